This is an optimization exercise on Yosys and OpenROAD, whose aim is small area and a short achievable clock period, not a production implementation. Where RTL was checked, it was by simulation tests only, not by an equivalence proof against the original. The runs stand in the order in which they began. Some may have run side by side, so a run need not build on the results above it, and the first need not be the original design. Not every run is shown, and edits may drop behaviour that the tests do not exercise. For runs 7, 8 and 10 to 12, only the layout was checked, not whether the RTL still works. Power and IR drop assume default switching activity.

`flow/design.v`:
```
`timescale 1ns / 1ps
module fp16_adder(
input [15:0] numi1,
input [15:0] numi2,
input clk,
output reg [15:0] ans,
output reg [1:0] iszero,
output reg [1:0] isinf,
output reg isnan
    );
    reg sign1o,sign2o;
    reg [4:0] exp1o;
    reg [4:0] exp2o;
    reg [4:0] expdiffo;
    reg szo;
    reg [4:0] lambdao;
    reg flago;
    reg [10:0] mro;
    reg [4:0] rexpo;
    reg [4:0] ra;
    reg [10:0] num1;
    reg [10:0] num2;
    reg sign1,sign2;
    reg [15:0] num3;
    reg [11:0] tempreg;
    reg [4:0] exp1;
    reg [4:0] exp2;
    reg [4:0] expdiff;
    reg sz;
    reg [4:0] lambda;
    reg flag;
    reg f1,f2;
    reg [4:0] rb,rc,rd;
    always@(posedge clk)
    begin
        if(numi1 == 16'h7c00 || numi2 == 16'h7c00)
        begin
            isinf = 2'b01;
            isnan = 0;
            iszero = 2'b00;
            ans = 16'b0000000000000000;
        end
        else if(numi1 == 16'hfc00 || numi2 == 16'hfc00)
        begin
            isinf = 2'b10;
            isnan = 0;
            iszero = 2'b00;
            ans = 16'b0000000000000000;
        end
        else if((numi1[14:10] == 5'b11111 && numi1[9:0] != 10'b0000000000) || ((numi2[14:10] == 5'b11111 && numi2[9:0] != 10'b0000000000)))
        begin
            isnan = 1;
            isinf = 2'b00;
            iszero = 2'b00;
            ans = 16'b0000000000000000;
        end
        else begin
            isnan = 0;
            isinf = 0;
            ans = 0;
        end
        if(isnan == 0 && isinf == 2'b00)
        begin
            num1 = 0;
            num2 = 0;
            num3 = 0;
            exp1 = 0;
            exp2 = 0;
            sign1 = 0;
            sign2 = 0;
            tempreg = 0;
            sz = 0;
            f1 = 0;
            f2 = 0;
            flag = 0;
            lambda = 0;
            expdiff = 0;
            num1[9:0] = numi1[9:0];
            num2[9:0] = numi2[9:0];
            num1[10] = 1;
            num2[10] = 1;
            iszero = 2'b00;
            sign1 = numi1[15];
            sign2 = numi2[15];
            if(numi1[14:10] >= numi2[14:10])
            begin
                exp1 = numi1[14:10] - 5'b01111;
                exp2 = numi2[14:10] - 5'b01111;
            end
            else 
            begin
                exp1 = numi2[14:10] - 5'b01111;
                exp2 = numi1[14:10] - 5'b01111;
            end
            expdiff = exp1 - exp2;
            num2[10:0] = num2[10:0] >> expdiff;
            mro = num2[10:0];
            sz = sign1 ^ sign2;
            if(sz)
            begin
                if(num2 < num1)
                begin
                    tempreg[11:0] = num1[10:0] - num2[10:0];
                    num3[9:0] = tempreg[9:0];
                    num3[15] = sign1;
                end
                else if(num2 > num1) begin
                    tempreg[11:0] = num1[10:0] - num2[10:0];
                    num3[9:0] = tempreg[9:0];
                    num3[9:0] = -num3[9:0];
                    num3[15] = sign2;
                end
                else begin
                    num3[15] = 1'b0;
                    tempreg[11:0] = 0;
                    num3[9:0] = 0;
                end
                f1 = 1;
            end
            else begin
                if(sign1 == 0 && sign2 == 0) 
                begin
                    tempreg[11:0] = num1[10:0] + num2[10:0];
                    num3[9:0] = tempreg[9:0];
                    num3[15] = 0;
                end
                else begin
                    tempreg[11:0] = num1[10:0] + num2[10:0];
                    num3[9:0] = tempreg[9:0];
                    num3[15] = 1;
                end
                f2 = 1;
            end
            num3[14:10] = exp1;
            rexpo = num3[14:10];
            if(tempreg[11])
            begin
                num3[9:0] = num3[9:0] >> 1;
                num3[14:10] = num3[14:10] + 5'b00001 + 5'b01111;
                ra = 5'b00000;
            end
            else if(tempreg[10] == 0 && tempreg[11:0] != 12'b000000000000)
            begin
                flag = 0;
                lambda = 1;
                if((num3[9] ^ 1 == 1) && flag == 0)
                begin
                    lambda = lambda + 1;
                end
                else begin
                    flag = 1;
                end
                if(((num3[8] ^ 1 == 1) && flag == 0))
                begin
                    lambda = lambda + 1;
                end
                else begin
                    flag = 1;
                end
                if((num3[7] ^ 1 == 1) && flag == 0)
                    lambda = lambda + 1;
                else flag = 1;
                if((num3[6] ^ 1 == 1) && flag == 0)
                    lambda = lambda + 1;
                else flag = 1;
                if((num3[5] ^ 1 == 1) && flag == 0)
                    lambda = lambda + 1;
                else flag = 1;
                if((num3[4] ^ 1 == 1) && flag == 0)
                    lambda = lambda + 1;
                else flag = 1;
                if((num3[3] ^ 1 == 1) && flag == 0)
                    lambda = lambda + 1;
                else flag = 1;
                if((num3[2] ^ 1 == 1) && flag == 0)
                    lambda = lambda + 1;
                else flag = 1;
                if((num3[1] ^ 1 == 1) && flag == 0)     
                    lambda = lambda + 1;
                else flag = 1;
                if((num3[0] ^ 1 == 1) && flag == 0)
                    lambda = lambda + 1;
                else flag = 1;
                if(num3[14:10] - lambda < 5'b10010)
                begin
                    num3[9:0] = num3[9:0] << (num3[14:11] + 14);
                    num3[14:10] = -14;
                    rexpo = 1;
                end
                else begin
                    num3[9:0] = num3[9:0] << lambda;
                    rexpo = num3[14:10];
                    rexpo = rexpo - lambda;
                    num3[14:10] = rexpo + 5'b01111;
                end
            end
            else begin
                num3[14:10] = 0;
            end
        if(num3[14:0] == 15'b000000000000000)
        begin
            if(num3[15] == 1)
            begin
                iszero = 2'b10;
                ans = 16'b0000000000000000;
            end
            else if(num3[15] == 1'b0) begin
                iszero = 2'b11;
                ans = 16'b0000000000000000;
            end
            else
            begin
                iszero = 2'b01;
                ans = 16'b0000000000000000;
            end
        end
       else begin 
        ans = num3;
       end
        sign1o = sign1;
        sign2o = sign2;
        exp1o = exp1;
        exp2o = exp2;
        expdiffo = expdiff;
        szo = sz;
        lambdao = lambda;
        flago = flag;
        end 
    end
endmodule
`timescale 1ns / 1ps
module fp16_simple_multiplier(
input [15:0] numi1,
input [15:0] numi2,
input clk,
output reg [15:0] ans
    );
    reg [10:0] num1;
    reg [10:0] num2;
    reg [4:0] exp1;
    reg [4:0] exp2;
    reg [4:0] expsum;
    reg [15:0] tempreg;
    reg [21:0] multi;
    reg [11:0] mrounded;
    reg s1,s2,sz;
    reg [9:0] round;
    always@(posedge clk)
    begin
        num1[9:0] = numi1[9:0];
        num1[10] = 1'b1;
        num2[9:0] = numi2[9:0];
        num2[10] = 1'b1;
        exp1 = numi1[14:10];
        exp2 = numi2[14:10];
        s1 = numi1[15];
        s2 = numi2[15];
        sz = s1 ^ s2;
        expsum = exp1 + exp2 - 5'b01111;
        multi = num1 * num2;
        mrounded = multi[21:10];
        round = multi[9:0];
        if(round <= 10'd512)
        begin
            if(sz)
                mrounded = mrounded + 12'd1;
        end
        else begin
            if(!sz)
                mrounded = mrounded + 12'd1;
        end
        if(mrounded[11])
        begin
            mrounded = mrounded >> 1;
            expsum = expsum + 5'b00001;
        end
        tempreg[9:0] = mrounded[9:0];
        tempreg[14:10] = expsum[4:0];
        tempreg[15] = sz;
        ans <= tempreg;
    end
endmodule
`timescale 1ns / 1ps
module fp16_arith(
input clk,
input [15:0] numi1,
input [15:0] numi2,
output [15:0] sum,
output [1:0] iszero,
output [1:0] isinf,
output isnan,
output [15:0] prod
    );
    fp16_adder u_add(
        .numi1(numi1),
        .numi2(numi2),
        .clk(clk),
        .ans(sum),
        .iszero(iszero),
        .isinf(isinf),
        .isnan(isnan)
    );
    fp16_simple_multiplier u_mul(
        .numi1(numi1),
        .numi2(numi2),
        .clk(clk),
        .ans(prod)
    );
endmodule
```
`flow/run.sh`:
```
#!/bin/bash
# synth_recipe.tcl (not shown) runs the flow's synth.tcl, then flattens the netlist and writes it again
# the make line also repeats each setting of config.mk as NAME=value (left out here)
make -C /OpenROAD-flow-scripts/flow DESIGN_CONFIG=/design/flow/config.mk WORK_HOME=/design/flow/orfs CLKGATE_MAP_FILE= SYNTH_SCRIPT=/design/flow/synth_recipe.tcl finish
```
`flow/config.mk`:
```
export PLATFORM = sky130hd
export DESIGN_NAME = fp16_arith
export DESIGN_NICKNAME = fp16_arith
export VERILOG_FILES = /design/flow/design.v
export SDC_FILE = /design/flow/constraint.sdc
export NUM_CORES = 4
export LEC_CHECK = 0
export CAP_MARGIN = 20
export CORE_MARGIN = 2
export CORE_UTILIZATION = 40
export SLEW_MARGIN = 20
```
`flow/constraint.sdc`:
```
create_clock -name core_clock -period 17.0 [get_ports {clk}]
set_input_delay 3.4000 -clock core_clock [delete_from_list [all_inputs] [get_ports {clk}]]
set_output_delay 3.4000 -clock core_clock [all_outputs]
set_load 0.01 [all_outputs]
```
==> results of run 1 <==
## layer usage
metal  track usage, %  up-vias  part of all wire (%)
li1                 -     4464                     -
met2             35.7      231                    46
met1             30.6     4428                    48
met4             4.79        0                   1.6
met5                0        -                     0
met3             2.30       34                   4.7
## cells in the final DEF (no fill, tap or decap), types with 13 or more instances in the layout
cell	Yosys	layout
nor2_1	69	67
dfxtp_1	35	35
o21ai_0	41	38
and2_1	68	68
nor3_1	29	28
a21o_1	20	20
o211ai_1	14	14
nor2b_1	14	14
a21oi_1	68	63
nand2_1	97	95
buf_4	1	69
nor4_1	15	13
fa_1	85	84
xnor2_1	42	40
mux2i_1	27	24
clkdlybuf4s50_1	0	68
ha_1	115	109
xor2_1	18	17
and3_1	14	13
nand3_1	35	35
inv_1	133	133
## synth_stat cells, types with 5 or more instances
cell	count	area (µm²)
inv_1	133	499
ha_1	115	1440
nand2_1	97	364
fa_1	85	1700
nor2_1	69	259
a21oi_1	68	340
and2_1	68	425
xnor2_1	42	368
o21ai_0	41	205
clkbuf_1	40	150
dfxtp_1	35	701
nand3_1	35	175
nor3_1	29	145
mux2i_1	27	270
a21o_1	20	150
xor2_1	18	158
nor4_1	15	93.8
and3_1	14	87.6
nor2b_1	14	87.6
o211ai_1	14	105
o21a_1	13	97.6
or3_1	13	81.3
nand2b_1	12	75.1
o31ai_1	12	90.1
nand4_1	10	62.6
o21ai_1	10	50.1
o22ai_1	10	62.6
a211oi_1	8	60.1
a21boi_0	8	60.1
mux2_2	7	78.8
buf_2	6	30.0
o2111ai_1	6	52.6
or2_2	6	37.5
a31oi_1	5	31.3
mux4_2	5	113
o21bai_1	5	37.5
## logic make-up (layout without fill, tap and decap cells)
group                      after synthesis  in the layout  share of synthesized area (%)
and+or+nand+nor                        419            419                           22.8
AOI/OAI and AO/OA                      279            279                           19.7
adders and majority gates              200            200                           32.1
buffers and inverters                  184            279                           7.34
xor gates and xnor gates                60             60                           5.38
muxes                                   40             40                           4.84
DFF                                     37             37                           7.78
other                                    1              2                         0.0384
## power breakdown
part	total [µW]	internal (µW)	switching, µW
Combinational	2310	996	1310
Clock	129	84.8	43.9
Sequential	146	136	9.32
Total	2580	1220	1360
## through the flow
step,std cells,hold slack (ns)
2_1_floorplan,1221,3.51
3_3_place_gp,1621,4.08
3_5_place_dp,1621,4.06
4_1_cts,1629,3.75
5_1_grt,1640,3.77
6_report,1640,3.77
## flip-flops by register name (all words and copies together), names as in the netlist
register / count
u_add.ans: 16
u_mul.ans: 16
u_add.isinf: 2
u_add.iszero: 2
u_add.isnan: 1
## layout make-up
class	count	area share (%)
multi-input combinational	1000	73.7
timing repair buffer	138	10.4
sequential	37	6.50
inverter	133	4.27
tap	324	3.47
clock buffer	5	1.07
clock inverter	3	0.588
## path summary, 6_finish.rpt
check,end,slack [ns],depth (start not counted)
worst max-delay path,u_add.ans[15],0.78,66
worst min-delay path,u_add.isinf[0],3.77,2
## timing repair
item	in CTS	in global routing
setup endpoints to repair	2	13
gates resized for setup	1	59
pin swaps	0	13
setup buffers	0	11
==> flow_summary.ini, run 1 <==
[timing]
worst_pin_slew_ns = 1.02
period_share_pct = 95.4
fmaxAchievable_mhz = 61.6
tns_ns = 0
final-hold-violation-count = 0
relSlewSlack_pct = 30.3
min_period_ns = 16.22
setup_ws_ns = 0.776
setup_viol = 0
finalMaxSlewViolations = 0

[status]
outcome = finished clean

[synthesis]
synth_edf_count = 2
yosys_most_used_dff = dfxtp_1
syn_area_mm2 = 0.00977
async_flop_share_pct = 0
synth-seq-cells = 37
yosysSeqAreaShare_pct = 7.78
syn_inst = 1220
synth_area_per_cell_um2 = 8.01
ys_warn_count = 2
synth.distinct_cells = 95

[die]
core_area_mm2 = 0.0242
ios = 70
die_area_mm2 = 0.0257
start_util_pct = 40.4
die_x_um = 160
dieHeight_um = 160
num_rows = 57

[critical_path]
crit_path_start_kind = input pin
crit_top_cell = ha_1
cp_top_family = compound AO/OA/AOI/OAI gates
critPathArrivalTime_ns = 16.40
cp.required_ns = 17.17
crit_path_max_incr_delay_ns = 0.48
cp_num_buf_inv = 10
cp-startpoint = numi2[12]
cp-end-kind = flip-flop
crit_slowest_cell = clkdlybuf4s50_1
worstSetupPathType = in2reg
cp_max_fo = 12

[routing]
wl_per_cell_um = 16.8
route.detailed.drc = 0
dr.pass1.iters = 5
drt_iter0_drc = 509
drt_wl_total_um = 27600
ant_nets = 0
via_per_inst = 5.58
num_vias = 9157

[cts]
clk_pin_slew_ns = 0.06
hold_buffers = 0
clockBufferDepth = 2
root_buffer = clkbuf_16
cts_made_buffers = 5
cts_tree = done
htreeDepth = 2
cts_sinks = 37

[global_route]
grt_max_degree = 27
antenna_found_initial = 1
grt_first_pass_wirelength_um = 45600
grt-ovfl-total = 0
grt_pass1_vias = 9164
grt_usage_pct = 21.6

[layout]
synthToLayoutAreaGrowth_pct = 19.7
seq_area_um2 = 761
fillCellCount = 2387
finish.utilization_pct = 48.4
n_antenna_cell = 0
multi_input_area_mm2 = 0.00863
drive_gt1_share_pct = 12.4
final_area_mm2 = 0.0117
nNetsFinal = 1548

[min_path]
min-delay-start = numi2[15]
hp-class = in2reg

[place]
io_buffer_count = 69
placed_cell_area_mm2 = 0.0111
hpwl_um = 22400
globalplace.congestion = 0.907
dp_slack_ns = -0.331

[pwr]
vdd_drop_max_v = 0.000179
powerDensity_mw_per_mm2 = 221
total_power_uw = 2580
leakage_uw = 0.00527

[run]
maxCapViolations = 0
==> run 2: changes to the inputs <==
==> flow/design.v (replaced) <==
`timescale 1ns / 1ps
module fp16_adder(
input [15:0] numi1,
input [15:0] numi2,
input clk,
output [15:0] ans,
output [1:0] iszero,
output reg [1:0] isinf,
output reg isnan
    );
    wire [4:0]  e1 = numi1[14:10];
    wire [4:0]  e2 = numi2[14:10];
    wire        s1 = numi1[15];
    wire        s2 = numi2[15];
    wire [10:0] m1 = {1'b1, numi1[9:0]};
    wire [10:0] m2 = {1'b1, numi2[9:0]};
    wire inf_p = (numi1 == 16'h7c00) | (numi2 == 16'h7c00);
    wire inf_n = (numi1 == 16'hfc00) | (numi2 == 16'hfc00);
    wire special = (&e1) | (&e2);
    wire [5:0]  d12  = {1'b0, e1} - {1'b0, e2};
    wire [4:0]  d21  = e2 - e1;
    wire        ge   = ~d12[5];
    wire [4:0]  d    = ge ? d12[4:0] : d21;
    wire [4:0]  emax = ge ? e1 : e2;
    wire [10:0] m2s  = m2 >> d;
    wire        sz = s1 ^ s2;
    wire [11:0] t  = {1'b0, m1} + ({1'b0, m2s} ^ {12{sz}}) + {11'd0, sz};
    wire        neg = sz & (e1 == e2) & (numi2[9:0] > numi1[9:0]);
    wire [9:0]  nt  = numi2[9:0] - numi1[9:0];
    reg [4:0] emax_r;
    reg       c_r, h_r, rs_r;
    reg [9:0] v_r;
    always @(posedge clk) begin
        isinf  <= inf_p ? 2'b01 : inf_n ? 2'b10 : 2'b00;
        isnan  <= special & ~inf_p & ~inf_n;
        emax_r <= emax;
        c_r    <= t[11];
        h_r    <= t[10];
        rs_r   <= neg ? s2 : s1;
        v_r    <= neg ? {nt[9:1], 1'b0} : t[9:0];
    end
    reg [3:0] lz;
    integer i;
    always @* begin
        lz = 4'd10;
        for (i = 0; i < 10; i = i + 1)
            if (v_r[i]) lz = 4'd9 - i[3:0];
    end
    wire [4:0] xe = emax_r + ~{1'b0, lz};
    wire       uf = (xe == 5'd0) | (xe >= 5'd15);
    wire [9:0] vn = v_r << lz;
    reg [4:0] re;
    reg [9:0] rf;
    always @* begin
        if (c_r) begin
            re = emax_r + 5'd1;
            rf = {1'b0, v_r[9:1]};
        end else if (!h_r) begin
            re = uf ? 5'd18 : xe;
            rf = uf ? 10'd0 : {vn[8:0], 1'b0};
        end else begin
            re = 5'd0;
            rf = v_r;
        end
    end
    wire zero = ~c_r & (v_r == 10'd0);
    wire zsgn = rs_r & h_r;
    wire spec = isinf[1] | isinf[0] | isnan;
    assign iszero = (spec | ~zero) ? 2'b00 : {1'b1, ~zsgn};
    assign ans    = (spec | zero) ? 16'd0 : {rs_r, re, rf};
endmodule
`timescale 1ns / 1ps
module fp16_simple_multiplier(
input [15:0] numi1,
input [15:0] numi2,
input clk,
output [15:0] ans
    );
    wire [9:0]  x = numi1[9:0];
    wire [9:0]  y = numi2[9:0];
    wire [21:0] ra, rb;
    wire pp0_0 = x[0] & y[0];
    wire pp0_1 = x[0] & y[1];
    wire pp0_2 = x[0] & y[2];
    wire pp0_3 = x[0] & y[3];
    wire pp0_4 = x[0] & y[4];
    wire pp0_5 = x[0] & y[5];
    wire pp0_6 = x[0] & y[6];
    wire pp0_7 = x[0] & y[7];
    wire pp0_8 = x[0] & y[8];
    wire pp0_9 = x[0] & y[9];
    wire pp1_0 = x[1] & y[0];
    wire pp1_1 = x[1] & y[1];
    wire pp1_2 = x[1] & y[2];
    wire pp1_3 = x[1] & y[3];
    wire pp1_4 = x[1] & y[4];
    wire pp1_5 = x[1] & y[5];
    wire pp1_6 = x[1] & y[6];
    wire pp1_7 = x[1] & y[7];
    wire pp1_8 = x[1] & y[8];
    wire pp1_9 = x[1] & y[9];
    wire pp2_0 = x[2] & y[0];
    wire pp2_1 = x[2] & y[1];
    wire pp2_2 = x[2] & y[2];
    wire pp2_3 = x[2] & y[3];
    wire pp2_4 = x[2] & y[4];
    wire pp2_5 = x[2] & y[5];
    wire pp2_6 = x[2] & y[6];
    wire pp2_7 = x[2] & y[7];
    wire pp2_8 = x[2] & y[8];
    wire pp2_9 = x[2] & y[9];
    wire pp3_0 = x[3] & y[0];
    wire pp3_1 = x[3] & y[1];
    wire pp3_2 = x[3] & y[2];
    wire pp3_3 = x[3] & y[3];
    wire pp3_4 = x[3] & y[4];
    wire pp3_5 = x[3] & y[5];
    wire pp3_6 = x[3] & y[6];
    wire pp3_7 = x[3] & y[7];
    wire pp3_8 = x[3] & y[8];
    wire pp3_9 = x[3] & y[9];
    wire pp4_0 = x[4] & y[0];
    wire pp4_1 = x[4] & y[1];
    wire pp4_2 = x[4] & y[2];
    wire pp4_3 = x[4] & y[3];
    wire pp4_4 = x[4] & y[4];
    wire pp4_5 = x[4] & y[5];
    wire pp4_6 = x[4] & y[6];
    wire pp4_7 = x[4] & y[7];
    wire pp4_8 = x[4] & y[8];
    wire pp4_9 = x[4] & y[9];
    wire pp5_0 = x[5] & y[0];
    wire pp5_1 = x[5] & y[1];
    wire pp5_2 = x[5] & y[2];
    wire pp5_3 = x[5] & y[3];
    wire pp5_4 = x[5] & y[4];
    wire pp5_5 = x[5] & y[5];
    wire pp5_6 = x[5] & y[6];
    wire pp5_7 = x[5] & y[7];
    wire pp5_8 = x[5] & y[8];
    wire pp5_9 = x[5] & y[9];
    wire pp6_0 = x[6] & y[0];
    wire pp6_1 = x[6] & y[1];
    wire pp6_2 = x[6] & y[2];
    wire pp6_3 = x[6] & y[3];
    wire pp6_4 = x[6] & y[4];
    wire pp6_5 = x[6] & y[5];
    wire pp6_6 = x[6] & y[6];
    wire pp6_7 = x[6] & y[7];
    wire pp6_8 = x[6] & y[8];
    wire pp6_9 = x[6] & y[9];
    wire pp7_0 = x[7] & y[0];
    wire pp7_1 = x[7] & y[1];
    wire pp7_2 = x[7] & y[2];
    wire pp7_3 = x[7] & y[3];
    wire pp7_4 = x[7] & y[4];
    wire pp7_5 = x[7] & y[5];
    wire pp7_6 = x[7] & y[6];
    wire pp7_7 = x[7] & y[7];
    wire pp7_8 = x[7] & y[8];
    wire pp7_9 = x[7] & y[9];
    wire pp8_0 = x[8] & y[0];
    wire pp8_1 = x[8] & y[1];
    wire pp8_2 = x[8] & y[2];
    wire pp8_3 = x[8] & y[3];
    wire pp8_4 = x[8] & y[4];
    wire pp8_5 = x[8] & y[5];
    wire pp8_6 = x[8] & y[6];
    wire pp8_7 = x[8] & y[7];
    wire pp8_8 = x[8] & y[8];
    wire pp8_9 = x[8] & y[9];
    wire pp9_0 = x[9] & y[0];
    wire pp9_1 = x[9] & y[1];
    wire pp9_2 = x[9] & y[2];
    wire pp9_3 = x[9] & y[3];
    wire pp9_4 = x[9] & y[4];
    wire pp9_5 = x[9] & y[5];
    wire pp9_6 = x[9] & y[6];
    wire pp9_7 = x[9] & y[7];
    wire pp9_8 = x[9] & y[8];
    wire pp9_9 = x[9] & y[9];
    wire hs0, hc0;
    fp16_ha u_hs0 (.a(pp0_9), .b(pp1_8), .s(hs0), .co(hc0));
    wire fs1, fc1;
    fp16_fa u_fs1 (.a(pp1_9), .b(pp2_8), .c(pp3_7), .s(fs1), .co(fc1));
    wire hs2, hc2;
    fp16_ha u_hs2 (.a(pp4_6), .b(pp5_5), .s(hs2), .co(hc2));
    wire fs3, fc3;
    fp16_fa u_fs3 (.a(pp2_9), .b(pp3_8), .c(pp4_7), .s(fs3), .co(fc3));
    wire hs4, hc4;
    fp16_ha u_hs4 (.a(pp5_6), .b(pp6_5), .s(hs4), .co(hc4));
    wire fs5, fc5;
    fp16_fa u_fs5 (.a(pp3_9), .b(pp4_8), .c(pp5_7), .s(fs5), .co(fc5));
    wire hs6, hc6;
    fp16_ha u_hs6 (.a(pp0_6), .b(pp1_5), .s(hs6), .co(hc6));
    wire fs7, fc7;
    fp16_fa u_fs7 (.a(pp0_7), .b(pp1_6), .c(pp2_5), .s(fs7), .co(fc7));
    wire hs8, hc8;
    fp16_ha u_hs8 (.a(pp3_4), .b(pp4_3), .s(hs8), .co(hc8));
    wire fs9, fc9;
    fp16_fa u_fs9 (.a(pp0_8), .b(pp1_7), .c(pp2_6), .s(fs9), .co(fc9));
    wire fs10, fc10;
    fp16_fa u_fs10 (.a(pp3_5), .b(pp4_4), .c(pp5_3), .s(fs10), .co(fc10));
    wire hs11, hc11;
    fp16_ha u_hs11 (.a(pp6_2), .b(pp7_1), .s(hs11), .co(hc11));
    wire fs12, fc12;
    fp16_fa u_fs12 (.a(hs0), .b(pp2_7), .c(pp3_6), .s(fs12), .co(fc12));
    wire fs13, fc13;
    fp16_fa u_fs13 (.a(pp4_5), .b(pp5_4), .c(pp6_3), .s(fs13), .co(fc13));
    wire fs14, fc14;
    fp16_fa u_fs14 (.a(pp7_2), .b(pp8_1), .c(pp9_0), .s(fs14), .co(fc14));
    wire fs15, fc15;
    fp16_fa u_fs15 (.a(hc0), .b(fs1), .c(hs2), .s(fs15), .co(fc15));
    wire fs16, fc16;
    fp16_fa u_fs16 (.a(pp6_4), .b(pp7_3), .c(pp8_2), .s(fs16), .co(fc16));
    wire fs17, fc17;
    fp16_fa u_fs17 (.a(pp9_1), .b(x[0]), .c(y[0]), .s(fs17), .co(fc17));
    wire fs18, fc18;
    fp16_fa u_fs18 (.a(fc1), .b(hc2), .c(fs3), .s(fs18), .co(fc18));
    wire fs19, fc19;
    fp16_fa u_fs19 (.a(hs4), .b(pp7_4), .c(pp8_3), .s(fs19), .co(fc19));
    wire fs20, fc20;
    fp16_fa u_fs20 (.a(pp9_2), .b(x[1]), .c(y[1]), .s(fs20), .co(fc20));
    wire fs21, fc21;
    fp16_fa u_fs21 (.a(fc3), .b(hc4), .c(fs5), .s(fs21), .co(fc21));
    wire fs22, fc22;
    fp16_fa u_fs22 (.a(pp6_6), .b(pp7_5), .c(pp8_4), .s(fs22), .co(fc22));
    wire fs23, fc23;
    fp16_fa u_fs23 (.a(pp9_3), .b(x[2]), .c(y[2]), .s(fs23), .co(fc23));
    wire fs24, fc24;
    fp16_fa u_fs24 (.a(fc5), .b(pp4_9), .c(pp5_8), .s(fs24), .co(fc24));
    wire fs25, fc25;
    fp16_fa u_fs25 (.a(pp6_7), .b(pp7_6), .c(pp8_5), .s(fs25), .co(fc25));
    wire fs26, fc26;
    fp16_fa u_fs26 (.a(pp9_4), .b(x[3]), .c(y[3]), .s(fs26), .co(fc26));
    wire fs27, fc27;
    fp16_fa u_fs27 (.a(pp5_9), .b(pp6_8), .c(pp7_7), .s(fs27), .co(fc27));
    wire fs28, fc28;
    fp16_fa u_fs28 (.a(pp8_6), .b(pp9_5), .c(x[4]), .s(fs28), .co(fc28));
    wire fs29, fc29;
    fp16_fa u_fs29 (.a(pp6_9), .b(pp7_8), .c(pp8_7), .s(fs29), .co(fc29));
    wire hs30, hc30;
    fp16_ha u_hs30 (.a(pp0_4), .b(pp1_3), .s(hs30), .co(hc30));
    wire fs31, fc31;
    fp16_fa u_fs31 (.a(pp0_5), .b(pp1_4), .c(pp2_3), .s(fs31), .co(fc31));
    wire hs32, hc32;
    fp16_ha u_hs32 (.a(pp3_2), .b(pp4_1), .s(hs32), .co(hc32));
    wire fs33, fc33;
    fp16_fa u_fs33 (.a(hs6), .b(pp2_4), .c(pp3_3), .s(fs33), .co(fc33));
    wire fs34, fc34;
    fp16_fa u_fs34 (.a(pp4_2), .b(pp5_1), .c(pp6_0), .s(fs34), .co(fc34));
    wire fs35, fc35;
    fp16_fa u_fs35 (.a(hc6), .b(fs7), .c(hs8), .s(fs35), .co(fc35));
    wire fs36, fc36;
    fp16_fa u_fs36 (.a(pp5_2), .b(pp6_1), .c(pp7_0), .s(fs36), .co(fc36));
    wire fs37, fc37;
    fp16_fa u_fs37 (.a(fc7), .b(hc8), .c(fs9), .s(fs37), .co(fc37));
    wire fs38, fc38;
    fp16_fa u_fs38 (.a(fs10), .b(hs11), .c(pp8_0), .s(fs38), .co(fc38));
    wire fs39, fc39;
    fp16_fa u_fs39 (.a(fc9), .b(fc10), .c(hc11), .s(fs39), .co(fc39));
    wire fs40, fc40;
    fp16_fa u_fs40 (.a(fs12), .b(fs13), .c(fs14), .s(fs40), .co(fc40));
    wire fs41, fc41;
    fp16_fa u_fs41 (.a(fc12), .b(fc13), .c(fc14), .s(fs41), .co(fc41));
    wire fs42, fc42;
    fp16_fa u_fs42 (.a(fs15), .b(fs16), .c(fs17), .s(fs42), .co(fc42));
    wire fs43, fc43;
    fp16_fa u_fs43 (.a(fc15), .b(fc16), .c(fc17), .s(fs43), .co(fc43));
    wire fs44, fc44;
    fp16_fa u_fs44 (.a(fs18), .b(fs19), .c(fs20), .s(fs44), .co(fc44));
    wire fs45, fc45;
    fp16_fa u_fs45 (.a(fc18), .b(fc19), .c(fc20), .s(fs45), .co(fc45));
    wire fs46, fc46;
    fp16_fa u_fs46 (.a(fs21), .b(fs22), .c(fs23), .s(fs46), .co(fc46));
    wire fs47, fc47;
    fp16_fa u_fs47 (.a(fc21), .b(fc22), .c(fc23), .s(fs47), .co(fc47));
    wire fs48, fc48;
    fp16_fa u_fs48 (.a(fs24), .b(fs25), .c(fs26), .s(fs48), .co(fc48));
    wire fs49, fc49;
    fp16_fa u_fs49 (.a(fc24), .b(fc25), .c(fc26), .s(fs49), .co(fc49));
    wire fs50, fc50;
    fp16_fa u_fs50 (.a(fs27), .b(fs28), .c(y[4]), .s(fs50), .co(fc50));
    wire fs51, fc51;
    fp16_fa u_fs51 (.a(fc27), .b(fc28), .c(fs29), .s(fs51), .co(fc51));
    wire fs52, fc52;
    fp16_fa u_fs52 (.a(pp9_6), .b(x[5]), .c(y[5]), .s(fs52), .co(fc52));
    wire fs53, fc53;
    fp16_fa u_fs53 (.a(fc29), .b(pp7_9), .c(pp8_8), .s(fs53), .co(fc53));
    wire fs54, fc54;
    fp16_fa u_fs54 (.a(pp9_7), .b(x[6]), .c(y[6]), .s(fs54), .co(fc54));
    wire fs55, fc55;
    fp16_fa u_fs55 (.a(pp8_9), .b(pp9_8), .c(x[7]), .s(fs55), .co(fc55));
    wire hs56, hc56;
    fp16_ha u_hs56 (.a(pp0_3), .b(pp1_2), .s(hs56), .co(hc56));
    wire fs57, fc57;
    fp16_fa u_fs57 (.a(hs30), .b(pp2_2), .c(pp3_1), .s(fs57), .co(fc57));
    wire fs58, fc58;
    fp16_fa u_fs58 (.a(hc30), .b(fs31), .c(hs32), .s(fs58), .co(fc58));
    wire fs59, fc59;
    fp16_fa u_fs59 (.a(fc31), .b(hc32), .c(fs33), .s(fs59), .co(fc59));
    wire fs60, fc60;
    fp16_fa u_fs60 (.a(fc33), .b(fc34), .c(fs35), .s(fs60), .co(fc60));
    wire fs61, fc61;
    fp16_fa u_fs61 (.a(fc35), .b(fc36), .c(fs37), .s(fs61), .co(fc61));
    wire fs62, fc62;
    fp16_fa u_fs62 (.a(fc37), .b(fc38), .c(fs39), .s(fs62), .co(fc62));
    wire fs63, fc63;
    fp16_fa u_fs63 (.a(fc39), .b(fc40), .c(fs41), .s(fs63), .co(fc63));
    wire fs64, fc64;
    fp16_fa u_fs64 (.a(fc41), .b(fc42), .c(fs43), .s(fs64), .co(fc64));
    wire fs65, fc65;
    fp16_fa u_fs65 (.a(fc43), .b(fc44), .c(fs45), .s(fs65), .co(fc65));
    wire fs66, fc66;
    fp16_fa u_fs66 (.a(fc45), .b(fc46), .c(fs47), .s(fs66), .co(fc66));
    wire fs67, fc67;
    fp16_fa u_fs67 (.a(fc47), .b(fc48), .c(fs49), .s(fs67), .co(fc67));
    wire fs68, fc68;
    fp16_fa u_fs68 (.a(fc49), .b(fc50), .c(fs51), .s(fs68), .co(fc68));
    wire fs69, fc69;
    fp16_fa u_fs69 (.a(fc51), .b(fc52), .c(fs53), .s(fs69), .co(fc69));
    wire fs70, fc70;
    fp16_fa u_fs70 (.a(fc53), .b(fc54), .c(fs55), .s(fs70), .co(fc70));
    wire fs71, fc71;
    fp16_fa u_fs71 (.a(fc55), .b(pp9_9), .c(x[8]), .s(fs71), .co(fc71));
    wire hs72, hc72;
    fp16_ha u_hs72 (.a(pp0_2), .b(pp1_1), .s(hs72), .co(hc72));
    wire fs73, fc73;
    fp16_fa u_fs73 (.a(hs56), .b(pp2_1), .c(pp3_0), .s(fs73), .co(fc73));
    wire fs74, fc74;
    fp16_fa u_fs74 (.a(hc56), .b(fs57), .c(pp4_0), .s(fs74), .co(fc74));
    wire fs75, fc75;
    fp16_fa u_fs75 (.a(fc57), .b(fs58), .c(pp5_0), .s(fs75), .co(fc75));
    wire fs76, fc76;
    fp16_fa u_fs76 (.a(fc58), .b(fs59), .c(fs34), .s(fs76), .co(fc76));
    wire fs77, fc77;
    fp16_fa u_fs77 (.a(fc59), .b(fs60), .c(fs36), .s(fs77), .co(fc77));
    wire fs78, fc78;
    fp16_fa u_fs78 (.a(fc60), .b(fs61), .c(fs38), .s(fs78), .co(fc78));
    wire fs79, fc79;
    fp16_fa u_fs79 (.a(fc61), .b(fs62), .c(fs40), .s(fs79), .co(fc79));
    wire fs80, fc80;
    fp16_fa u_fs80 (.a(fc62), .b(fs63), .c(fs42), .s(fs80), .co(fc80));
    wire fs81, fc81;
    fp16_fa u_fs81 (.a(fc63), .b(fs64), .c(fs44), .s(fs81), .co(fc81));
    wire fs82, fc82;
    fp16_fa u_fs82 (.a(fc64), .b(fs65), .c(fs46), .s(fs82), .co(fc82));
    wire fs83, fc83;
    fp16_fa u_fs83 (.a(fc65), .b(fs66), .c(fs48), .s(fs83), .co(fc83));
    wire fs84, fc84;
    fp16_fa u_fs84 (.a(fc66), .b(fs67), .c(fs50), .s(fs84), .co(fc84));
    wire fs85, fc85;
    fp16_fa u_fs85 (.a(fc67), .b(fs68), .c(fs52), .s(fs85), .co(fc85));
    wire fs86, fc86;
    fp16_fa u_fs86 (.a(fc68), .b(fs69), .c(fs54), .s(fs86), .co(fc86));
    wire fs87, fc87;
    fp16_fa u_fs87 (.a(fc69), .b(fs70), .c(y[7]), .s(fs87), .co(fc87));
    wire fs88, fc88;
    fp16_fa u_fs88 (.a(fc70), .b(fs71), .c(y[8]), .s(fs88), .co(fc88));
    wire fs89, fc89;
    fp16_fa u_fs89 (.a(fc71), .b(x[9]), .c(y[9]), .s(fs89), .co(fc89));
    assign ra = {1'b0, fc89, fc88, fc87, fc86, fc85, fc84, fc83, fc82, fc81, fc80, fc79, fc78, fc77, fc76, fc75, fc74, fc73, hc72, hs72, pp0_1, pp0_0};
    assign rb = {1'b0, 1'b1, fs89, fs88, fs87, fs86, fs85, fs84, fs83, fs82, fs81, fs80, fs79, fs78, fs77, fs76, fs75, fs74, fs73, pp2_0, pp1_0, 1'b0};
    wire [21:0] p   = ra + rb;
    wire        sz  = numi1[15] ^ numi2[15];
    reg  [11:0] hi_r;
    reg         inc_r, sz_r;
    reg  [4:0]  eb_r;
    always @(posedge clk) begin
        hi_r  <= p[21:10];
        inc_r <= sz ^ (p[9] & (p[8:0] != 9'd0));
        sz_r  <= sz;
        eb_r  <= numi1[14:10] + numi2[14:10] + 5'd17;
    end
    wire [11:0] r   = hi_r + {11'd0, inc_r};
    wire [4:0]  eb1 = eb_r + 5'd1;
    assign ans = r[11] ? {sz_r, eb1, r[10:1]} : {sz_r, eb_r, r[9:0]};
endmodule
module fp16_fa(input a, input b, input c, output s, output co);
    assign s  = a ^ b ^ c;
    assign co = (a & b) | (c & (a ^ b));
endmodule
module fp16_ha(input a, input b, output s, output co);
    assign s  = a ^ b;
    assign co = a & b;
endmodule
`timescale 1ns / 1ps
module fp16_arith(
input clk,
input [15:0] numi1,
input [15:0] numi2,
output [15:0] sum,
output [1:0] iszero,
output [1:0] isinf,
output isnan,
output [15:0] prod
    );
    fp16_adder u_add(
        .numi1(numi1),
        .numi2(numi2),
        .clk(clk),
        .ans(sum),
        .iszero(iszero),
        .isinf(isinf),
        .isnan(isnan)
    );
    fp16_simple_multiplier u_mul(
        .numi1(numi1),
        .numi2(numi2),
        .clk(clk),
        .ans(prod)
    );
endmodule
==> flow_summary.ini, run 2 <==
[routing]
ant_nets = 0
drt_iter0_drc = 480
via_per_inst = 5.29
wl_per_cell_um = 16.0
route.detailed.drc = 0
dr.pass1.iters = 5
drt_wl_total_um = 21800
num_vias = 7213

[critical_path]
critPathArrivalTime_ns = 8.76
crit_path_max_incr_delay_ns = 0.72
cp.depth = 20
cp_max_fo = 10
cp-end-kind = flip-flop
crit_top_cell = inv_1
crit_chain = clkdlybuf4s50_1 > inv_1 > nor2_1 > ha_1 > inv_1 > fa_1 > fa_1 > inv_1 > fa_1 > inv_1 > fa_1 > inv_1 > ha_1 > nand3_1 > o211ai_1 > nand3_1 > and3_1 > o41ai_1 > a21oi_1 > xor2_1
cp.required_ns = 17.17
worstSetupPathType = in2reg
crit_slowest_cell = clkdlybuf4s50_1
cp_num_buf_inv = 6
cp_top_family = adder cells
crit_path_start_kind = input pin

[synthesis]
async_flop_share_pct = 0
synth_top_area_share_pct = 21.2
synth_xor_xnor_area_share_pct = 6.09
yosysSeqAreaShare_pct = 9.77
synth.most_common_cell = inv_1
synth_top_family_by_area = adder cells
synth_area_per_cell_um2 = 7.80
syn_inst = 1051
ys_top_cells_by_count = inv_1 (175), nand2_1 (122), nor2_1 (92), fa_1 (87), ha_1 (82)
yosys-top-cells-area = fa_1 (21%), ha_1 (13%), dfxtp_1 (9.8%)
yosysTopAreaCell = fa_1
synth-seq-cells = 40
synth.mux.area_fraction_pct = 4.44
syn_area_mm2 = 0.00820
synth_edf_count = 0
synth_compound_area_share_pct = 16.5
synth-simple-area-share_pct = 19.3
yosys_most_used_dff = dfxtp_1
synthAdderAreaFrac_pct = 33.8
synth.distinct_cells = 74
ys_warn_count = 2

[layout]
top_register = u_mul.hi_r
reg_top3 = u_mul.hi_r: 12 flops, u_add.v_r: 10 flops
multi_input_area_mm2 = 0.00658
nNetsFinal = 1294
final_common_cell = inv_1
fillCellCount = 2038
final_cell_mix = inv_1 (175), nand2_1 (122), nor2_1 (92), fa_1 (87), ha_1 (82)
n_antenna_cell = 0
drive_gt1_share_pct = 3.57
seq_area_um2 = 801
synthToLayoutAreaGrowth_pct = 13.2
largest_reg_flops = 12

[cts]
cts_resized = 0
hold_buffers = 0
post_cts_buffers = 0
cts_tree = done
htreeDepth = 2
cts_sinks = 40
clk_pin_slew_ns = 0.06
cts_made_buffers = 5
clockBufferDepth = 2
root_buffer = clkbuf_16

[pwr]
powerDensity_mw_per_mm2 = 141
vdd_drop_max_v = 0.0000760
power_frac_comb_pct = 76.7
leakage_uw = 0.00437
switchingPower_uw = 632
p_clk_share_pct = 8.3
intPower_uw = 672
switching_share_pct = 48.5
seqPwrFrac_pct = 15.0

[global_route]
grt-ovfl-total = 0
grt_pass1_vias = 6706
grt_max_degree = 27
antenna_found_initial = 0
grt_first_pass_wirelength_um = 35500
grt_usage_pct = 20.1

[place]
dp_slack_ns = 8.12
globalplace.congestion = 0.879
hpwl_um = 17800
io_buffer_count = 69

[timing]
min_period_ns = 8.59
final-hold-violation-count = 0
fmaxAchievable_mhz = 116
relSlewSlack_pct = 32.6
setup_viol = 0
worst_pin_slew_ns = 1.00
setup_ws_ns = 8.41
rsz0062_at_grt = false
finalMaxSlewViolations = 0
tns_ns = 0
period_share_pct = 50.6

[die]
core_area_mm2 = 0.0202
dieHeight_um = 147
die_x_um = 147
start_util_pct = 40.7
die_area_mm2 = 0.0217
ios = 70
num_rows = 52

[status]
outcome = finished clean

[run]
maxCapViolations = 0

[min_path]
hp-class = in2reg
hold_depth = 3
[run 2: changes by cell type in the layout (fill, tap and decap cells not counted), sizes merged, moves of 15 or more]
cell,previous run,this run
nand2,99,122
a21oi,70,55
o21ai,55,36
inv,134,177
ha,115,82
and2,69,20
nor2,70,93
buf,69,4
[run 2: cell families (layout without fill, tap and decap cells)]
logic type	after synthesis	in the layout
AND/OR/NAND/NOR	342	342
adder cells (fa/ha/maj)	169	169
buffers and inverters	216	258
multiplexers	31	31
XOR/XNOR	57	57
AO/OA/AOI/OAI	196	196
flip-flops	40	40
[run 2: final cells by class]
class | count | area share (%)
Clock buffer | 6 | 1.50
Sequential cell | 40 | 8.63
Clock inverter | 2 | 0.418
Timing Repair Buffer | 73 | 7.77
Multi-Input combinational cell | 795 | 70.9
Inverter | 177 | 7.16
Tap cell | 270 | 3.64
[run 2: path summary, 6_finish.rpt]
check	from	to
max	numi1[1]	u_mul.hi_r[10]
min	numi2[15]	u_add.rs_r
[run 2: metrics by stage]
stage          hold slack, ns  instances  cell area [µm²]  util (%)  total power (µW)
2_1_floorplan            3.50       1051             8200         -               899
3_3_place_gp             4.05       1355             9100      45.1              1190
3_5_place_dp             4.07       1355             9100      45.1              1190
4_1_cts                  3.77       1363             9280      46.0              1310
5_1_grt                  3.80       1363             9280      46.0              1430
6_report                 3.77       1363             9280      46.0              1300
[run 2: layer usage]
metal	wire length (µm)	vias up	GRT usage [%]	part of all wire (%)
met1	11000	3428	31.8	50
met5	0	-	0	0
met4	162	0	3.32	0.74
met2	9500	217	30.5	44
met3	1180	11	1.30	5.4
li1	-	3557	-	-
[run 2: tightest hold or removal path: cells and delay by family]
kind	cells	cell delay (ns)
buf+inv	1	0.46
simple gates	2	0.13
[run 2: power groups by stage]
stage	logic [µW]	registers [µW]	clock network, µW
after floorplan	736	163	0
final	1000	196	108
after CTS	1000	194	110
after detailed placement	998	197	0
after global placement	990	196	0
after global routing	1120	204	113
==> run 3: changes to the inputs <==
--- a/flow/config.mk
+++ b/flow/config.mk
@@ -10,2 +10,3 @@
 export CORE_UTILIZATION = 40
 export SLEW_MARGIN = 20
+export SYNTH_HIERARCHICAL = 1
==> flow_summary.ini, run 3 <==
[status]
outcome = finished clean

[cts]
cts_tree = done
root_buffer = clkbuf_16
cts_sinks = 40
htreeDepth = 2
cts_made_buffers = 5
clockBufferDepth = 2
cts_resized = 0
hold_buffers = 0
clk_pin_slew_ns = 0.06
post_cts_buffers = 0

[pwr]
powerDensity_mw_per_mm2 = 144
vdd_drop_max_v = 0.0000859
leakage_uw = 0.00389

[timing]
final-hold-violation-count = 0
setup_viol = 0
finalMaxSlewViolations = 0
setup_ws_ns = 7.90
fmaxAchievable_mhz = 110
period_share_pct = 53.5
tns_ns = 0
worst_pin_slew_ns = 0.993
relSlewSlack_pct = 33.3
rsz0062_at_grt = false
min_period_ns = 9.10

[synthesis]
synth.most_common_cell = and2_1
syn_area_mm2 = 0.00795
synth.distinct_cells = 81
synth_edf_count = 0
synth_top_area_share_pct = 21.9
async_flop_share_pct = 0
yosys-top-cells-area = fa_1 (22%), ha_1 (11%), dfxtp_1 (10%)
synth_area_per_cell_um2 = 8.54
syn_inst = 930
ys_warn_count = 8
yosys_most_used_dff = dfxtp_1
ys_top_cells_by_count = and2_1 (104), fa_1 (87), nand2_1 (73), ha_1 (72), nor2_1 (61)
yosysTopAreaCell = fa_1
synth-seq-cells = 40
yosysSeqAreaShare_pct = 10.1

[place]
globalplace.congestion = 0.860
hpwl_um = 15500
placed_cell_area_mm2 = 0.00885
io_buffer_count = 69
dp.cells = 1236
dp_slack_ns = 7.72

[layout]
final_area_mm2 = 0.00899
fillCellCount = 1974
n_antenna_cell = 0
final_common_cell = and2_1
stdcell_count = 1243
final_cell_mix = and2_1 (104), fa_1 (87), nand2_1 (73), ha_1 (72), clkdlybuf4s50_1 (69)
drive_gt1_share_pct = 3.99
reg_top3 = u_mul.hi_r: 12 flops, u_add.v_r: 10 flops
nNetsFinal = 1170
top_register = u_mul.hi_r
largest_reg_flops = 12
synthToLayoutAreaGrowth_pct = 13.1

[routing]
drt_wl_total_um = 19800
via_per_inst = 5.49
route.detailed.drc = 0
dr.pass1.iters = 5
wl_per_cell_um = 15.9
ant_nets = 0
num_vias = 6818
drt_iter0_drc = 288

[global_route]
grt_pass1_vias = 6630
grt_max_degree = 30
grt-ovfl-total = 0
grt_usage_pct = 18.9
grt_first_pass_wirelength_um = 33100
antenna_found_initial = 0

[critical_path]
cp.required_ns = 17.24
cp_num_buf_inv = 2
worstSetupPathType = in2reg
crit_path_start_kind = input pin
cp-end-kind = flip-flop
cp_top_family = compound AO/OA/AOI/OAI gates
crit_top_cell = a21o_1
crit_slowest_cell = mux2i_1
cp_max_fo = 13
critPathArrivalTime_ns = 9.34
crit_path_max_incr_delay_ns = 0.64
crit_chain = clkdlybuf4s50_1 > inv_1 > ha_1 > a21o_1 > a31oi_1 > and2_1 > mux2i_1 > mux2i_1 > or3b_2 > a21oi_1 > xnor2_1 > ha_1 > a21o_1 > a21o_1 > a2111oi_0 > nor3_1 > a21oi_1 > nor2b_1 > nor2_1 > nand4_1 > a311oi_1 > or3_1

[die]
die_x_um = 145
dieHeight_um = 145
core_area_mm2 = 0.0195
num_rows = 51
start_util_pct = 40.8
die_area_mm2 = 0.0210
ios = 70

[run]
maxCapViolations = 0

[min_path]
hp-class = in2reg
[run 3: changes by cell type after synthesis, sizes merged, moves of 11 or more]
cell   change
inv      -127
nor2      -31
and2      +85
nand2     -49
xor2      +11
[run 3: final cells by class]
class	count	area, µm²	area share [%]
multi-input cells	808	6810	75.8
clock buffers	5	125	1.39
inverters	50	188	2.09
repair buffers	73	721	8.02
flip-flops and latches	40	801	8.91
well taps	265	332	3.69
clock inverters	2	12.5	0.139
[run 3: path summary, 6_finish.rpt]
path	from	to	slack [ns]	cells after the start
max	numi2[14]	u_add.c_r	7.90	22
min	numi2[13]	u_add.emax_r[3]	3.82	3
[run 3: modules after synthesis, one instance, submodules excluded, a selection]
| module | times used | flip-flops and latches |
|---|---|---|
| fp16_fa | 80 | 0 |
| fp16_adder | 1 | 21 |
| fp16_simple_multiplier | 1 | 19 |
| fp16_ha | 10 | 0 |
[run 3: logic make-up after synthesis]
group	share of synthesized area, %
XOR/XNOR	7.57
AO/OA/AOI/OAI	16.0
adder cells (fa/ha/maj)	33.3
AND/OR/NAND/NOR	24.1
buffers and inverters	4.31
multiplexers	4.61
flip-flops	10.1
[run 3: per-stage QoR]
stage	utilization, %	hold slack (ns)	total power, µW
after floorplan	-	3.51	933
after global placement	45.5	4.11	1210
after detailed placement	45.5	4.12	1210
after CTS	46.2	3.81	1310
after global routing	46.2	3.84	1440
final	46.2	3.82	1300
[run 3: layer usage]
metal / GRT usage, % / vias up / routed length, µm
met2: 32.0 / 146 / 9420
met5: 0 / - / 0
li1: - / 3352 / -
met1: 25.8 / 3306 / 9340
met4: 3.56 / 0 / 192
met3: 2.77 / 14 / 831
[run 3: tightest hold or removal path, delay by kind of cell]
family	cells	cell delay (ns)
buffers and inverters	1	0.50
AO/OA/AOI/OAI	1	0.07
AND/OR/NAND/NOR	1	0.09
[run 3: power breakdown]
group | leakage [µW] | total (µW) | switching, µW | internal, µW
clock | 0.0000657 | 91.5 | 38.2 | 53.2
combinational | 0.00349 | 1000 | 525 | 480
sequential | 0.000336 | 201 | 64.3 | 137
==> run 4: changes to the inputs <==
==> flow/flow/run.sh (new file) <==
#!/bin/bash
# Own layout flow: the standard ORFS flow, with plain buf_1 cells as the
# port buffers (buffer_ports would otherwise pick clkdlybuf4s50_1, a slow
# delay cell). Every input and output port still gets its own buffer.
set -euo pipefail
export BUFFER_PORTS_ARGS="-buffer_cell sky130_fd_sc_hd__buf_1"
if [[ -f flow/env.sh ]]; then source flow/env.sh; fi
bash standard.sh > standard.log 2>&1
==> flow/standard.sh (new file) <==
#!/bin/bash
# synth_recipe.tcl (not shown) runs the flow's synth.tcl, then flattens the netlist and writes it again
# the make line also repeats each setting of config.mk as NAME=value (left out here)
make -C /OpenROAD-flow-scripts/flow DESIGN_CONFIG=/design/flow/config.mk WORK_HOME=/design/flow/orfs CLKGATE_MAP_FILE= SYNTH_SCRIPT=/design/flow/synth_recipe.tcl "${@:-finish}"
--- a/flow/config.mk
+++ b/flow/config.mk
@@ -10,3 +10,2 @@
 export CORE_UTILIZATION = 40
 export SLEW_MARGIN = 20
-export SYNTH_HIERARCHICAL = 1
removed: flow/run.sh
==> flow_summary.ini, run 4 <==
[global_route]
grt_first_pass_wirelength_um = 35000
grt_usage_pct = 19.8
grt-ovfl-total = 0
grt_pass1_vias = 6797
grt_max_degree = 27
antenna_found_initial = 0

[pwr]
total_power_uw = 1210
intPower_uw = 584
vdd_drop_max_v = 0.0000826
power_frac_comb_pct = 76.6
switchingPower_uw = 628
p_clk_share_pct = 7.2
seqPwrFrac_pct = 16.1
leakage_uw = 0.00419
powerDensity_mw_per_mm2 = 137
switching_share_pct = 51.8

[critical_path]
crit_path_start_kind = input pin
critPathArrivalTime_ns = 8.39
worstSetupPathType = in2reg
crit_end = u_mul.hi_r[10]
cp_max_fo = 10
cp-startpoint = numi1[1]
cp-end-kind = flip-flop
cp.required_ns = 17.16

[run]
maxCapViolations = 0

[cts]
cts_tree = done
cts_sinks = 40
clk_pin_slew_ns = 0.05
hold_buffers = 0
htreeDepth = 2
cts_made_buffers = 5
root_buffer = clkbuf_16
cts_resized = 0
post_cts_buffers = 0
clockBufferDepth = 2

[place]
io_buffer_count = 69
globalplace.congestion = 0.884
placed_cell_area_mm2 = 0.00871
hpwl_um = 17500

[synthesis]
synth_area_per_cell_um2 = 7.80
synth.most_common_cell = inv_1
yosys-top-cells-area = fa_1 (21%), ha_1 (13%), dfxtp_1 (9.8%)
yosys_most_used_dff = dfxtp_1
ys_top_cells_by_count = inv_1 (175), nand2_1 (122), nor2_1 (92), fa_1 (87), ha_1 (82)
syn_inst = 1051
syn_area_mm2 = 0.00820
ys_warn_count = 2
synth_edf_count = 0
yosysTopAreaCell = fa_1
yosysSeqAreaShare_pct = 9.77
synth_top_area_share_pct = 21.2
async_flop_share_pct = 0
synth-seq-cells = 40
synth.distinct_cells = 74

[die]
start_util_pct = 40.7
core_area_mm2 = 0.0202
die_area_mm2 = 0.0217
dieHeight_um = 147
die_x_um = 147
ios = 70
num_rows = 52

[layout]
nNetsFinal = 1300
synthToLayoutAreaGrowth_pct = 7.95
final_cell_mix = inv_1 (175), nand2_1 (122), nor2_1 (92), fa_1 (87), ha_1 (82)
largest_reg_flops = 12
reg_top3 = u_mul.hi_r: 12 flops, u_add.v_r: 10 flops
final_common_cell = inv_1
top_register = u_mul.hi_r
final_area_mm2 = 0.00885
n_antenna_cell = 0
drive_gt1_share_pct = 4.01

[min_path]
hp-class = in2reg

[timing]
fmaxAchievable_mhz = 122
finalMaxSlewViolations = 0
setup_viol = 0
period_share_pct = 48.4
rsz0062_at_grt = false
tns_ns = 0
relSlewSlack_pct = 30.3
final-hold-violation-count = 0
min_period_ns = 8.23
worst_pin_slew_ns = 1.04

[status]
outcome = finished clean

[routing]
drt_wl_total_um = 21300
route.detailed.drc = 0
via_per_inst = 5.19
num_vias = 7102
dr.pass1.iters = 5
wl_per_cell_um = 15.6
ant_nets = 0
drt_iter0_drc = 357
## run 4: how the worst min path moves through the flow
| stage | from | endpoint | slack (ns) | cells after the start |
|---|---|---|---|---|
| after floorplan | numi2[15] | u_add.rs_r | 3.50 | 2 |
| after global placement | numi2[15] | u_add.rs_r | 3.71 | 3 |
| after detailed placement | numi2[15] | u_add.rs_r | 3.72 | 3 |
| after CTS | numi2[15] | u_add.rs_r | 3.42 | 3 |
| after global routing | numi1[15] | u_add.rs_r | 3.47 | 3 |
| final | numi2[15] | u_add.rs_r | 3.43 | 3 |
## run 4: through the flow
step / hold WS, ns / cells / setup slack, ns / util [%]
4_1_cts: 3.42 / 1368 / 8.81 / 43.9
2_1_floorplan: 3.50 / 1051 / 9.23 / -
5_1_grt: 3.47 / 1368 / 8.45 / 43.9
3_5_place_dp: 3.72 / 1361 / 8.48 / 43.2
3_3_place_gp: 3.71 / 1361 / 8.60 / 43.2
6_report: 3.43 / 1368 / 8.77 / 43.9
## run 4: area by class of cell
type / instances / area, µm²
fill: 2107 / 11300
multi-input combinational: 795 / 6580
sequential: 40 / 801
inverter: 177 / 664
tap: 270 / 338
timing repair buffer: 79 / 334
clock buffer: 5 / 125
clock inverter: 2 / 12.5
## run 4: power groups by stage
stage	Combinational, µW	Sequential [µW]	Clock, µW
floorplan	736	163	0
global placement	918	196	0
detailed placement	927	196	0
CTS	930	194	90.6
global route	1050	203	92.9
finish	929	196	87.9
## run 4: worst max-delay path: stages
cell	delay [ns]
buf_1	0.47
inv_1	0.32
nor2_1	0.16
ha_1	0.13
inv_1	0.05
fa_1	0.46
fa_1	0.54
inv_1	0.05
fa_1	0.47
inv_1	0.05
fa_1	0.49
inv_1	0.04
ha_1	0.38
nand3_1	0.14
o211ai_1	0.30
nand3_1	0.14
and3_1	0.18
o41ai_1	0.33
a21oi_1	0.13
xor2_1	0.15
## run 4: cell families (layout without fill, tap and decap cells)
logic type | after synthesis | after routing | synth area share, %
compound gates | 196 | 196 | 16.5
xor+xnor | 57 | 57 | 6.09
buf+inv | 216 | 263 | 10.1
fa+ha+maj | 169 | 169 | 33.8
mux | 31 | 31 | 4.44
simple gates | 342 | 342 | 19.3
flops | 40 | 40 | 9.77
## run 4: layer usage
layer | part of all wire, % | vias to the layer above | GRT usage (%)
met1 | 51 | 3343 | 31.3
li1 | - | 3573 | -
met2 | 44 | 179 | 30.3
met5 | 0 | - | 0
met4 | 0.62 | 0 | 2.88
met3 | 4.6 | 7 | 1.18
==> run 5: changes to the inputs <==
==> flow/flow/env.sh (new file) <==
export SETUP_SLACK_MARGIN=10
--- a/flow/config.mk
+++ b/flow/config.mk
@@ -8,4 +8,4 @@
 export CAP_MARGIN = 20
 export CORE_MARGIN = 2
-export CORE_UTILIZATION = 40
+export CORE_UTILIZATION = 70
 export SLEW_MARGIN = 20
==> flow_summary.ini, run 5 <==
[status]
outcome = finished clean

[routing]
wl_per_cell_um = 19.3
m1WireLength_um = 9890
drt_iter0_drc = 1003
met3WireLength_um = 2120
ant_nets = 0
drt_wl_total_um = 25100
via_per_inst = 6.29
highest_layer = met4
num_vias = 8210
dr.pass1.iters = 6
met2WireLength_um = 12200
route.detailed.drc = 0

[global_route]
grt-ovfl-total = 0
grt_first_pass_wirelength_um = 36100
grt_usage_pct = 34.9
antenna_found_initial = 1
grt_pass1_vias = 7541
grt_max_degree = 27

[place]
dp.cells = 1228
globalplace.congestion = 0.936
io_buffer_count = 69
placed_cell_area_mm2 = 0.00866
hpwl_um = 16300

[synthesis]
yosysSeqAreaShare_pct = 9.77
yosys-top-cells-area = fa_1 (21%), ha_1 (13%), dfxtp_1 (9.8%)
yosys_most_used_dff = dfxtp_1
syn_area_mm2 = 0.00820
synth_area_per_cell_um2 = 7.80
async_flop_share_pct = 0
yosysTopAreaCell = fa_1
synth-seq-cells = 40
synth.most_common_cell = inv_1
syn_inst = 1051
ys_top_cells_by_count = inv_1 (175), nand2_1 (122), nor2_1 (92), fa_1 (87), ha_1 (82)
synth_top_area_share_pct = 21.2
synth.distinct_cells = 74
ys_warn_count = 2
synth_edf_count = 0

[layout]
synthToLayoutAreaGrowth_pct = 22.4
top_register = u_mul.hi_r
final_common_cell = inv_1
final_cell_mix = inv_1 (157), nand2_1 (120), nor2_1 (83), fa_1 (78), buf_4 (74)
stdcell_count = 1305
nNetsFinal = 1362
largest_reg_flops = 12
reg_top3 = u_mul.hi_r: 12 flops, u_add.v_r: 10 flops
drive_gt1_share_pct = 22.0
final_area_mm2 = 0.0100

[pwr]
total_power_uw = 1620
leakage_uw = 0.00471
vdd_drop_max_v = 0.000213
powerDensity_mw_per_mm2 = 161

[critical_path]
crit_slowest_cell = fa_1
crit_path_start_kind = input pin
cp_num_buf_inv = 6
cp_top_family = adder cells
crit_path_max_incr_delay_ns = 0.52
cp-end-kind = flip-flop
crit_top_cell = fa_1
cp.required_ns = 17.17
critPathArrivalTime_ns = 7.60
worstSetupPathType = in2reg
cp_max_fo = 6
crit_chain = buf_12 > buf_6 > and2_4 > fa_1 > inv_1 > fa_2 > fa_1 > inv_1 > fa_1 > inv_1 > fa_1 > inv_2 > ha_4 > and3_4 > nand3_4 > and3_4 > o41ai_2 > a21oi_1 > xor2_1

[run]
maxCapViolations = 0

[cts]
htreeDepth = 2
cts_made_buffers = 5
cts_tree = done
cts_sinks = 40
root_buffer = clkbuf_16
clockBufferDepth = 2
clk_pin_slew_ns = 0.06

[min_path]
hp-class = in2reg
min-delay-start = numi2[15]
whs_endpoint = u_add.rs_r
hold_depth = 3

[timing]
fmaxAchievable_mhz = 135
worst_pin_slew_ns = 0.956
tns_ns = 0
rsz0062_at_grt = true
finalMaxSlewViolations = 0
period_share_pct = 43.7
worst_hold_slack_ns = 3.39
min_period_ns = 7.43
relSlewSlack_pct = 35.8
final-hold-violation-count = 0
setup_viol = 0

[die]
num_rows = 39
ios = 70
core_area_mm2 = 0.0114
die_x_um = 112
start_util_pct = 71.8
dieHeight_um = 112
die_area_mm2 = 0.0126
-- run 5: where the power goes --
group | leakage (µW) | internal [µW] | switching [µW]
clock | 0.0000691 | 58.3 | 37.2
combinational | 0.00431 | 608 | 713
sequential | 0.000337 | 139 | 64.3
-- run 5: tightest hold or removal path: stages --
cell and delay (ns):
buf_1 0.12, nand2_1 0.07, nand2_1 0.04
-- run 5: how the worst max path moves through the flow --
stage                        start             end  slack (ns)  cells past startpoint
after floorplan           numi2[7]  u_mul.hi_r[10]        9.49                     19
after global placement    numi2[7]  u_mul.hi_r[10]        8.77                     18
after detailed placement  numi2[7]  u_mul.hi_r[10]        8.66                     18
after CTS                 numi1[2]  u_mul.hi_r[10]        9.54                     19
after global routing      numi2[9]  u_mul.hi_r[10]        9.43                     19
final                     numi2[9]  u_mul.hi_r[10]        9.57                     19
-- run 5: cell families after synthesis --
kind of cell	after synthesis	synth area share (%)
adders and majority gates	169	33.8
muxes	31	4.44
AOI/OAI and AO/OA	196	16.5
DFF	40	9.77
and+or+nand+nor	342	19.3
buffers and inverters	216	10.1
xor gates and xnor gates	57	6.09
-- run 5: cell type report --
| class | count | area (µm²) |
|---|---|---|
| Fill cell | 613 | 1380 |
| Clock inverter | 2 | 15.0 |
| Antenna cell | 1 | 2.50 |
| Multi-Input combinational cell | 795 | 7180 |
| Sequential cell | 40 | 811 |
| Inverter | 177 | 697 |
| Timing Repair Buffer | 141 | 1010 |
| Clock buffer | 6 | 139 |
| Tap cell | 143 | 179 |
-- run 5: repair_timing --
action / in CTS / in global routing
cloned: 0 / 1
setup buffers: 36 / 31
pin swaps: 42 / 65
hold buffers: 0 / 0
endpoints found under the setup margin: 33 / 35
resized for setup: 107 / 97
-- run 5: per-layer routing --
layer | up-vias | global-route usage (%)
met3 | 112 | 3.35
met4 | 0 | 9.43
met1 | 3899 | 47.8
li1 | 3706 | -
met5 | - | 0
met2 | 493 | 59.8
-- run 5: metrics by stage --
stage,setup WS [ns],util (%)
after floorplan,9.49,-
after global placement,8.77,75.8
after detailed placement,8.66,75.8
after CTS,9.54,82.6
after global routing,9.43,87.9
final,9.57,87.9
==> run 6: changes to the inputs <==
==> flow/flow/env.sh (replaced) <==
export SETUP_SLACK_MARGIN=10.5
--- a/flow/config.mk
+++ b/flow/config.mk
@@ -8,4 +8,4 @@
 export CAP_MARGIN = 20
 export CORE_MARGIN = 2
-export CORE_UTILIZATION = 70
+export CORE_UTILIZATION = 60
 export SLEW_MARGIN = 20
==> flow_summary.ini, run 6 <==
[timing]
final-hold-violation-count = 0
rsz0062_at_grt = true
fmaxAchievable_mhz = 135
worst_pin_slew_ns = 1.06
finalMaxSlewViolations = 0
min_period_ns = 7.41
period_share_pct = 43.6
tns_ns = 0
setup_viol = 0
setup_ws_ns = 9.59
relSlewSlack_pct = 29.1

[place]
placed_cell_area_mm2 = 0.00882
hpwl_um = 16700
io_buffer_count = 69
globalplace.congestion = 0.923
dp_slack_ns = 8.60

[routing]
dr.pass1.iters = 5
ant_nets = 0
drt_wl_total_um = 24100
num_vias = 7894
wl_per_cell_um = 17.8
drt_iter0_drc = 699
route.detailed.drc = 0
via_per_inst = 5.83

[layout]
multi_input_area_mm2 = 0.00745
drive_gt1_share_pct = 27.6
final_cell_mix = inv_1 (152), nand2_1 (113), nor2_1 (81), buf_4 (80), fa_1 (78)
seq_area_um2 = 813
nNetsFinal = 1379
final_area_mm2 = 0.0105
fillCellCount = 927
largest_reg_flops = 12
top_register = u_mul.hi_r
final_common_cell = inv_1
synthToLayoutAreaGrowth_pct = 28.6
n_antenna_cell = 0
reg_top3 = u_mul.hi_r: 12 flops, u_add.v_r: 10 flops

[global_route]
grt_first_pass_wirelength_um = 38600
grt_max_degree = 27
grt-ovfl-total = 0
antenna_found_initial = 0
grt_pass1_vias = 7759
grt_usage_pct = 33.1

[die]
die_x_um = 121
dieHeight_um = 121
core_area_mm2 = 0.0133
ios = 70
die_area_mm2 = 0.0146
num_rows = 42
start_util_pct = 61.7

[pwr]
p_clk_share_pct = 6.5
vdd_drop_max_v = 0.000128
power_frac_comb_pct = 81.3
leakage_uw = 0.00491
seqPwrFrac_pct = 12.2
switching_share_pct = 47.7
powerDensity_mw_per_mm2 = 159
total_power_uw = 1680
intPower_uw = 876
switchingPower_uw = 800

[synthesis]
synth.distinct_cells = 74
synth_edf_count = 0
yosysTopAreaCell = fa_1
synth_area_per_cell_um2 = 7.80
synth_top_area_share_pct = 21.2
syn_area_mm2 = 0.00820
syn_inst = 1051
synth.most_common_cell = inv_1
ys_warn_count = 2
yosys-top-cells-area = fa_1 (21%), ha_1 (13%), dfxtp_1 (9.8%)
synth-seq-cells = 40
async_flop_share_pct = 0
yosys_most_used_dff = dfxtp_1
ys_top_cells_by_count = inv_1 (175), nand2_1 (122), nor2_1 (92), fa_1 (87), ha_1 (82)
yosysSeqAreaShare_pct = 9.77

[critical_path]
worstSetupPathType = in2reg
cp_max_fo = 7
cp-end-kind = flip-flop
cp.required_ns = 17.17
critPathArrivalTime_ns = 7.58
crit_path_start_kind = input pin

[status]
outcome = finished clean

[min_path]
hp-class = in2reg
hold_depth = 3
whs_endpoint = u_add.rs_r
min-delay-start = numi1[15]

[run]
maxCapViolations = 0

[cts]
cts_sinks = 40
cts_made_buffers = 5
clk_pin_slew_ns = 0.06
hold_buffers = 0
cts_tree = done
htreeDepth = 2
root_buffer = clkbuf_16
clockBufferDepth = 2
-- run 6: cell counts after synthesis --
No cell type changed its count.
-- run 6: logic make-up (layout without fill, tap and decap cells) --
logic type / count (synthesis) / count (layout) / synth area share (%)
simple gates: 342 / 342 / 19.3
compound gates: 196 / 196 / 16.5
buf+inv: 216 / 343 / 10.1
mux: 31 / 31 / 4.44
xor+xnor: 57 / 57 / 6.09
fa+ha+maj: 169 / 169 / 33.8
flops: 40 / 40 / 9.77
-- run 6: layout make-up --
class,count,share of cell area [%]
Multi-Input combinational cell,795,70.7
Timing Repair Buffer,158,11.3
Sequential cell,40,7.71
Inverter,177,6.55
Tap cell,176,2.09
Clock buffer,6,1.32
Clock inverter,2,0.368
-- run 6: worst max-delay path by stage --
stage | startpoint | end | slack, ns | depth (start not counted)
4_1_cts | numi1[0] | u_mul.hi_r[10] | 9.62 | 20
3_5_place_dp | numi2[7] | u_mul.hi_r[10] | 8.60 | 18
5_1_grt | numi1[2] | u_mul.hi_r[9] | 9.46 | 19
6_report | numi1[0] | u_mul.hi_r[10] | 9.59 | 20
2_1_floorplan | numi2[7] | u_mul.hi_r[10] | 9.49 | 19
3_3_place_gp | numi2[7] | u_mul.hi_r[10] | 8.66 | 18
-- run 6: what timing repair did --
item	CTS	global route
setup buffers	70	13
setup endpoints to repair	39	41
gates resized for setup	198	64
pin swaps	82	62
-- run 6: routing by layer --
metal	wire (µm)	up-vias	global-route usage [%]	share of wire [%]
li1	-	3726	-	-
met2	11600	308	54.6	48
met5	0	-	0	0
met1	10300	3812	46.3	43
met3	1600	48	3.38	6.6
met4	589	0	9.67	2.4
-- run 6: power by group through the flow --
stage	combinational (µW)	sequential (µW)	clock (µW)
2_1_floorplan	823	164	0
3_3_place_gp	993	196	0
3_5_place_dp	1000	196	0
4_1_cts	1230	199	112
5_1_grt	1490	211	116
6_report	1360	204	109
-- run 6: worst max-delay path: stages --
cell,delay (ns)
buf_1,0.08
buf_6,0.13
and2_4,0.14
ha_4,0.25
inv_2,0.03
fa_2,0.33
fa_1,0.51
inv_1,0.05
fa_1,0.50
inv_2,0.04
fa_1,0.51
inv_2,0.04
ha_4,0.28
nand3_2,0.07
o211ai_1,0.29
nand3_2,0.13
and3_4,0.17
o41ai_2,0.33
a21oi_1,0.11
xor2_1,0.16
-- run 6: per-stage QoR --
stage	hold slack (ns)	util, %	std cells
after floorplan	3.50	-	1051
after global placement	3.69	66.3	1263
after detailed placement	3.69	66.3	1263
after CTS	3.39	77.0	1341
after global routing	3.40	79.3	1354
final	3.39	79.3	1354
==> run 7: changes to the inputs <==
--- a/flow/design.v
+++ b/flow/design.v
@@ -26,8 +26,6 @@
     wire        sz = s1 ^ s2;
     wire [11:0] t  = {1'b0, m1} + ({1'b0, m2s} ^ {12{sz}}) + {11'd0, sz};
-    wire        neg = sz & (e1 == e2) & (numi2[9:0] > numi1[9:0]);
-    wire [9:0]  nt  = numi2[9:0] - numi1[9:0];
     reg [4:0] emax_r;
-    reg       c_r, h_r, rs_r;
+    reg       c_r, h_r, s1_r, sz_r;
     reg [9:0] v_r;
     always @(posedge clk) begin
@@ -37,7 +35,11 @@
         c_r    <= t[11];
         h_r    <= t[10];
-        rs_r   <= neg ? s2 : s1;
-        v_r    <= neg ? {nt[9:1], 1'b0} : t[9:0];
+        s1_r   <= s1;
+        sz_r   <= sz;
+        v_r    <= t[9:0];
     end
+    wire       neg = c_r & sz_r;
+    wire       rs  = s1_r ^ neg;
+    wire [9:0] nv  = 10'd0 - v_r;
     reg [3:0] lz;
     integer i;
@@ -55,5 +57,5 @@
         if (c_r) begin
             re = emax_r + 5'd1;
-            rf = {1'b0, v_r[9:1]};
+            rf = neg ? {1'b0, nv[9:1]} : {1'b0, v_r[9:1]};
         end else if (!h_r) begin
             re = uf ? 5'd18 : xe;
@@ -65,8 +67,8 @@
     end
     wire zero = ~c_r & (v_r == 10'd0);
-    wire zsgn = rs_r & h_r;
+    wire zsgn = s1_r & h_r;
     wire spec = isinf[1] | isinf[0] | isnan;
     assign iszero = (spec | ~zero) ? 2'b00 : {1'b1, ~zsgn};
-    assign ans    = (spec | zero) ? 16'd0 : {rs_r, re, rf};
+    assign ans    = (spec | zero) ? 16'd0 : {rs, re, rf};
 endmodule
 `timescale 1ns / 1ps
@@ -362,5 +364,8 @@
     assign ra = {1'b0, fc89, fc88, fc87, fc86, fc85, fc84, fc83, fc82, fc81, fc80, fc79, fc78, fc77, fc76, fc75, fc74, fc73, hc72, hs72, pp0_1, pp0_0};
     assign rb = {1'b0, 1'b1, fs89, fs88, fs87, fs86, fs85, fs84, fs83, fs82, fs81, fs80, fs79, fs78, fs77, fs76, fs75, fs74, fs73, pp2_0, pp1_0, 1'b0};
-    wire [21:0] p   = ra + rb;
+    wire [10:0] ls  = {1'b0, ra[9:0]} + {1'b0, rb[9:0]};
+    wire [8:0]  zb  = (ra[8:0] ^ rb[8:0]) ^ {ra[7:0] | rb[7:0], 1'b0};
+    wire        gt  = ls[9] & (zb != 9'd0);
+    wire [11:0] hi  = ra[21:10] + rb[21:10] + {11'd0, ls[10]};
     wire        sz  = numi1[15] ^ numi2[15];
     reg  [11:0] hi_r;
@@ -368,6 +373,6 @@
     reg  [4:0]  eb_r;
     always @(posedge clk) begin
-        hi_r  <= p[21:10];
-        inc_r <= sz ^ (p[9] & (p[8:0] != 9'd0));
+        hi_r  <= hi;
+        inc_r <= sz ^ gt;
         sz_r  <= sz;
         eb_r  <= numi1[14:10] + numi2[14:10] + 5'd17;
==> flow/flow/env.sh (replaced) <==
export SETUP_SLACK_MARGIN=9
--- a/flow/config.mk
+++ b/flow/config.mk
@@ -10,2 +10,3 @@
 export CORE_UTILIZATION = 60
 export SLEW_MARGIN = 20
+export SYNTH_HIERARCHICAL = 1
==> flow_summary.ini, run 7 <==
[synthesis]
syn_area_mm2 = 0.00737
synth_area_per_cell_um2 = 8.98
synth_top_family_by_area = adder cells
synth_top_area_share_pct = 23.6
ys_warn_count = 8
async_flop_share_pct = 0
syn_inst = 820
synth_xor_xnor_area_share_pct = 8.09
synth.most_common_cell = and2_1
synth-seq-cells = 41
synth.mux.area_fraction_pct = 5.71
synth-simple-area-share_pct = 20.2
yosys-top-cells-area = fa_1 (24%), ha_1 (12%), dfxtp_1 (11%)
yosysSeqAreaShare_pct = 11.1
yosysTopAreaCell = fa_1
synthAdderAreaFrac_pct = 35.7
synth_compound_area_share_pct = 15.3
synth.distinct_cells = 68
yosys_most_used_dff = dfxtp_1
synth_edf_count = 0
ys_top_cells_by_count = and2_1 (99), fa_1 (87), ha_1 (71), nor2_1 (54), inv_1 (51)

[cts]
cts_sinks = 41
htreeDepth = 2
root_buffer = clkbuf_16
cts_made_buffers = 5
clockBufferDepth = 2
hold_buffers = 0
clk_pin_slew_ns = 0.06
cts_tree = done

[routing]
drt_wl_total_um = 19200
num_vias = 6488
wl_per_cell_um = 18.2
ant_nets = 0
dr.pass1.iters = 5
route.detailed.drc = 0
via_per_inst = 6.14
drt_iter0_drc = 553

[global_route]
grt-ovfl-total = 0
grt_usage_pct = 29.7
grt_pass1_vias = 6418
grt_max_degree = 30
grt_first_pass_wirelength_um = 31300
antenna_found_initial = 0

[die]
ios = 70
num_rows = 40
die_area_mm2 = 0.0132
die_x_um = 115
dieHeight_um = 115
core_area_mm2 = 0.0120
start_util_pct = 61.3

[critical_path]
cp.required_ns = 17.21
critPathArrivalTime_ns = 8.55
crit_path_start_kind = input pin
cp_max_fo = 2
worstSetupPathType = in2reg
cp-end-kind = flip-flop

[layout]
reg_top3 = u_mul.hi_r: 12 flops, u_add.v_r: 10 flops
largest_reg_flops = 12
seq_area_um2 = 823
final_area_mm2 = 0.00848
drive_gt1_share_pct = 13.2
synthToLayoutAreaGrowth_pct = 15.1
nNetsFinal = 1100
top_register = u_mul.hi_r
multi_input_area_mm2 = 0.00646
fillCellCount = 962
final_common_cell = and2_1
n_antenna_cell = 0
final_cell_mix = and2_1 (93), fa_1 (85), ha_1 (68), buf_1 (55), nor2_1 (53)

[timing]
worst_hold_slack_ns = 3.32
rsz0062_at_grt = true
min_period_ns = 8.34
finalMaxSlewViolations = 0
fmaxAchievable_mhz = 120
worst_pin_slew_ns = 0.969
relSlewSlack_pct = 35.3
tns_ns = 0
setup_ws_ns = 8.66
period_share_pct = 49.1
setup_viol = 0
final-hold-violation-count = 0

[place]
placed_cell_area_mm2 = 0.00777
hpwl_um = 14500
io_buffer_count = 69
dp_slack_ns = 7.74
globalplace.congestion = 0.915

[pwr]
intPower_uw = 701
switching_share_pct = 49.2
p_clk_share_pct = 6.5
power_frac_comb_pct = 78.3
leakage_uw = 0.00374
vdd_drop_max_v = 0.0000869
total_power_uw = 1380
switchingPower_uw = 680
seqPwrFrac_pct = 15.2
powerDensity_mw_per_mm2 = 163

[min_path]
hp-class = in2reg

[status]
outcome = finished clean

[run]
maxCapViolations = 0
run 7: changes by cell type in the layout (fill, tap and decap cells not counted), sizes merged, moves of 11 or more:
cell,change
buf,-48
xor2,+21
and2,+79
nand2,-73
nor2,-39
ha,-11
inv,-124
a21oi,-18
run 7: metal layers:
layer | global-route usage (%) | vias up | share of wire [%]
li1 | - | 3027 | -
met1 | 41.5 | 3168 | 45
met2 | 49.3 | 260 | 47
met3 | 3.32 | 33 | 6.0
met4 | 8.35 | 0 | 2.2
met5 | 0 | - | 0
run 7: through the flow:
step	instances	utilization (%)
after CTS	1040	68.2
after detailed placement	1013	64.7
after floorplan	820	-
final	1057	70.6
after global placement	1013	64.7
after global routing	1057	70.6
run 7: power groups by stage:
| stage | logic (µW) | registers [µW] | clock network (µW) |
|---|---|---|---|
| finish | 1080 | 210 | 90.1 |
| global route | 1180 | 216 | 96.4 |
| CTS | 956 | 205 | 91.6 |
| detailed placement | 895 | 206 | 0 |
| global placement | 869 | 204 | 0 |
| floorplan | 717 | 165 | 0 |
run 7: modules after synthesis (local to each module, per instance), a selection:
module                  cells inside  flip-flops and latches  cell area (µm²)  times used
fp16_ha                            1                       0             12.5          10
fp16_adder                       401                      22             3090           1
fp16_fa                            1                       0             20.0          80
fp16_simple_multiplier           329                      19             2550           1
run 7: cells by family (layout without fill, tap and decap cells):
family	after synthesis	in the layout
AOI/OAI and AO/OA	163	163
xor gates and xnor gates	68	68
adders and majority gates	158	158
buffers and inverters	76	166
DFF	41	41
muxes	36	36
and+or+nand+nor	278	278
run 7: what timing repair did:
action | CTS | global route
endpoints found under the setup margin | 21 | 22
gates resized for setup | 43 | 35
pin swaps | 10 | 18
buffers inserted | 19 | 17
run 7: cell type report:
cell class,count,area share [%]
clock inverter,2,0.177
tap,147,2.17
multi-input combinational,703,76.2
inverter,52,2.30
sequential,41,9.71
clock buffer,6,1.52
timing repair buffer,106,7.94
run 7: worst paths after layout:
kind	start	slack (ns)	cells after the start	to
worst min-delay path	numi1[15]	3.32	1	u_add.s1_r
worst max-delay path	numi2[7]	8.66	19	u_mul.hi_r[10]
run 7: worst max-delay path: stages:
cell and delay (ns):
buf_12 0.10, and2_4 0.15, fa_1 0.56, fa_1 0.46, fa_1 0.48, fa_1 0.55, inv_2 0.06, ha_4 0.21
o21a_1 0.11, o21ai_2 0.15, a221oi_2 0.10, or2_4 0.28, fa_2 0.39, fa_2 0.38, a211oi_2 0.22, o21bai_1 0.11
or4_4 0.46, a221oi_4 0.24, xor2_1 0.16
==> run 8: changes to the inputs <==
--- a/flow/config.mk
+++ b/flow/config.mk
@@ -10,3 +10,2 @@
 export CORE_UTILIZATION = 60
 export SLEW_MARGIN = 20
-export SYNTH_HIERARCHICAL = 1
==> flow_summary.ini, run 8 <==
[routing]
route.detailed.drc = 0
wl_per_cell_um = 16.6
drt_iter0_drc = 416
via_per_inst = 5.69
drt_wl_total_um = 20000
dr.pass1.iters = 5
ant_nets = 0
num_vias = 6840

[pwr]
vdd_drop_max_v = 0.000239
powerDensity_mw_per_mm2 = 161
total_power_uw = 1430
leakage_uw = 0.00429

[synthesis]
ys_top_cells_by_count = inv_1 (156), nand2_1 (101), fa_1 (87), ha_1 (71), and2_1 (56)
yosys_most_used_dff = dfxtp_1
synth-simple-area-share_pct = 18.2
yosys-top-cells-area = fa_1 (23%), ha_1 (12%), dfxtp_1 (10%)
yosysTopAreaCell = fa_1
synth.mux.area_fraction_pct = 5.45
synth_compound_area_share_pct = 14.4
synth_area_per_cell_um2 = 8.13
syn_inst = 949
synth_edf_count = 0
synth_xor_xnor_area_share_pct = 6.93
synth_top_area_share_pct = 22.6
synthAdderAreaFrac_pct = 34.1
synth-seq-cells = 40
ys_warn_count = 2
synth.distinct_cells = 67
synth.most_common_cell = inv_1
yosysSeqAreaShare_pct = 10.4
syn_area_mm2 = 0.00771
async_flop_share_pct = 0
synth_top_family_by_area = adder cells

[cts]
cts_sinks = 40
htreeDepth = 2
root_buffer = clkbuf_16
clockBufferDepth = 2
cts_tree = done
cts_made_buffers = 5
clk_pin_slew_ns = 0.07

[timing]
setup_viol = 0
worst_pin_slew_ns = 0.970
relSlewSlack_pct = 35.2
tns_ns = 0
min_period_ns = 8.14
rsz0062_at_grt = true
period_share_pct = 47.9
fmaxAchievable_mhz = 123
final-hold-violation-count = 0
finalMaxSlewViolations = 0

[layout]
synthToLayoutAreaGrowth_pct = 15.4
drive_gt1_share_pct = 13.8
final_cell_mix = inv_1 (151), nand2_1 (99), fa_1 (81), ha_1 (67), and2_1 (55)
largest_reg_flops = 12
n_antenna_cell = 0
top_register = u_mul.hi_r
seq_area_um2 = 801
final_common_cell = inv_1
fillCellCount = 996
reg_top3 = u_mul.hi_r: 12 flops, u_add.v_r: 10 flops
multi_input_area_mm2 = 0.00628
nNetsFinal = 1221

[die]
die_area_mm2 = 0.0138
core_area_mm2 = 0.0126
ios = 70
die_x_um = 117
start_util_pct = 61.4
dieHeight_um = 117
num_rows = 41

[place]
globalplace.congestion = 0.922
hpwl_um = 14500
io_buffer_count = 69

[global_route]
grt_usage_pct = 28.9
use_met2_pct = 50.7
met1_usage_pct = 37.1
grt_first_pass_wirelength_um = 32500
antenna_found_initial = 0
use_met3_pct = 3.84
grt_max_degree = 32
grt_pass1_vias = 6694
grt-busiest-layer = met2
grt-ovfl-total = 0

[critical_path]
cp-end-kind = flip-flop
worstSetupPathType = in2reg
critPathArrivalTime_ns = 8.33
cp.required_ns = 17.19
crit_path_start_kind = input pin
cp_max_fo = 6

[min_path]
hp-class = in2reg

[status]
outcome = finished clean

[run]
maxCapViolations = 0
## run 8: cell count changes after synthesis, sizes merged, moves of 5 or more
| cell | change |
|---|---|
| o21ai | +5 |
| buf | +6 |
| inv | +105 |
| clkbuf | +18 |
| a221oi | -5 |
| nor3 | -6 |
| xor2 | -8 |
| a21o | +5 |
| nand3b | +5 |
| a211oi | -7 |
| nand2 | +53 |
| and2 | -42 |
| a21boi | +6 |
## run 8: stage by stage
| step | utilization [%] | instances | setup slack (ns) | hold WS [ns] | instance area (µm²) |
|---|---|---|---|---|---|
| global route | 70.8 | 1203 | 8.69 | 3.30 | 8900 |
| CTS | 68.9 | 1185 | 8.83 | 3.28 | 8660 |
| floorplan | - | 949 | 8.83 | 3.43 | 7790 |
| global placement | 64.0 | 1147 | 7.85 | 3.59 | 8040 |
| finish | 70.8 | 1203 | 8.86 | 3.29 | 8900 |
| detailed placement | 64.0 | 1147 | 7.77 | 3.60 | 8040 |
## run 8: report_power, final
part,switching (µW),total [µW],internal [µW]
clock network,40.9,114,73.5
registers,67.7,203,136
logic,576,1110,539
total,684,1430,748
## run 8: area by class of cell
cell class / count / area share [%]
Tap cell: 172 / 2.42
Multi-Input combinational cell: 703 / 70.6
Clock inverter: 2 / 0.436
Inverter: 158 / 6.66
Clock buffer: 6 / 1.56
Timing Repair Buffer: 122 / 9.38
Sequential cell: 40 / 9.00
## run 8: worst max-delay path, stage by stage
cell      delay, ns
buf_12         0.11
buf_4          0.14
and2_4         0.15
fa_1           0.54
fa_2           0.46
fa_1           0.51
inv_2          0.04
fa_1           0.50
inv_2          0.05
ha_4           0.28
a21oi_4        0.07
nor2b_4        0.14
nor2_4         0.05
fa_2           0.38
fa_2           0.36
nor2b_2        0.14
o21ai_2        0.08
a21boi_2       0.18
o21ai_2        0.09
a21boi_2       0.15
o21ai_1        0.07
nand2b_1       0.10
a21o_1         0.13
a21oi_2        0.05
xor2_1         0.13
## run 8: worst paths after layout
check	slack [ns]	start	cells past startpoint	to
setup / recovery	8.86	numi1[0]	25	u_mul.hi_r[10]
hold / removal	3.29	numi1[15]	1	u_add.s1_r
## run 8: kinds of logic (layout without fill, tap and decap cells)
kind of cell             count (synthesis)  in the layout
XOR/XNOR                                61             61
buffers and inverters                  206            288
flip-flops                              40             40
AO/OA/AOI/OAI                          159            159
AND/OR/NAND/NOR                        290            290
adder cells (fa/ha/maj)                158            158
multiplexers                            35             35
## run 8: metal layers
metal | part of all wire, % | up-vias
li1 | - | 3238
met3 | 5.4 | 30
met1 | 42 | 3327
met2 | 50 | 245
met5 | 0 | -
met4 | 2.1 | 0
## run 8: timing repair
action / in CTS / in global routing
hold buffers: 0 / 0
setup buffers: 30 / 18
resized for setup: 73 / 31
pin swaps: 20 / 16
endpoints found under the setup margin: 9 / 21
==> run 9: changes to the inputs <==
--- a/flow/design.v
+++ b/flow/design.v
@@ -26,6 +26,8 @@
     wire        sz = s1 ^ s2;
     wire [11:0] t  = {1'b0, m1} + ({1'b0, m2s} ^ {12{sz}}) + {11'd0, sz};
+    wire        neg = sz & (e1 == e2) & (numi2[9:0] > numi1[9:0]);
+    wire [9:0]  nt  = numi2[9:0] - numi1[9:0];
     reg [4:0] emax_r;
-    reg       c_r, h_r, s1_r, sz_r;
+    reg       c_r, h_r, rs_r;
     reg [9:0] v_r;
     always @(posedge clk) begin
@@ -35,11 +37,7 @@
         c_r    <= t[11];
         h_r    <= t[10];
-        s1_r   <= s1;
-        sz_r   <= sz;
-        v_r    <= t[9:0];
+        rs_r   <= neg ? s2 : s1;
+        v_r    <= neg ? {nt[9:1], 1'b0} : t[9:0];
     end
-    wire       neg = c_r & sz_r;
-    wire       rs  = s1_r ^ neg;
-    wire [9:0] nv  = 10'd0 - v_r;
     reg [3:0] lz;
     integer i;
@@ -57,5 +55,5 @@
         if (c_r) begin
             re = emax_r + 5'd1;
-            rf = neg ? {1'b0, nv[9:1]} : {1'b0, v_r[9:1]};
+            rf = {1'b0, v_r[9:1]};
         end else if (!h_r) begin
             re = uf ? 5'd18 : xe;
@@ -67,8 +65,8 @@
     end
     wire zero = ~c_r & (v_r == 10'd0);
-    wire zsgn = s1_r & h_r;
+    wire zsgn = rs_r & h_r;
     wire spec = isinf[1] | isinf[0] | isnan;
     assign iszero = (spec | ~zero) ? 2'b00 : {1'b1, ~zsgn};
-    assign ans    = (spec | zero) ? 16'd0 : {rs, re, rf};
+    assign ans    = (spec | zero) ? 16'd0 : {rs_r, re, rf};
 endmodule
 `timescale 1ns / 1ps
@@ -364,8 +362,5 @@
     assign ra = {1'b0, fc89, fc88, fc87, fc86, fc85, fc84, fc83, fc82, fc81, fc80, fc79, fc78, fc77, fc76, fc75, fc74, fc73, hc72, hs72, pp0_1, pp0_0};
     assign rb = {1'b0, 1'b1, fs89, fs88, fs87, fs86, fs85, fs84, fs83, fs82, fs81, fs80, fs79, fs78, fs77, fs76, fs75, fs74, fs73, pp2_0, pp1_0, 1'b0};
-    wire [10:0] ls  = {1'b0, ra[9:0]} + {1'b0, rb[9:0]};
-    wire [8:0]  zb  = (ra[8:0] ^ rb[8:0]) ^ {ra[7:0] | rb[7:0], 1'b0};
-    wire        gt  = ls[9] & (zb != 9'd0);
-    wire [11:0] hi  = ra[21:10] + rb[21:10] + {11'd0, ls[10]};
+    wire [21:0] p   = ra + rb;
     wire        sz  = numi1[15] ^ numi2[15];
     reg  [11:0] hi_r;
@@ -373,6 +368,6 @@
     reg  [4:0]  eb_r;
     always @(posedge clk) begin
-        hi_r  <= hi;
-        inc_r <= sz ^ gt;
+        hi_r  <= p[21:10];
+        inc_r <= sz ^ (p[9] & (p[8:0] != 9'd0));
         sz_r  <= sz;
         eb_r  <= numi1[14:10] + numi2[14:10] + 5'd17;
==> flow/flow/env.sh (replaced) <==
# extra flow variables: repair setup timing towards a tighter target
export SETUP_SLACK_MARGIN=9
==> flow_summary.ini, run 9 <==
[timing]
final-hold-violation-count = 0
finalMaxSlewViolations = 0
fmaxAchievable_mhz = 128
worst_pin_slew_ns = 0.949
worst_hold_slack_ns = 3.38
period_share_pct = 45.8
setup_ws_ns = 9.21
min_period_ns = 7.79
setup_viol = 0
relSlewSlack_pct = 36.3
rsz0062_at_grt = false
tns_ns = 0

[layout]
reg_top3 = u_mul.hi_r: 12 flops, u_add.v_r: 10 flops
stdcell_count = 1279
final_common_cell = inv_1
n_antenna_cell = 0
synthToLayoutAreaGrowth_pct = 7.81
largest_reg_flops = 12
nNetsFinal = 1304
final_cell_mix = inv_1 (172), nand2_1 (122), nor2_1 (91), fa_1 (87), ha_1 (81)
final_area_mm2 = 0.00884
top_register = u_mul.hi_r
drive_gt1_share_pct = 6.44

[place]
io_buffer_count = 69
globalplace.congestion = 0.890
hpwl_um = 16500
placed_cell_area_mm2 = 0.00856
dp.cells = 1263
dp_slack_ns = 8.53

[synthesis]
ys_warn_count = 2
yosysSeqAreaShare_pct = 9.77
synth.distinct_cells = 74
synth_top_area_share_pct = 21.2
synth_area_per_cell_um2 = 7.80
yosys_most_used_dff = dfxtp_1
yosys-top-cells-area = fa_1 (21%), ha_1 (13%), dfxtp_1 (9.8%)
synth_edf_count = 0
syn_area_mm2 = 0.00820
yosysTopAreaCell = fa_1
synth.most_common_cell = inv_1
synth-seq-cells = 40
syn_inst = 1051
ys_top_cells_by_count = inv_1 (175), nand2_1 (122), nor2_1 (92), fa_1 (87), ha_1 (82)
async_flop_share_pct = 0

[routing]
num_vias = 7176
via_per_inst = 5.61
drt_wl_total_um = 20100
dr.pass1.iters = 5
met3WireLength_um = 864
highest_layer = met4
ant_nets = 0
wl_per_cell_um = 15.7
route.detailed.drc = 0
m1WireLength_um = 9880
met2WireLength_um = 9070
drt_iter0_drc = 469

[global_route]
grt_max_degree = 27
grt_first_pass_wirelength_um = 32900
grt_usage_pct = 28.1
antenna_found_initial = 0
grt-ovfl-total = 0
grt_pass1_vias = 6672

[die]
num_rows = 42
start_util_pct = 61.7
dieHeight_um = 121
die_x_um = 121
core_area_mm2 = 0.0133
ios = 70
die_area_mm2 = 0.0146

[cts]
cts_made_buffers = 5
htreeDepth = 2
cts_tree = done
clockBufferDepth = 2
cts_sinks = 40
hold_buffers = 0
clk_pin_slew_ns = 0.06
root_buffer = clkbuf_16

[run]
maxCapViolations = 0

[critical_path]
cp_max_fo = 11
crit_slowest_cell = fa_1
cp-startpoint = numi1[2]
cp-end-kind = flip-flop
crit_path_max_incr_delay_ns = 0.56
worstSetupPathType = in2reg
cp_num_buf_inv = 5
cp.required_ns = 17.16
cp_top_family = adder cells
cp.depth = 19
critPathArrivalTime_ns = 7.95
crit_top_cell = fa_1
crit_end = u_mul.hi_r[10]
crit_chain = clkbuf_2 > and2_1 > fa_1 > inv_1 > fa_1 > fa_1 > inv_1 > fa_1 > inv_1 > fa_1 > inv_1 > ha_1 > nor2_1 > nor2_1 > nand3_1 > and3_1 > o41ai_2 > a21oi_1 > xor2_1
crit_path_start_kind = input pin

[min_path]
hp-class = in2reg

[pwr]
seqPwrFrac_pct = 15.8
switchingPower_uw = 625
intPower_uw = 596
power_frac_comb_pct = 76.5
powerDensity_mw_per_mm2 = 138
switching_share_pct = 51.2
leakage_uw = 0.00425
vdd_drop_max_v = 0.0000847
p_clk_share_pct = 7.7

[status]
outcome = finished clean
## run 9: cell count changes after synthesis, moves of 9 or more
| cell | delta |
|---|---|
| nor2_1 | +38 |
| nor3_1 | +15 |
| xnor2_1 | +9 |
| nand2_1 | +21 |
| ha_1 | +11 |
| a21oi_1 | +23 |
| and2_1 | -36 |
| xor2_1 | -13 |
| inv_1 | +19 |
## run 9: cells by family after synthesis
| logic type | share of synthesized area, % |
|---|---|
| DFF | 9.77 |
| buffers and inverters | 10.1 |
| AOI/OAI and AO/OA | 16.5 |
| and+or+nand+nor | 19.3 |
| muxes | 4.44 |
| adders and majority gates | 33.8 |
| xor gates and xnor gates | 6.09 |
## run 9: through the flow
| step | util [%] | power (µW) |
|---|---|---|
| final | 66.5 | 1220 |
| after global routing | 66.5 | 1360 |
| after CTS | 65.6 | 1200 |
| after detailed placement | 64.4 | 1100 |
| after global placement | 64.4 | 1090 |
| after floorplan | - | 899 |
## run 9: worst min-delay path by stage
stage,start,to,cells after the start
finish,numi2[15],u_add.rs_r,3
global route,numi2[15],u_add.rs_r,3
CTS,numi2[15],u_add.rs_r,3
detailed placement,numi2[15],u_add.rs_r,3
global placement,numi2[15],u_add.rs_r,3
floorplan,numi2[15],u_add.rs_r,2
## run 9: per-layer routing
| layer | track usage (%) | up-vias |
|---|---|---|
| met1 | 42.1 | 3394 |
| met3 | 2.16 | 17 |
| met4 | 5.38 | 0 |
| li1 | - | 3574 |
| met2 | 44.7 | 191 |
| met5 | 0 | - |
## run 9: what timing repair did
item / CTS / global route
endpoints found under the setup margin: 4 / 12
pin swaps: 0 / 2
buffers inserted: 0 / 8
gates resized for setup: 8 / 22
## run 9: tightest hold or removal path, delay by kind of cell
kind                   cells  cell delay (ns)
buffers and inverters      1             0.11
and+or+nand+nor            2             0.12
## run 9: cell type report
type	count	area, µm²
Clock inverter	1	7.51
Multi-Input combinational cell	795	6610
Clock buffer	7	143
Timing Repair Buffer	83	387
Inverter	177	672
Tap cell	176	220
Sequential cell	40	801
Fill cell	1236	4450
## run 9: power by group through the flow
stage          clock [µW]  sequential [µW]  combinational (µW)
6_report             93.4              193                 934
3_3_place_gp            0              194                 900
5_1_grt              99.2              202                1060
2_1_floorplan           0              163                 736
3_5_place_dp            0              194                 910
4_1_cts              95.0              191                 913
==> run 10: changes to the inputs <==
--- a/flow/design.v
+++ b/flow/design.v
@@ -25,9 +25,9 @@
     wire [10:0] m2s  = m2 >> d;
     wire        sz = s1 ^ s2;
-    wire [11:0] t  = {1'b0, m1} + ({1'b0, m2s} ^ {12{sz}}) + {11'd0, sz};
-    wire        neg = sz & (e1 == e2) & (numi2[9:0] > numi1[9:0]);
-    wire [9:0]  nt  = numi2[9:0] - numi1[9:0];
+    wire [11:0] t;
+    wire        tco;
+    fp16_add12 u_t(.a({1'b0, m1}), .b({1'b0, m2s} ^ {12{sz}}), .ci(sz), .s(t), .co(tco));
     reg [4:0] emax_r;
-    reg       c_r, h_r, rs_r;
+    reg       c_r, h_r, s1_r, sz_r;
     reg [9:0] v_r;
     always @(posedge clk) begin
@@ -37,7 +37,11 @@
         c_r    <= t[11];
         h_r    <= t[10];
-        rs_r   <= neg ? s2 : s1;
-        v_r    <= neg ? {nt[9:1], 1'b0} : t[9:0];
+        s1_r   <= s1;
+        sz_r   <= sz;
+        v_r    <= t[9:0];
     end
+    wire       neg = c_r & sz_r;
+    wire       rs  = s1_r ^ neg;
+    wire [9:0] nv  = 10'd0 - v_r;
     reg [3:0] lz;
     integer i;
@@ -55,5 +59,5 @@
         if (c_r) begin
             re = emax_r + 5'd1;
-            rf = {1'b0, v_r[9:1]};
+            rf = neg ? {1'b0, nv[9:1]} : {1'b0, v_r[9:1]};
         end else if (!h_r) begin
             re = uf ? 5'd18 : xe;
@@ -65,8 +69,8 @@
     end
     wire zero = ~c_r & (v_r == 10'd0);
-    wire zsgn = rs_r & h_r;
+    wire zsgn = s1_r & h_r;
     wire spec = isinf[1] | isinf[0] | isnan;
     assign iszero = (spec | ~zero) ? 2'b00 : {1'b1, ~zsgn};
-    assign ans    = (spec | zero) ? 16'd0 : {rs_r, re, rf};
+    assign ans    = (spec | zero) ? 16'd0 : {rs, re, rf};
 endmodule
 `timescale 1ns / 1ps
@@ -362,5 +366,10 @@
     assign ra = {1'b0, fc89, fc88, fc87, fc86, fc85, fc84, fc83, fc82, fc81, fc80, fc79, fc78, fc77, fc76, fc75, fc74, fc73, hc72, hs72, pp0_1, pp0_0};
     assign rb = {1'b0, 1'b1, fs89, fs88, fs87, fs86, fs85, fs84, fs83, fs82, fs81, fs80, fs79, fs78, fs77, fs76, fs75, fs74, fs73, pp2_0, pp1_0, 1'b0};
-    wire [21:0] p   = ra + rb;
+    wire [10:0] ls  = {1'b0, ra[9:0]} + {1'b0, rb[9:0]};
+    wire [8:0]  zb  = (ra[8:0] ^ rb[8:0]) ^ {ra[7:0] | rb[7:0], 1'b0};
+    wire        gt  = ls[9] & (zb != 9'd0);
+    wire [11:0] hi;
+    wire        hco;
+    fp16_add12 u_hi(.a(ra[21:10]), .b(rb[21:10]), .ci(ls[10]), .s(hi), .co(hco));
     wire        sz  = numi1[15] ^ numi2[15];
     reg  [11:0] hi_r;
@@ -368,6 +377,6 @@
     reg  [4:0]  eb_r;
     always @(posedge clk) begin
-        hi_r  <= p[21:10];
-        inc_r <= sz ^ (p[9] & (p[8:0] != 9'd0));
+        hi_r  <= hi;
+        inc_r <= sz ^ gt;
         sz_r  <= sz;
         eb_r  <= numi1[14:10] + numi2[14:10] + 5'd17;
@@ -385,4 +394,53 @@
     assign co = a & b;
 endmodule
+module fp16_add12(
+input  [11:0] a,
+input  [11:0] b,
+input         ci,
+output [11:0] s,
+output        co
+    );
+    wire [12:0] g0 = {a & b, ci};
+    wire [12:0] p0 = {a ^ b, 1'b0};
+    wire [12:0] g1, p1, g2, p2, g3, p3, g4;
+    genvar i;
+    generate
+        for (i = 0; i < 13; i = i + 1) begin : l1
+            if (i >= 1) begin
+                assign g1[i] = g0[i] | (p0[i] & g0[i-1]);
+                assign p1[i] = p0[i] & p0[i-1];
+            end else begin
+                assign g1[i] = g0[i];
+                assign p1[i] = p0[i];
+            end
+        end
+        for (i = 0; i < 13; i = i + 1) begin : l2
+            if (i >= 2) begin
+                assign g2[i] = g1[i] | (p1[i] & g1[i-2]);
+                assign p2[i] = p1[i] & p1[i-2];
+            end else begin
+                assign g2[i] = g1[i];
+                assign p2[i] = p1[i];
+            end
+        end
+        for (i = 0; i < 13; i = i + 1) begin : l3
+            if (i >= 4) begin
+                assign g3[i] = g2[i] | (p2[i] & g2[i-4]);
+                assign p3[i] = p2[i] & p2[i-4];
+            end else begin
+                assign g3[i] = g2[i];
+                assign p3[i] = p2[i];
+            end
+        end
+        for (i = 0; i < 13; i = i + 1) begin : l4
+            if (i >= 8)
+                assign g4[i] = g3[i] | (p3[i] & g3[i-8]);
+            else
+                assign g4[i] = g3[i];
+        end
+    endgenerate
+    assign s  = p0[12:1] ^ g4[11:0];
+    assign co = g4[12];
+endmodule
 `timescale 1ns / 1ps
 module fp16_arith(
==> flow/flow/env.sh (replaced) <==
export SETUP_SLACK_MARGIN=9
--- a/flow/config.mk
+++ b/flow/config.mk
@@ -10,2 +10,3 @@
 export CORE_UTILIZATION = 60
 export SLEW_MARGIN = 20
+export SYNTH_HIERARCHICAL = 1
==> flow_summary.ini, run 10 <==
[layout]
n_antenna_cell = 0
final_cell_mix = and2_1 (94), fa_1 (85), ha_1 (75), nand2_1 (60), nor2_1 (59)
top_register = u_mul.hi_r
drive_gt1_share_pct = 9.06
fillCellCount = 1140
multi_input_area_mm2 = 0.00674
final_common_cell = and2_1
stdcell_count = 1110
nNetsFinal = 1133
reg_top3 = u_mul.hi_r: 12 flops, u_add.v_r: 10 flops
largest_reg_flops = 12
final_area_mm2 = 0.00850
synthToLayoutAreaGrowth_pct = 8.37
seq_area_um2 = 823

[global_route]
grt_usage_pct = 28.1
grt_pass1_vias = 6556
grt-busiest-layer = met2
antenna_found_initial = 0
use_met3_pct = 3.96
grt_first_pass_wirelength_um = 32500
grt-ovfl-total = 0
grt_max_degree = 33
met1_usage_pct = 39.2
use_met2_pct = 45.8

[cts]
hold_buffers = 0
htreeDepth = 2
cts_made_buffers = 5
cts_tree = done
cts_sinks = 41
clk_pin_slew_ns = 0.06
clockBufferDepth = 2
root_buffer = clkbuf_16

[die]
die_area_mm2 = 0.0140
core_area_mm2 = 0.0127
ios = 70
dieHeight_um = 118
die_x_um = 118
num_rows = 41
start_util_pct = 61.9

[routing]
drt_iter0_drc = 523
route.detailed.drc = 0
wl_per_cell_um = 17.6
dr.pass1.iters = 6
num_vias = 6753
ant_nets = 0
via_per_inst = 6.08
drt_wl_total_um = 19600

[status]
outcome = finished clean

[critical_path]
critPathArrivalTime_ns = 8.28
cp.required_ns = 17.18
crit_slowest_cell = fa_1
cp-startpoint = numi1[1]
cp-end-kind = flip-flop
crit_end = u_mul.hi_r[9]
cp_num_buf_inv = 3
crit_path_start_kind = input pin
cp_max_fo = 13
worstSetupPathType = in2reg
cp.depth = 20
cp_top_family = adder cells
crit_path_max_incr_delay_ns = 0.56
crit_chain = buf_4 > and2_1 > ha_1 > fa_1 > fa_1 > fa_1 > inv_1 > ha_1 > nor3_2 > nor2_2 > o211ai_1 > nand2b_1 > inv_2 > fa_2 > nor2b_4 > o31a_1 > or4_4 > a31oi_4 > nor3_1 > a311o_1
crit_top_cell = fa_1

[run]
maxCapViolations = 0

[timing]
setup_viol = 0
finalMaxSlewViolations = 0
fmaxAchievable_mhz = 123
relSlewSlack_pct = 48.7
period_share_pct = 47.7
worst_pin_slew_ns = 0.770
final-hold-violation-count = 0
min_period_ns = 8.10
tns_ns = 0
rsz0062_at_grt = true

[place]
globalplace.congestion = 0.933
placed_cell_area_mm2 = 0.00816
hpwl_um = 15500
io_buffer_count = 69
dp.cells = 1097

[synthesis]
ys_warn_count = 8
syn_area_mm2 = 0.00785
synth_area_per_cell_um2 = 8.86
syn_inst = 886

[min_path]
hp-class = in2reg

[pwr]
powerDensity_mw_per_mm2 = 156
vdd_drop_max_v = 0.0000893
leakage_uw = 0.00360
-- run 10: cell count changes in the layout (fill, tap and decap cells not counted), sizes merged, moves of 9 or more --
| cell | delta |
|---|---|
| a211oi | +9 |
| a21oi | -9 |
| and2 | +77 |
| and3 | -10 |
| clkbuf | -9 |
| inv | -118 |
| mux2i | -15 |
| nand2 | -61 |
| nor2 | -30 |
-- run 10: routing by layer --
| metal | routed length, µm | vias up | part of all wire (%) |
|---|---|---|---|
| li1 | - | 3193 | - |
| met1 | 8510 | 3245 | 43 |
| met2 | 9170 | 288 | 47 |
| met3 | 1520 | 27 | 7.8 |
| met4 | 374 | 0 | 1.9 |
| met5 | 0 | - | 0 |
-- run 10: what timing repair did --
item | CTS | global route
resized for setup | 17 | 36
endpoints found under the setup margin | 14 | 19
setup buffers | 2 | 3
pin swaps | 2 | 8
-- run 10: how the worst min path moves through the flow --
stage              start          to  slack, ns  depth (start not counted)
2_1_floorplan  numi1[15]  u_add.s1_r       3.43                          0
3_3_place_gp   numi1[15]  u_add.s1_r       3.66                          1
3_5_place_dp   numi1[15]  u_add.s1_r       3.67                          1
4_1_cts        numi1[15]  u_add.s1_r       3.36                          1
5_1_grt        numi1[15]  u_add.s1_r       3.38                          1
6_report       numi1[15]  u_add.s1_r       3.36                          1
-- run 10: through the flow --
stage / hold slack, ns / total power [µW] / worst slack (ns) / utilization, %
6_report: 3.36 / 1330 / 8.90 / 67.1
5_1_grt: 3.38 / 1450 / 8.75 / 67.1
4_1_cts: 3.36 / 1290 / 8.82 / 66.0
3_5_place_dp: 3.67 / 1180 / 8.19 / 64.4
3_3_place_gp: 3.66 / 1160 / 8.32 / 64.4
2_1_floorplan: 3.43 / 964 / 9.01 / -
-- run 10: cell type report --
type | count | share of cell area (%)
multi-input combinational | 759 | 79.3
sequential | 41 | 9.68
timing repair buffer | 76 | 4.28
tap | 172 | 2.53
inverter | 54 | 2.38
clock buffer | 5 | 1.47
clock inverter | 3 | 0.338
-- run 10: where the power goes --
part	switching, µW	total (µW)	internal [µW]
logic	562	1010	448
clock network	42.6	99.1	56.5
registers	81.8	222	140
==> run 11: changes to the inputs <==
--- a/flow/design.v
+++ b/flow/design.v
@@ -366,10 +366,26 @@
     assign ra = {1'b0, fc89, fc88, fc87, fc86, fc85, fc84, fc83, fc82, fc81, fc80, fc79, fc78, fc77, fc76, fc75, fc74, fc73, hc72, hs72, pp0_1, pp0_0};
     assign rb = {1'b0, 1'b1, fs89, fs88, fs87, fs86, fs85, fs84, fs83, fs82, fs81, fs80, fs79, fs78, fs77, fs76, fs75, fs74, fs73, pp2_0, pp1_0, 1'b0};
-    wire [10:0] ls  = {1'b0, ra[9:0]} + {1'b0, rb[9:0]};
+    wire [9:0]  lg  = ra[9:0] & rb[9:0];
+    wire [9:0]  lp  = ra[9:0] ^ rb[9:0];
+    wire        g10 = lg[1] | (lp[1] & lg[0]);
+    wire        g32 = lg[3] | (lp[3] & lg[2]);
+    wire        p32 = lp[3] & lp[2];
+    wire        g54 = lg[5] | (lp[5] & lg[4]);
+    wire        p54 = lp[5] & lp[4];
+    wire        g76 = lg[7] | (lp[7] & lg[6]);
+    wire        p76 = lp[7] & lp[6];
+    wire        g98 = lg[9] | (lp[9] & lg[8]);
+    wire        p98 = lp[9] & lp[8];
+    wire        g30 = g32 | (p32 & g10);
+    wire        g74 = g76 | (p76 & g54);
+    wire        p74 = p76 & p54;
+    wire        g70 = g74 | (p74 & g30);
+    wire        c9  = lg[8] | (lp[8] & g70);
+    wire        c10 = g98 | (p98 & g70);
     wire [8:0]  zb  = (ra[8:0] ^ rb[8:0]) ^ {ra[7:0] | rb[7:0], 1'b0};
-    wire        gt  = ls[9] & (zb != 9'd0);
+    wire        gt  = (lp[9] ^ c9) & (zb != 9'd0);
     wire [11:0] hi;
     wire        hco;
-    fp16_add12 u_hi(.a(ra[21:10]), .b(rb[21:10]), .ci(ls[10]), .s(hi), .co(hco));
+    fp16_add12 u_hi(.a(ra[21:10]), .b(rb[21:10]), .ci(c10), .s(hi), .co(hco));
     wire        sz  = numi1[15] ^ numi2[15];
     reg  [11:0] hi_r;
@@ -401,10 +417,10 @@
 output        co
     );
-    wire [12:0] g0 = {a & b, ci};
-    wire [12:0] p0 = {a ^ b, 1'b0};
-    wire [12:0] g1, p1, g2, p2, g3, p3, g4;
+    wire [11:0] g0 = a & b;
+    wire [11:0] p0 = a ^ b;
+    wire [11:0] g1, p1, g2, p2, g3, p3, g4, p4;
     genvar i;
     generate
-        for (i = 0; i < 13; i = i + 1) begin : l1
+        for (i = 0; i < 12; i = i + 1) begin : l1
             if (i >= 1) begin
                 assign g1[i] = g0[i] | (p0[i] & g0[i-1]);
@@ -415,5 +431,5 @@
             end
         end
-        for (i = 0; i < 13; i = i + 1) begin : l2
+        for (i = 0; i < 12; i = i + 1) begin : l2
             if (i >= 2) begin
                 assign g2[i] = g1[i] | (p1[i] & g1[i-2]);
@@ -424,5 +440,5 @@
             end
         end
-        for (i = 0; i < 13; i = i + 1) begin : l3
+        for (i = 0; i < 12; i = i + 1) begin : l3
             if (i >= 4) begin
                 assign g3[i] = g2[i] | (p2[i] & g2[i-4]);
@@ -433,13 +449,17 @@
             end
         end
-        for (i = 0; i < 13; i = i + 1) begin : l4
-            if (i >= 8)
+        for (i = 0; i < 12; i = i + 1) begin : l4
+            if (i >= 8) begin
                 assign g4[i] = g3[i] | (p3[i] & g3[i-8]);
-            else
+                assign p4[i] = p3[i] & p3[i-8];
+            end else begin
                 assign g4[i] = g3[i];
+                assign p4[i] = p3[i];
+            end
         end
     endgenerate
-    assign s  = p0[12:1] ^ g4[11:0];
-    assign co = g4[12];
+    wire [12:0] c = {g4 | (p4 & {12{ci}}), ci};
+    assign s  = p0 ^ c[11:0];
+    assign co = c[12];
 endmodule
 `timescale 1ns / 1ps
==> flow_summary.ini, run 11 <==
[status]
outcome = finished clean

[die]
core_area_mm2 = 0.0125
die_x_um = 117
start_util_pct = 60.8
die_area_mm2 = 0.0136
dieHeight_um = 117
num_rows = 41
ios = 70

[critical_path]
cp_max_fo = 14
worstSetupPathType = in2reg
crit_slowest_cell = fa_1
cp.required_ns = 17.17
cp_num_buf_inv = 2
critPathArrivalTime_ns = 7.98
crit_path_start_kind = input pin
crit_top_cell = fa_1
crit_chain = clkbuf_4 > and2_1 > fa_1 > fa_1 > fa_1 > fa_1 > inv_1 > ha_4 > a21o_1 > a21o_1 > a21oi_2 > o21bai_4 > a211oi_2 > o211ai_1 > a21bo_1 > a221o_1 > xor2_1
cp.depth = 17
cp-end-kind = flip-flop
crit_end = u_mul.hi_r[11]
cp-startpoint = numi1[0]
crit_path_max_incr_delay_ns = 0.57
cp_top_family = adder cells

[pwr]
switchingPower_uw = 649
power_frac_comb_pct = 73.1
intPower_uw = 631
p_clk_share_pct = 8.1
seqPwrFrac_pct = 18.8
switching_share_pct = 50.7
leakage_uw = 0.00352
powerDensity_mw_per_mm2 = 156
vdd_drop_max_v = 0.0000708

[place]
hpwl_um = 14800
io_buffer_count = 69
globalplace.congestion = 0.945

[layout]
final_common_cell = and2_1
n_antenna_cell = 0
reg_top3 = u_mul.hi_r: 12 flops, u_add.v_r: 10 flops
final_cell_mix = and2_1 (98), fa_1 (86), ha_1 (76), nor2_1 (62), buf_1 (58)
top_register = u_mul.hi_r
nNetsFinal = 1094
largest_reg_flops = 12
finish.utilization_pct = 65.5
synthToLayoutAreaGrowth_pct = 7.74
drive_gt1_share_pct = 6.90
fillCellCount = 1143

[cts]
clockBufferDepth = 2
cts_sinks = 41
hold_buffers = 0
root_buffer = clkbuf_16
clk_pin_slew_ns = 0.06
cts_made_buffers = 5
htreeDepth = 2
cts_tree = done

[run]
maxCapViolations = 0

[routing]
wl_per_cell_um = 17.6
via_per_inst = 5.96
ant_nets = 0
route.detailed.drc = 0
num_vias = 6379
drt_wl_total_um = 18900
drt_iter0_drc = 410
dr.pass1.iters = 5

[timing]
setup_viol = 0
worst_pin_slew_ns = 1.03
relSlewSlack_pct = 31.2
rsz0062_at_grt = false
period_share_pct = 45.9
tns_ns = 0
fmaxAchievable_mhz = 128
min_period_ns = 7.81
finalMaxSlewViolations = 0
final-hold-violation-count = 0

[synthesis]
synth_area_per_cell_um2 = 8.97
syn_area_mm2 = 0.00761
ys_warn_count = 8
syn_inst = 848

[global_route]
grt_pass1_vias = 6203
grt-ovfl-total = 0
grt_max_degree = 33
antenna_found_initial = 0
grt_first_pass_wirelength_um = 30200
grt_usage_pct = 28.3

[min_path]
hp-class = in2reg
==> run 11: worst min path at each step <==
stage	startpoint	endpoint	cells after the start	slack [ns]
floorplan	numi1[15]	u_add.s1_r	0	3.43
global route	numi1[15]	u_add.s1_r	1	3.32
detailed placement	numi1[15]	u_add.s1_r	1	3.61
global placement	numi1[15]	u_add.s1_r	1	3.60
CTS	numi1[15]	u_add.s1_r	1	3.31
finish	numi1[15]	u_add.s1_r	1	3.32
==> run 11: power by group through the flow <==
stage	clock network (µW)	logic, µW	registers, µW
2_1_floorplan	0	757	166
6_report	103	936	241
5_1_grt	109	1050	249
3_3_place_gp	0	881	237
4_1_cts	105	909	237
3_5_place_dp	0	904	239
==> run 11: through the flow <==
stage	cells	setup WS [ns]	total power, µW	area [µm²]	hold slack [ns]
after floorplan	849	9.46	923	7610	3.43
after global placement	1061	8.70	1120	7940	3.60
after detailed placement	1061	8.57	1140	7940	3.61
after CTS	1068	9.08	1250	8110	3.31
after global routing	1070	8.99	1410	8200	3.32
final	1070	9.19	1280	8200	3.32
==> run 11: final cells by class <==
cell class	count	area, µm²	share of cell area (%)
clock buffers	5	125	1.53
clock inverters	2	35.0	0.427
inverters	53	199	2.43
multi-input cells	725	6500	79.3
flip-flops and latches	41	821	10.0
repair buffers	72	305	3.72
well taps	172	215	2.62
==> run 11: repair_timing <==
item / CTS / global route
resized for setup: 6 / 19
hold endpoints to repair: 0 / 0
pin swaps: 0 / 6
endpoints found under the setup margin: 2 / 23
buffers inserted: 0 / 2
==> run 11: per-layer routing <==
metal,vias to the layer above,global-route usage (%),wire length [µm]
met4,0,7.45,440
met1,3113,37.4,8570
li1,3045,-,-
met2,190,49.6,8960
met3,31,3.11,880
met5,-,0,0
==> run 12: changes to the inputs <==
--- a/flow/design.v
+++ b/flow/design.v
@@ -25,7 +25,7 @@
     wire [10:0] m2s  = m2 >> d;
     wire        sz = s1 ^ s2;
-    wire [11:0] t;
-    wire        tco;
-    fp16_add12 u_t(.a({1'b0, m1}), .b({1'b0, m2s} ^ {12{sz}}), .ci(sz), .s(t), .co(tco));
+    wire [11:0] tp, tgg, tgp;
+    fp16_pg12 u_t(.a({1'b0, m1}), .b({1'b0, m2s} ^ {12{sz}}), .p(tp), .gg(tgg), .gp(tgp));
+    wire [11:0] t  = tp ^ {tgg[10:0] | (tgp[10:0] & {11{sz}}), sz};
     reg [4:0] emax_r;
     reg       c_r, h_r, s1_r, sz_r;
@@ -44,11 +44,20 @@
     wire       rs  = s1_r ^ neg;
     wire [9:0] nv  = 10'd0 - v_r;
-    reg [3:0] lz;
-    integer i;
-    always @* begin
-        lz = 4'd10;
-        for (i = 0; i < 10; i = i + 1)
-            if (v_r[i]) lz = 4'd9 - i[3:0];
-    end
+    wire [9:0] zt;
+    assign zt[0] = ~v_r[9];
+    assign zt[1] = ~|v_r[9:8];
+    assign zt[2] = ~|v_r[9:7];
+    assign zt[3] = ~|v_r[9:6];
+    assign zt[4] = ~|v_r[9:5];
+    assign zt[5] = ~|v_r[9:4];
+    assign zt[6] = ~|v_r[9:3];
+    assign zt[7] = ~|v_r[9:2];
+    assign zt[8] = ~|v_r[9:1];
+    assign zt[9] = ~|v_r[9:0];
+    wire [3:0] lz = {zt[7],
+                     zt[3] & ~zt[7],
+                     (zt[1] & ~zt[3]) | (zt[5] & ~zt[7]),
+                     (zt[0] & ~zt[1]) | (zt[2] & ~zt[3]) | (zt[4] & ~zt[5]) |
+                     (zt[6] & ~zt[7]) | (zt[8] & ~zt[9])};
     wire [4:0] xe = emax_r + ~{1'b0, lz};
     wire       uf = (xe == 5'd0) | (xe >= 5'd15);
@@ -68,5 +77,5 @@
         end
     end
-    wire zero = ~c_r & (v_r == 10'd0);
+    wire zero = ~c_r & zt[9];
     wire zsgn = s1_r & h_r;
     wire spec = isinf[1] | isinf[0] | isnan;
@@ -385,7 +394,7 @@
     wire [8:0]  zb  = (ra[8:0] ^ rb[8:0]) ^ {ra[7:0] | rb[7:0], 1'b0};
     wire        gt  = (lp[9] ^ c9) & (zb != 9'd0);
-    wire [11:0] hi;
-    wire        hco;
-    fp16_add12 u_hi(.a(ra[21:10]), .b(rb[21:10]), .ci(c10), .s(hi), .co(hco));
+    wire [11:0] hp, hgg, hgp;
+    fp16_pg12 u_hi(.a(ra[21:10]), .b(rb[21:10]), .p(hp), .gg(hgg), .gp(hgp));
+    wire [11:0] hi  = hp ^ {hgg[10:0] | (hgp[10:0] & {11{c10}}), c10};
     wire        sz  = numi1[15] ^ numi2[15];
     reg  [11:0] hi_r;
@@ -410,14 +419,14 @@
     assign co = a & b;
 endmodule
-module fp16_add12(
+module fp16_pg12(
 input  [11:0] a,
 input  [11:0] b,
-input         ci,
-output [11:0] s,
-output        co
+output [11:0] p,
+output [11:0] gg,
+output [11:0] gp
     );
     wire [11:0] g0 = a & b;
     wire [11:0] p0 = a ^ b;
-    wire [11:0] g1, p1, g2, p2, g3, p3, g4, p4;
+    wire [11:0] g1, p1, g2, p2, g3, p3;
     genvar i;
     generate
@@ -451,15 +460,13 @@
         for (i = 0; i < 12; i = i + 1) begin : l4
             if (i >= 8) begin
-                assign g4[i] = g3[i] | (p3[i] & g3[i-8]);
-                assign p4[i] = p3[i] & p3[i-8];
+                assign gg[i] = g3[i] | (p3[i] & g3[i-8]);
+                assign gp[i] = p3[i] & p3[i-8];
             end else begin
-                assign g4[i] = g3[i];
-                assign p4[i] = p3[i];
+                assign gg[i] = g3[i];
+                assign gp[i] = p3[i];
             end
         end
     endgenerate
-    wire [12:0] c = {g4 | (p4 & {12{ci}}), ci};
-    assign s  = p0 ^ c[11:0];
-    assign co = c[12];
+    assign p = p0;
 endmodule
 `timescale 1ns / 1ps
==> flow_summary.ini, run 12 <==
[layout]
n_antenna_cell = 0
final_area_mm2 = 0.00855
synthToLayoutAreaGrowth_pct = 4.26
largest_reg_flops = 12
finish.utilization_pct = 64.3
final_cell_mix = and2_1 (104), fa_1 (84), ha_1 (75), nand2_1 (66), buf_1 (63)
nNetsFinal = 1140
drive_gt1_share_pct = 7.70
top_register = u_mul.hi_r
multi_input_area_mm2 = 0.00692
fillCellCount = 1193
seq_area_um2 = 823
reg_top3 = u_mul.hi_r: 12 flops, u_add.v_r: 10 flops
final_common_cell = and2_1

[synthesis]
syn_area_mm2 = 0.00820
syn_inst = 910
synth_area_per_cell_um2 = 9.01
ys_warn_count = 8

[critical_path]
worstSetupPathType = in2reg
critPathArrivalTime_ns = 7.98
cp.required_ns = 17.17
crit_end = u_mul.hi_r[9]
crit_path_start_kind = input pin
cp_max_fo = 13
cp-startpoint = numi1[4]
cp-end-kind = flip-flop

[cts]
cts_tree = done
hold_buffers = 0
cts_sinks = 41
clk_pin_slew_ns = 0.06
clockBufferDepth = 2
root_buffer = clkbuf_16
htreeDepth = 2
cts_made_buffers = 5

[routing]
drt_iter0_drc = 648
ant_nets = 0
via_per_inst = 6.17
num_vias = 6932
drt_wl_total_um = 19900
route.detailed.drc = 0
wl_per_cell_um = 17.7
dr.pass1.iters = 7

[pwr]
powerDensity_mw_per_mm2 = 168
leakage_uw = 0.00371
vdd_drop_max_v = 0.0000841

[die]
core_area_mm2 = 0.0133
die_area_mm2 = 0.0146
num_rows = 42
dieHeight_um = 121
die_x_um = 121
ios = 70
start_util_pct = 61.7

[place]
hpwl_um = 15500
io_buffer_count = 69
dp_slack_ns = 8.78
placed_cell_area_mm2 = 0.00837
globalplace.congestion = 0.947

[timing]
worst_pin_slew_ns = 0.946
fmaxAchievable_mhz = 128
relSlewSlack_pct = 36.8
worst_hold_slack_ns = 3.39
finalMaxSlewViolations = 0
final-hold-violation-count = 0
setup_viol = 0
tns_ns = 0
period_share_pct = 46.0
min_period_ns = 7.82
rsz0062_at_grt = true
setup_ws_ns = 9.18

[min_path]
hp-class = in2reg

[global_route]
grt_first_pass_wirelength_um = 32500
grt-ovfl-total = 0
grt_pass1_vias = 6620
grt_usage_pct = 27.3
grt_max_degree = 28
antenna_found_initial = 0

[run]
maxCapViolations = 0

[status]
outcome = finished clean
[run 12: repair_timing]
| action | in CTS | in global routing |
|---|---|---|
| endpoints found under the setup margin | 2 | 14 |
| resized for setup | 1 | 10 |
| buffers inserted | 0 | 1 |
| pin swaps | 0 | 1 |
[run 12: stage by stage]
| stage | cells | power (µW) |
|---|---|---|
| 3_3_place_gp | 1116 | 1290 |
| 5_1_grt | 1124 | 1560 |
| 4_1_cts | 1123 | 1420 |
| 2_1_floorplan | 911 | 1140 |
| 3_5_place_dp | 1116 | 1320 |
| 6_report | 1124 | 1440 |
[run 12: how the worst min path moves through the flow]
stage / start / end / slack, ns / depth (start not counted)
3_3_place_gp: numi1[15] / u_add.s1_r / 3.68 / 1
3_5_place_dp: numi1[15] / u_add.s1_r / 3.69 / 1
6_report: numi1[15] / u_add.s1_r / 3.39 / 1
4_1_cts: numi1[15] / u_add.s1_r / 3.40 / 1
2_1_floorplan: numi1[15] / u_add.s1_r / 3.43 / 0
5_1_grt: numi1[15] / u_add.s1_r / 3.39 / 1
[run 12: power breakdown]
group,total [µW],leakage [µW],internal (µW),switching [µW]
Combinational,1100,0.00330,478,627
Sequential,239,0.000345,142,96.9
Clock,92.8,0.0000690,57.5,35.4
[run 12: area by class of cell]
cell class                      instances  area share [%]
Multi-Input combinational cell        788            81.0
Sequential cell                        41            9.63
Timing Repair Buffer                   72            3.38
Tap cell                              176            2.57
Inverter                               40            1.76
Clock buffer                            6            1.62
Clock inverter                          1          0.0878
[run 12: routing by layer]
metal | wire length, µm | share of wire [%] | global-route usage [%]
met1 | 9490 | 48 | 40.2
met2 | 8890 | 45 | 43.3
met3 | 1120 | 5.6 | 2.26
met4 | 402 | 2.0 | 7.34
met5 | 0 | 0 | 0
[run 12: worst max-delay path: stages]
cell,delay [ns]
buf_1,0.46
and2_1,0.23
fa_1,0.43
fa_1,0.47
fa_1,0.46
fa_1,0.55
fa_1,0.42
ha_1,0.39
and4_4,0.27
and2_4,0.16
and3_1,0.26
and3_1,0.23
a31oi_4,0.09
xnor2_1,0.15
==> run 13: changes to the inputs <==
--- a/flow/design.v
+++ b/flow/design.v
@@ -25,7 +25,7 @@
     wire [10:0] m2s  = m2 >> d;
     wire        sz = s1 ^ s2;
-    wire [11:0] tp, tgg, tgp;
-    fp16_pg12 u_t(.a({1'b0, m1}), .b({1'b0, m2s} ^ {12{sz}}), .p(tp), .gg(tgg), .gp(tgp));
-    wire [11:0] t  = tp ^ {tgg[10:0] | (tgp[10:0] & {11{sz}}), sz};
+    wire [11:0] t;
+    wire        tco;
+    fp16_add12 u_t(.a({1'b0, m1}), .b({1'b0, m2s} ^ {12{sz}}), .ci(sz), .s(t), .co(tco));
     reg [4:0] emax_r;
     reg       c_r, h_r, s1_r, sz_r;
@@ -394,7 +394,7 @@
     wire [8:0]  zb  = (ra[8:0] ^ rb[8:0]) ^ {ra[7:0] | rb[7:0], 1'b0};
     wire        gt  = (lp[9] ^ c9) & (zb != 9'd0);
-    wire [11:0] hp, hgg, hgp;
-    fp16_pg12 u_hi(.a(ra[21:10]), .b(rb[21:10]), .p(hp), .gg(hgg), .gp(hgp));
-    wire [11:0] hi  = hp ^ {hgg[10:0] | (hgp[10:0] & {11{c10}}), c10};
+    wire [11:0] hi;
+    wire        hco;
+    fp16_add12 u_hi(.a(ra[21:10]), .b(rb[21:10]), .ci(c10), .s(hi), .co(hco));
     wire        sz  = numi1[15] ^ numi2[15];
     reg  [11:0] hi_r;
@@ -419,14 +419,14 @@
     assign co = a & b;
 endmodule
-module fp16_pg12(
+module fp16_add12(
 input  [11:0] a,
 input  [11:0] b,
-output [11:0] p,
-output [11:0] gg,
-output [11:0] gp
+input         ci,
+output [11:0] s,
+output        co
     );
     wire [11:0] g0 = a & b;
     wire [11:0] p0 = a ^ b;
-    wire [11:0] g1, p1, g2, p2, g3, p3;
+    wire [11:0] g1, p1, g2, p2, g3, p3, g4, p4;
     genvar i;
     generate
@@ -460,13 +460,15 @@
         for (i = 0; i < 12; i = i + 1) begin : l4
             if (i >= 8) begin
-                assign gg[i] = g3[i] | (p3[i] & g3[i-8]);
-                assign gp[i] = p3[i] & p3[i-8];
+                assign g4[i] = g3[i] | (p3[i] & g3[i-8]);
+                assign p4[i] = p3[i] & p3[i-8];
             end else begin
-                assign gg[i] = g3[i];
-                assign gp[i] = p3[i];
+                assign g4[i] = g3[i];
+                assign p4[i] = p3[i];
             end
         end
     endgenerate
-    assign p = p0;
+    wire [12:0] c = {g4 | (p4 & {12{ci}}), ci};
+    assign s  = p0 ^ c[11:0];
+    assign co = c[12];
 endmodule
 `timescale 1ns / 1ps
==> flow_summary.ini, run 13 <==
[critical_path]
cp-end-kind = flip-flop
crit_path_max_incr_delay_ns = 0.56
crit_slowest_cell = buf_1
crit_chain = buf_1 > and2_1 > ha_1 > fa_1 > fa_1 > fa_1 > inv_1 > ha_1 > a21o_1 > a21o_1 > a21oi_1 > o21bai_1 > a211oi_2 > o211ai_1 > and3b_1 > nor3_2 > xnor2_1
cp_max_fo = 16
crit_top_cell = fa_1
crit_path_start_kind = input pin
cp.required_ns = 17.21
critPathArrivalTime_ns = 7.94
worstSetupPathType = in2reg

[timing]
relSlewSlack_pct = 38.9
setup_viol = 0
finalMaxSlewViolations = 0
period_share_pct = 45.5
tns_ns = 0
worst_pin_slew_ns = 0.916
final-hold-violation-count = 0
min_period_ns = 7.73
fmaxAchievable_mhz = 129
rsz0062_at_grt = false

[pwr]
power_frac_comb_pct = 73.8
switching_share_pct = 51.5
vdd_drop_max_v = 0.0000689
powerDensity_mw_per_mm2 = 151
p_clk_share_pct = 7.3
switchingPower_uw = 635
leakage_uw = 0.00350
seqPwrFrac_pct = 18.9
intPower_uw = 598

[routing]
drt_wl_total_um = 18300
via_per_inst = 5.96
wl_per_cell_um = 17.2
drt_iter0_drc = 506
ant_nets = 0
num_vias = 6318
dr.pass1.iters = 5
route.detailed.drc = 0

[cts]
clk_pin_slew_ns = 0.06
htreeDepth = 2
root_buffer = clkbuf_16
cts_made_buffers = 5
cts_sinks = 41
clockBufferDepth = 2
post_cts_buffers = 0
cts_tree = done

[global_route]
grt_first_pass_wirelength_um = 29600
antenna_found_initial = 0
grt_usage_pct = 27.4
grt_pass1_vias = 5961
grt-ovfl-total = 0
grt_max_degree = 25

[synthesis]
synth_area_per_cell_um2 = 9.15
syn_area_mm2 = 0.00769
syn_inst = 841
ys_warn_count = 8

[layout]
final_common_cell = and2_1
largest_reg_flops = 12
top_register = u_mul.hi_r
multi_input_area_mm2 = 0.00652
final_area_mm2 = 0.00815
drive_gt1_share_pct = 7.32
seq_area_um2 = 821
final_cell_mix = and2_1 (99), fa_1 (86), ha_1 (75), buf_1 (63), nand2_1 (56)
reg_top3 = u_mul.hi_r: 12 flops, u_add.v_r: 10 flops
n_antenna_cell = 0
fillCellCount = 1104
synthToLayoutAreaGrowth_pct = 5.95
nNetsFinal = 1081

[place]
globalplace.congestion = 0.930
io_buffer_count = 69
hpwl_um = 14400
placed_cell_area_mm2 = 0.00800

[die]
die_x_um = 117
dieHeight_um = 117
core_area_mm2 = 0.0126
num_rows = 41
start_util_pct = 61.2
die_area_mm2 = 0.0137
ios = 70

[status]
outcome = finished clean

[min_path]
hp-class = in2reg

[run]
maxCapViolations = 0
[run 13: power by group through the flow]
stage / combinational (µW) / sequential, µW / clock (µW)
2_1_floorplan: 774 / 164 / 0
4_1_cts: 908 / 230 / 92.2
6_report: 909 / 233 / 90.1
3_3_place_gp: 877 / 231 / 0
5_1_grt: 1010 / 241 / 96.9
3_5_place_dp: 903 / 232 / 0
[run 13: cell type report]
class	count	area share (%)
clock buffers	6	1.58
clock inverters	2	0.123
inverters	47	2.16
multi-input cells	722	80.1
flip-flops and latches	41	10.1
well taps	172	2.64
repair buffers	70	3.36
[run 13: final timing paths]
path | to | slack [ns] | start | cells after the start
setup / recovery | u_mul.hi_r[10] | 9.27 | numi2[4] | 17
hold / removal | u_add.s1_r | 3.35 | numi1[15] | 1
[run 13: through the flow]
stage                     cells  hold slack, ns  total power (µW)  setup WS [ns]  utilization [%]
after floorplan             842            3.43               939           9.66                -
after global placement     1052            3.63              1110           8.96             63.7
after detailed placement   1052            3.63              1140           8.81             63.7
after CTS                  1060            3.34              1230           9.09             64.8
after global routing       1060            3.36              1350           9.00             64.8
final                      1060            3.35              1230           9.27             64.8
[run 13: critical path, delay by kind of cell]
| family | cells | cell delay, ns |
|---|---|---|
| fa+ha+maj | 5 | 2.04 |
| compound gates | 6 | 1.12 |
| simple gates | 3 | 0.63 |
| buf+inv | 2 | 0.61 |
| xor+xnor | 1 | 0.14 |
[run 13: layer usage]
metal	routed length, µm	GRT usage, %	share of wire (%)
met3	965	2.01	5.3
met5	0	0	0
met4	211	6.90	1.2
met2	8520	44.6	47
met1	8580	40.0	47
[run 13: what timing repair did]
action,in CTS,in global routing
resized for setup,0,7
endpoints found under the setup margin,0,12
hold endpoints to repair,0,0
hold buffers,0,0
==> run 14: changes to the inputs <==
==> flow/flow/env.sh (replaced) <==
export SETUP_SLACK_MARGIN=10
==> flow_summary.ini, run 14 <==
[global_route]
use_met3_pct = 2.94
grt-ovfl-total = 0
use_met2_pct = 50.4
grt_pass1_vias = 6431
grt_first_pass_wirelength_um = 31500
grt-busiest-layer = met2
grt_max_degree = 25
grt_usage_pct = 29.2
antenna_found_initial = 0
met1_usage_pct = 39.6

[critical_path]
crit_end = u_mul.hi_r[10]
crit_path_max_incr_delay_ns = 0.55
cp-end-kind = flip-flop
crit_top_cell = fa_1
cp.required_ns = 17.17
crit_path_start_kind = input pin
cp-startpoint = numi2[7]
crit_slowest_cell = fa_1
worstSetupPathType = in2reg
critPathArrivalTime_ns = 7.52
cp_max_fo = 2
crit_chain = buf_12 > and2_4 > fa_1 > fa_1 > fa_1 > fa_1 > inv_2 > ha_4 > a21o_1 > a21o_1 > a21oi_4 > o21bai_4 > a211oi_4 > o211ai_1 > and3b_2 > nor3_2 > xnor2_1

[run]
maxCapViolations = 0

[die]
core_area_mm2 = 0.0126
die_x_um = 117
start_util_pct = 61.2
ios = 70
dieHeight_um = 117
num_rows = 41
die_area_mm2 = 0.0137

[timing]
worst_pin_slew_ns = 0.980
final-hold-violation-count = 0
relSlewSlack_pct = 34.6
finalMaxSlewViolations = 0
fmaxAchievable_mhz = 136
setup_viol = 0
worst_hold_slack_ns = 3.35
rsz0062_at_grt = true
tns_ns = 0
period_share_pct = 43.2
min_period_ns = 7.35

[routing]
drt_iter0_drc = 566
dr.pass1.iters = 5
wl_per_cell_um = 18.3
drt_wl_total_um = 20300
via_per_inst = 6.00
route.detailed.drc = 0
num_vias = 6669
ant_nets = 0

[layout]
n_antenna_cell = 0
drive_gt1_share_pct = 22.6
synthToLayoutAreaGrowth_pct = 19.5
final_cell_mix = and2_1 (96), fa_1 (83), ha_1 (68), nand2_1 (54), buf_4 (45)
nNetsFinal = 1132
largest_reg_flops = 12
final_common_cell = and2_1
reg_top3 = u_mul.hi_r: 12 flops, u_add.v_r: 10 flops
fillCellCount = 942
top_register = u_mul.hi_r
final_area_mm2 = 0.00919

[cts]
clockBufferDepth = 2
clk_pin_slew_ns = 0.06
cts_tree = done
cts_made_buffers = 5
hold_buffers = 0
cts_sinks = 41
htreeDepth = 2
root_buffer = clkbuf_16

[place]
globalplace.congestion = 0.973
hpwl_um = 14700
io_buffer_count = 69
placed_cell_area_mm2 = 0.00804

[synthesis]
syn_inst = 841
ys_warn_count = 8
syn_area_mm2 = 0.00769
synth_area_per_cell_um2 = 9.15

[pwr]
powerDensity_mw_per_mm2 = 161
vdd_drop_max_v = 0.0000885
leakage_uw = 0.00396

[min_path]
hp-class = in2reg

[status]
outcome = finished clean
[run 14: worst min-delay path by stage]
stage / startpoint / end / slack, ns / cells past startpoint
2_1_floorplan: numi1[15] / u_add.s1_r / 3.43 / 0
3_3_place_gp: numi1[15] / u_add.s1_r / 3.64 / 1
3_5_place_dp: numi1[15] / u_add.s1_r / 3.65 / 1
4_1_cts: numi1[15] / u_add.s1_r / 3.35 / 1
5_1_grt: numi1[15] / u_add.s1_r / 3.36 / 1
6_report: numi1[15] / u_add.s1_r / 3.35 / 1
[run 14: per-layer routing]
| metal | vias up | part of all wire (%) |
|---|---|---|
| li1 | 3121 | - |
| met1 | 3272 | 43 |
| met2 | 242 | 50 |
| met3 | 34 | 5.3 |
| met4 | 0 | 2.1 |
| met5 | - | 0 |
[run 14: where the power goes]
part / switching [µW] / leakage [µW] / internal, µW / total [µW]
clock network: 37.5 / 0.0000800 / 69.4 / 107
logic: 597 / 0.00354 / 546 / 1140
registers: 89.1 / 0.000346 / 143 / 232
[run 14: worst max-delay path, delay by kind of cell]
kind,cells,cell delay (ns)
adders and majority gates,5,2.23
AOI/OAI and AO/OA,6,1.07
and+or+nand+nor,3,0.57
buffers and inverters,2,0.16
xor gates and xnor gates,1,0.09
[run 14: layout make-up]
cell class / instances / area (µm²) / share of cell area [%]
inverter: 47 / 176 / 1.92
tap: 172 / 215 / 2.34
multi-input combinational: 722 / 6970 / 75.9
clock buffer: 5 / 125 / 1.36
sequential: 41 / 833 / 9.07
timing repair buffer: 121 / 818 / 8.91
clock inverter: 3 / 46.3 / 0.504
[run 14: timing repair]
action                                  4_1_cts  5_1_grt
pin swaps                                    36       34
buffers inserted                             29       22
gates resized for setup                      90       62
endpoints found under the setup margin       35       35
[run 14: per-stage QoR]
step | instances | util (%) | worst slack [ns] | power, µW
global route | 1111 | 73.1 | 9.54 | 1610
floorplan | 842 | - | 9.71 | 951
detailed placement | 1052 | 63.9 | 8.82 | 1150
global placement | 1052 | 63.9 | 8.98 | 1130
CTS | 1089 | 69.4 | 9.64 | 1390
finish | 1111 | 73.1 | 9.65 | 1480
==> run 15: changes to the inputs <==
==> flow/flow/env.sh (replaced) <==
export SETUP_SLACK_MARGIN=9.5
--- a/flow/config.mk
+++ b/flow/config.mk
@@ -8,5 +8,6 @@
 export CAP_MARGIN = 20
 export CORE_MARGIN = 2
-export CORE_UTILIZATION = 60
+export CORE_UTILIZATION = 70
+export CTS_BUF_LIST = sky130_fd_sc_hd__clkbuf_4
 export SLEW_MARGIN = 20
 export SYNTH_HIERARCHICAL = 1
==> flow_summary.ini, run 15 <==
[synthesis]
syn_inst = 841
syn_area_mm2 = 0.00769
synth_area_per_cell_um2 = 9.15
ys_warn_count = 8

[layout]
final_area_mm2 = 0.00841
final_common_cell = and2_1
reg_top3 = u_mul.hi_r: 12 flops, u_add.v_r: 10 flops
largest_reg_flops = 12
n_antenna_cell = 0
top_register = u_mul.hi_r
final_cell_mix = and2_1 (99), fa_1 (85), ha_1 (73), nand2_1 (54), buf_1 (47)
drive_gt1_share_pct = 13.9
synthToLayoutAreaGrowth_pct = 9.39
nNetsFinal = 1105

[die]
die_x_um = 109
start_util_pct = 71.3
core_area_mm2 = 0.0108
die_area_mm2 = 0.0118
dieHeight_um = 109
ios = 70
num_rows = 38

[pwr]
switching_share_pct = 51.2
switchingPower_uw = 664
leakage_uw = 0.00366
power_frac_comb_pct = 78.0
p_clk_share_pct = 5.1
vdd_drop_max_v = 0.000111
powerDensity_mw_per_mm2 = 154
seqPwrFrac_pct = 16.9
intPower_uw = 631

[timing]
worst_pin_slew_ns = 0.813
relSlewSlack_pct = 45.8
setup_viol = 0
period_share_pct = 44.6
tns_ns = 0
min_period_ns = 7.58
rsz0062_at_grt = true
finalMaxSlewViolations = 0
fmaxAchievable_mhz = 132
final-hold-violation-count = 0

[global_route]
grt_max_degree = 25
grt_first_pass_wirelength_um = 30200
antenna_found_initial = 0
grt-ovfl-total = 0
grt_usage_pct = 32.3
grt_pass1_vias = 6457

[critical_path]
cp_max_fo = 2
critPathArrivalTime_ns = 4.18
worstSetupPathType = reg2out
cp-end-kind = output port
crit_path_start_kind = flip-flop
cp.required_ns = 13.60

[cts]
htreeDepth = 2
cts_sinks = 41
clk_pin_slew_ns = 0.12
clockBufferDepth = 2
cts_made_buffers = 5
root_buffer = clkbuf_4
cts_tree = done

[routing]
dr.pass1.iters = 5
wl_per_cell_um = 17.9
drt_iter0_drc = 587
ant_nets = 0
via_per_inst = 6.30
route.detailed.drc = 0
drt_wl_total_um = 18800
num_vias = 6623

[place]
hpwl_um = 14200
globalplace.congestion = 0.924
placed_cell_area_mm2 = 0.00797
io_buffer_count = 69

[status]
outcome = finished clean

[min_path]
hp-class = in2reg

[run]
maxCapViolations = 0
[run 15: power groups by stage]
stage               Combinational (µW)  Sequential, µW  Clock, µW
CTS                                963             216       66.9
global route                      1110             226       72.5
detailed placement                 910             225          0
global placement                   883             222          0
finish                            1010             219       65.8
floorplan                          774             164          0
[run 15: final timing paths]
kind,from,endpoint,slack [ns],cells after the start
min,numi1[15],u_add.s1_r,3.23,1
max,u_add.v_r[5],sum[2],9.42,15
[run 15: repair_timing]
| item | in CTS | in global routing |
|---|---|---|
| buffers inserted | 16 | 7 |
| hold buffers | 0 | 0 |
| pin swaps | 11 | 16 |
| gates resized for setup | 38 | 21 |
| endpoints found under the setup margin | 23 | 25 |
| gates cloned | 0 | 0 |
[run 15: stage by stage]
step / total power (µW) / hold WS [ns] / util [%] / cells / worst slack (ns)
2_1_floorplan: 939 / 3.43 / - / 842 / 9.66
3_3_place_gp: 1110 / 3.60 / 73.8 / 1021 / 8.91
3_5_place_dp: 1140 / 3.62 / 73.8 / 1021 / 8.75
4_1_cts: 1250 / 3.22 / 76.8 / 1045 / 9.50
5_1_grt: 1410 / 3.20 / 78.0 / 1052 / 9.25
6_report: 1290 / 3.23 / 78.0 / 1052 / 9.42
[run 15: worst max-delay path: stages (launching register included)]
cell,delay (ns)
dfxtp_4,0.36
or4_4,0.55
nor4_4,0.20
o21ai_2,0.10
and2_4,0.18
ha_4,0.16
fa_2,0.36
a21o_1,0.21
a21oi_2,0.19
xor2_2,0.11
a41oi_2,0.22
o41ai_4,0.13
or2_1,0.28
or3_4,0.36
a221oi_2,0.24
buf_2,0.17
[run 15: layout make-up]
cell class	count	area, µm²
fill	791	2380
inverter	47	176
sequential	41	833
clock inverter	2	38.8
clock buffer	6	45.0
timing repair buffer	94	489
tap	140	175
multi-input combinational	722	6660
[run 15: routing by layer]
metal  global-route usage (%)  vias to the layer above  share of wire (%)
li1                         -                     3071                  -
met1                     43.1                     3238                 42
met2                     55.0                      283                 49
met3                     4.18                       31                7.0
met4                     10.2                        0                2.1
met5                        0                        -                  0
==> run 16: changes to the inputs <==
--- a/flow/design.v
+++ b/flow/design.v
@@ -4,8 +4,9 @@
 input [15:0] numi2,
 input clk,
+input sz_r,
 output [15:0] ans,
 output [1:0] iszero,
 output reg [1:0] isinf,
-output reg isnan
+output isnan
     );
     wire [4:0]  e1 = numi1[14:10];
@@ -29,14 +30,12 @@
     fp16_add12 u_t(.a({1'b0, m1}), .b({1'b0, m2s} ^ {12{sz}}), .ci(sz), .s(t), .co(tco));
     reg [4:0] emax_r;
-    reg       c_r, h_r, s1_r, sz_r;
+    reg       c_r, h_r, s1_r;
     reg [9:0] v_r;
     always @(posedge clk) begin
         isinf  <= inf_p ? 2'b01 : inf_n ? 2'b10 : 2'b00;
-        isnan  <= special & ~inf_p & ~inf_n;
         emax_r <= emax;
         c_r    <= t[11];
         h_r    <= t[10];
         s1_r   <= s1;
-        sz_r   <= sz;
         v_r    <= t[9:0];
     end
@@ -79,5 +78,6 @@
     wire zero = ~c_r & zt[9];
     wire zsgn = s1_r & h_r;
-    wire spec = isinf[1] | isinf[0] | isnan;
+    wire spec = &emax_r;
+    assign isnan = spec & ~isinf[1] & ~isinf[0];
     assign iszero = (spec | ~zero) ? 2'b00 : {1'b1, ~zsgn};
     assign ans    = (spec | zero) ? 16'd0 : {rs, re, rf};
@@ -88,5 +88,6 @@
 input [15:0] numi2,
 input clk,
-output [15:0] ans
+output [15:0] ans,
+output reg sz_r
     );
     wire [9:0]  x = numi1[9:0];
@@ -399,5 +400,5 @@
     wire        sz  = numi1[15] ^ numi2[15];
     reg  [11:0] hi_r;
-    reg         inc_r, sz_r;
+    reg         inc_r;
     reg  [4:0]  eb_r;
     always @(posedge clk) begin
@@ -483,8 +484,10 @@
 output [15:0] prod
     );
+    wire sz_r;
     fp16_adder u_add(
         .numi1(numi1),
         .numi2(numi2),
         .clk(clk),
+        .sz_r(sz_r),
         .ans(sum),
         .iszero(iszero),
@@ -496,5 +499,6 @@
         .numi2(numi2),
         .clk(clk),
-        .ans(prod)
+        .ans(prod),
+        .sz_r(sz_r)
     );
 endmodule
--- a/flow/config.mk
+++ b/flow/config.mk
@@ -8,6 +8,5 @@
 export CAP_MARGIN = 20
 export CORE_MARGIN = 2
-export CORE_UTILIZATION = 70
-export CTS_BUF_LIST = sky130_fd_sc_hd__clkbuf_4
+export CORE_UTILIZATION = 50
 export SLEW_MARGIN = 20
 export SYNTH_HIERARCHICAL = 1
==> flow_summary.ini, run 16 <==
[critical_path]
cp-end-kind = flip-flop
crit_slowest_cell = fa_1
worstSetupPathType = in2reg
cp.required_ns = 17.20
crit_chain = buf_12 > and2_4 > fa_1 > fa_1 > fa_1 > fa_1 > inv_2 > ha_4 > a21o_1 > a21o_1 > a21oi_2 > o21bai_2 > a211oi_2 > o211ai_1 > and3b_2 > nor3_2 > xnor2_1
crit_top_cell = fa_1
cp-startpoint = numi2[5]
crit_path_max_incr_delay_ns = 0.57
critPathArrivalTime_ns = 7.61
cp_max_fo = 4
crit_path_start_kind = input pin

[min_path]
hp-class = in2reg
min-delay-start = numi1[15]

[cts]
htreeDepth = 2
root_buffer = clkbuf_16
cts_sinks = 39
clockBufferDepth = 2
cts_tree = done
cts_made_buffers = 5
clk_pin_slew_ns = 0.06
hold_buffers = 0

[layout]
final_common_cell = and2_1
n_antenna_cell = 0
reg_top3 = u_mul.hi_r: 12 flops, u_add.v_r: 10 flops
drive_gt1_share_pct = 14.5
synthToLayoutAreaGrowth_pct = 12.4
nNetsFinal = 1106
finish.utilization_pct = 57.1
top_register = u_mul.hi_r
largest_reg_flops = 12
final_cell_mix = and2_1 (95), fa_1 (85), ha_1 (72), nand2_1 (51), buf_1 (51)

[die]
die_area_mm2 = 0.0163
num_rows = 45
die_x_um = 128
start_util_pct = 50.8
dieHeight_um = 128
ios = 70
core_area_mm2 = 0.0151

[global_route]
grt_first_pass_wirelength_um = 31600
grt_max_degree = 25
grt_usage_pct = 23.9
grt-ovfl-total = 0
grt_pass1_vias = 6294
antenna_found_initial = 0

[routing]
wl_per_cell_um = 17.6
num_vias = 6460
drt_iter0_drc = 377
ant_nets = 0
drt_wl_total_um = 19400
via_per_inst = 5.87
route.detailed.drc = 0
dr.pass1.iters = 5

[synthesis]
syn_area_mm2 = 0.00767
syn_inst = 838
synth_area_per_cell_um2 = 9.15
ys_warn_count = 8

[pwr]
vdd_drop_max_v = 0.0000630
powerDensity_mw_per_mm2 = 155
leakage_uw = 0.00371

[run]
maxCapViolations = 0

[timing]
final-hold-violation-count = 0
tns_ns = 0
relSlewSlack_pct = 42.7
finalMaxSlewViolations = 0
rsz0062_at_grt = true
fmaxAchievable_mhz = 135
period_share_pct = 43.6
worst_pin_slew_ns = 0.859
min_period_ns = 7.41
worst_hold_slack_ns = 3.37
setup_viol = 0

[place]
io_buffer_count = 69
globalplace.congestion = 0.892
hpwl_um = 14900

[status]
outcome = finished clean
-- run 16: final cells by class --
cell class | count | area (µm²)
clock inverters | 2 | 38.8
multi-input cells | 721 | 6670
flip-flops and latches | 39 | 790
clock buffers | 6 | 139
inverters | 50 | 190
well taps | 188 | 235
fillers | 1366 | 6470
repair buffers | 94 | 554
-- run 16: metrics by stage --
stage | instance area [µm²] | cells | worst slack (ns) | total power (µW)
floorplan | 7670 | 839 | 9.66 | 936
global placement | 7960 | 1069 | 8.92 | 1100
detailed placement | 7960 | 1069 | 8.69 | 1130
CTS | 8280 | 1081 | 9.47 | 1270
global route | 8620 | 1100 | 9.46 | 1470
finish | 8620 | 1100 | 9.59 | 1330
-- run 16: final timing paths --
path,end,cells after the start
hold / removal,u_add.s1_r,1
setup / recovery,u_mul.hi_r[10],17
-- run 16: where the power goes --
part | leakage [µW] | internal, µW | total [µW] | switching (µW)
Combinational | 0.00329 | 465 | 999 | 534
Sequential | 0.000329 | 138 | 226 | 88.9
Clock | 0.0000875 | 73.6 | 108 | 34.4
-- run 16: timing repair --
action	CTS	global route
setup buffers	4	19
gates resized for setup	36	49
endpoints found under the setup margin	31	28
pin swaps	11	24
-- run 16: routing by layer --
metal / share of wire, % / wire (µm) / GRT usage [%] / up-vias
li1: - / - / - / 3068
met1: 48 / 9280 / 35.0 / 3198
met2: 47 / 9130 / 39.8 / 183
met3: 4.1 / 798 / 1.50 / 11
met4: 0.74 / 144 / 4.01 / 0
met5: 0 / 0 / 0 / -
-- run 16: critical path, delay by kind of cell --
family / cells / cell delay, ns
AOI/OAI and AO/OA: 6 / 0.98
xor gates and xnor gates: 1 / 0.14
adders and majority gates: 5 / 2.31
buffers and inverters: 2 / 0.16
and+or+nand+nor: 3 / 0.60
==> run 17: changes to the inputs <==
--- a/flow/design.v
+++ b/flow/design.v
@@ -4,9 +4,8 @@
 input [15:0] numi2,
 input clk,
-input sz_r,
 output [15:0] ans,
 output [1:0] iszero,
 output reg [1:0] isinf,
-output isnan
+output reg isnan
     );
     wire [4:0]  e1 = numi1[14:10];
@@ -30,12 +29,14 @@
     fp16_add12 u_t(.a({1'b0, m1}), .b({1'b0, m2s} ^ {12{sz}}), .ci(sz), .s(t), .co(tco));
     reg [4:0] emax_r;
-    reg       c_r, h_r, s1_r;
+    reg       c_r, h_r, s1_r, sz_r;
     reg [9:0] v_r;
     always @(posedge clk) begin
         isinf  <= inf_p ? 2'b01 : inf_n ? 2'b10 : 2'b00;
+        isnan  <= special & ~inf_p & ~inf_n;
         emax_r <= emax;
         c_r    <= t[11];
         h_r    <= t[10];
         s1_r   <= s1;
+        sz_r   <= sz;
         v_r    <= t[9:0];
     end
@@ -78,6 +79,5 @@
     wire zero = ~c_r & zt[9];
     wire zsgn = s1_r & h_r;
-    wire spec = &emax_r;
-    assign isnan = spec & ~isinf[1] & ~isinf[0];
+    wire spec = isinf[1] | isinf[0] | isnan;
     assign iszero = (spec | ~zero) ? 2'b00 : {1'b1, ~zsgn};
     assign ans    = (spec | zero) ? 16'd0 : {rs, re, rf};
@@ -88,6 +88,5 @@
 input [15:0] numi2,
 input clk,
-output [15:0] ans,
-output reg sz_r
+output [15:0] ans
     );
     wire [9:0]  x = numi1[9:0];
@@ -400,5 +399,5 @@
     wire        sz  = numi1[15] ^ numi2[15];
     reg  [11:0] hi_r;
-    reg         inc_r;
+    reg         inc_r, sz_r;
     reg  [4:0]  eb_r;
     always @(posedge clk) begin
@@ -484,10 +483,8 @@
 output [15:0] prod
     );
-    wire sz_r;
     fp16_adder u_add(
         .numi1(numi1),
         .numi2(numi2),
         .clk(clk),
-        .sz_r(sz_r),
         .ans(sum),
         .iszero(iszero),
@@ -499,6 +496,5 @@
         .numi2(numi2),
         .clk(clk),
-        .ans(prod),
-        .sz_r(sz_r)
+        .ans(prod)
     );
 endmodule
--- a/flow/config.mk
+++ b/flow/config.mk
@@ -8,5 +8,5 @@
 export CAP_MARGIN = 20
 export CORE_MARGIN = 2
-export CORE_UTILIZATION = 50
+export CORE_UTILIZATION = 60
 export SLEW_MARGIN = 20
 export SYNTH_HIERARCHICAL = 1
==> flow_summary.ini, run 17 <==
[layout]
synthToLayoutAreaGrowth_pct = 9.14
n_antenna_cell = 0
drive_gt1_share_pct = 12.2
nNetsFinal = 1089
top_register = u_mul.hi_r
final_common_cell = and2_1
largest_reg_flops = 12
final_cell_mix = and2_1 (97), fa_1 (85), ha_1 (73), nand2_1 (55), buf_1 (47)
finish.utilization_pct = 66.8
fillCellCount = 1083
reg_top3 = u_mul.hi_r: 12 flops, u_add.v_r: 10 flops

[critical_path]
cp-startpoint = u_add.v_r[5]
crit_end = sum[1]
cp-end-kind = output port
critPathArrivalTime_ns = 3.98
cp.required_ns = 13.60
crit_path_start_kind = flip-flop
worstSetupPathType = reg2out
cp_max_fo = 11

[die]
die_area_mm2 = 0.0137
ios = 70
core_area_mm2 = 0.0126
start_util_pct = 61.2
num_rows = 41
die_x_um = 117
dieHeight_um = 117

[global_route]
grt_max_degree = 25
grt_usage_pct = 27.7
grt_pass1_vias = 6021
grt-ovfl-total = 0
grt_first_pass_wirelength_um = 29900
antenna_found_initial = 0

[routing]
num_vias = 6372
wl_per_cell_um = 17.4
ant_nets = 0
via_per_inst = 5.97
drt_iter0_drc = 572
dr.pass1.iters = 6
drt_wl_total_um = 18600
route.detailed.drc = 0

[synthesis]
syn_inst = 841
synth_area_per_cell_um2 = 9.15
ys_warn_count = 8
syn_area_mm2 = 0.00769

[timing]
rsz0062_at_grt = true
setup_viol = 0
worst_pin_slew_ns = 0.958
period_share_pct = 43.4
tns_ns = 0
setup_ws_ns = 9.62
final-hold-violation-count = 0
finalMaxSlewViolations = 0
min_period_ns = 7.38
fmaxAchievable_mhz = 136
relSlewSlack_pct = 36.1

[cts]
cts_made_buffers = 5
htreeDepth = 2
cts_tree = done
root_buffer = clkbuf_16
clk_pin_slew_ns = 0.06
hold_buffers = 0
clockBufferDepth = 2
cts_sinks = 41

[place]
dp_slack_ns = 8.81
globalplace.congestion = 0.930
io_buffer_count = 69
hpwl_um = 14400

[pwr]
leakage_uw = 0.00362
vdd_drop_max_v = 0.0000698
powerDensity_mw_per_mm2 = 153

[status]
outcome = finished clean

[run]
maxCapViolations = 0

[min_path]
hp-class = in2reg
==> run 17: how the worst min path moves through the flow <==
| stage | start | end | slack, ns | cells past startpoint |
|---|---|---|---|---|
| 2_1_floorplan | numi1[15] | u_add.s1_r | 3.43 | 0 |
| 3_3_place_gp | numi1[15] | u_add.s1_r | 3.63 | 1 |
| 3_5_place_dp | numi1[15] | u_add.s1_r | 3.63 | 1 |
| 4_1_cts | numi1[15] | u_add.s1_r | 3.34 | 1 |
| 5_1_grt | numi1[15] | u_add.s1_r | 3.36 | 1 |
| 6_report | numi1[15] | u_add.s1_r | 3.35 | 1 |
==> run 17: metal layers <==
metal / track usage (%) / share of wire [%] / vias to the layer above
met5: 0 / 0 / -
met4: 6.98 / 1.5 / 0
met3: 2.01 / 5.8 / 28
met2: 45.2 / 47 / 256
met1: 40.3 / 46 / 3046
li1: - / - / 3042
==> run 17: power breakdown <==
group          internal (µW)  switching, µW  total [µW]
Clock                   53.9           36.3        90.1
Combinational            438            526         964
Sequential               142           90.3         232
==> run 17: stage by stage <==
step | std cells | instance area, µm² | total power [µW] | hold WS, ns
final | 1068 | 8390 | 1290 | 3.35
after global routing | 1068 | 8390 | 1410 | 3.36
after CTS | 1066 | 8270 | 1260 | 3.34
after detailed placement | 1052 | 8000 | 1140 | 3.63
after global placement | 1052 | 8000 | 1110 | 3.63
after floorplan | 842 | 7690 | 939 | 3.43
==> run 17: critical path: stages, from the launching register on <==
cell and delay [ns]:
dfxtp_2 0.39, or4_4 0.55, nor4_4 0.16, o21ai_2 0.10
and2_4 0.21, ha_1 0.22, fa_2 0.35, a21o_1 0.17
a21oi_2 0.14, xor2_1 0.10, a41oi_1 0.21, o41ai_2 0.12
or2_1 0.24, or3_1 0.33, a221oi_2 0.24, buf_2 0.17
==> run 17: layout make-up <==
cell class	count	area, µm²	area share [%]
clock buffers	6	129	1.54
clock inverters	2	10.0	0.119
inverters	47	176	2.10
multi-input cells	722	6650	79.2
flip-flops and latches	41	827	9.85
well taps	172	215	2.56
repair buffers	78	389	4.64
==> run 17: what timing repair did <==
action	CTS	global route
setup endpoints to repair	25	28
pin swaps	6	12
buffers inserted	6	2
resized for setup	31	33
==> run 18: changes to the inputs <==
--- a/flow/design.v
+++ b/flow/design.v
@@ -4,8 +4,9 @@
 input [15:0] numi2,
 input clk,
+input sz_r,
 output [15:0] ans,
 output [1:0] iszero,
 output reg [1:0] isinf,
-output reg isnan
+output isnan
     );
     wire [4:0]  e1 = numi1[14:10];
@@ -29,14 +30,12 @@
     fp16_add12 u_t(.a({1'b0, m1}), .b({1'b0, m2s} ^ {12{sz}}), .ci(sz), .s(t), .co(tco));
     reg [4:0] emax_r;
-    reg       c_r, h_r, s1_r, sz_r;
+    reg       c_r, h_r, s1_r;
     reg [9:0] v_r;
     always @(posedge clk) begin
         isinf  <= inf_p ? 2'b01 : inf_n ? 2'b10 : 2'b00;
-        isnan  <= special & ~inf_p & ~inf_n;
         emax_r <= emax;
         c_r    <= t[11];
         h_r    <= t[10];
         s1_r   <= s1;
-        sz_r   <= sz;
         v_r    <= t[9:0];
     end
@@ -79,5 +78,6 @@
     wire zero = ~c_r & zt[9];
     wire zsgn = s1_r & h_r;
-    wire spec = isinf[1] | isinf[0] | isnan;
+    wire spec = &emax_r;
+    assign isnan = spec & ~isinf[1] & ~isinf[0];
     assign iszero = (spec | ~zero) ? 2'b00 : {1'b1, ~zsgn};
     assign ans    = (spec | zero) ? 16'd0 : {rs, re, rf};
@@ -88,5 +88,6 @@
 input [15:0] numi2,
 input clk,
-output [15:0] ans
+output [15:0] ans,
+output reg sz_r
     );
     wire [9:0]  x = numi1[9:0];
@@ -399,5 +400,5 @@
     wire        sz  = numi1[15] ^ numi2[15];
     reg  [11:0] hi_r;
-    reg         inc_r, sz_r;
+    reg         inc_r;
     reg  [4:0]  eb_r;
     always @(posedge clk) begin
@@ -483,8 +484,10 @@
 output [15:0] prod
     );
+    wire sz_r;
     fp16_adder u_add(
         .numi1(numi1),
         .numi2(numi2),
         .clk(clk),
+        .sz_r(sz_r),
         .ans(sum),
         .iszero(iszero),
@@ -496,5 +499,6 @@
         .numi2(numi2),
         .clk(clk),
-        .ans(prod)
+        .ans(prod),
+        .sz_r(sz_r)
     );
 endmodule
==> flow_summary.ini, run 18 <==
[status]
outcome = finished clean

[timing]
fmaxAchievable_mhz = 136
worst_pin_slew_ns = 0.837
final-hold-violation-count = 0
tns_ns = 0
period_share_pct = 43.3
setup_viol = 0
worst_hold_slack_ns = 3.33
rsz0062_at_grt = true
relSlewSlack_pct = 43.9
min_period_ns = 7.36
finalMaxSlewViolations = 0

[min_path]
hp-class = in2reg
hold_depth = 1
min-delay-start = numi1[15]

[critical_path]
cp_max_fo = 13
cp_num_buf_inv = 1
cp.required_ns = 17.19
cp-end-kind = flip-flop
crit_path_max_incr_delay_ns = 0.57
cp_top_family = adder cells
crit_slowest_cell = fa_1
crit_chain = buf_2 > and2_1 > fa_1 > fa_1 > fa_1 > fa_1 > fa_1 > ha_4 > o211ai_2 > o211ai_1 > a21boi_2 > nand2b_1 > a211oi_1
worstSetupPathType = in2reg
cp-startpoint = numi1[3]
cp.depth = 13
crit_top_cell = fa_1
crit_path_start_kind = input pin
critPathArrivalTime_ns = 7.55

[routing]
num_vias = 6418
wl_per_cell_um = 17.8
ant_nets = 0
via_per_inst = 5.98
drt_iter0_drc = 484
dr.pass1.iters = 5
route.detailed.drc = 0
drt_wl_total_um = 19100

[layout]
synthToLayoutAreaGrowth_pct = 9.89
final_cell_mix = and2_1 (96), fa_1 (85), ha_1 (69), buf_1 (52), nand2_1 (51)
top_register = u_mul.hi_r
drive_gt1_share_pct = 12.4
finish.utilization_pct = 67.0
largest_reg_flops = 12
reg_top3 = u_mul.hi_r: 12 flops, u_add.v_r: 10 flops
nNetsFinal = 1095
final_common_cell = and2_1
n_antenna_cell = 0

[pwr]
powerDensity_mw_per_mm2 = 157
leakage_uw = 0.00361
total_power_uw = 1320
vdd_drop_max_v = 0.0000990

[die]
start_util_pct = 61.0
ios = 70
die_area_mm2 = 0.0137
core_area_mm2 = 0.0126
die_x_um = 117
num_rows = 41
dieHeight_um = 117

[place]
hpwl_um = 15000
globalplace.congestion = 0.954
io_buffer_count = 69

[global_route]
grt_first_pass_wirelength_um = 30500
grt_usage_pct = 28.4
antenna_found_initial = 0
grt_max_degree = 25
grt_pass1_vias = 6180
grt-ovfl-total = 0

[cts]
cts_made_buffers = 5
htreeDepth = 2
cts_sinks = 39
cts_tree = done
hold_buffers = 0
clk_pin_slew_ns = 0.06
clockBufferDepth = 2
root_buffer = clkbuf_16

[run]
maxCapViolations = 0

[synthesis]
ys_warn_count = 8
syn_area_mm2 = 0.00767
synth_area_per_cell_um2 = 9.15
syn_inst = 838
==> run 18: layout make-up <==
| type | instances | area, µm² |
|---|---|---|
| fill | 1064 | 4140 |
| sequential | 39 | 788 |
| clock inverter | 2 | 12.5 |
| timing repair buffer | 83 | 420 |
| inverter | 50 | 190 |
| multi-input combinational | 721 | 6670 |
| tap | 172 | 215 |
| clock buffer | 6 | 129 |
==> run 18: where the power goes <==
| part | internal [µW] | switching [µW] | total (µW) |
|---|---|---|---|
| clock network | 54.1 | 37.9 | 92.1 |
| logic | 464 | 540 | 1000 |
| registers | 137 | 85.5 | 223 |
==> run 18: path summary, 6_finish.rpt <==
path / endpoint
setup / recovery: u_mul.hi_r[9]
hold / removal: u_add.s1_r
==> run 18: per-stage QoR <==
stage / cell area [µm²] / instances / setup WS (ns)
2_1_floorplan: 7670 / 839 / 9.66
3_3_place_gp: 7960 / 1055 / 9.00
3_5_place_dp: 7960 / 1055 / 8.80
4_1_cts: 8240 / 1067 / 9.51
5_1_grt: 8420 / 1073 / 9.48
6_report: 8420 / 1073 / 9.64
==> run 18: routing by layer <==
| metal | global-route usage [%] | wire (µm) |
|---|---|---|
| met1 | 42.3 | 8870 |
| met2 | 44.2 | 8650 |
| met3 | 4.38 | 1320 |
| met4 | 6.20 | 234 |
| met5 | 0 | 0 |
==> run 18: timing repair <==
action | in CTS | in global routing
pin swaps | 16 | 19
buffers inserted | 4 | 6
gates resized for setup | 39 | 28
endpoints found under the setup margin | 21 | 27
==> run 19: changes to the inputs <==
--- a/flow/config.mk
+++ b/flow/config.mk
@@ -9,4 +9,5 @@
 export CORE_MARGIN = 2
 export CORE_UTILIZATION = 60
+export PLACE_DENSITY = 0.75
 export SLEW_MARGIN = 20
 export SYNTH_HIERARCHICAL = 1
==> flow_summary.ini, run 19 <==
[die]
num_rows = 41
core_area_mm2 = 0.0126
start_util_pct = 61.0
dieHeight_um = 117
die_area_mm2 = 0.0137
die_x_um = 117
ios = 70

[pwr]
total_power_uw = 1300
powerDensity_mw_per_mm2 = 152
leakage_uw = 0.00373
vdd_drop_max_v = 0.000125

[synthesis]
synth_area_per_cell_um2 = 9.15
syn_inst = 838
syn_area_mm2 = 0.00767
ys_warn_count = 8

[routing]
wl_per_cell_um = 18.1
drt_wl_total_um = 19700
num_vias = 6590
route.detailed.drc = 0
ant_nets = 0
dr.pass1.iters = 6
via_per_inst = 6.05
drt_iter0_drc = 638

[layout]
nNetsFinal = 1113
final_cell_mix = and2_1 (95), fa_1 (85), ha_1 (73), nand2_1 (51), buf_1 (49)
reg_top3 = u_mul.hi_r: 12 flops, u_add.v_r: 10 flops
finish.utilization_pct = 68.3
n_antenna_cell = 0
final_common_cell = and2_1
fillCellCount = 1026
drive_gt1_share_pct = 14.6
largest_reg_flops = 12
top_register = u_mul.hi_r
synthToLayoutAreaGrowth_pct = 11.9

[timing]
setup_ws_ns = 9.63
setup_viol = 0
tns_ns = 0
fmaxAchievable_mhz = 136
period_share_pct = 43.4
worst_pin_slew_ns = 0.876
min_period_ns = 7.37
final-hold-violation-count = 0
rsz0062_at_grt = true
finalMaxSlewViolations = 0
relSlewSlack_pct = 41.5

[critical_path]
cp.required_ns = 13.60
cp-startpoint = u_add.v_r[8]
cp-end-kind = output port
critPathArrivalTime_ns = 3.97
crit_path_start_kind = flip-flop
worstSetupPathType = reg2out
crit_end = sum[1]
cp_max_fo = 13

[status]
outcome = finished clean

[cts]
cts_made_buffers = 5
root_buffer = clkbuf_16
htreeDepth = 2
clk_pin_slew_ns = 0.06
clockBufferDepth = 2
cts_sinks = 39
cts_tree = done

[place]
globalplace.congestion = 0.947
hpwl_um = 14600
dp_slack_ns = 8.76
io_buffer_count = 69

[global_route]
grt_first_pass_wirelength_um = 31000
grt_pass1_vias = 6472
grt_usage_pct = 28.7
grt_max_degree = 25
grt-ovfl-total = 0
antenna_found_initial = 0

[min_path]
hp-class = in2reg

[run]
maxCapViolations = 0
-- run 19: changes by cell type in the layout (fill, tap and decap cells not counted), moves of 2 or more --
cell	previous run	this run
buf_4	16	30
ha_1	69	73
buf_1	52	49
ha_4	4	2
clkbuf_2	2	5
ha_2	3	1
buf_12	0	4
-- run 19: critical path: stages, from the launching register on --
cell,delay [ns]
dfxtp_1,0.48
nor2_4,0.27
nand2_2,0.18
a2111oi_4,0.33
or2_4,0.20
inv_4,0.04
ha_2,0.18
fa_2,0.40
xor2_1,0.19
and3_1,0.19
mux2i_2,0.23
nand3b_1,0.25
nor3_1,0.24
a211oi_1,0.08
a211oi_1,0.24
buf_2,0.18
-- run 19: final cells by class --
class / count / area, µm² / area share, %
multi-input cells: 721 / 6640 / 77.4
well taps: 172 / 215 / 2.51
repair buffers: 101 / 603 / 7.03
flip-flops and latches: 39 / 790 / 9.20
clock buffers: 6 / 139 / 1.62
clock inverters: 1 / 5.00 / 0.0583
inverters: 50 / 190 / 2.22
-- run 19: how the worst min path moves through the flow --
| stage | startpoint | to | slack, ns | cells after the start |
|---|---|---|---|---|
| 3_5_place_dp | numi1[15] | u_add.s1_r | 3.63 | 1 |
| 2_1_floorplan | numi1[15] | u_add.s1_r | 3.43 | 0 |
| 5_1_grt | numi1[15] | u_add.s1_r | 3.31 | 1 |
| 4_1_cts | numi1[15] | u_add.s1_r | 3.31 | 1 |
| 6_report | numi1[15] | u_add.s1_r | 3.32 | 1 |
| 3_3_place_gp | numi1[15] | u_add.s1_r | 3.63 | 1 |
-- run 19: metal layers --
layer / global-route usage [%] / vias to the layer above / wire length (µm)
met1: 41.1 / 3239 / 8630
met2: 46.3 / 250 / 9640
met5: 0 / - / 0
met3: 4.58 / 20 / 1200
met4: 6.43 / 0 / 221
li1: - / 3081 / -
-- run 19: report_power, final --
part | internal (µW) | switching, µW
Combinational | 450 | 527
Clock | 57.3 | 39.2
Sequential | 137 | 89.6
Total | 645 | 656
-- run 19: repair_timing --
action                     CTS  global route
setup endpoints to repair   25            26
buffers inserted             3            28
pin swaps                   14            28
hold buffers                 0             0
resized for setup           36            44
-- run 19: through the flow --
step | hold WS, ns | cell area (µm²) | instances
final | 3.32 | 8580 | 1090
after global routing | 3.31 | 8580 | 1090
after CTS | 3.31 | 8200 | 1062
after detailed placement | 3.63 | 7940 | 1052
after global placement | 3.63 | 7940 | 1052
after floorplan | 3.43 | 7670 | 839
==> run 20: changes to the inputs <==
==> flow/flow/env.sh (replaced) <==
export SETUP_SLACK_MARGIN=9.7
--- a/flow/config.mk
+++ b/flow/config.mk
@@ -9,5 +9,4 @@
 export CORE_MARGIN = 2
 export CORE_UTILIZATION = 60
-export PLACE_DENSITY = 0.75
 export SLEW_MARGIN = 20
 export SYNTH_HIERARCHICAL = 1
==> flow_summary.ini, run 20 <==
[cts]
hold_buffers = 0
clockBufferDepth = 2
cts_made_buffers = 5
cts_tree = done
clk_pin_slew_ns = 0.06
htreeDepth = 2
root_buffer = clkbuf_16
cts_sinks = 39

[die]
core_area_mm2 = 0.0126
die_area_mm2 = 0.0137
start_util_pct = 61.0
die_x_um = 117
num_rows = 41
dieHeight_um = 117
ios = 70

[pwr]
switchingPower_uw = 708
power_frac_comb_pct = 76.0
vdd_drop_max_v = 0.000133
seqPwrFrac_pct = 15.5
powerDensity_mw_per_mm2 = 165
total_power_uw = 1450
switching_share_pct = 48.7
intPower_uw = 746
leakage_uw = 0.00382
p_clk_share_pct = 8.6

[synthesis]
syn_area_mm2 = 0.00767
syn_inst = 838
ys_warn_count = 8
synth_area_per_cell_um2 = 9.15

[layout]
reg_top3 = u_mul.hi_r: 12 flops, u_add.v_r: 10 flops
final_common_cell = and2_1
finish.utilization_pct = 70.3
fillCellCount = 1033
n_antenna_cell = 0
nNetsFinal = 1116
largest_reg_flops = 12
top_register = u_mul.hi_r
drive_gt1_share_pct = 17.5
final_cell_mix = and2_1 (95), fa_1 (85), ha_1 (68), nand2_1 (51), inv_1 (45)
synthToLayoutAreaGrowth_pct = 15.3

[routing]
via_per_inst = 6.01
ant_nets = 0
route.detailed.drc = 0
drt_iter0_drc = 624
drt_wl_total_um = 20100
dr.pass1.iters = 6
num_vias = 6572
wl_per_cell_um = 18.4

[critical_path]
crit_slowest_cell = fa_1
cp_num_buf_inv = 2
cp.required_ns = 17.22
crit_top_cell = fa_1
cp_max_fo = 5
crit_path_start_kind = input pin
cp_top_family = adder cells
cp-end-kind = flip-flop
crit_chain = buf_12 > and2_4 > fa_1 > fa_1 > fa_1 > fa_1 > inv_2 > ha_4 > a21o_1 > a21o_1 > a21oi_2 > o21bai_2 > a211oi_2 > o211ai_1 > and3b_2 > nor3_4 > xnor2_1
worstSetupPathType = in2reg
crit_path_max_incr_delay_ns = 0.55
critPathArrivalTime_ns = 7.60

[global_route]
grt_first_pass_wirelength_um = 31500
antenna_found_initial = 0
grt_usage_pct = 29.5
grt-ovfl-total = 0
grt_max_degree = 25
grt_pass1_vias = 6327

[timing]
worst_pin_slew_ns = 0.848
period_share_pct = 43.4
rsz0062_at_grt = true
setup_viol = 0
tns_ns = 0
fmaxAchievable_mhz = 136
min_period_ns = 7.38
finalMaxSlewViolations = 0
final-hold-violation-count = 0
relSlewSlack_pct = 43.4

[place]
io_buffer_count = 69
hpwl_um = 15200
globalplace.congestion = 0.974

[run]
maxCapViolations = 0

[min_path]
hp-class = in2reg

[status]
outcome = finished clean
[run 20: area by class of cell]
type | count | area (µm²) | area share [%]
Clock buffer | 6 | 129 | 1.46
Clock inverter | 2 | 60.1 | 0.680
Inverter | 50 | 193 | 2.18
Multi-Input combinational cell | 721 | 6790 | 76.9
Sequential cell | 39 | 788 | 8.92
Tap cell | 172 | 215 | 2.43
Timing Repair Buffer | 104 | 659 | 7.46
[run 20: timing repair]
| item | 4_1_cts | 5_1_grt |
|---|---|---|
| gates cloned | 0 | 1 |
| gates resized for setup | 69 | 49 |
| buffers inserted | 9 | 23 |
| setup endpoints to repair | 32 | 27 |
| pin swaps | 21 | 48 |
[run 20: routing by layer]
metal	vias up	GRT usage [%]	share of wire (%)
met5	-	0	0
met4	0	6.43	1.2
met3	20	3.60	6.5
met2	289	47.2	47
met1	3184	43.3	46
li1	3079	-	-
[run 20: final timing paths]
path / start / to / slack (ns) / depth (start not counted)
worst max-delay path: numi2[7] / u_mul.hi_r[10] / 9.62 / 17
worst min-delay path: numi1[15] / u_add.s1_r / 3.34 / 1
[run 20: stage by stage]
stage | setup slack (ns) | area, µm² | hold WS [ns] | std cells
final | 9.62 | 8840 | 3.34 | 1094
after global routing | 9.49 | 8840 | 3.36 | 1094
after floorplan | 9.71 | 7680 | 3.43 | 839
after CTS | 9.69 | 8470 | 3.33 | 1070
after global placement | 9.01 | 7960 | 3.64 | 1053
after detailed placement | 8.89 | 7960 | 3.64 | 1053
[run 20: power groups by stage]
stage	registers, µW	clock network [µW]	logic [µW]
finish	225	125	1100
global route	231	129	1220
CTS	220	127	995
detailed placement	219	0	910
global placement	217	0	891
floorplan	164	0	775
==> run 21: changes to the inputs <==
--- a/flow/design.v
+++ b/flow/design.v
@@ -197,13 +197,13 @@
     fp16_ha u_hs0 (.a(pp0_9), .b(pp1_8), .s(hs0), .co(hc0));
     wire fs1, fc1;
-    fp16_fa u_fs1 (.a(pp1_9), .b(pp2_8), .c(pp3_7), .s(fs1), .co(fc1));
+    fp16_fa u_fs1 (.a(x[0]), .b(y[0]), .c(pp1_9), .s(fs1), .co(fc1));
     wire hs2, hc2;
-    fp16_ha u_hs2 (.a(pp4_6), .b(pp5_5), .s(hs2), .co(hc2));
+    fp16_ha u_hs2 (.a(pp2_8), .b(pp3_7), .s(hs2), .co(hc2));
     wire fs3, fc3;
-    fp16_fa u_fs3 (.a(pp2_9), .b(pp3_8), .c(pp4_7), .s(fs3), .co(fc3));
+    fp16_fa u_fs3 (.a(x[1]), .b(y[1]), .c(pp2_9), .s(fs3), .co(fc3));
     wire hs4, hc4;
-    fp16_ha u_hs4 (.a(pp5_6), .b(pp6_5), .s(hs4), .co(hc4));
+    fp16_ha u_hs4 (.a(pp3_8), .b(pp4_7), .s(hs4), .co(hc4));
     wire fs5, fc5;
-    fp16_fa u_fs5 (.a(pp3_9), .b(pp4_8), .c(pp5_7), .s(fs5), .co(fc5));
+    fp16_fa u_fs5 (.a(x[2]), .b(y[2]), .c(pp3_9), .s(fs5), .co(fc5));
     wire hs6, hc6;
     fp16_ha u_hs6 (.a(pp0_6), .b(pp1_5), .s(hs6), .co(hc6));
@@ -219,39 +219,39 @@
     fp16_ha u_hs11 (.a(pp6_2), .b(pp7_1), .s(hs11), .co(hc11));
     wire fs12, fc12;
-    fp16_fa u_fs12 (.a(hs0), .b(pp2_7), .c(pp3_6), .s(fs12), .co(fc12));
+    fp16_fa u_fs12 (.a(pp2_7), .b(pp3_6), .c(pp4_5), .s(fs12), .co(fc12));
     wire fs13, fc13;
-    fp16_fa u_fs13 (.a(pp4_5), .b(pp5_4), .c(pp6_3), .s(fs13), .co(fc13));
+    fp16_fa u_fs13 (.a(pp5_4), .b(pp6_3), .c(pp7_2), .s(fs13), .co(fc13));
     wire fs14, fc14;
-    fp16_fa u_fs14 (.a(pp7_2), .b(pp8_1), .c(pp9_0), .s(fs14), .co(fc14));
+    fp16_fa u_fs14 (.a(pp8_1), .b(pp9_0), .c(hs0), .s(fs14), .co(fc14));
     wire fs15, fc15;
-    fp16_fa u_fs15 (.a(hc0), .b(fs1), .c(hs2), .s(fs15), .co(fc15));
+    fp16_fa u_fs15 (.a(pp4_6), .b(pp5_5), .c(pp6_4), .s(fs15), .co(fc15));
     wire fs16, fc16;
-    fp16_fa u_fs16 (.a(pp6_4), .b(pp7_3), .c(pp8_2), .s(fs16), .co(fc16));
+    fp16_fa u_fs16 (.a(pp7_3), .b(pp8_2), .c(pp9_1), .s(fs16), .co(fc16));
     wire fs17, fc17;
-    fp16_fa u_fs17 (.a(pp9_1), .b(x[0]), .c(y[0]), .s(fs17), .co(fc17));
+    fp16_fa u_fs17 (.a(hc0), .b(hs2), .c(fs1), .s(fs17), .co(fc17));
     wire fs18, fc18;
-    fp16_fa u_fs18 (.a(fc1), .b(hc2), .c(fs3), .s(fs18), .co(fc18));
+    fp16_fa u_fs18 (.a(pp5_6), .b(pp6_5), .c(pp7_4), .s(fs18), .co(fc18));
     wire fs19, fc19;
-    fp16_fa u_fs19 (.a(hs4), .b(pp7_4), .c(pp8_3), .s(fs19), .co(fc19));
+    fp16_fa u_fs19 (.a(pp8_3), .b(pp9_2), .c(hc2), .s(fs19), .co(fc19));
     wire fs20, fc20;
-    fp16_fa u_fs20 (.a(pp9_2), .b(x[1]), .c(y[1]), .s(fs20), .co(fc20));
+    fp16_fa u_fs20 (.a(hs4), .b(fc1), .c(fs3), .s(fs20), .co(fc20));
     wire fs21, fc21;
-    fp16_fa u_fs21 (.a(fc3), .b(hc4), .c(fs5), .s(fs21), .co(fc21));
+    fp16_fa u_fs21 (.a(pp4_8), .b(pp5_7), .c(pp6_6), .s(fs21), .co(fc21));
     wire fs22, fc22;
-    fp16_fa u_fs22 (.a(pp6_6), .b(pp7_5), .c(pp8_4), .s(fs22), .co(fc22));
+    fp16_fa u_fs22 (.a(pp7_5), .b(pp8_4), .c(pp9_3), .s(fs22), .co(fc22));
     wire fs23, fc23;
-    fp16_fa u_fs23 (.a(pp9_3), .b(x[2]), .c(y[2]), .s(fs23), .co(fc23));
+    fp16_fa u_fs23 (.a(hc4), .b(fc3), .c(fs5), .s(fs23), .co(fc23));
     wire fs24, fc24;
-    fp16_fa u_fs24 (.a(fc5), .b(pp4_9), .c(pp5_8), .s(fs24), .co(fc24));
+    fp16_fa u_fs24 (.a(x[3]), .b(y[3]), .c(pp4_9), .s(fs24), .co(fc24));
     wire fs25, fc25;
-    fp16_fa u_fs25 (.a(pp6_7), .b(pp7_6), .c(pp8_5), .s(fs25), .co(fc25));
+    fp16_fa u_fs25 (.a(pp5_8), .b(pp6_7), .c(pp7_6), .s(fs25), .co(fc25));
     wire fs26, fc26;
-    fp16_fa u_fs26 (.a(pp9_4), .b(x[3]), .c(y[3]), .s(fs26), .co(fc26));
+    fp16_fa u_fs26 (.a(pp8_5), .b(pp9_4), .c(fc5), .s(fs26), .co(fc26));
     wire fs27, fc27;
-    fp16_fa u_fs27 (.a(pp5_9), .b(pp6_8), .c(pp7_7), .s(fs27), .co(fc27));
+    fp16_fa u_fs27 (.a(x[4]), .b(y[4]), .c(pp5_9), .s(fs27), .co(fc27));
     wire fs28, fc28;
-    fp16_fa u_fs28 (.a(pp8_6), .b(pp9_5), .c(x[4]), .s(fs28), .co(fc28));
+    fp16_fa u_fs28 (.a(pp6_8), .b(pp7_7), .c(pp8_6), .s(fs28), .co(fc28));
     wire fs29, fc29;
-    fp16_fa u_fs29 (.a(pp6_9), .b(pp7_8), .c(pp8_7), .s(fs29), .co(fc29));
+    fp16_fa u_fs29 (.a(x[5]), .b(y[5]), .c(pp6_9), .s(fs29), .co(fc29));
     wire hs30, hc30;
     fp16_ha u_hs30 (.a(pp0_4), .b(pp1_3), .s(hs30), .co(hc30));
@@ -261,117 +261,117 @@
     fp16_ha u_hs32 (.a(pp3_2), .b(pp4_1), .s(hs32), .co(hc32));
     wire fs33, fc33;
-    fp16_fa u_fs33 (.a(hs6), .b(pp2_4), .c(pp3_3), .s(fs33), .co(fc33));
+    fp16_fa u_fs33 (.a(pp2_4), .b(pp3_3), .c(pp4_2), .s(fs33), .co(fc33));
     wire fs34, fc34;
-    fp16_fa u_fs34 (.a(pp4_2), .b(pp5_1), .c(pp6_0), .s(fs34), .co(fc34));
+    fp16_fa u_fs34 (.a(pp5_1), .b(pp6_0), .c(hs6), .s(fs34), .co(fc34));
     wire fs35, fc35;
-    fp16_fa u_fs35 (.a(hc6), .b(fs7), .c(hs8), .s(fs35), .co(fc35));
+    fp16_fa u_fs35 (.a(pp5_2), .b(pp6_1), .c(pp7_0), .s(fs35), .co(fc35));
     wire fs36, fc36;
-    fp16_fa u_fs36 (.a(pp5_2), .b(pp6_1), .c(pp7_0), .s(fs36), .co(fc36));
+    fp16_fa u_fs36 (.a(hc6), .b(hs8), .c(fs7), .s(fs36), .co(fc36));
     wire fs37, fc37;
-    fp16_fa u_fs37 (.a(fc7), .b(hc8), .c(fs9), .s(fs37), .co(fc37));
+    fp16_fa u_fs37 (.a(pp8_0), .b(hc8), .c(hs11), .s(fs37), .co(fc37));
     wire fs38, fc38;
-    fp16_fa u_fs38 (.a(fs10), .b(hs11), .c(pp8_0), .s(fs38), .co(fc38));
+    fp16_fa u_fs38 (.a(fc7), .b(fs9), .c(fs10), .s(fs38), .co(fc38));
     wire fs39, fc39;
-    fp16_fa u_fs39 (.a(fc9), .b(fc10), .c(hc11), .s(fs39), .co(fc39));
+    fp16_fa u_fs39 (.a(hc11), .b(fc9), .c(fc10), .s(fs39), .co(fc39));
     wire fs40, fc40;
     fp16_fa u_fs40 (.a(fs12), .b(fs13), .c(fs14), .s(fs40), .co(fc40));
     wire fs41, fc41;
-    fp16_fa u_fs41 (.a(fc12), .b(fc13), .c(fc14), .s(fs41), .co(fc41));
+    fp16_fa u_fs41 (.a(fc12), .b(fc13), .c(fs15), .s(fs41), .co(fc41));
     wire fs42, fc42;
-    fp16_fa u_fs42 (.a(fs15), .b(fs16), .c(fs17), .s(fs42), .co(fc42));
+    fp16_fa u_fs42 (.a(fs16), .b(fc14), .c(fs17), .s(fs42), .co(fc42));
     wire fs43, fc43;
-    fp16_fa u_fs43 (.a(fc15), .b(fc16), .c(fc17), .s(fs43), .co(fc43));
+    fp16_fa u_fs43 (.a(fc15), .b(fc16), .c(fs18), .s(fs43), .co(fc43));
     wire fs44, fc44;
-    fp16_fa u_fs44 (.a(fs18), .b(fs19), .c(fs20), .s(fs44), .co(fc44));
+    fp16_fa u_fs44 (.a(fs19), .b(fc17), .c(fs20), .s(fs44), .co(fc44));
     wire fs45, fc45;
-    fp16_fa u_fs45 (.a(fc18), .b(fc19), .c(fc20), .s(fs45), .co(fc45));
+    fp16_fa u_fs45 (.a(fc18), .b(fs21), .c(fs22), .s(fs45), .co(fc45));
     wire fs46, fc46;
-    fp16_fa u_fs46 (.a(fs21), .b(fs22), .c(fs23), .s(fs46), .co(fc46));
+    fp16_fa u_fs46 (.a(fc19), .b(fc20), .c(fs23), .s(fs46), .co(fc46));
     wire fs47, fc47;
-    fp16_fa u_fs47 (.a(fc21), .b(fc22), .c(fc23), .s(fs47), .co(fc47));
+    fp16_fa u_fs47 (.a(fc21), .b(fc22), .c(fs24), .s(fs47), .co(fc47));
     wire fs48, fc48;
-    fp16_fa u_fs48 (.a(fs24), .b(fs25), .c(fs26), .s(fs48), .co(fc48));
+    fp16_fa u_fs48 (.a(fs25), .b(fc23), .c(fs26), .s(fs48), .co(fc48));
     wire fs49, fc49;
-    fp16_fa u_fs49 (.a(fc24), .b(fc25), .c(fc26), .s(fs49), .co(fc49));
+    fp16_fa u_fs49 (.a(pp9_5), .b(fc24), .c(fc25), .s(fs49), .co(fc49));
     wire fs50, fc50;
-    fp16_fa u_fs50 (.a(fs27), .b(fs28), .c(y[4]), .s(fs50), .co(fc50));
+    fp16_fa u_fs50 (.a(fs27), .b(fs28), .c(fc26), .s(fs50), .co(fc50));
     wire fs51, fc51;
-    fp16_fa u_fs51 (.a(fc27), .b(fc28), .c(fs29), .s(fs51), .co(fc51));
+    fp16_fa u_fs51 (.a(pp7_8), .b(pp8_7), .c(pp9_6), .s(fs51), .co(fc51));
     wire fs52, fc52;
-    fp16_fa u_fs52 (.a(pp9_6), .b(x[5]), .c(y[5]), .s(fs52), .co(fc52));
+    fp16_fa u_fs52 (.a(fc27), .b(fc28), .c(fs29), .s(fs52), .co(fc52));
     wire fs53, fc53;
-    fp16_fa u_fs53 (.a(fc29), .b(pp7_9), .c(pp8_8), .s(fs53), .co(fc53));
+    fp16_fa u_fs53 (.a(x[6]), .b(y[6]), .c(pp7_9), .s(fs53), .co(fc53));
     wire fs54, fc54;
-    fp16_fa u_fs54 (.a(pp9_7), .b(x[6]), .c(y[6]), .s(fs54), .co(fc54));
+    fp16_fa u_fs54 (.a(pp8_8), .b(pp9_7), .c(fc29), .s(fs54), .co(fc54));
     wire fs55, fc55;
-    fp16_fa u_fs55 (.a(pp8_9), .b(pp9_8), .c(x[7]), .s(fs55), .co(fc55));
+    fp16_fa u_fs55 (.a(x[7]), .b(y[7]), .c(pp8_9), .s(fs55), .co(fc55));
     wire hs56, hc56;
     fp16_ha u_hs56 (.a(pp0_3), .b(pp1_2), .s(hs56), .co(hc56));
     wire fs57, fc57;
-    fp16_fa u_fs57 (.a(hs30), .b(pp2_2), .c(pp3_1), .s(fs57), .co(fc57));
+    fp16_fa u_fs57 (.a(pp2_2), .b(pp3_1), .c(pp4_0), .s(fs57), .co(fc57));
     wire fs58, fc58;
-    fp16_fa u_fs58 (.a(hc30), .b(fs31), .c(hs32), .s(fs58), .co(fc58));
+    fp16_fa u_fs58 (.a(pp5_0), .b(hc30), .c(hs32), .s(fs58), .co(fc58));
     wire fs59, fc59;
-    fp16_fa u_fs59 (.a(fc31), .b(hc32), .c(fs33), .s(fs59), .co(fc59));
+    fp16_fa u_fs59 (.a(hc32), .b(fc31), .c(fs33), .s(fs59), .co(fc59));
     wire fs60, fc60;
-    fp16_fa u_fs60 (.a(fc33), .b(fc34), .c(fs35), .s(fs60), .co(fc60));
+    fp16_fa u_fs60 (.a(fc33), .b(fs35), .c(fc34), .s(fs60), .co(fc60));
     wire fs61, fc61;
-    fp16_fa u_fs61 (.a(fc35), .b(fc36), .c(fs37), .s(fs61), .co(fc61));
+    fp16_fa u_fs61 (.a(fc35), .b(fs37), .c(fc36), .s(fs61), .co(fc61));
     wire fs62, fc62;
     fp16_fa u_fs62 (.a(fc37), .b(fc38), .c(fs39), .s(fs62), .co(fc62));
     wire fs63, fc63;
-    fp16_fa u_fs63 (.a(fc39), .b(fc40), .c(fs41), .s(fs63), .co(fc63));
+    fp16_fa u_fs63 (.a(fc39), .b(fs41), .c(fc40), .s(fs63), .co(fc63));
     wire fs64, fc64;
-    fp16_fa u_fs64 (.a(fc41), .b(fc42), .c(fs43), .s(fs64), .co(fc64));
+    fp16_fa u_fs64 (.a(fc41), .b(fs43), .c(fc42), .s(fs64), .co(fc64));
     wire fs65, fc65;
-    fp16_fa u_fs65 (.a(fc43), .b(fc44), .c(fs45), .s(fs65), .co(fc65));
+    fp16_fa u_fs65 (.a(fc43), .b(fs45), .c(fc44), .s(fs65), .co(fc65));
     wire fs66, fc66;
-    fp16_fa u_fs66 (.a(fc45), .b(fc46), .c(fs47), .s(fs66), .co(fc66));
+    fp16_fa u_fs66 (.a(fc45), .b(fs47), .c(fc46), .s(fs66), .co(fc66));
     wire fs67, fc67;
-    fp16_fa u_fs67 (.a(fc47), .b(fc48), .c(fs49), .s(fs67), .co(fc67));
+    fp16_fa u_fs67 (.a(fc47), .b(fs49), .c(fc48), .s(fs67), .co(fc67));
     wire fs68, fc68;
-    fp16_fa u_fs68 (.a(fc49), .b(fc50), .c(fs51), .s(fs68), .co(fc68));
+    fp16_fa u_fs68 (.a(fs51), .b(fc49), .c(fs52), .s(fs68), .co(fc68));
     wire fs69, fc69;
-    fp16_fa u_fs69 (.a(fc51), .b(fc52), .c(fs53), .s(fs69), .co(fc69));
+    fp16_fa u_fs69 (.a(fc51), .b(fs53), .c(fc52), .s(fs69), .co(fc69));
     wire fs70, fc70;
-    fp16_fa u_fs70 (.a(fc53), .b(fc54), .c(fs55), .s(fs70), .co(fc70));
+    fp16_fa u_fs70 (.a(pp9_8), .b(fc53), .c(fs55), .s(fs70), .co(fc70));
     wire fs71, fc71;
-    fp16_fa u_fs71 (.a(fc55), .b(pp9_9), .c(x[8]), .s(fs71), .co(fc71));
+    fp16_fa u_fs71 (.a(x[8]), .b(y[8]), .c(pp9_9), .s(fs71), .co(fc71));
     wire hs72, hc72;
     fp16_ha u_hs72 (.a(pp0_2), .b(pp1_1), .s(hs72), .co(hc72));
     wire fs73, fc73;
-    fp16_fa u_fs73 (.a(hs56), .b(pp2_1), .c(pp3_0), .s(fs73), .co(fc73));
+    fp16_fa u_fs73 (.a(pp2_1), .b(pp3_0), .c(hs56), .s(fs73), .co(fc73));
     wire fs74, fc74;
-    fp16_fa u_fs74 (.a(hc56), .b(fs57), .c(pp4_0), .s(fs74), .co(fc74));
+    fp16_fa u_fs74 (.a(hc56), .b(hs30), .c(fs57), .s(fs74), .co(fc74));
     wire fs75, fc75;
-    fp16_fa u_fs75 (.a(fc57), .b(fs58), .c(pp5_0), .s(fs75), .co(fc75));
+    fp16_fa u_fs75 (.a(fc57), .b(fs31), .c(fs58), .s(fs75), .co(fc75));
     wire fs76, fc76;
-    fp16_fa u_fs76 (.a(fc58), .b(fs59), .c(fs34), .s(fs76), .co(fc76));
+    fp16_fa u_fs76 (.a(fc58), .b(fs34), .c(fs59), .s(fs76), .co(fc76));
     wire fs77, fc77;
-    fp16_fa u_fs77 (.a(fc59), .b(fs60), .c(fs36), .s(fs77), .co(fc77));
+    fp16_fa u_fs77 (.a(fc59), .b(fs36), .c(fs60), .s(fs77), .co(fc77));
     wire fs78, fc78;
-    fp16_fa u_fs78 (.a(fc60), .b(fs61), .c(fs38), .s(fs78), .co(fc78));
+    fp16_fa u_fs78 (.a(fs38), .b(fc60), .c(fs61), .s(fs78), .co(fc78));
     wire fs79, fc79;
-    fp16_fa u_fs79 (.a(fc61), .b(fs62), .c(fs40), .s(fs79), .co(fc79));
+    fp16_fa u_fs79 (.a(fs40), .b(fc61), .c(fs62), .s(fs79), .co(fc79));
     wire fs80, fc80;
-    fp16_fa u_fs80 (.a(fc62), .b(fs63), .c(fs42), .s(fs80), .co(fc80));
+    fp16_fa u_fs80 (.a(fc62), .b(fs42), .c(fs63), .s(fs80), .co(fc80));
     wire fs81, fc81;
-    fp16_fa u_fs81 (.a(fc63), .b(fs64), .c(fs44), .s(fs81), .co(fc81));
+    fp16_fa u_fs81 (.a(fs44), .b(fc63), .c(fs64), .s(fs81), .co(fc81));
     wire fs82, fc82;
-    fp16_fa u_fs82 (.a(fc64), .b(fs65), .c(fs46), .s(fs82), .co(fc82));
+    fp16_fa u_fs82 (.a(fs46), .b(fc64), .c(fs65), .s(fs82), .co(fc82));
     wire fs83, fc83;
-    fp16_fa u_fs83 (.a(fc65), .b(fs66), .c(fs48), .s(fs83), .co(fc83));
+    fp16_fa u_fs83 (.a(fs48), .b(fc65), .c(fs66), .s(fs83), .co(fc83));
     wire fs84, fc84;
-    fp16_fa u_fs84 (.a(fc66), .b(fs67), .c(fs50), .s(fs84), .co(fc84));
+    fp16_fa u_fs84 (.a(fs50), .b(fc66), .c(fs67), .s(fs84), .co(fc84));
     wire fs85, fc85;
-    fp16_fa u_fs85 (.a(fc67), .b(fs68), .c(fs52), .s(fs85), .co(fc85));
+    fp16_fa u_fs85 (.a(fc50), .b(fs68), .c(fc67), .s(fs85), .co(fc85));
     wire fs86, fc86;
-    fp16_fa u_fs86 (.a(fc68), .b(fs69), .c(fs54), .s(fs86), .co(fc86));
+    fp16_fa u_fs86 (.a(fs54), .b(fc68), .c(fs69), .s(fs86), .co(fc86));
     wire fs87, fc87;
-    fp16_fa u_fs87 (.a(fc69), .b(fs70), .c(y[7]), .s(fs87), .co(fc87));
+    fp16_fa u_fs87 (.a(fc54), .b(fs70), .c(fc69), .s(fs87), .co(fc87));
     wire fs88, fc88;
-    fp16_fa u_fs88 (.a(fc70), .b(fs71), .c(y[8]), .s(fs88), .co(fc88));
+    fp16_fa u_fs88 (.a(fc55), .b(fs71), .c(fc70), .s(fs88), .co(fc88));
     wire fs89, fc89;
-    fp16_fa u_fs89 (.a(fc71), .b(x[9]), .c(y[9]), .s(fs89), .co(fc89));
+    fp16_fa u_fs89 (.a(x[9]), .b(y[9]), .c(fc71), .s(fs89), .co(fc89));
     assign ra = {1'b0, fc89, fc88, fc87, fc86, fc85, fc84, fc83, fc82, fc81, fc80, fc79, fc78, fc77, fc76, fc75, fc74, fc73, hc72, hs72, pp0_1, pp0_0};
     assign rb = {1'b0, 1'b1, fs89, fs88, fs87, fs86, fs85, fs84, fs83, fs82, fs81, fs80, fs79, fs78, fs77, fs76, fs75, fs74, fs73, pp2_0, pp1_0, 1'b0};
==> flow_summary.ini, run 21 <==
[status]
outcome = finished clean

[cts]
clockBufferDepth = 2
hold_buffers = 0
clk_pin_slew_ns = 0.06
root_buffer = clkbuf_16
cts_tree = done
cts_sinks = 39
htreeDepth = 2
cts_made_buffers = 5

[pwr]
p_clk_share_pct = 7.2
seqPwrFrac_pct = 16.9
switching_share_pct = 50.6
intPower_uw = 658
vdd_drop_max_v = 0.000107
power_frac_comb_pct = 75.8
powerDensity_mw_per_mm2 = 156
leakage_uw = 0.00369
switchingPower_uw = 673

[timing]
fmaxAchievable_mhz = 138
min_period_ns = 7.22
worst_hold_slack_ns = 3.36
relSlewSlack_pct = 41.4
rsz0062_at_grt = true
worst_pin_slew_ns = 0.874
setup_viol = 0
tns_ns = 0
period_share_pct = 42.5
final-hold-violation-count = 0
finalMaxSlewViolations = 0

[synthesis]
ys_warn_count = 8
syn_area_mm2 = 0.00767
synth_area_per_cell_um2 = 9.15
syn_inst = 838

[routing]
route.detailed.drc = 0
wl_per_cell_um = 18.7
drt_iter0_drc = 596
dr.pass1.iters = 5
drt_wl_total_um = 20200
ant_nets = 0
via_per_inst = 6.11
num_vias = 6609

[layout]
largest_reg_flops = 12
final_common_cell = and2_1
top_register = u_mul.hi_r
drive_gt1_share_pct = 15.2
n_antenna_cell = 0
fillCellCount = 1046
final_cell_mix = and2_1 (98), fa_1 (85), ha_1 (71), nand2_1 (51), inv_1 (46)
reg_top3 = u_mul.hi_r: 12 flops, u_add.v_r: 10 flops
nNetsFinal = 1104
synthToLayoutAreaGrowth_pct = 11.5

[critical_path]
cp.required_ns = 13.60
cp_max_fo = 4
worstSetupPathType = reg2out
critPathArrivalTime_ns = 3.82
cp-end-kind = output port
crit_path_start_kind = flip-flop

[global_route]
antenna_found_initial = 0
grt_pass1_vias = 6405
grt_first_pass_wirelength_um = 31900
grt_usage_pct = 30.1
grt_max_degree = 25
grt-ovfl-total = 0

[die]
start_util_pct = 61.0
ios = 70
num_rows = 41
core_area_mm2 = 0.0126
die_area_mm2 = 0.0137
dieHeight_um = 117
die_x_um = 117

[run]
maxCapViolations = 0

[place]
hpwl_um = 15500
io_buffer_count = 69
globalplace.congestion = 0.971

[min_path]
min-delay-start = numi1[15]
whs_endpoint = u_add.s1_r
hp-class = in2reg
hold_depth = 1
run 21: worst max-delay path by stage:
| stage | start | endpoint | slack [ns] | cells after the start |
|---|---|---|---|---|
| after CTS | u_add.v_r[4] | sum[1] | 9.71 | 14 |
| final | u_add.v_r[1] | sum[11] | 9.78 | 18 |
| after floorplan | u_add.v_r[1] | sum[7] | 10.00 | 16 |
| after global placement | numi1[0] | u_mul.hi_r[7] | 9.27 | 17 |
| after global routing | u_add.v_r[0] | sum[11] | 9.64 | 18 |
| after detailed placement | numi1[1] | u_mul.hi_r[9] | 9.14 | 15 |
run 21: timing repair:
item | in CTS | in global routing
endpoints found under the setup margin | 27 | 27
resized for setup | 42 | 47
pin swaps | 7 | 11
setup buffers | 6 | 14
hold endpoints to repair | 0 | 0
run 21: power by group through the flow:
| stage | sequential (µW) | clock [µW] | combinational (µW) |
|---|---|---|---|
| after global routing | 232 | 101 | 1120 |
| after global placement | 217 | 0 | 875 |
| after floorplan | 164 | 0 | 769 |
| final | 226 | 95.9 | 1010 |
| after detailed placement | 220 | 0 | 899 |
| after CTS | 220 | 97.8 | 937 |
run 21: area by class of cell:
| class | count | area (µm²) | share of cell area (%) |
|---|---|---|---|
| clock buffers | 6 | 129 | 1.51 |
| clock inverters | 2 | 12.5 | 0.146 |
| inverters | 50 | 190 | 2.22 |
| multi-input cells | 721 | 6730 | 78.7 |
| flip-flops and latches | 39 | 793 | 9.28 |
| well taps | 172 | 215 | 2.52 |
| repair buffers | 92 | 482 | 5.63 |
run 21: worst max-delay path, stage by stage (launching register included):
cell and delay, ns:
dfxtp_4 0.34, inv_2 0.04, ha_4 0.16, or3_4 0.34, a2111oi_4 0.33, or2_4 0.21
inv_4 0.04, ha_4 0.15, fa_2 0.36, xor2_2 0.24, and3_4 0.24, mux2i_4 0.07
nand2_2 0.17, buf_6 0.13, buf_6 0.09, nor2_1 0.03, or3_1 0.30, a21oi_1 0.13
buf_2 0.14
run 21: metrics by stage:
stage | power [µW] | instance area (µm²) | setup slack (ns) | std cells | util [%]
5_1_grt | 1460 | 8550 | 9.64 | 1082 | 68.0
4_1_cts | 1250 | 8250 | 9.71 | 1068 | 65.7
2_1_floorplan | 933 | 7670 | 10.00 | 839 | -
3_3_place_gp | 1090 | 7950 | 9.27 | 1054 | 63.3
6_report | 1330 | 8550 | 9.78 | 1082 | 68.0
3_5_place_dp | 1120 | 7950 | 9.14 | 1054 | 63.3
run 21: metal layers:
layer,vias to the layer above,GRT usage [%],part of all wire (%)
met5,-,0,0
met4,0,6.75,1.2
met3,19,4.84,6.8
met2,256,46.3,47
met1,3270,45.2,45
li1,3064,-,-
==> run 22: changes to the inputs <==
==> flow/flow/env.sh (replaced) <==
export SETUP_SLACK_MARGIN=9.5
==> flow_summary.ini, run 22 <==
[die]
ios = 70
die_area_mm2 = 0.0137
start_util_pct = 61.0
dieHeight_um = 117
num_rows = 41
core_area_mm2 = 0.0126
die_x_um = 117

[run]
maxCapViolations = 0

[timing]
setup_ws_ns = 9.63
worst_pin_slew_ns = 0.844
min_period_ns = 7.37
fmaxAchievable_mhz = 136
final-hold-violation-count = 0
finalMaxSlewViolations = 0
relSlewSlack_pct = 43.4
setup_viol = 0
rsz0062_at_grt = false
period_share_pct = 43.4
tns_ns = 0

[min_path]
hold_depth = 1
whs_endpoint = u_add.s1_r
min-delay-start = numi1[15]
hp-class = in2reg

[layout]
nNetsFinal = 1093
reg_top3 = u_mul.hi_r: 12 flops, u_add.v_r: 10 flops
synthToLayoutAreaGrowth_pct = 9.09
final_cell_mix = and2_1 (98), fa_1 (85), ha_1 (74), nand2_1 (51), buf_1 (49)
drive_gt1_share_pct = 12.3
final_area_mm2 = 0.00836
final_common_cell = and2_1
n_antenna_cell = 0
top_register = u_mul.hi_r
fillCellCount = 1071
largest_reg_flops = 12

[critical_path]
cp-end-kind = output port
critPathArrivalTime_ns = 3.97
cp_max_fo = 4
crit_path_start_kind = flip-flop
cp.required_ns = 13.60
worstSetupPathType = reg2out

[cts]
cts_tree = done
hold_buffers = 0
cts_made_buffers = 5
clockBufferDepth = 2
htreeDepth = 2
clk_pin_slew_ns = 0.06
root_buffer = clkbuf_16
cts_sinks = 39

[routing]
dr.pass1.iters = 5
via_per_inst = 6.12
wl_per_cell_um = 18.5
drt_iter0_drc = 489
num_vias = 6555
route.detailed.drc = 0
drt_wl_total_um = 19800
ant_nets = 0

[pwr]
p_clk_share_pct = 7.5
switchingPower_uw = 655
intPower_uw = 625
leakage_uw = 0.00360
seqPwrFrac_pct = 17.6
vdd_drop_max_v = 0.0000986
switching_share_pct = 51.2
power_frac_comb_pct = 74.9
powerDensity_mw_per_mm2 = 153

[status]
outcome = finished clean

[global_route]
grt-ovfl-total = 0
grt_usage_pct = 30.0
grt_pass1_vias = 6377
grt_first_pass_wirelength_um = 31700
antenna_found_initial = 0
grt_max_degree = 25

[place]
placed_cell_area_mm2 = 0.00795
globalplace.congestion = 0.971
dp_slack_ns = 9.14
hpwl_um = 15500
io_buffer_count = 69

[synthesis]
synth_area_per_cell_um2 = 9.15
ys_warn_count = 8
syn_area_mm2 = 0.00767
syn_inst = 838
run 22: layer usage:
layer  GRT usage, %  vias up  share of wire [%]  routed length [µm]
met5              0        -                  0                   0
met4           6.67        0                1.2                 242
met3           4.74       20                6.1                1200
met2           46.5      259                 47                9230
met1           44.6     3232                 46                9140
li1               -     3044                  -                   -
run 22: worst max-delay path by stage:
stage                     depth (start not counted)  slack, ns         start            end
final                                            16       9.63  u_add.v_r[0]         sum[1]
after global routing                             16       9.50  u_add.v_r[0]         sum[1]
after CTS                                        17       9.51     numi1[11]      u_add.h_r
after detailed placement                         15       9.14      numi1[1]  u_mul.hi_r[9]
after global placement                           17       9.27      numi1[0]  u_mul.hi_r[7]
after floorplan                                  16      10.00  u_add.v_r[1]         sum[7]
run 22: final cells by class:
cell class,count,area (µm²),share of cell area (%)
Timing Repair Buffer,81,374,4.47
Sequential cell,39,792,9.47
Multi-Input combinational cell,721,6650,79.5
Clock inverter,2,12.5,0.150
Clock buffer,6,129,1.54
Tap cell,172,215,2.57
Inverter,50,190,2.27
run 22: power by group through the flow:
| stage | logic (µW) | clock network, µW | registers, µW |
|---|---|---|---|
| 2_1_floorplan | 769 | 0 | 164 |
| 3_3_place_gp | 875 | 0 | 217 |
| 3_5_place_dp | 899 | 0 | 220 |
| 4_1_cts | 926 | 97.8 | 222 |
| 5_1_grt | 1070 | 101 | 232 |
| 6_report | 959 | 95.6 | 226 |
run 22: through the flow:
stage	utilization (%)	power (µW)	cells	hold WS (ns)
2_1_floorplan	-	933	839	3.43
3_3_place_gp	63.3	1090	1054	3.65
3_5_place_dp	63.3	1120	1054	3.66
4_1_cts	65.1	1250	1065	3.35
5_1_grt	66.5	1410	1071	3.36
6_report	66.5	1280	1071	3.36
run 22: repair_timing:
action | 4_1_cts | 5_1_grt
gates resized for setup | 25 | 34
setup buffers | 3 | 6
pin swaps | 6 | 10
endpoints found under the setup margin | 13 | 29
hold endpoints to repair | 0 | 0
run 22: critical path, stage by stage, from the launching register on:
cell and delay [ns]:
dfxtp_4 0.36, inv_1 0.06, ha_4 0.17, or3_4 0.34, a2111oi_4 0.32, or2_4 0.20, inv_4 0.04, ha_2 0.18
fa_2 0.41, a21o_1 0.18, a21oi_2 0.20, xnor2_2 0.16, nand3b_1 0.22, nor3_1 0.23, a211oi_1 0.07, a211oi_1 0.33
buf_2 0.20
==> run 23: changes to the inputs <==
==> flow/flow/env.sh (replaced) <==
export SETUP_SLACK_MARGIN=9.7
--- a/flow/config.mk
+++ b/flow/config.mk
@@ -9,4 +9,5 @@
 export CORE_MARGIN = 2
 export CORE_UTILIZATION = 60
+export CTS_BUF_LIST = sky130_fd_sc_hd__clkbuf_8
 export SLEW_MARGIN = 20
 export SYNTH_HIERARCHICAL = 1
==> flow_summary.ini, run 23 <==
[place]
io_buffer_count = 69
dp_slack_ns = 9.14
hpwl_um = 15500
placed_cell_area_mm2 = 0.00795
globalplace.congestion = 0.971
dp.cells = 1054

[pwr]
power_frac_comb_pct = 77.6
seqPwrFrac_pct = 17.3
vdd_drop_max_v = 0.000106
switching_share_pct = 51.6
leakage_uw = 0.00368
p_clk_share_pct = 5.1
powerDensity_mw_per_mm2 = 153
switchingPower_uw = 669
intPower_uw = 629

[cts]
root_buffer = clkbuf_8
cts_tree = done
htreeDepth = 2
clockBufferDepth = 2
cts_made_buffers = 5
hold_buffers = 0
clk_pin_slew_ns = 0.08
cts_sinks = 39

[critical_path]
worstSetupPathType = reg2out
cp-startpoint = u_add.v_r[0]
cp_max_fo = 4
cp.required_ns = 13.60
critPathArrivalTime_ns = 3.98
cp-end-kind = output port
crit_path_start_kind = flip-flop

[die]
ios = 70
start_util_pct = 61.0
num_rows = 41
die_area_mm2 = 0.0137
dieHeight_um = 117
core_area_mm2 = 0.0126
die_x_um = 117

[global_route]
antenna_found_initial = 0
grt-busiest-layer = met2
grt_usage_pct = 30.1
grt_first_pass_wirelength_um = 31800
use_met2_pct = 46.5
grt_max_degree = 25
met1_usage_pct = 45.0
use_met3_pct = 4.74
grt_pass1_vias = 6380
grt-ovfl-total = 0

[timing]
rsz0062_at_grt = true
final-hold-violation-count = 0
setup_ws_ns = 9.62
relSlewSlack_pct = 43.7
setup_viol = 0
fmaxAchievable_mhz = 135
tns_ns = 0
period_share_pct = 43.4
worst_pin_slew_ns = 0.840
worst_hold_slack_ns = 3.33
min_period_ns = 7.38
finalMaxSlewViolations = 0

[min_path]
whs_endpoint = u_add.s1_r
hp-class = in2reg
min-delay-start = numi1[15]
hold_depth = 1

[layout]
multi_input_area_mm2 = 0.00673
n_antenna_cell = 0
reg_top3 = u_mul.hi_r: 12 flops, u_add.v_r: 10 flops
synthToLayoutAreaGrowth_pct = 10.7
final_common_cell = and2_1
nNetsFinal = 1103
stdcell_count = 1081
largest_reg_flops = 12
seq_area_um2 = 792
final_area_mm2 = 0.00849
fillCellCount = 1066
drive_gt1_share_pct = 15.8
final_cell_mix = and2_1 (98), fa_1 (84), ha_1 (72), nand2_1 (51), inv_1 (47)
top_register = u_mul.hi_r

[synthesis]
syn_area_mm2 = 0.00767
syn_inst = 838
synth_area_per_cell_um2 = 9.15
ys_warn_count = 8

[routing]
wl_per_cell_um = 18.5
dr.pass1.iters = 5
num_vias = 6546
ant_nets = 0
drt_wl_total_um = 20000
drt_iter0_drc = 469
route.detailed.drc = 0
via_per_inst = 6.06

[status]
outcome = finished clean

[run]
maxCapViolations = 0
[run 23: cell type report]
| type | instances | share of cell area [%] |
|---|---|---|
| Multi-Input combinational cell | 721 | 79.3 |
| Sequential cell | 39 | 9.33 |
| Timing Repair Buffer | 91 | 5.60 |
| Tap cell | 172 | 2.54 |
| Inverter | 50 | 2.24 |
| Clock buffer | 5 | 0.811 |
| Clock inverter | 3 | 0.192 |
[run 23: critical path, stage by stage, from the launching register on]
cell	delay (ns)
dfxtp_4	0.35
inv_2	0.04
ha_4	0.16
or3_4	0.34
a2111oi_4	0.37
or2_4	0.20
inv_4	0.04
ha_4	0.16
fa_2	0.40
a21o_1	0.20
a21oi_2	0.18
xnor2_2	0.16
nand3b_1	0.21
buf_4	0.20
nor3_2	0.11
a211oi_1	0.06
a211oi_1	0.29
buf_2	0.18
[run 23: worst max-delay path by stage]
stage	to	slack (ns)	depth (start not counted)
after global placement	u_mul.hi_r[7]	9.27	17
after floorplan	sum[7]	10.00	16
final	sum[2]	9.62	17
after global routing	sum[2]	9.49	17
after detailed placement	u_mul.hi_r[9]	9.14	15
after CTS	sum[1]	9.70	16
[run 23: metrics by stage]
step / util (%) / power (µW)
5_1_grt: 67.5 / 1430
3_3_place_gp: 63.3 / 1090
3_5_place_dp: 63.3 / 1120
2_1_floorplan: - / 933
4_1_cts: 65.3 / 1230
6_report: 67.5 / 1300
[run 23: routing by layer]
layer	vias up	part of all wire (%)
met3	13	7.3
li1	3065	-
met4	0	0.99
met5	-	0
met2	262	47
met1	3206	45
[run 23: power by group through the flow]
stage	logic, µW	registers [µW]	clock network (µW)
2_1_floorplan	769	164	0
3_3_place_gp	875	217	0
3_5_place_dp	899	220	0
4_1_cts	937	219	68.9
5_1_grt	1120	231	72.3
6_report	1010	225	66.2
[run 23: repair_timing]
item	in CTS	in global routing
buffers inserted	7	12
cloned	0	0
pin swaps	11	28
gates resized for setup	42	58
setup endpoints to repair	27	28
==> run 24: changes to the inputs <==
--- a/flow/config.mk
+++ b/flow/config.mk
@@ -8,6 +8,5 @@
 export CAP_MARGIN = 20
 export CORE_MARGIN = 2
-export CORE_UTILIZATION = 60
-export CTS_BUF_LIST = sky130_fd_sc_hd__clkbuf_8
+export CORE_UTILIZATION = 65
 export SLEW_MARGIN = 20
 export SYNTH_HIERARCHICAL = 1
==> flow_summary.ini, run 24 <==
[routing]
num_vias = 6647
route.detailed.drc = 0
wl_per_cell_um = 19.1
via_per_inst = 6.34
ant_nets = 0
drt_iter0_drc = 666
dr.pass1.iters = 5
drt_wl_total_um = 20100

[die]
core_area_mm2 = 0.0115
dieHeight_um = 113
start_util_pct = 66.9
die_x_um = 113
die_area_mm2 = 0.0127
ios = 70
num_rows = 39

[critical_path]
cp_num_buf_inv = 4
crit_top_cell = ha_4
critPathArrivalTime_ns = 3.96
cp-end-kind = output port
cp_max_fo = 6
cp.required_ns = 13.60
crit_slowest_cell = fa_2
cp_top_family = simple AND/OR/NAND/NOR gates
crit_path_start_kind = flip-flop
worstSetupPathType = reg2out
crit_path_max_incr_delay_ns = 0.41
crit_chain = inv_2 > ha_4 > or3_4 > a2111oi_4 > or2_4 > inv_4 > ha_4 > fa_2 > xor2_2 > and3_4 > mux2i_2 > buf_4 > nand2_4 > nor4b_4 > a211oi_2 > a211oi_1 > buf_2

[pwr]
vdd_drop_max_v = 0.000143
switchingPower_uw = 675
switching_share_pct = 50.1
power_frac_comb_pct = 74.6
seqPwrFrac_pct = 17.2
leakage_uw = 0.00371
intPower_uw = 672
powerDensity_mw_per_mm2 = 158
p_clk_share_pct = 8.2

[cts]
cts_tree = done
htreeDepth = 2
root_buffer = clkbuf_16
cts_made_buffers = 5
hold_buffers = 0
cts_sinks = 39
clk_pin_slew_ns = 0.06
clockBufferDepth = 2

[layout]
drive_gt1_share_pct = 16.0
top_register = u_mul.hi_r
final_common_cell = and2_1
n_antenna_cell = 0
reg_top3 = u_mul.hi_r: 12 flops, u_add.v_r: 10 flops
largest_reg_flops = 12
synthToLayoutAreaGrowth_pct = 11.5
final_cell_mix = and2_1 (98), fa_1 (83), ha_1 (71), nand2_1 (51), inv_1 (46)
nNetsFinal = 1100

[timing]
tns_ns = 0
worst_pin_slew_ns = 0.885
setup_viol = 0
rsz0062_at_grt = true
fmaxAchievable_mhz = 136
finalMaxSlewViolations = 0
final-hold-violation-count = 0
worst_hold_slack_ns = 3.34
min_period_ns = 7.36
period_share_pct = 43.3
relSlewSlack_pct = 40.9

[place]
io_buffer_count = 69
hpwl_um = 15100
globalplace.congestion = 0.945

[global_route]
antenna_found_initial = 0
grt-ovfl-total = 0
grt_max_degree = 25
grt_usage_pct = 31.2
grt_pass1_vias = 6697
grt_first_pass_wirelength_um = 32100

[synthesis]
synth_area_per_cell_um2 = 9.15
syn_area_mm2 = 0.00767
syn_inst = 838
ys_warn_count = 8

[status]
outcome = finished clean

[min_path]
hp-class = in2reg

[run]
maxCapViolations = 0
==> run 24: worst paths after layout <==
kind / endpoint / slack (ns) / startpoint / cells past startpoint
max: sum[4] / 9.64 / u_add.v_r[0] / 17
min: u_add.s1_r / 3.34 / numi1[15] / 1
==> run 24: final cells by class <==
cell class / count / area (µm²)
well taps: 143 / 179
clock buffers: 6 / 139
repair buffers: 88 / 460
clock inverters: 2 / 35.0
flip-flops and latches: 39 / 791
multi-input cells: 721 / 6750
fillers: 894 / 2920
inverters: 50 / 190
==> run 24: routing by layer <==
metal / GRT usage (%) / wire length [µm] / vias up
li1: - / - / 3054
met1: 43.7 / 8620 / 3254
met2: 51.2 / 9550 / 298
met3: 4.10 / 1520 / 41
met4: 8.78 / 390 / 0
met5: 0 / 0 / -
==> run 24: power by group through the flow <==
stage	combinational (µW)	clock (µW)	sequential, µW
finish	1000	110	231
global route	1110	116	238
CTS	933	112	223
detailed placement	893	0	223
global placement	869	0	220
floorplan	769	0	164
==> run 24: timing repair <==
| item | in CTS | in global routing |
|---|---|---|
| gates resized for setup | 51 | 49 |
| setup buffers | 4 | 13 |
| setup endpoints to repair | 31 | 28 |
| pin swaps | 13 | 29 |
==> run 24: per-stage QoR <==
stage | utilization [%] | setup slack [ns] | cells | area [µm²] | total power, µW
after global placement | 69.0 | 9.14 | 1024 | 7910 | 1090
after CTS | 72.0 | 9.70 | 1036 | 8250 | 1270
after global routing | 74.5 | 9.50 | 1049 | 8550 | 1460
after floorplan | - | 10.00 | 839 | 7670 | 933
after detailed placement | 69.0 | 9.07 | 1024 | 7910 | 1120
final | 74.5 | 9.64 | 1049 | 8550 | 1350

-- what the ideal ports hide --
No port has a modelled driver above. Below, the same layouts with a new extraction and two added sets of constraints.
Step 1 sets driving cells, clkbuf_16 on the clock port and buf_2 on the other inputs (assumed; they add their load-dependent delay and slew).
Step 2 times the ports against the registers' clock, not the clock port: input delays grow and output delays shrink by t, the midpoint of the rising clock arrivals with the driver on.
a / b / c = ideal / step 1 / step 2; a / b = the first two.
run	t, ns	setup slack, ns	pins driven straight from the clock port
run 1	0.340	0.776 / 0.792 / 0.452	1
run 2	0.314	8.406 / 8.416 / 8.102	1
run 3	0.334	7.901 / 7.922 / 7.588	1
run 4	0.315	8.775 / 8.782 / 8.468	1
run 5	0.321	9.567 / 9.521 / 9.201	1
run 6	0.318	9.590 / 9.593 / 9.276	1
run 7	0.319	8.660 / 8.649 / 8.331	1
run 8	0.339	8.857 / 8.850 / 8.511	1
run 9	0.316	9.210 / 9.217 / 8.901	1
run 10	0.323	8.898 / 8.909 / 8.586	1
run 11	0.322	9.190 / 9.210 / 8.888	1
run 12	0.313	9.184 / 9.155 / 8.878	1
run 13	0.320	9.268 / 9.283 / 8.963	1
run 14	0.319	9.651 / 9.643 / 9.325	1
run 15	0.397	9.424 / 9.394 / 9.247	1
run 16	0.312	9.594 / 9.583 / 9.270	1
run 17	0.319	9.622 / 9.584 / 9.406	1
run 18	0.323	9.639 / 9.610 / 9.335	1
run 19	0.338	9.629 / 9.586 / 9.298	1
run 20	0.331	9.625 / 9.584 / 9.253	1
run 21	0.334	9.775 / 9.737 / 9.512	1
run 22	0.333	9.625 / 9.587 / 9.411	1
run 23	0.352	9.619 / 9.584 / 9.484	1
run 24	0.322	9.643 / 9.605 / 9.494	1
After both steps every run listed still meets setup and hold. The setup slack of run 20, which loses most, moves by -0.041 ns with the drivers and by -0.372 ns with both steps.
